This design comes from an exercise in tuning for a short achievable clock period and few clock cycles on the open sky130 flow, not from production work. At most, simulation tests tie the RTL to the original design; equivalence was not proved. Order is by start time. A run may have started before the one above it ended, and the first run may already hold edits. The series may have gaps, and a smaller design here may also do less where the tests do not look. Only the layout flow was run in runs 1 and 4 to 7; the RTL was not checked for function there. Power figures rest on the tool's default switching activity, not on a simulated workload.

### flow/run.sh
#!/bin/bash
# synth_recipe.tcl (not shown) runs the flow's synth.tcl, then flattens the netlist and writes it again
# the make line also repeats each setting of config.mk as NAME=value (left out here)
make -C /OpenROAD-flow-scripts/flow DESIGN_CONFIG=/design/flow/config.mk WORK_HOME=/design/flow/orfs CLKGATE_MAP_FILE= SYNTH_SCRIPT=/design/flow/synth_recipe.tcl finish
### flow/config.mk
export PLATFORM = sky130hd
export DESIGN_NAME = mips
export DESIGN_NICKNAME = mips
export VERILOG_FILES = /design/flow/design.v
export SDC_FILE = /design/flow/constraint.sdc
export NUM_CORES = 4
export LEC_CHECK = 0
export CAP_MARGIN = 20
export CORE_MARGIN = 2
export CORE_UTILIZATION = 40
export SLEW_MARGIN = 20
### flow/constraint.sdc
create_clock -name core_clock -period 12.0 [get_ports {clk}]
set_input_delay 2.4000 -clock core_clock [delete_from_list [all_inputs] [get_ports {clk}]]
set_output_delay 2.4000 -clock core_clock [all_outputs]
set_load 0.01 [all_outputs]
### flow/design.v
module mips #(parameter WIDTH = 32, REGBITS = 5)
             (input              clk,
              input              rst,
              output [WIDTH-1:0] pc,
              input  [WIDTH-1:0] instr,
              output [WIDTH-1:0] aluout,
              output [WIDTH-1:0] writedata,
              output             memwrite,
              input  [WIDTH-1:0] readdata);
    localparam OPCODEW   = 6;
    localparam SHAMTW    = 5;
    localparam FUNCTW    = 6;
    localparam IMMW      = 16;
    localparam JADDRW    = 26;
    localparam OP_RTYPE  = 6'b000000;
    localparam OP_LB     = 6'b100000;
    localparam OP_SB     = 6'b101000;
    localparam OP_LW     = 6'b100011;
    localparam OP_SW     = 6'b101011;
    localparam OP_BEQ    = 6'b000100;
    localparam OP_ADDI   = 6'b001000;
    localparam OP_J      = 6'b000010;
    wire [WIDTH-1:0] pcbranch_d;
    wire [WIDTH-1:0] pcbranch_f;
    wire             pcsrc_d;
    wire [WIDTH-1:0] pcjump_d;
    wire             jump_d;
    wire [WIDTH-1:0] pcplus4_f;
    wire [WIDTH-1:0] pcnext;
    wire             stall_f;
    wire             stall_d;
    wire [WIDTH-1:0] instr_d;
    wire [WIDTH-1:0] pcplus4_d;
    wire             rst_d;
    wire             nop_f;
    wire             nop_d;
    assign pcplus4_f = pc + 4;
    mux2    #(WIDTH) pcbranch_mux(pcplus4_f, pcbranch_d, pcsrc_d, pcbranch_f);
    mux2    #(WIDTH) pcnext_mux(pcbranch_f, pcjump_d, jump_d, pcnext);
    flopenr #(WIDTH) pc_flop(clk, rst, !stall_f, pcnext, pc);
    assign rst_d = rst | pcsrc_d | (jump_d & !stall_d);
    assign nop_f = pcsrc_d | jump_d;
    flopenr #(WIDTH) instr_d_flop(clk, rst_d, !stall_d, instr, instr_d);
    flopenr #(WIDTH) pcplus4_d_flop(clk, rst_d, !stall_d, pcplus4_f, pcplus4_d);
    flopenr #(1)     nop_d_flop(clk, rst, !stall_d, nop_f, nop_d);
    wire [OPCODEW-1:0] opcode_d;
    wire [REGBITS-1:0] rs_d;
    wire [REGBITS-1:0] rt_d;
    wire [REGBITS-1:0] rd_d;
    wire [SHAMTW-1:0]  shamt_d;
    wire [FUNCTW-1:0]  funct_d;
    wire [IMMW-1:0]    imm_d;
    wire [WIDTH-1:0]   signimm_d;
    assign { opcode_d, rs_d, rt_d, rd_d, shamt_d, funct_d } = instr_d;
    assign imm_d      = instr_d[IMMW-1:0];
    assign signimm_d  = {{(WIDTH-IMMW){imm_d[IMMW-1]}}, imm_d};
    assign pcbranch_d = {signimm_d[WIDTH-3:0],2'b00} + pcplus4_d;
    wire [JADDRW-1:0]  addr_d;
    assign addr_d     = instr_d[JADDRW-1:0];
    assign pcjump_d   = {pcplus4_d[WIDTH-1:WIDTH-4],addr_d,2'b00};
    wire               regwrite_w;
    wire [REGBITS-1:0] writereg_w;
    wire [WIDTH-1:0]   result_w;
    wire [WIDTH-1:0]   rd1_d;
    wire [WIDTH-1:0]   rd2_d;
    regfile #(WIDTH, REGBITS) rfile(clk, rst, regwrite_w, rs_d, rt_d,
                                    writereg_w, result_w,
                                    rd1_d, rd2_d);
    wire [WIDTH-1:0]   rd1_e;
    wire [WIDTH-1:0]   rd2_e;
    wire [REGBITS-1:0] rs_e;
    wire [REGBITS-1:0] rt_e;
    wire [REGBITS-1:0] rd_e;
    wire [WIDTH-1:0]   signimm_e;
    wire               flush_e;
    wire               rst_e;
    wire [WIDTH-1:0] forwarda_d;
    wire [WIDTH-1:0] forwardb_d;
    wire             forwarda_sel_d;
    wire             forwardb_sel_d;
    wire [WIDTH-1:0] aluout_m;
    mux2 #(WIDTH) forwarda_d_mux(rd1_d, aluout_m, forwarda_sel_d, forwarda_d);
    mux2 #(WIDTH) forwardb_d_mux(rd2_d, aluout_m, forwardb_sel_d, forwardb_d);
    assign rst_e = rst | flush_e;
    flopr #(WIDTH)   rd1_e_flop(clk, rst_e, forwarda_d, rd1_e);
    flopr #(WIDTH)   rd2_e_flop(clk, rst_e, forwardb_d, rd2_e);
    flopr #(REGBITS) rs_e_flop(clk, rst_e, rs_d, rs_e);
    flopr #(REGBITS) rt_e_flop(clk, rst_e, rt_d, rt_e);
    flopr #(REGBITS) rd_e_flop(clk, rst_e, rd_d, rd_e);
    flopr #(WIDTH)   signimm_e_flop(clk, rst_e, signimm_d, signimm_e);
    wire op_rtype_d;
    wire op_lb_d;
    wire op_sb_d;
    wire op_lw_d;
    wire op_sw_d;
    wire op_beq_d;
    wire op_addi_d;
    wire op_j_d;
    assign op_rtype_d = (opcode_d == OP_RTYPE);
    assign op_lb_d    = (opcode_d == OP_LB);
    assign op_sb_d    = (opcode_d == OP_SB);
    assign op_lw_d    = (opcode_d == OP_LW);
    assign op_sw_d    = (opcode_d == OP_SW);
    assign op_beq_d   = (opcode_d == OP_BEQ);
    assign op_addi_d  = (opcode_d == OP_ADDI);
    assign op_j_d     = (opcode_d == OP_J);
    wire regwrite_d;
    wire memtoreg_d;
    wire memwrite_d;
    wire branch_d;
    wire alusrc_d;
    wire regdst_d;
    wire [1:0] aluop_d;
    wire [2:0] alucontrol_d;
    assign regwrite_d   = !nop_d & (op_rtype_d | op_lw_d | op_lb_d | op_addi_d);
    assign memtoreg_d   = !nop_d & (op_lw_d | op_lb_d);
    assign memwrite_d   = !nop_d & (op_sw_d | op_sb_d);
    assign branch_d     = !nop_d & op_beq_d;
    assign alusrc_d     = !nop_d & (op_lw_d | op_sw_d | op_lb_d | op_sb_d | op_addi_d);
    assign regdst_d     = !nop_d & op_rtype_d;
    assign jump_d       = !nop_d & op_j_d;
    assign aluop_d      = (op_lw_d | op_sw_d | op_lb_d | op_sb_d | op_addi_d) ? 2'b00 :
                          (op_beq_d) ? 2'b01 :
                          (op_rtype_d) ? 2'b10 : 2'b11;
    alucontrol alucont(aluop_d, funct_d, alucontrol_d);
    wire equal_d;
    assign equal_d      = forwarda_d == forwardb_d;
    assign pcsrc_d      = equal_d & branch_d & (!stall_d);
    wire       regwrite_e;
    wire       memtoreg_e;
    wire       memwrite_e;
    wire       branch_e;
    wire       alusrc_e;
    wire       regdst_e;
    wire [2:0] alucontrol_e;
    flopr #(1) regwrite_e_flop(clk, rst_e, regwrite_d, regwrite_e);
    flopr #(1) memtoreg_e_flop(clk, rst_e, memtoreg_d, memtoreg_e);
    flopr #(1) memwrite_e_flop(clk, rst_e, memwrite_d, memwrite_e);
    flopr #(1) branch_e_flop(clk, rst_e, branch_d, branch_e);
    flopr #(1) alusrc_e_flop(clk, rst_e, alusrc_d, alusrc_e);
    flopr #(1) regdst_e_flop(clk, rst_e, regdst_d, regdst_e);
    flopr #(3) alucontrol_e_flop(clk, rst_e, alucontrol_d, alucontrol_e);
    wire [WIDTH-1:0]   srca_e;
    wire [WIDTH-1:0]   srcb_e;
    wire [1:0]         forwarda_sel_e;
    wire [1:0]         forwardb_sel_e;
    wire [WIDTH-1:0]   forwarda_e;
    wire [WIDTH-1:0]   forwardb_e;
    wire [REGBITS-1:0] writereg_e;
    wire [WIDTH-1:0]   aluout_e;
    wire               zero_e;
    wire [WIDTH-1:0]   writedata_e;
    mux4 #(WIDTH) forwarda_e_mux(rd1_e, result_w, aluout_m, 0, forwarda_sel_e, forwarda_e);
    mux4 #(WIDTH) forwardb_e_mux(rd2_e, result_w, aluout_m, 0, forwardb_sel_e, forwardb_e);
    mux2 #(WIDTH) srcb_e_mux(forwardb_e, signimm_e, alusrc_e, srcb_e);
    assign srca_e      = forwarda_e;
    assign writedata_e = forwardb_e;
    mux2 #(REGBITS) writereg_e_mux(rt_e, rd_e, regdst_e, writereg_e);
    alu  #(WIDTH)   alu0(srca_e, srcb_e, alucontrol_e, aluout_e, zero_e);
    wire               regwrite_m;
    wire               memtoreg_m;
    wire               memwrite_m;
    wire [WIDTH-1:0]   writedata_m;
    wire [REGBITS-1:0] writereg_m;
    flopr #(1)       regwrite_m_flop(clk, rst, regwrite_e, regwrite_m);
    flopr #(1)       memtoreg_m_flop(clk, rst, memtoreg_e, memtoreg_m);
    flopr #(1)       memwrite_m_flop(clk, rst, memwrite_e, memwrite_m);
    flopr #(WIDTH)   aluout_m_flop(clk, rst, aluout_e, aluout_m);
    flopr #(WIDTH)   writedata_m_flop(clk, rst, writedata_e, writedata_m);
    flopr #(REGBITS) writereg_m_flop(clk, rst, writereg_e, writereg_m);
    wire [WIDTH-1:0] readdata_m;
    assign aluout     = aluout_m;
    assign writedata  = writedata_m;
    assign memwrite   = memwrite_m;
    assign readdata_m = readdata;
    wire             memtoreg_w;
    wire [WIDTH-1:0] aluout_w;
    wire [WIDTH-1:0] readdata_w;
    flopr #(1)       regwrite_w_flop(clk, rst, regwrite_m, regwrite_w);
    flopr #(1)       memtoreg_w_flop(clk, rst, memtoreg_m, memtoreg_w);
    flopr #(WIDTH)   aluout_w_flop(clk, rst, aluout_m, aluout_w);
    flopr #(WIDTH)   readdata_w_flop(clk, rst, readdata_m, readdata_w);
    flopr #(REGBITS) writereg_w_flop(clk, rst, writereg_m, writereg_w);
    mux2 #(WIDTH) result_w_mux(aluout_w, readdata_w, memtoreg_w, result_w);
    hazard_detect #(WIDTH, REGBITS) hazard_unit(
        rs_d, rt_d, rs_e, rt_e,
        branch_d,
        memtoreg_e, memtoreg_m,
        regwrite_e, regwrite_m, regwrite_w,
        writereg_e, writereg_m, writereg_w,
        stall_f, stall_d, flush_e,
        forwarda_sel_d, forwardb_sel_d,
        forwarda_sel_e, forwardb_sel_e);
endmodule
module alucontrol #(parameter FUNCTW = 6)
                   (input  [1:0]        aluop,
                    input  [FUNCTW-1:0] funct,
                    output [2:0]        alucont);
    localparam FUNCT_ADD = 6'b100000;
    localparam FUNCT_SUB = 6'b100010;
    localparam FUNCT_AND = 6'b100100;
    localparam FUNCT_OR  = 6'b100101;
    localparam FUNCT_SLT = 6'b101010;
    wire funct_add;
    wire funct_sub;
    wire funct_and;
    wire funct_or;
    wire funct_slt;
    assign funct_add = (funct == FUNCT_ADD);
    assign funct_sub = (funct == FUNCT_SUB);
    assign funct_and = (funct == FUNCT_AND);
    assign funct_or  = (funct == FUNCT_OR);
    assign funct_slt = (funct == FUNCT_SLT);
    assign alucont = (aluop == 2'b00) ? 3'b010 :
                     (aluop == 2'b01) ? 3'b110 :
                     (aluop == 2'b10 && funct_add) ? 3'b010 :
                     (aluop == 2'b10 && funct_sub) ? 3'b110 :
                     (aluop == 2'b10 && funct_and) ? 3'b000 :
                     (aluop == 2'b10 && funct_or)  ? 3'b001  :
                     (aluop == 2'b10 && funct_slt) ? 3'b111 : 3'b101;
endmodule
module hazard_detect #(parameter WIDTH = 32, REGBITS = 5)
                      (input  [REGBITS-1:0] rs_d,
                       input  [REGBITS-1:0] rt_d,
                       input  [REGBITS-1:0] rs_e,
                       input  [REGBITS-1:0] rt_e,
                       input                branch_d,
                       input                memtoreg_e,
                       input                memtoreg_m,
                       input                regwrite_e,
                       input                regwrite_m,
                       input                regwrite_w,
                       input  [REGBITS-1:0] writereg_e,
                       input  [REGBITS-1:0] writereg_m,
                       input  [REGBITS-1:0] writereg_w,
                       output               stall_f,
                       output               stall_d,
                       output               flush_e,
                       output               forwarda_sel_d,
                       output               forwardb_sel_d,
                       output [1:0]         forwarda_sel_e,
                       output [1:0]         forwardb_sel_e);
    assign forwarda_sel_d =
        (rs_d != 0) && (rs_d == writereg_m) && regwrite_m;
    assign forwardb_sel_d =
        (rt_d != 0) && (rt_d == writereg_m) && regwrite_m;
    assign forwarda_sel_e =
        ((rs_e != 0) && (rs_e == writereg_m) && regwrite_m) ? 2'b10 :
        ((rs_e != 0) && (rs_e == writereg_w) && regwrite_w) ? 2'b01 : 2'b00;
    assign forwardb_sel_e =
        ((rt_e != 0) && (rt_e == writereg_m) && regwrite_m) ? 2'b10 :
        ((rt_e != 0) && (rt_e == writereg_w) && regwrite_w) ? 2'b01 : 2'b00;
    wire lw_stall;
    wire branch_stall;
    wire stall;
    assign lw_stall = ((rs_d == rt_e) || (rt_d == rt_e)) && memtoreg_e;
    assign branch_stall = 
        (branch_d && regwrite_e &&
            ((writereg_e == rs_d) || (writereg_e == rt_d))) ||
        (branch_d && memtoreg_m &&
            ((writereg_m == rs_d) || (writereg_m == rt_d)));
    assign stall    = lw_stall | branch_stall;
    assign stall_f  = stall;
    assign stall_d  = stall;
    assign flush_e  = stall;
endmodule
module alu #(parameter WIDTH = 32)
            (input  [WIDTH-1:0] a,
             input  [WIDTH-1:0] b,
             input  [2:0]       s,
             output [WIDTH-1:0] y,
             output             zero);
    assign y = (s == 3'b010) ? a + b :
               (s == 3'b110) ? a - b :
               (s == 3'b000) ? a & b :
               (s == 3'b001)  ? a | b :
               (s == 3'b111) ? ((a < b) ? 1 : 0) : 0;
    assign zero = (y == 0);
endmodule
module regfile #(parameter WIDTH = 32, REGBITS = 5)
                (input                clk,
                 input                rst,
                 input                regwrite,
                 input  [REGBITS-1:0] ra1,
                 input  [REGBITS-1:0] ra2,
                 input  [REGBITS-1:0] wa,
                 input  [WIDTH-1:0]   wd,
                 output [WIDTH-1:0]   rd1,
                 output [WIDTH-1:0]   rd2);
    integer i;
    reg [WIDTH-1:0] rf[0:(1<<REGBITS)-1];
    assign rd1 = (|ra1 == 0) ? 0 : rf[ra1];
    assign rd2 = (|ra2 == 0) ? 0 : rf[ra2];
    always @(negedge clk) begin
        if (rst) begin
            for (i = 0; i < (1 << REGBITS); i = i + 1) begin
                rf[i] <= 32'b0;
            end
        end else if (regwrite) begin
            rf[wa] <= wd;
        end
    end
endmodule
module flop #(parameter WIDTH = 32)
             (input                  clk,
              input      [WIDTH-1:0] d,
              output reg [WIDTH-1:0] q);
    always @(posedge clk) begin
        q <= d;
    end
endmodule
module flopr #(parameter WIDTH = 32)
              (input                  clk,
               input                  rst,
               input      [WIDTH-1:0] d,
               output reg [WIDTH-1:0] q);
    always @(posedge clk) begin
        if (rst)
            q <= 0;
        else
            q <= d;
    end
endmodule
module flopenr #(parameter WIDTH = 32)
                (input                  clk,
                 input                  rst,
                 input                  en,
                 input      [WIDTH-1:0] d,
                 output reg [WIDTH-1:0] q);
    always @(posedge clk) begin
        if (rst)
            q <= 0;
        else if (en)
            q <= d;
    end
endmodule
module mux2 #(parameter WIDTH = 32)
             (input  [WIDTH-1:0] d0,
              input  [WIDTH-1:0] d1,
              input              s,
              output [WIDTH-1:0] y);
    assign y = s ? d1 : d0;
endmodule
module mux4 #(parameter WIDTH = 32)
             (input  [WIDTH-1:0] d0,
              input  [WIDTH-1:0] d1,
              input  [WIDTH-1:0] d2,
              input  [WIDTH-1:0] d3,
              input  [1:0]       s,
              output [WIDTH-1:0] y);
    assign y = (s == 2'b00) ? d0 :
               (s == 2'b01) ? d1 :
               (s == 2'b10) ? d2 : d3;
endmodule
==> results of run 1 <==
## cells in the mapped netlist, types with 89 or more instances
cell type / count
nor2_1: 1269
edfxtp_1: 1024
mux4_2: 477
clkbuf_1: 385
nand2_1: 361
dfxtp_1: 338
mux2i_1: 235
o21ai_0: 230
a21oi_1: 193
nor2b_1: 162
ha_1: 126
inv_1: 123
xnor2_1: 102
a22oi_1: 90
a211oi_1: 89
## sequential cells by signal (all words and copies together), names as in the netlist, 32 cells and up
| register | cells |
|---|---|
| pcplus4_d_flop.q | 32 |
| aluout_w_flop.q | 32 |
| aluout_m_flop.q | 32 |
| instr_d_flop.q | 32 |
| pc_flop.q | 32 |
| readdata_w_flop.q | 32 |
| rd1_e_flop.q | 32 |
| rfile.rf | 1024 |
| writedata_m_flop.q | 32 |
| rd2_e_flop.q | 32 |
## metrics by stage
step                setup slack, ns  power, mW  hold slack (ns)  instance area (µm²)
floorplan                      1.28       7.19            0.414                72400
global placement               1.08       7.93            0.445                76800
detailed placement             1.09       7.96            0.442                77100
CTS                            1.11       13.7            0.457                86000
global route                  0.919       14.2            0.463                86100
finish                         1.04       13.6            0.456                86100
## power by group
group          total (mW)  internal (mW)  switching [mW]
logic                1.99          0.762            1.23
registers            5.46           5.27           0.185
clock network        6.16           3.18            2.98
## layout by cell type (no fill, tap or decap), drive strengths merged, types with 56 or more instances in the layout
master and count:
nor2 1269, inv 1193, edfxtp 1024, mux4 484
nand2 362, dfxtp 338, mux2i 235, o21ai 232
buf 207, a21oi 193, clkbuf 170, nor2b 162
clkdlybuf4s50 161, ha 126, xnor2 102, a22oi 90
a211oi 90, a221oi 68, nand2b 65, nor3 56
## layout make-up
class,count,area (µm²)
diodes,5,12.5
repair buffers,369,3700
clock buffers,169,4030
multi-input cells,4071,32500
fillers,16300,94300
well taps,2370,2970
clock inverters,1141,4890
flip-flops and latches,1362,37600
inverters,125,469
## layer usage
| metal | global-route usage [%] | vias up |
|---|---|---|
| li1 | - | 24500 |
| met4 | 14.3 | 2 |
| met5 | 0 | - |
| met1 | 34.8 | 28600 |
| met3 | 8.82 | 659 |
| met2 | 45.1 | 3657 |
## cells by family (layout without fill, tap and decap cells)
family / after synthesis / after routing / synth area share, %
AND/OR/NAND/NOR: 2127 / 2127 / 12.7
multiplexers: 730 / 730 / 18.5
adder cells (fa/ha/maj): 129 / 129 / 2.26
AO/OA/AOI/OAI: 930 / 930 / 8.52
buffers and inverters: 673 / 1804 / 4.27
XOR/XNOR: 155 / 155 / 1.88
other: 0 / 5 / 0
flip-flops: 1362 / 1362 / 51.8
## worst min path at each step
stage / end / depth (start not counted)
global route: memwrite_m_flop.q$_SDFF_PP0_ / 1
detailed placement: memwrite_m_flop.q$_SDFF_PP0_ / 1
global placement: pcplus4_d_flop.q[0]$_SDFFE_PP0N_ / 2
finish: memwrite_m_flop.q$_SDFF_PP0_ / 1
floorplan: memwrite_m_flop.q$_SDFF_PP0_ / 1
CTS: pcplus4_d_flop.q[0]$_SDFFE_PP0N_ / 2
==> notes.md, run 1 <==
* Startpoint types: flip-flop
* Slew Viols, Final at 0
* Worst vdd ir at 0.000116 V
* Clock tree buffer depth at 3
* Vias per std cell at ~6
* Routed length on met2 at 125000 µm
* First-pass detailed-route iteration total at 6
* Critical Path Sink Type: flip-flop
* Post-route ant nets at 0
* RePlAce Congestion at between 0.9 and 1
* First-pass GRT wire length at around 380000 µm
* Hold-fix buffers, CTS at 0
* Outcome: no timing/DRC/antenna violations
* Syn Nets at between 6000 and 7000
* Total grt overflow at 0
* Setup_tns at 0 ns
* Vias in the first global route at between 50000 and 60000
* PD cells at approximately 160 nW/µm²
* Post-synth top area share at about 42%
* CTS Buf Count at about 150
* Fin util at 47.7%
* Maxcap violations at 0
* CORE AREA at ~180000 µm²
* Hold Startpoint: memwrite_e_flop.q$_SDFF_PP0_
* Chip height at 429 µm
* Antenna violations before repair at 6
* Final HPWL DP at 170000 µm
* WP depth at 13
* Buf/Inv on CP at 1
* Initial drt markers at between 7000 and 8000
* Total wire length at roughly 270000 µm
* Number of flops mapped to enable cells by yosys at just over 1000
* RSZ-0062 raised after global routing: no
* Max Clock Skew at 0.0772 ns
* Slowest-stage cell, CP: or4b_1
* Critical path launch point: rfile.rf[6][20]$_SDFFCE_NN0P_
* Top Layer Used: met5
* R2R setup slack at slightly above 1 ns
* Row cnt at 156
* Asr flop ratio synth at 0%
* Post-Syn Instances at about 6000
* Area Growth Syn to Fin at 18.9%
* Via count at around 57000
* Htree depth at 4
* Top cell family by delay on the critical path: simple AND/OR/NAND/NOR gates
* WL/cell at around 28 µm
* Sequential fraction of the synthesis area at around half
* Clock latency on the worst-skew pair at 0.84 ns
* HP Class: reg -> reg
* CTS root buffer: clkbuf_16
* Primary FF master, synth: edfxtp_1
* Worst reg2reg startpoint: rfile.rf[6][20]$_SDFFCE_NN0P_
* Post-Layout Cell Count at approximately 9600
* Largest net degree at the start of global routing at 98
* Crit-path cells: mux4_1, mux4_2, nand2_1, a221oi_1, o21a_1, or4b_1, or4_1, nor4_4, nor2_1, a21o_1, buf_4, a221oi_1, a21o_1
* Max-slew headroom at about 18%
* RR Endpoint: pc_flop.q[10]$_SDFFE_PP0N_
* Total track usage at between 20% and 30%
* Setup-failing EPs final at 0
* Top cell type by total area after synthesis: edfxtp_1
* Die W at ~430 µm
* Met3 Wirelength at roughly 31000 µm
* CTS Sinks at 1362
* CP peak stage delay at about 0.55 ns
* LEAKAGE at about 33 nW
* Critical path class: reg -> reg
* Least-Margin Pin Slew at 1.23 ns
* CTS resizes at 0
* CTS tree: yes
* Residual DRC at 0
* Synthesized area per cell at roughly 12 µm²
* Port Buffer Count at ~160
* Cell area after technology mapping at about 72000 µm²
* Biggest fanout along the worst timing path at 11
* Syn. warnings at 7
* DRT met1 WL at about 100000 µm
* R2r worst-path depth at 13
* Largest cells by area after synthesis: edfxtp_1 (42%), mux4_2 (15%), dfxtp_1 (9.3%)
* CTS clk-pin slew, worst paths at approximately 0.06 ns
* Setup crit end: pc_flop.q[10]$_SDFFE_PP0N_
* Fin. Hold Viols at 0
* Share of cells above drive strength 1 at 15.1%
* Number of distinct library cells after synthesis at 95
* Flops & latches, synth at 1362
* Dpl cells at just over 8000
* Postcts setup bufs at 0
* Worst path required time at between 10 and 15 ns
* Initial Utilization at 40.1%
* CP arrival at 11.72 ns
* Final net count at 7302
* Die area at about 180000 µm²
* Io pins at between 150 and 200
==> run 2: changes to the inputs <==
==> flow/design.v (replaced) <==
module mips #(parameter WIDTH = 32, REGBITS = 5)
             (input              clk,
              input              rst,
              output [WIDTH-1:0] pc,
              input  [WIDTH-1:0] instr,
              output [WIDTH-1:0] aluout,
              output [WIDTH-1:0] writedata,
              output             memwrite,
              input  [WIDTH-1:0] readdata);
    localparam OP_RTYPE = 6'b000000;
    localparam OP_LB    = 6'b100000;
    localparam OP_SB    = 6'b101000;
    localparam OP_LW    = 6'b100011;
    localparam OP_SW    = 6'b101011;
    localparam OP_BEQ   = 6'b000100;
    localparam OP_ADDI  = 6'b001000;
    localparam OP_J     = 6'b000010;
    localparam FUNCT_ADD = 6'b100000;
    localparam FUNCT_SUB = 6'b100010;
    localparam FUNCT_AND = 6'b100100;
    localparam FUNCT_OR  = 6'b100101;
    localparam FUNCT_SLT = 6'b101010;
    reg  [31:0] pc_f;
    reg  [31:0] ir_d, pc4_d;
    reg         v_d;
    reg  [31:0] a_e, b_e, s_e, tgt_e;
    reg         rw_e, ld_e, st_e, beq_e;
    reg         add_e, sub_e, and_e, or_e, slt_e;
    reg  [4:0]  dst_e;
    reg         fa_m, fa_w, fb_m, fb_w, fs_m, fs_w, fs_rd;
    reg  [31:0] res_m, wd_m;
    reg         mw_m, rw_m, ld_m;
    reg  [4:0]  dst_m;
    reg  [31:0] val_w;
    reg         rw_w;
    reg  [4:0]  dst_w;
    reg         rst_r;
    reg  [31:0] rf [1:31];
    wire [5:0]  op_d    = ir_d[31:26];
    wire [4:0]  rs_d    = ir_d[25:21];
    wire [4:0]  rt_d    = ir_d[20:16];
    wire [4:0]  rd_d    = ir_d[15:11];
    wire [5:0]  fn_d    = ir_d[5:0];
    wire [31:0] simm_d  = {{16{ir_d[15]}}, ir_d[15:0]};
    wire is_r_d    = (op_d == OP_RTYPE);
    wire is_addi_d = (op_d == OP_ADDI);
    wire is_ld_d   = (op_d == OP_LW) | (op_d == OP_LB);
    wire is_st_d   = (op_d == OP_SW) | (op_d == OP_SB);
    wire is_beq_d  = (op_d == OP_BEQ);
    wire rseqrt_d  = (rs_d == rt_d);
    wire use_rs_d  = is_r_d | is_addi_d | is_ld_d | is_st_d | (is_beq_d & !rseqrt_d);
    wire use_rt_d  = is_r_d | (is_beq_d & !rseqrt_d);    
    wire use_st_d  = is_st_d;                            
    wire alusrc_d  = is_addi_d | is_ld_d | is_st_d;
    wire [4:0] dst_d = is_r_d ? rd_d : rt_d;
    wire rw_d = v_d & (is_r_d | is_addi_d | is_ld_d) & (dst_d != 5'd0);
    wire f_add_d = is_r_d & (fn_d == FUNCT_ADD);
    wire f_sub_d = is_r_d & (fn_d == FUNCT_SUB);
    wire f_and_d = is_r_d & (fn_d == FUNCT_AND);
    wire f_or_d  = is_r_d & (fn_d == FUNCT_OR);
    wire f_slt_d = is_r_d & (fn_d == FUNCT_SLT);
    wire rs_nz = (rs_d != 5'd0);
    wire rt_nz = (rt_d != 5'd0);
    wire rs_he = rs_nz & rw_e & (dst_e == rs_d);
    wire rs_hm = rs_nz & rw_m & (dst_m == rs_d);
    wire rs_hw = rs_nz & rw_w & (dst_w == rs_d);
    wire rt_he = rt_nz & rw_e & (dst_e == rt_d);
    wire rt_hm = rt_nz & rw_m & (dst_m == rt_d);
    wire rt_hw = rt_nz & rw_w & (dst_w == rt_d);
    wire stall = v_d & ld_e & ((use_rs_d & rs_he) | (use_rt_d & rt_he));
    wire [31:0] rf_rs = rs_nz ? rf[rs_d] : 32'd0;
    wire [31:0] rf_rt = rt_nz ? rf[rt_d] : 32'd0;
    wire [31:0] rsv_d = (rs_hm & !ld_m) ? res_m : rs_hw ? val_w : rf_rs;
    wire [31:0] rtv_d = (rt_hm & !ld_m) ? res_m : rt_hw ? val_w : rf_rt;
    wire [31:0] tgt_d = pc4_d + {simm_d[29:0], 2'b00};
    wire redir_d = v_d & is_beq_d & rseqrt_d;
    wire [31:0] opa = fa_m ? res_m : fa_w ? val_w : a_e;
    wire [31:0] opb = fb_m ? res_m : fb_w ? val_w : b_e;
    wire [31:0] ops = fs_m ? res_m : fs_w ? val_w : s_e;
    wire        dosub = sub_e | slt_e;
    wire [32:0] sum   = {1'b0, opa} + {1'b0, opb ^ {32{dosub}}} + {32'd0, dosub};
    wire        ltu   = !sum[32];
    wire [31:0] res_e = ({32{add_e | sub_e}} & sum[31:0]) |
                        ({32{and_e}} & (opa & opb)) |
                        ({32{or_e}}  & (opa | opb)) |
                        {31'd0, slt_e & ltu};
    wire taken_e = beq_e & (opa == opb);
    wire [31:0] pc4_f  = pc_f + 32'd4;
    wire        j_f    = (instr[31:26] == OP_J);
    wire [31:0] jtgt_f = {pc4_f[31:28], instr[25:0], 2'b00};
    assign pc        = pc_f;
    assign aluout    = res_m;
    assign writedata = wd_m;
    assign memwrite  = mw_m;
    integer i;
    always @(posedge clk) begin
        rst_r <= rst;
        if (rst)
            pc_f <= 32'd0;
        else if (taken_e)
            pc_f <= tgt_e;
        else if (redir_d)
            pc_f <= tgt_d;
        else if (stall)
            pc_f <= pc_f;
        else if (j_f)
            pc_f <= jtgt_f;
        else
            pc_f <= pc4_f;
        if (rst | taken_e | redir_d)
            v_d <= 1'b0;
        else if (!stall)
            v_d <= !j_f;
        if (!stall) begin
            ir_d  <= instr;
            pc4_d <= pc4_f;
        end
        if (rst | taken_e | stall | !v_d) begin
            rw_e  <= 1'b0;
            ld_e  <= 1'b0;
            st_e  <= 1'b0;
            beq_e <= 1'b0;
        end else begin
            rw_e  <= rw_d;
            ld_e  <= is_ld_d;
            st_e  <= is_st_d;
            beq_e <= is_beq_d & !rseqrt_d;
        end
        add_e <= alusrc_d | f_add_d;
        sub_e <= f_sub_d;
        and_e <= f_and_d;
        or_e  <= f_or_d;
        slt_e <= f_slt_d;
        dst_e <= dst_d;
        a_e   <= rsv_d;
        b_e   <= alusrc_d ? simm_d : rtv_d;
        s_e   <= rtv_d;
        tgt_e <= tgt_d;
        fa_m  <= use_rs_d & rs_he;
        fa_w  <= use_rs_d & !rs_he & rs_hm & ld_m;
        fb_m  <= !alusrc_d & rt_he;
        fb_w  <= !alusrc_d & !rt_he & rt_hm & ld_m;
        fs_m  <= rt_he & !ld_e;
        fs_rd <= rt_he & ld_e;
        fs_w  <= !rt_he & rt_hm & ld_m;
        if (rst) begin
            mw_m <= 1'b0;
            rw_m <= 1'b0;
            ld_m <= 1'b0;
        end else begin
            mw_m <= st_e;
            rw_m <= rw_e;
            ld_m <= ld_e;
        end
        dst_m <= dst_e;
        res_m <= res_e;
        wd_m  <= fs_rd ? readdata : ops;
        if (rst)
            rw_w <= 1'b0;
        else
            rw_w <= rw_m;
        dst_w <= dst_m;
        val_w <= ld_m ? readdata : res_m;
        if (rst_r) begin
            for (i = 1; i < 32; i = i + 1)
                rf[i] <= 32'd0;
        end else if (rw_w) begin
            rf[dst_w] <= val_w;
        end
    end
endmodule
--- a/flow/config.mk
+++ b/flow/config.mk
@@ -5,7 +5,9 @@
 export SDC_FILE = /design/flow/constraint.sdc
 export NUM_CORES = 4
 export LEC_CHECK = 0
+export ABC_CLOCK_PERIOD_IN_PS = 3000
 export CAP_MARGIN = 20
 export CORE_MARGIN = 2
 export CORE_UTILIZATION = 40
+export SETUP_SLACK_MARGIN = 5
 export SLEW_MARGIN = 20
==> run 2 against run 1 <==
Against the previous run: area after synthesis up 2.5%; final cell count decreased by 17%; die area up 2.4%; total power is 13% lower; register-to-register slack gained 6.0 ns; first-iteration DRC count is 16% lower; sequential share of layout area grew 2.9 points; sequential power is 2% higher; critical path type unchanged; critical endpoint is now ld_e$_SDFF_PP0_.
==> notes.md, run 2 <==
* Clock power share at 40.4% (-4.9 points)
* Fill cells at 16400 (+0.54%)
* Worst path required time at 12.69 ns (-0.07 ns)
* Vias per std cell at 5.98 (about the same)
* Top cell family by delay on the critical path: simple AND/OR/NAND/NOR gates
* Setup crit end: ld_e$_SDFF_PP0_
* Startpoint types: flip-flop
* Share of cells above drive strength 1 at 23.1% (+8.0 points)
* Total track usage at 25.3% (-3.1 points)
* Number of flops mapped to enable cells by yosys at 1088 (+6.3%)
* Residual DRC at 0 (unchanged)
* Clock latency on the worst-skew pair at 0.80 ns (-0.04 ns)
* First-pass detailed-route iteration total at 6 (unchanged)
* Critical path class: reg -> reg
* WL/cell at 30.0 µm (+8.3%)
* Via count at 47500 (-17%)
* Crit-path cells: buf_4, nor2_1, a21oi_1, ha_1, nor4_1, buf_4, nand4_1, or4_1, buf_4, nand3_1, nand4_1, nor3_1
* P_sw at 3.04 mW (-31%)
* CORE AREA at 185000 µm² (+2.5%)
* Chip height at 435 µm (+1.2%)
* Max reg flops at 1024 (unchanged)
* Synthesized area per cell at 13.8 µm² (+16%)
* Post-synth top area share at 44.0% (+1.6 points)
* Initial Utilization at 40.1% (about the same)
* Pre-CTS WS at 7.16 ns (+6.07 ns)
* RR Endpoint: ld_e$_SDFF_PP0_
* Syn Nets at 5587 (-11%)
* Setup_tns at 0 ns (unchanged)
* Vias in the first global route at 48400 (-17%)
* Seq pwr share at 47.1% (+7.0 points)
* Post-Layout Cell Count at 7944 (-17%)
* Die area at 189000 µm² (+2.4%)
* Critical path launch point: fb_m$_DFF_P_
* HP Class: reg -> reg
* Cell Int Power at 8.80 mW (-4.5%)
* CP arrival at 5.63 ns (-6.09 ns)
* Outcome: no timing/DRC/antenna violations
* Slowest-stage cell, CP: nand3_1
* Fin util at 45.1% (-2.6 points)
* Commonest non-fill, non-tap cell in the layout: edfxtp_1
* Max-slew headroom at 24.0% (+6.1 points)
* Total wire length at 238000 µm (-10%)
* CTS resizes at 0 (unchanged)
* Fin crit share at roughly two fifths
* Final net count at 5525 (-24%)
* Post-route ant nets at 0 (unchanged)
* CTS Sinks at 1391 (+2.1%)
* Fin. Hold Viols at 0 (unchanged)
* Biggest fanout along the worst timing path at 43 (+32)
* PD cells at 142 nW/µm² (-10%)
* First-pass GRT wire length at 344000 µm (-10%)
* Sequential fraction of the synthesis area at 52.2% (+0.40 points)
* LEAKAGE at 30.4 nW (-8.9%)
* Antenna violations before repair at 10 (+4)
* CP peak stage delay at 0.69 ns (+0.14 ns)
* Setup-failing EPs final at 0 (unchanged)
* Number of distinct library cells after synthesis at 75 (-21%)
* Largest cells by area after synthesis: edfxtp_1 (44%), mux4_2 (19%), and2_1 (8.4%)
* Area of the multi-input gates at 33300 µm² (+2.7%)
* Final HPWL DP at 139000 µm (-18%)
* CTS root buffer: clkbuf_16
* Max Clock Skew at 0.0293 ns (-0.0479 ns)
* Power, Total at 11.8 mW (-13%)
* Top cell type by total area after synthesis: edfxtp_1
* CTS Buf Count at 153 (-0.65%)
* Initial drt markers at 6052 (-16%)
* Crit path time final at 4.93 ns
* Clock tree buffer depth at 3 (unchanged)
* Crit path top cell by count: buf_4
* Flops & latches, synth at 1391 (+2.1%)
* Worst reg2reg startpoint: fb_m$_DFF_P_
* Syn. warnings at 1 (-6)
* Maxcap violations at 0 (unchanged)
* Combinational Power Share at 12.5% (-2.1 points)
* Most frequent cells after synthesis: edfxtp_1 (1088), and2_1 (1000), mux4_2 (640)
* CTS tree: yes
* F_max at ~0.2 GHz
* Hold-fix buffers, CTS at 0 (unchanged)
* Most frequent cells in the layout: edfxtp_1 (1088), and2_1 (1000), mux4_2 (640)
* Worst vdd ir at 0.000151 V (+30%)
* Busiest grt layer: met2
* GR Util met2 at 40.1% (-5.0 points)
* GR met3 Demand/Resource at 3.85% (-5.0 points)
* Post-Syn Instances at 5394 (-12%)
* Asr flop ratio synth at 0% (unchanged)
* Largest reg by FF count: rf
* Cell area after technology mapping at 74200 µm² (+2.5%)
* RePlAce Congestion at 0.902 (-4.4%)
* WP depth at 12 (-1)
* Die W at 435 µm (+1.2%)
* Htree depth at 4 (unchanged)
* Critical Path Sink Type: flip-flop
* R2R setup slack at 7.07 ns (+6.03 ns)
* Port Buffer Count at 162 (unchanged)
* CTS clk-pin slew, worst paths at 0.06 ns (about the same)
* Met1 Track Usage GR at 34.5% (-0.24 points)
* Slew Viols, Final at 0 (unchanged)
* Row cnt at 158 (+1.3%)
* RSZ-0062 raised after global routing: no
* Postcts setup bufs at 0 (unchanged)
* Total grt overflow at 0 (unchanged)
* R2r worst-path depth at 12 (-1)
* Least-Margin Pin Slew at 1.14 ns (-0.0911 ns)
* Buf/Inv on CP at 3 (+2)
* Largest net degree at the start of global routing at 130 (+33%)
* FF+latch area at 38800 µm² (+3.3%)
* Switching portion of total power at 25.7% (-6.6 points)
* Area Growth Syn to Fin at 12.4%
* Io pins at 163 (unchanged)
* Dpl cells at 7657 (-7.7%)
* Worst Setup Slack, final at 7.07 ns (+6.03 ns)
* Primary FF master, synth: edfxtp_1
* Most frequent cell after synthesis: edfxtp_1
[run 2: cell count changes after synthesis, sizes merged, moves of 77 or more]
cell | before | now
mux4 | 484 | 640
nand2 | 362 | 187
a211oi | 90 | 13
nor2 | 1269 | 312
a22oi | 90 | 2
o21ai | 232 | 94
mux2 | 11 | 133
and2 | 42 | 1002
mux2i | 235 | 118
nor2b | 162 | 15
[run 2: through the flow]
stage | cell area [µm²] | hold slack (ns)
after floorplan | 74200 | 0.349
after global placement | 78300 | 0.355
after detailed placement | 78300 | 0.367
after CTS | 83300 | 0.380
after global routing | 83300 | 0.398
final | 83300 | 0.377
[run 2: worst min-delay path by stage]
| stage | endpoint | from | cells past startpoint | slack (ns) |
|---|---|---|---|---|
| global placement | tgt_e[0]$_DFF_P_ | pc4_d[0]$_DFFE_PP_ | 0 | 0.36 |
| detailed placement | tgt_e[0]$_DFF_P_ | pc4_d[0]$_DFFE_PP_ | 0 | 0.37 |
| CTS | tgt_e[0]$_DFF_P_ | pc4_d[0]$_DFFE_PP_ | 0 | 0.38 |
| global route | dst_m[0]$_DFF_P_ | dst_e[0]$_DFF_P_ | 0 | 0.40 |
| floorplan | tgt_e[0]$_DFF_P_ | pc4_d[0]$_DFFE_PP_ | 0 | 0.35 |
| finish | tgt_e[0]$_DFF_P_ | pc4_d[0]$_DFFE_PP_ | 0 | 0.38 |
[run 2: power groups by stage]
stage | sequential, mW | clock (mW) | combinational [mW]
2_1_floorplan | 5.58 | 0 | 1.01
3_3_place_gp | 5.67 | 0 | 1.46
3_5_place_dp | 5.67 | 0 | 1.47
4_1_cts | 5.57 | 4.83 | 1.48
5_1_grt | 5.60 | 5.01 | 1.58
6_report | 5.58 | 4.78 | 1.48
[run 2: metal layers]
metal	wire length [µm]	vias to the layer above
met4	11100	6
met5	34	-
li1	-	20100
met3	20000	429
met1	95600	24700
met2	112000	2298
[run 2: worst register-to-register path, cell delays in order, from the launching register on]
cell and delay [ns]:
dfxtp_2 0.52, buf_4 0.63, nor2_1 0.17, a21oi_1 0.32, ha_1 0.31, nor4_1 0.41, buf_4 0.22, nand4_1 0.16
or4_1 0.58, buf_4 0.26, nand3_1 0.71, nand4_1 0.30, nor3_1 0.27
[run 2: logic make-up (layout without fill, tap and decap cells)]
kind of cell	count (synthesis)	in the layout	synth area share [%]
mux	891	891	23.2
simple gates	1700	1700	12.6
compound gates	507	507	4.57
buf+inv	617	681	3.23
other cells	0	6	0
flops	1391	1391	52.2
fa+ha+maj	128	128	2.18
xor+xnor	160	160	1.96
[run 2: final cells by class]
class	count	area share, %
repair buffers	294	3.22
inverters	106	0.477
clock buffers	193	4.97
flip-flops and latches	1391	46.5
well taps	2480	3.72
clock inverters	88	1.04
diodes	6	0.0180
multi-input cells	3386	40.0
Testbench counts for the RTL of run 2, summed over its fixed seeds: cycles 64,684.
==> run 3: changes to the inputs <==
==> flow/flow/run.sh (new file) <==
#!/bin/bash
set -euo pipefail
MARGIN=${MARGIN:-8.7}
bash standard.sh SETUP_SLACK_MARGIN=$MARGIN TNS_END_PERCENT=100 finish > run_standard.log 2>&1
==> flow/standard.sh (new file) <==
#!/bin/bash
# synth_recipe.tcl (not shown) runs the flow's synth.tcl, then flattens the netlist and writes it again
# the make line also repeats each setting of config.mk as NAME=value (left out here)
make -C /OpenROAD-flow-scripts/flow DESIGN_CONFIG=/design/flow/config.mk WORK_HOME=/design/flow/orfs CLKGATE_MAP_FILE= SYNTH_SCRIPT=/design/flow/synth_recipe.tcl "${@:-finish}"
--- a/flow/config.mk
+++ b/flow/config.mk
@@ -9,5 +9,4 @@
 export CAP_MARGIN = 20
 export CORE_MARGIN = 2
 export CORE_UTILIZATION = 40
-export SETUP_SLACK_MARGIN = 5
 export SLEW_MARGIN = 20
removed: flow/run.sh
==> run 3 against run 2 <==
Against the previous run: sequential share of layout area decreased by 2.0 points; largest power group unchanged; count of clock-buffer cells in the layout increased by 17; combinational power is 18% higher; fmax increased by 26%; highest routed layer unchanged; core utilization grew 2.4 points; still clean; final cell count rose by 3.1%; largest cell class unchanged; die area stayed put; critical endpoint is now res_m[29]$_DFF_P_; worst hold slack better by 0.016 ns; critical path depth up 7; register-to-register slack gained 1.0 ns.
==> notes.md, run 3 <==
* Outcome: no timing/DRC/antenna violations
* Total grt overflow at 0 (unchanged)
* Die W at 435 µm (unchanged)
* Port Buffer Count at 162 (unchanged)
* Power, Total at 12.1 mW (+1.8%)
* Startpoint types: flip-flop
* CTS clk-pin slew, worst paths at 0.06 ns (about the same)
* Share of cells above drive strength 1 at 31.5% (+8.4 points)
* Most frequent cells after synthesis: edfxtp_1 (1088), and2_1 (1000), mux4_2 (640)
* Dpl cells at 7653 (-0.052%)
* Syn. warnings at 1 (unchanged)
* CTS Buf Count at 151 (-1.3%)
* Slew Viols, Final at 0 (unchanged)
* CTS tree: yes
* CTS Sinks at 1391 (unchanged)
* Hold Startpoint: dst_e[1]$_DFF_P_
* Worst Setup Slack, final at 8.10 ns (+1.03 ns)
* RSZ-0062 raised after global routing: yes
* Number of distinct library cells after synthesis at 75 (unchanged)
* Top cell family by delay on the critical path: compound AO/OA/AOI/OAI gates
* Vias in the first global route at 49900 (+3.0%)
* Final Cell Area at 87700 µm² (+5.2%)
* LEAKAGE at 32.6 nW (+7.3%)
* Post-Layout Cell Count at 8188 (+3.1%)
* Antenna violations before repair at 20 (+10)
* Setup-failing EPs final at 0 (unchanged)
* Flops & latches, synth at 1391 (unchanged)
* Worst reg2reg startpoint: fb_w$_DFF_P_
* Fin. Hold Viols at 0 (unchanged)
* Worst vdd ir at 0.000124 V (-18%)
* Crit path top cell by count: a21o_1
* Top cell type by total area after synthesis: edfxtp_1
* Total track usage at 28.0% (+2.8 points)
* F_max at 0.256 GHz (+26%)
* Hold slack final at 0.392 ns (+0.0156 ns)
* Row cnt at 158 (unchanged)
* CORE AREA at 185000 µm² (unchanged)
* Largest cells by area after synthesis: edfxtp_1 (44%), mux4_2 (19%), and2_1 (8.4%)
* Primary FF master, synth: edfxtp_1
* RePlAce Congestion at 0.904 (+0.23%)
* Max reg flops at 1024 (unchanged)
* Least-Margin Pin Slew at 1.03 ns (-0.114 ns)
* Via count at 50400 (+6.0%)
* Crit path time final at 3.90 ns (-1.03 ns)
* Initial drt markers at 7350 (+21%)
* Vias per std cell at 6.15 (+2.9%)
* Io pins at 163 (unchanged)
* First-pass detailed-route iteration total at 7 (+1)
* DP Area at 78400 µm² (+0.15%)
* Cell area after technology mapping at 74200 µm² (unchanged)
* WL/cell at 32.5 µm (+8.4%)
* Critical Path Sink Type: flip-flop
* Biggest fanout along the worst timing path at 6 (-86%)
* Max-slew headroom at 31.6% (+7.6 points)
* HP Class: reg -> reg
* Most frequent cells in the layout: edfxtp_1 (1088), and2_1 (999), mux4_2 (640)
* Pre-CTS WS at 7.14 ns (-0.0155 ns)
* Most frequent cell after synthesis: edfxtp_1
* Fill cells at 16000 (-2.3%)
* Worst path required time at 12.64 ns (-0.05 ns)
* Final net count at 5766 (+4.4%)
* Slowest-stage cell, CP: ha_1
* Setup_tns at 0 ns (unchanged)
* Commonest non-fill, non-tap cell in the layout: edfxtp_1
* Total wire length at 266000 µm (+12%)
* Max Clock Skew at 0.0258 ns (-0.00350 ns)
* Fin crit share at 32.5% (-8.6 points)
* Residual DRC at 0 (unchanged)
* Htree depth at 4 (unchanged)
* Largest reg by FF count: rf
* Chip height at 435 µm (unchanged)
* Crit-path cells: buf_4, buf_12, buf_16, buf_12, mux2i_1, nor2_1, a21oi_1, xnor2_1, ha_1, a21o_1, a21o_1, a21o_1, a21o_1, a21oi_1, nor2_1, a311o_1, a21oi_2, xnor2_1, o221ai_1
* Fin util at 47.4% (+2.4 points)
* Post-synth top area share at 44.0% (unchanged)
* PD cells at 137 nW/µm² (-3.3%)
* CTS root buffer: clkbuf_16
* Area Growth Syn to Fin at 18.2%
* Clock latency on the worst-skew pair at 0.81 ns (about the same)
* Largest net degree at the start of global routing at 71 (-45%)
* Initial Utilization at 40.1% (unchanged)
* Synthesized area per cell at 13.8 µm² (unchanged)
* Sequential fraction of the synthesis area at 52.2% (unchanged)
* Critical path class: reg -> reg
* CP arrival at 4.54 ns (-1.09 ns)
* Number of flops mapped to enable cells by yosys at 1088 (unchanged)
* Asr flop ratio synth at 0% (unchanged)
* CP peak stage delay at 0.44 ns (-0.25 ns)
* Clock tree buffer depth at 3 (unchanged)
* Maxcap violations at 0 (unchanged)
* Final HPWL DP at 142000 µm (+2.4%)
* Critical path launch point: fb_w$_DFF_P_
* Syn Nets at 5587 (unchanged)
* Buf/Inv on CP at 4 (+1)
* Post-route ant nets at 0 (unchanged)
* Post-Syn Instances at 5394 (unchanged)
* Die area at 189000 µm² (unchanged)
* First-pass GRT wire length at 373000 µm (+8.5%)
run 3: cell counts after synthesis:
No cell type changed its count.
run 3: worst paths after layout:
check | endpoint | cells after the start | slack, ns
worst min-delay path | dst_m[1]$_DFF_P_ | 0 | 0.39
worst max-delay path | res_m[29]$_DFF_P_ | 19 | 8.10
worst min register to register | dst_m[1]$_DFF_P_ | 0 | 0.39
worst max register to register | res_m[29]$_DFF_P_ | 19 | 8.10
run 3: final cells by class:
type | instances | area, µm² | area share [%]
timing repair inverter | 1 | 7.51 | 0.00856
inverter | 106 | 408 | 0.465
antenna | 8 | 20.0 | 0.0228
clock inverter | 70 | 682 | 0.777
clock buffer | 210 | 4260 | 4.86
sequential | 1391 | 39000 | 44.5
tap | 2480 | 3100 | 3.54
multi-input combinational | 3397 | 34300 | 39.1
timing repair buffer | 525 | 5850 | 6.67
run 3: cell families after synthesis:
kind of cell | count (synthesis) | share of synthesized area, %
mux | 891 | 23.2
simple gates | 1700 | 12.6
fa+ha+maj | 128 | 2.18
compound gates | 507 | 4.57
flops | 1391 | 52.2
xor+xnor | 160 | 1.96
buf+inv | 617 | 3.23
run 3: routing by layer:
metal	wire [µm]	global-route usage, %	up-vias
li1	-	-	20600
met1	105000	39.5	26000
met2	119000	41.7	3141
met5	14	0	-
met4	14400	13.6	2
met3	28300	5.35	620
run 3: repair_timing:
| item | CTS | global route |
|---|---|---|
| gates resized for setup | 842 | 107 |
| pin swaps | 53 | 46 |
| hold buffers | 0 | 0 |
| endpoints found under the setup margin | 1007 | 529 |
| setup buffers | 167 | 36 |
| cloned | 37 | 7 |
| hold endpoints to repair | 0 | 0 |
run 3: worst register-to-register path: cells and delay by family (launching register included):
kind	cells	cell delay, ns
buf+inv	4	0.55
simple gates	2	0.14
flops	1	0.35
xor+xnor	2	0.27
fa+ha+maj	1	0.44
mux	1	0.14
compound gates	9	1.86
run 3: report_power, final:
group          switching [mW]  internal (mW)  total [mW]
clock                    2.02           2.74        4.76
sequential              0.149           5.39        5.54
combinational           0.955          0.793        1.75
==> run 4: changes to the inputs <==
--- a/flow/design.v
+++ b/flow/design.v
@@ -22,12 +22,26 @@
     localparam FUNCT_SLT = 6'b101010;
     reg  [31:0] pc_f;
     reg  [31:0] ir_d, pc4_d;
-    reg         v_d;
+    reg         v_d, pt_d, bh_d;
+    reg  [1:0]  bc_d;
+    reg         bv   [0:15];
+    reg  [5:0]  btag [0:15];
+    reg  [9:0]  btgt [0:15];
+    reg  [1:0]  bctr [0:15];
+    reg  [31:0] pc4_e;
+    reg         isbeq_e, se_e, pt_e, bh_e;
+    reg  [1:0]  bc_e;
+    reg         u_v, u_act, u_bh, u_ok;
+    reg  [1:0]  u_bc;
+    reg  [3:0]  u_i;
+    reg  [5:0]  u_tag;
+    reg  [9:0]  u_tgt;
     reg  [31:0] a_e, b_e, s_e, tgt_e;
     reg         rw_e, ld_e, st_e, beq_e;
     reg         add_e, sub_e, and_e, or_e, slt_e;
     reg  [4:0]  dst_e;
-    reg         fa_m, fa_w, fb_m, fb_w, fs_m, fs_w, fs_rd;
+    reg  [3:0]  fa_m, fb_m;
+    reg         fs_m, fs_rd;
     reg  [31:0] res_m, wd_m;
     reg         mw_m, rw_m, ld_m;
     reg  [4:0]  dst_m;
@@ -70,13 +84,21 @@
     wire stall = v_d & ld_e & ((use_rs_d & rs_he) | (use_rt_d & rt_he));
     wire [31:0] rf_rs = rs_nz ? rf[rs_d] : 32'd0;
     wire [31:0] rf_rt = rt_nz ? rf[rt_d] : 32'd0;
-    wire [31:0] rsv_d = (rs_hm & !ld_m) ? res_m : rs_hw ? val_w : rf_rs;
-    wire [31:0] rtv_d = (rt_hm & !ld_m) ? res_m : rt_hw ? val_w : rf_rt;
+    wire [31:0] rsv_d = rs_hm ? res_m : rs_hw ? val_w : rf_rs;
+    wire [31:0] rtv_d = rt_hm ? res_m : rt_hw ? val_w : rf_rt;
+    wire        rd_a  = rs_hm & ld_m;
+    wire        rd_b  = rt_hm & ld_m;
     wire [31:0] tgt_d = pc4_d + {simm_d[29:0], 2'b00};
-    wire redir_d = v_d & is_beq_d & rseqrt_d;
-    wire [31:0] opa = fa_m ? res_m : fa_w ? val_w : a_e;
-    wire [31:0] opb = fb_m ? res_m : fb_w ? val_w : b_e;
-    wire [31:0] ops = fs_m ? res_m : fs_w ? val_w : s_e;
+    wire redir_d = v_d & is_beq_d & rseqrt_d & !pt_d;
+    wire [31:0] opa, opb;
+    genvar g;
+    generate
+        for (g = 0; g < 4; g = g + 1) begin : fwd
+            assign opa[8*g+7:8*g] = fa_m[g] ? res_m[8*g+7:8*g] : a_e[8*g+7:8*g];
+            assign opb[8*g+7:8*g] = fb_m[g] ? res_m[8*g+7:8*g] : b_e[8*g+7:8*g];
+        end
+    endgenerate
+    wire [31:0] ops = fs_m ? res_m : s_e;
     wire        dosub = sub_e | slt_e;
     wire [32:0] sum   = {1'b0, opa} + {1'b0, opb ^ {32{dosub}}} + {32'd0, dosub};
     wire        ltu   = !sum[32];
@@ -84,10 +106,22 @@
                         ({32{and_e}} & (opa & opb)) |
                         ({32{or_e}}  & (opa | opb)) |
                         {31'd0, slt_e & ltu};
-    wire taken_e = beq_e & (opa == opb);
+    wire eq_e    = (opa == opb);
+    wire taken_e = beq_e & (eq_e != pt_e);
+    wire [31:0] fix_e = pt_e ? pc4_e : tgt_e;
+    wire act_e   = se_e | eq_e;
+    wire [3:0] bi_e = pc4_e[5:2] - 4'd1;
+    wire [31:0] pcb_e = pc4_e - 32'd4;
     wire [31:0] pc4_f  = pc_f + 32'd4;
     wire        j_f    = (instr[31:26] == OP_J);
     wire [31:0] jtgt_f = {pc4_f[31:28], instr[25:0], 2'b00};
+    wire [3:0]  bi_f   = pc_f[5:2];
+    wire        bh_f   = bv[bi_f] & (btag[bi_f] == pc_f[11:6]) & (pc_f[31:12] == 20'd0);
+    wire [1:0]  bc_f   = bctr[bi_f];
+    wire        pt_f   = bh_f & bc_f[1];
+    wire [31:0] pcn_early = taken_e ? fix_e : redir_d ? tgt_d : stall ? pc_f :
+                            pt_f ? {20'd0, btgt[bi_f], 2'b00} : pc4_f;
+    wire        j_ok   = j_f & !taken_e & !redir_d & !stall;
     assign pc        = pc_f;
     assign aluout    = res_m;
     assign writedata = wd_m;
@@ -97,16 +131,10 @@
         rst_r <= rst;
         if (rst)
             pc_f <= 32'd0;
-        else if (taken_e)
-            pc_f <= tgt_e;
-        else if (redir_d)
-            pc_f <= tgt_d;
-        else if (stall)
-            pc_f <= pc_f;
-        else if (j_f)
+        else if (j_ok)
             pc_f <= jtgt_f;
         else
-            pc_f <= pc4_f;
+            pc_f <= pcn_early;
         if (rst | taken_e | redir_d)
             v_d <= 1'b0;
         else if (!stall)
@@ -114,13 +142,18 @@
         if (!stall) begin
             ir_d  <= instr;
             pc4_d <= pc4_f;
+            pt_d  <= pt_f;
+            bh_d  <= bh_f;
+            bc_d  <= bc_f;
         end
         if (rst | taken_e | stall | !v_d) begin
             rw_e  <= 1'b0;
             ld_e  <= 1'b0;
             st_e  <= 1'b0;
             beq_e <= 1'b0;
+            isbeq_e <= 1'b0;
         end else begin
+            isbeq_e <= is_beq_d;
             rw_e  <= rw_d;
             ld_e  <= is_ld_d;
             st_e  <= is_st_d;
@@ -132,17 +165,52 @@
         or_e  <= f_or_d;
         slt_e <= f_slt_d;
         dst_e <= dst_d;
-        a_e   <= rsv_d;
-        b_e   <= alusrc_d ? simm_d : rtv_d;
-        s_e   <= rtv_d;
+        a_e   <= rd_a ? readdata : rsv_d;
+        b_e   <= alusrc_d ? simm_d : rd_b ? readdata : rtv_d;
+        s_e   <= rd_b ? readdata : rtv_d;
         tgt_e <= tgt_d;
-        fa_m  <= use_rs_d & rs_he;
-        fa_w  <= use_rs_d & !rs_he & rs_hm & ld_m;
-        fb_m  <= !alusrc_d & rt_he;
-        fb_w  <= !alusrc_d & !rt_he & rt_hm & ld_m;
+        pc4_e <= pc4_d;
+        se_e  <= rseqrt_d;
+        pt_e  <= pt_d;
+        bh_e  <= bh_d;
+        bc_e  <= bc_d;
+        u_v   <= isbeq_e & !rst;
+        u_act <= act_e;
+        u_bh  <= bh_e;
+        u_bc  <= bc_e;
+        u_i   <= bi_e;
+        u_tag <= pcb_e[11:6];
+        u_tgt <= tgt_e[11:2];
+        u_ok  <= (pcb_e[31:12] == 20'd0) & (tgt_e[31:12] == 20'd0);
+        if (rst) begin
+            for (i = 0; i < 16; i = i + 1)
+                bv[i] <= 1'b0;
+        end else if (u_v) begin
+            if (u_act) begin
+                if (u_bh) begin
+                    if (u_bc != 2'd3)
+                        bctr[u_i] <= u_bc + 2'd1;
+                end else if (u_ok) begin
+                    bv[u_i]   <= 1'b1;
+                    btag[u_i] <= u_tag;
+                    btgt[u_i] <= u_tgt;
+                    bctr[u_i] <= 2'd2;
+                end
+            end else if (u_bh) begin
+                if (u_bc != 2'd0)
+                    bctr[u_i] <= u_bc - 2'd1;
+            end
+        end
+        fa_m[0] <= rs_he;
+        fa_m[1] <= rs_he & use_rs_d;
+        fa_m[2] <= rs_he & v_d;
+        fa_m[3] <= rs_he & (use_rs_d | !v_d);
+        fb_m[0] <= rt_he & !alusrc_d;
+        fb_m[1] <= rt_he & use_rt_d;
+        fb_m[2] <= rt_he & !alusrc_d & v_d;
+        fb_m[3] <= rt_he & !alusrc_d & (use_rt_d | !v_d);
         fs_m  <= rt_he & !ld_e;
         fs_rd <= rt_he & ld_e;
-        fs_w  <= !rt_he & rt_hm & ld_m;
         if (rst) begin
             mw_m <= 1'b0;
             rw_m <= 1'b0;
==> flow/flow/run.sh (replaced) <==
#!/bin/bash
set -euo pipefail
bash standard.sh SETUP_SLACK_MARGIN=8.4 finish > run_standard.log 2>&1
--- a/flow/config.mk
+++ b/flow/config.mk
@@ -5,7 +5,7 @@
 export SDC_FILE = /design/flow/constraint.sdc
 export NUM_CORES = 4
 export LEC_CHECK = 0
-export ABC_CLOCK_PERIOD_IN_PS = 3000
+export ABC_CLOCK_PERIOD_IN_PS = 2000
 export CAP_MARGIN = 20
 export CORE_MARGIN = 2
 export CORE_UTILIZATION = 40
==> run 4 against run 3 <==
Against the previous run: largest power group unchanged; worst hold slack got worse by 0.064 ns; still clean on timing, DRC and antenna; global-route usage fell by 2.0 points; critical endpoint is now writedata[0]; largest cell class unchanged; final cell count rose by 11%; critical path type is now reg -> out; total power rose by 24%; wire length rose by 11%; register-to-register slack improved by 0.13 ns; first-iteration DRC count fell by 5.1%; highest routed layer unchanged; fmax rose by 2.9%; final area rose by 17%.
==> notes.md, run 4 <==
* Setup-failing EPs final at 0 (unchanged)
* Slowest-stage cell, CP: dfxtp_4
* Vias in the first global route at 55200 (+11%)
* Antenna violations before repair at 17 (-15%)
* Critical Path Sink Type: output port
* Maxcap violations at 0 (unchanged)
* Total wire length at 294000 µm (+11%)
* Post-route ant nets at 0 (unchanged)
* Fin crit share at 31.6% (-0.91 points)
* HP Class: reg -> reg
* Number of distinct library cells after synthesis at 80 (+6.7%)
* Dpl cells at 8488 (+11%)
* Port Buffer Count at 162 (unchanged)
* First-pass GRT wire length at 411000 µm (+10%)
* Share of cells above drive strength 1 at 32.0% (+0.45 points)
* Post-synth top area share at 47.7% (+3.6 points)
* Clock tree buffer depth at 3 (unchanged)
* PD cells at 145 nW/µm² (+5.8%)
* Outcome: no timing/DRC/antenna violations
* Crit-path cells: buf_6
* RSZ-0062 raised after global routing: yes
* Buf/Inv on CP at 1 (-3)
* Syn. warnings at 1 (unchanged)
* Hold slack final at 0.328 ns (-0.0643 ns)
* Syn Nets at 6035 (+8.0%)
* Fin. Hold Viols at 0 (unchanged)
* Sequential fraction of the synthesis area at 56.6% (+4.4 points)
* Setup_tns at 0 ns (unchanged)
* Biggest fanout along the worst timing path at 1 (-5)
* Area Growth Syn to Fin at 17.8%
* Largest cells by area after synthesis: edfxtp_1 (48%), mux4_2 (19%), dfxtp_1 (8.9%)
* Via count at 55100 (+9.4%)
* CORE AREA at 217000 µm² (+17%)
* Initial drt markers at 6972 (-5.1%)
* CP peak stage delay at 0.42 ns (-0.02 ns)
* CTS Sinks at 1768 (+27%)
* Post-Layout Cell Count at 9072 (+11%)
* Residual DRC at 0 (unchanged)
* Max Clock Skew at 0.0510 ns (+0.0251 ns)
* LEAKAGE at 36.7 nW (+12%)
* Io pins at 163 (unchanged)
* Top cell type by total area after synthesis: edfxtp_1
* Fin util at 47.3% (-0.16 points)
* Largest reg by FF count: rf
* F_max at 0.263 GHz (+2.9%)
* CTS Buf Count at 185 (+23%)
* Final net count at 6254 (+8.5%)
* Clock latency on the worst-skew pair at 0.85 ns (+0.04 ns)
* Worst vdd ir at 0.000163 V (+31%)
* First-pass detailed-route iteration total at 7 (unchanged)
* RePlAce Congestion at 0.899 (-0.53%)
* Post-Syn Instances at 5839 (+8.2%)
* Biggest registers after layout: rf: 1024 flops, btgt: 160 flops, btag: 96 flops
* Max reg flops at 1024 (unchanged)
* Most frequent cells in the layout: edfxtp_1 (1380), and2_1 (1010), mux4_2 (731)
* CTS tree: yes
* Die W at 470 µm (+8.2%)
* CTS clk-pin slew, worst paths at 0.06 ns (about the same)
* Max-slew headroom at 21.9% (-9.7 points)
* Vias per std cell at 6.07 (-1.2%)
* Crit path time final at 3.80 ns (-0.109 ns)
* Asr flop ratio synth at 0% (unchanged)
* Most frequent cell after synthesis: edfxtp_1
* Startpoint types: flip-flop
* Initial Utilization at 40.2% (about the same)
* Critical path class: reg -> out
* WL/cell at 32.5 µm (-0.23%)
* Commonest non-fill, non-tap cell in the layout: edfxtp_1
* Primary FF master, synth: edfxtp_1
* Row cnt at 171 (+8.2%)
* Largest net degree at the start of global routing at 70 (-1.4%)
* Flops & latches, synth at 1768 (+27%)
* Top cell family by delay on the critical path: flip-flops
* Cell area after technology mapping at 86900 µm² (+17%)
* Final HPWL DP at 171000 µm (+20%)
* Die area at 221000 µm² (+17%)
* Slew Viols, Final at 0 (unchanged)
* Most frequent cells after synthesis: edfxtp_1 (1380), and2_1 (1013), mux4_2 (731)
* Number of flops mapped to enable cells by yosys at 1380 (+27%)
* Chip height at 470 µm (+8.2%)
* Total grt overflow at 0 (unchanged)
* CTS root buffer: clkbuf_16
* Least-Margin Pin Slew at 1.17 ns (+0.144 ns)
* Total track usage at 26.0% (-2.0 points)
* Htree depth at 4 (unchanged)
* Synthesized area per cell at 14.9 µm² (+8.3%)
* CP arrival at 1.40 ns (-3.14 ns)
* Worst path required time at 9.60 ns (-3.04 ns)
[run 4: cell types whose count changed after synthesis, sizes merged, moves of 33 or more]
cell / change
dfxtp: +85
edfxtp: +292
inv: +55
mux2i: +33
mux4: +91
nand2: -45
nor2: -150
[run 4: area by class of cell]
type                            count  area (µm²)
Multi-Input combinational cell   3421       36900
Clock inverter                     78         769
Tap cell                         2854        3570
Inverter                          162         619
Antenna cell                        6        15.0
Clock buffer                      263        5390
Sequential cell                  1768       49600
Timing Repair inverter              1        5.00
Timing Repair Buffer              519        5520
Fill cell                       18400      114000
[run 4: final timing paths]
path                         from                    to  slack [ns]  depth (start not counted)
hold reg to reg   bc_e[1]$_DFF_P_       u_bc[1]$_DFF_P_        0.33                          0
setup reg to reg  fb_m[3]$_DFF_P_  pc_f[7]$_SDFFE_PP0N_        8.23                         16
hold / removal    bc_e[1]$_DFF_P_       u_bc[1]$_DFF_P_        0.33                          0
setup / recovery  wd_m[0]$_DFF_P_          writedata[0]        8.20                          1
[run 4: kinds of logic (layout without fill, tap and decap cells)]
| logic type | count (synthesis) | count (layout) | share of synthesized area [%] |
|---|---|---|---|
| flops | 1768 | 1768 | 56.6 |
| simple gates | 1583 | 1588 | 10.5 |
| mux | 1006 | 1006 | 22.3 |
| buf+inv | 655 | 1023 | 2.88 |
| compound gates | 520 | 520 | 4.06 |
| xor+xnor | 176 | 176 | 1.79 |
| fa+ha+maj | 131 | 131 | 1.90 |
| other cells | 0 | 6 | 0 |
[run 4: report_power, final]
| group | leakage, nW | switching, mW | internal (mW) | total, mW |
|---|---|---|---|---|
| logic | 16.4 | 1.04 | 0.853 | 1.89 |
| registers | 17.2 | 0.256 | 6.85 | 7.11 |
| clock network | 3.03 | 2.54 | 3.35 | 5.88 |
[run 4: per-layer routing]
metal  GRT usage (%)  wire, µm  vias to the layer above
li1                -         -                    22800
met2            41.7    140000                     3001
met1            34.3    112000                    28600
met4            12.6     16600                        4
met5               0        27                        -
met3            4.61     25900                      675
[run 4: through the flow]
stage / worst slack [ns] / total power, mW / area, µm²
after floorplan: 7.91 / 8.19 / 87200
after global routing: 8.17 / 15.3 / 102000
after CTS: 8.15 / 14.8 / 101000
after global placement: 6.28 / 8.86 / 91700
after detailed placement: 6.25 / 8.89 / 91800
final: 8.20 / 14.9 / 102000
[run 4: repair_timing]
action	CTS	global route
hold buffers	0	0
gates cloned	14	6
pin swaps	38	74
endpoints found under the setup margin	759	341
resized for setup	874	148
buffers inserted	153	64
==> run 5: changes to the inputs <==
--- a/flow/design.v
+++ b/flow/design.v
@@ -42,6 +42,7 @@
     reg  [4:0]  dst_e;
     reg  [3:0]  fa_m, fb_m;
     reg         fs_m, fs_rd;
+    reg         fqa_e, fqb_e;
     reg  [31:0] res_m, wd_m;
     reg         mw_m, rw_m, ld_m;
     reg  [4:0]  dst_m;
@@ -88,6 +89,8 @@
     wire [31:0] rtv_d = rt_hm ? res_m : rt_hw ? val_w : rf_rt;
     wire        rd_a  = rs_hm & ld_m;
     wire        rd_b  = rt_hm & ld_m;
+    wire [31:0] an_d  = rd_a ? readdata : rsv_d;
+    wire [31:0] bn_d  = rd_b ? readdata : rtv_d;
     wire [31:0] tgt_d = pc4_d + {simm_d[29:0], 2'b00};
     wire redir_d = v_d & is_beq_d & rseqrt_d & !pt_d;
     wire [31:0] opa, opb;
@@ -106,7 +109,8 @@
                         ({32{and_e}} & (opa & opb)) |
                         ({32{or_e}}  & (opa | opb)) |
                         {31'd0, slt_e & ltu};
-    wire eq_e    = (opa == opb);
+    wire eq_e    = fqa_e ? (fqb_e | (res_m == b_e)) :
+                   fqb_e ? (a_e == res_m) : (a_e == b_e);
     wire taken_e = beq_e & (eq_e != pt_e);
     wire [31:0] fix_e = pt_e ? pc4_e : tgt_e;
     wire act_e   = se_e | eq_e;
@@ -119,9 +123,8 @@
     wire        bh_f   = bv[bi_f] & (btag[bi_f] == pc_f[11:6]) & (pc_f[31:12] == 20'd0);
     wire [1:0]  bc_f   = bctr[bi_f];
     wire        pt_f   = bh_f & bc_f[1];
-    wire [31:0] pcn_early = taken_e ? fix_e : redir_d ? tgt_d : stall ? pc_f :
-                            pt_f ? {20'd0, btgt[bi_f], 2'b00} : pc4_f;
-    wire        j_ok   = j_f & !taken_e & !redir_d & !stall;
+    wire [31:0] pcn_mid = redir_d ? tgt_d : pt_f ? {20'd0, btgt[bi_f], 2'b00} : pc4_f;
+    wire        j_ok   = j_f & !redir_d;
     assign pc        = pc_f;
     assign aluout    = res_m;
     assign writedata = wd_m;
@@ -131,10 +134,14 @@
         rst_r <= rst;
         if (rst)
             pc_f <= 32'd0;
+        else if (taken_e)
+            pc_f <= fix_e;
+        else if (stall)
+            pc_f <= pc_f;
         else if (j_ok)
             pc_f <= jtgt_f;
         else
-            pc_f <= pcn_early;
+            pc_f <= pcn_mid;
         if (rst | taken_e | redir_d)
             v_d <= 1'b0;
         else if (!stall)
@@ -165,9 +172,11 @@
         or_e  <= f_or_d;
         slt_e <= f_slt_d;
         dst_e <= dst_d;
-        a_e   <= rd_a ? readdata : rsv_d;
-        b_e   <= alusrc_d ? simm_d : rd_b ? readdata : rtv_d;
-        s_e   <= rd_b ? readdata : rtv_d;
+        a_e   <= an_d;
+        b_e   <= alusrc_d ? simm_d : bn_d;
+        s_e   <= bn_d;
+        fqa_e <= rs_he & is_beq_d;
+        fqb_e <= rt_he & is_beq_d;
         tgt_e <= tgt_d;
         pc4_e <= pc4_d;
         se_e  <= rseqrt_d;
==> run 5 against run 4 <==
Against the previous run: still clean; fmax down 3.4%; count of clock-buffer cells in the layout shrank 18; clock power barely moved; area after synthesis grew 0.26%; core utilization down 0.32 points; setup slack got worse by 0.13 ns; die area increased by 0.26%; worst hold slack got worse by 0.00066 ns; largest cell class unchanged; largest power group unchanged.
==> notes.md, run 5 <==
* Outcome: no timing/DRC/antenna violations
* Largest reg by FF count: rf
* Slowest-stage cell, CP: dfxtp_2
* LEAKAGE at 36.3 nW (-0.87%)
* Crit path time final at 3.93 ns (+0.132 ns)
* CP peak stage delay at 0.57 ns (+0.15 ns)
* Via count at 56000 (+1.6%)
* Fin. Hold Viols at 0 (unchanged)
* Synthesized area per cell at 14.7 µm² (-1.5%)
* Switching portion of total power at 26.0% (+0.22 points)
* CTS Buf Count at 188 (+1.6%)
* Worst Setup Slack, final at 8.07 ns (-0.132 ns)
* Htree depth at 4 (unchanged)
* Worst path required time at 12.72 ns (+3.12 ns)
* Top cell type by total area after synthesis: edfxtp_1
* Dpl cells at 8574 (+1.0%)
* Startpoint types: flip-flop
* Die W at 471 µm (+0.13%)
* Asr flop ratio synth at 0% (unchanged)
* Vias per std cell at 6.13 (+0.86%)
* Residual DRC at 0 (unchanged)
* CTS clk-pin slew, worst paths at 0.06 ns (about the same)
* Biggest fanout along the worst timing path at 17 (+16)
* P_sw at 3.85 mW (+0.52%)
* Slew Viols, Final at 0 (unchanged)
* CTS tree: yes
* Final HPWL DP at 171000 µm (+0.57%)
* Final net count at 6250 (-0.064%)
* Clock latency on the worst-skew pair at 0.86 ns (about the same)
* Seq pwr share at 48.2% (+0.4 points)
* Port Buffer Count at 162 (unchanged)
* Row cnt at 171 (unchanged)
* Fin util at 47.0% (-0.32 points)
* Io pins at 163 (unchanged)
* Number of distinct library cells after synthesis at 75 (-6.3%)
* Crit-path cells: mux2_2, ha_1, a21o_1, and3b_1, a21o_1, a311oi_2, a211oi_1, o21ai_0, a41oi_2, o41ai_2, o31a_1, xor2_1, o221ai_1
* CTS root buffer: clkbuf_16
* Cell Int Power at 11.0 mW (-0.62%)
* Die area at 222000 µm² (+0.26%)
* Area Growth Syn to Fin at 16.9%
* Fin crit share at 32.7% (+1.1 points)
* Flops & latches, synth at 1770 (+0.11%)
* F_max at 0.255 GHz (-3.4%)
* Least-Margin Pin Slew at 1.17 ns (+0.00311 ns)
* Number of flops mapped to enable cells by yosys at 1380 (unchanged)
* Critical Path Sink Type: flip-flop
* RSZ-0062 raised after global routing: yes
* Chip height at 471 µm (+0.13%)
* Most frequent cells after synthesis: edfxtp_1 (1380), and2_1 (1000), mux4_2 (734)
* Pre-CTS WS at 6.73 ns (+0.486 ns)
* Post-Layout Cell Count at 9142 (+0.77%)
* CP arrival at 4.65 ns (+3.25 ns)
* Post-route ant nets at 0 (unchanged)
* Sequential fraction of the synthesis area at 56.5% (-0.10 points)
* Maxcap violations at 0 (unchanged)
* Initial Utilization at 40.2% (about the same)
* Worst vdd ir at 0.000170 V (+4.0%)
* RePlAce Congestion at 0.882 (-1.9%)
* CORE AREA at 217000 µm² (+0.20%)
* Largest net degree at the start of global routing at 65 (-7.1%)
* Hold slack final at 0.327 ns (-0.000655 ns)
* Cell area after technology mapping at 87200 µm² (+0.26%)
* CTS Sinks at 1770 (+0.11%)
* Total track usage at 26.3% (+0.27 points)
* Clock tree buffer depth at 3 (unchanged)
* Hold-fix buffers, CTS at 0 (unchanged)
* Post-synth top area share at 47.5% (-0.12 points)
* Setup-failing EPs final at 0 (unchanged)
* Most frequent cell after synthesis: edfxtp_1
* Largest cells by area after synthesis: edfxtp_1 (48%), mux4_2 (19%), dfxtp_1 (9.0%)
* Primary FF master, synth: edfxtp_1
* Max reg flops at 1024 (unchanged)
* Critical path class: reg -> reg
* HP Class: reg -> reg
* Share of cells above drive strength 1 at 30.4% (-1.6 points)
* Clock power share at 39.9% (+0.4 points)
* Biggest registers after layout: rf: 1024 flops, btgt: 160 flops, btag: 96 flops
* Max-slew headroom at 21.6% (-0.21 points)
* PD cells at 146 nW/µm² (+0.15%)
* Crit path top cell by count: a21o_1
* WL/cell at 32.6 µm (+0.48%)
* First-pass detailed-route iteration total at 8 (+1)
* Combinational Power Share at 12.0% (-0.7 points)
* Post-Syn Instances at 5945 (+1.8%)
* Total wire length at 298000 µm (+1.3%)
* Syn. warnings at 1 (unchanged)
* First-pass GRT wire length at 417000 µm (+1.4%)
* Syn Nets at 6077 (+0.70%)
* Most frequent cells in the layout: edfxtp_1 (1380), and2_1 (998), mux4_2 (734)
* Max Clock Skew at 0.0545 ns (+0.00355 ns)
* Antenna violations before repair at 19 (+2)
* Initial drt markers at 7504 (+7.6%)
* Total grt overflow at 0 (unchanged)
* Setup_tns at 0 ns (unchanged)
* Vias in the first global route at 56000 (+1.5%)
* Commonest non-fill, non-tap cell in the layout: edfxtp_1
run 5: cell types whose count changed in the layout (fill, tap and decap cells not counted), moves of 30 or more:
cell	before	now
xor2_1	48	84
nand2_1	135	213
inv_1	159	77
o21ai_0	65	109
nor2_1	103	140
ha_1	121	60
o22ai_1	31	1
buf_4	257	220
run 5: cell families after synthesis:
family,Yosys count,synth area share (%)
DFF,1770,56.5
and+or+nand+nor,1701,10.9
muxes,1008,22.3
buffers and inverters,592,2.61
AOI/OAI and AO/OA,571,4.30
xor gates and xnor gates,236,2.39
adders and majority gates,67,0.976
run 5: per-stage QoR:
| step | cell area, µm² | total power, mW |
|---|---|---|
| 6_report | 102000 | 14.8 |
| 3_5_place_dp | 92000 | 8.89 |
| 3_3_place_gp | 92000 | 8.87 |
| 4_1_cts | 101000 | 14.8 |
| 2_1_floorplan | 87500 | 8.22 |
| 5_1_grt | 102000 | 15.2 |
run 5: cell type report:
| cell class | instances | area (µm²) |
|---|---|---|
| Inverter | 83 | 348 |
| Tap cell | 2854 | 3570 |
| Fill cell | 18500 | 115000 |
| Clock buffer | 245 | 5140 |
| Antenna cell | 7 | 17.5 |
| Clock inverter | 108 | 1080 |
| Multi-Input combinational cell | 3584 | 36800 |
| Timing Repair Buffer | 489 | 5320 |
| Sequential cell | 1770 | 49600 |
| Timing Repair inverter | 2 | 16.3 |
run 5: worst paths after layout:
| path | from | end | slack [ns] | cells past startpoint |
|---|---|---|---|---|
| worst max-delay path | fa_m[1]$_DFF_P_ | res_m[30]$_DFF_P_ | 8.07 | 13 |
| worst max register to register | fa_m[1]$_DFF_P_ | res_m[30]$_DFF_P_ | 8.07 | 13 |
| worst min-delay path | bc_e[0]$_DFF_P_ | u_bc[0]$_DFF_P_ | 0.33 | 0 |
| worst min register to register | bc_e[0]$_DFF_P_ | u_bc[0]$_DFF_P_ | 0.33 | 0 |
run 5: what timing repair did:
action | 4_1_cts | 5_1_grt
setup endpoints to repair | 821 | 427
setup buffers | 137 | 52
gates cloned | 10 | 8
resized for setup | 784 | 136
pin swaps | 39 | 51
run 5: routing by layer:
metal  up-vias  wire [µm]  part of all wire, %  global-route usage (%)
met5         -         54                0.018                       0
met4         8      15900                  5.3                    12.4
met3       636      26500                  8.9                    4.39
met2      3128     142000                   47                    42.2
met1     29200     114000                   38                    34.9
li1      23100          -                    -                       -
run 5: power by group through the flow:
stage                     Clock [mW]  Sequential [mW]  Combinational (mW)
after floorplan                    0             7.12                1.10
after global placement             0             7.28                1.59
after detailed placement           0             7.30                1.60
after CTS                       5.97             7.14                1.70
after global routing            6.20             7.17                1.86
final                           5.91             7.15                1.77
run 5: worst max-delay path: cells and delay by family, from the launching register on:
family | cells | cell delay [ns]
mux | 1 | 0.42
xor+xnor | 1 | 0.17
simple gates | 1 | 0.18
compound gates | 9 | 2.08
fa+ha+maj | 1 | 0.35
flops | 1 | 0.57
==> run 6: changes to the inputs <==
==> flow/flow/run.sh (replaced) <==
#!/bin/bash
set -euo pipefail
bash standard.sh SETUP_SLACK_MARGIN=8.4 \
  "CTS_ARGS=-sink_clustering_enable -repair_clock_nets -sink_clustering_size 25 -sink_clustering_max_diameter 100" \
  finish > run_standard.log 2>&1
--- a/flow/config.mk
+++ b/flow/config.mk
@@ -8,5 +8,5 @@
 export ABC_CLOCK_PERIOD_IN_PS = 2000
 export CAP_MARGIN = 20
 export CORE_MARGIN = 2
-export CORE_UTILIZATION = 40
+export CORE_UTILIZATION = 45
 export SLEW_MARGIN = 20
==> run 6 against run 5 <==
Against the previous run: sequential share of layout area up 2.1 points; non-clock buffer count grew 6; final area fell by 4.1%; worst hold slack better by 0.0096 ns; synthesized cell count unchanged; area after synthesis stayed put; combinational power barely moved; final cell count shrank 5.8%; count of clock-buffer cells in the layout is 120 lower; clock power down 42%; critical path type unchanged.
==> notes.md, run 6 <==
* Outcome: no timing/DRC/antenna violations
* Area Growth Syn to Fin at 12.1%
* Power, Total at 12.3 mW (-17%)
* Hold-critical path endpoint: u_bc[0]$_DFF_P_
* Hold Path Stages at 0 (unchanged)
* HP Class: reg -> reg
* Total track usage at 28.8% (+2.5 points)
* Number of distinct library cells after synthesis at 75 (unchanged)
* Io pins at 163 (unchanged)
* CTS tree: yes
* PD cells at 126 nW/µm² (-14%)
* Met1 Track Usage GR at 38.9% (+4.0 points)
* Die W at 444 µm (-5.7%)
* GR Util met2 at 46.3% (+4.2 points)
* Initial Utilization at 45.3% (+5.1 points)
* Slew Viols, Final at 0 (unchanged)
* Buf/Inv on CP at 2 (+2)
* Worst vdd ir at 0.000136 V (-20%)
* Max reg flops at 1024 (unchanged)
* Fill cells at 15900 (-14%)
* Largest cells by area after synthesis: edfxtp_1 (48%), mux4_2 (19%), dfxtp_1 (9.0%)
* Vias in the first global route at 54000 (-3.5%)
* Post-Syn Instances at 5945 (unchanged)
* Residual DRC at 0 (unchanged)
* Flops & latches, synth at 1770 (unchanged)
* First-pass detailed-route iteration total at 6 (-2)
* Clock latency on the worst-skew pair at 0.78 ns (-0.08 ns)
* Max-slew headroom at 22.6% (+0.96 points)
* CTS clk-pin slew, worst paths at 0.11 ns (+0.05 ns)
* Critical Path Sink Type: flip-flop
* LEAKAGE at 34.6 nW (-4.8%)
* F_max at 0.259 GHz (+1.6%)
* Primary FF master, synth: edfxtp_1
* Htree depth at 3 (-1)
* WL/cell at 33.5 µm (+2.8%)
* Vias per std cell at 6.34 (+3.4%)
* Top cell family by delay on the critical path: compound AO/OA/AOI/OAI gates
* Chip height at 444 µm (-5.7%)
* RePlAce Congestion at 0.911 (+3.3%)
* Syn. warnings at 1 (unchanged)
* Pre-CTS WS at 6.98 ns (+0.249 ns)
* Total wire length at 289000 µm (-3.2%)
* Final net count at 6154 (-1.5%)
* Sequential fraction of the synthesis area at 56.5% (unchanged)
* Hold-fix buffers, CTS at 0 (unchanged)
* Most frequent cell after synthesis: edfxtp_1
* RSZ-0062 raised after global routing: yes
* Post-route ant nets at 0 (unchanged)
* Setup-failing EPs final at 0 (unchanged)
* Largest reg by FF count: rf
* Total grt overflow at 0 (unchanged)
* Busiest grt layer: met2
* Final HPWL DP at 165000 µm (-3.7%)
* R2r worst-path depth at 16 (+3)
* Hold Startpoint: bc_e[0]$_DFF_P_
* First-pass GRT wire length at 404000 µm (-3.2%)
* Worst path required time at 12.63 ns (-0.09 ns)
* Synthesized area per cell at 14.7 µm² (unchanged)
* Setup_tns at 0 ns (unchanged)
* Cell area after technology mapping at 87200 µm² (unchanged)
* Number of flops mapped to enable cells by yosys at 1380 (unchanged)
* Commonest non-fill, non-tap cell in the layout: edfxtp_1
* CTS root buffer: clkbuf_16
* Row cnt at 161 (-5.8%)
* Most frequent cells in the layout: edfxtp_1 (1380), and2_1 (998), mux4_2 (734)
* Most frequent cells after synthesis: edfxtp_1 (1380), and2_1 (1000), mux4_2 (734)
* Antenna violations before repair at 13 (-6)
* Initial drt markers at 6899 (-8.1%)
* CTS Buf Count at 83 (-56%)
* Biggest registers after layout: rf: 1024 flops, btgt: 160 flops, btag: 96 flops
* Crit-path cells: buf_4, o21ba_2, o22ai_2, inv_1, fa_2, nor2b_4, o31ai_4, a21oi_2, or4b_4, a32oi_4, o2111ai_4, a41oi_2, o41ai_2, o31a_1, xor2_1, o221ai_1
* Share of cells above drive strength 1 at 28.4% (-2.0 points)
* Fin. Hold Viols at 0 (unchanged)
* Fin crit share at 32.2% (-0.50 points)
* Syn Nets at 6077 (unchanged)
* Critical path class: reg -> reg
* Post-synth top area share at 47.5% (unchanged)
* Crit path time final at 3.87 ns (-0.0600 ns)
* GR met3 Demand/Resource at 3.96% (-0.43 points)
* Top cell type by total area after synthesis: edfxtp_1
* Die area at 197000 µm² (-11%)
* Startpoint types: flip-flop
* Biggest fanout along the worst timing path at 7 (-10)
* Worst reg2reg startpoint: fb_m[0]$_DFF_P_
* CP arrival at 4.49 ns (-0.16 ns)
* CORE AREA at 193000 µm² (-11%)
* CP peak stage delay at 0.50 ns (-0.07 ns)
* Slowest-stage cell, CP: or4b_4
* Maxcap violations at 0 (unchanged)
* Largest net degree at the start of global routing at 65 (unchanged)
* Max Clock Skew at 0.0441 ns (-0.0104 ns)
* Asr flop ratio synth at 0% (unchanged)
* Via count at 54600 (-2.6%)
* Worst Setup Slack, final at 8.13 ns (+0.0600 ns)
* Least-Margin Pin Slew at 1.16 ns (-0.0144 ns)
* R2R setup slack at 8.13 ns (+0.06 ns)
* RR Endpoint: res_m[30]$_DFF_P_
* Clock tree buffer depth at 3 (unchanged)
* Port Buffer Count at 162 (unchanged)
* CTS Sinks at 1770 (unchanged)
==> run 6: cell counts after synthesis <==
No cell type changed its count.
==> run 6: metrics by stage <==
stage | cell area [µm²] | hold slack (ns) | std cells | utilization (%)
2_1_floorplan | 87500 | 0.310 | 5945 | -
3_3_place_gp | 91700 | 0.316 | 8253 | 47.6
3_5_place_dp | 91700 | 0.315 | 8253 | 47.6
4_1_cts | 96700 | 0.338 | 8557 | 50.2
5_1_grt | 97700 | 0.344 | 8605 | 50.7
6_report | 97700 | 0.337 | 8610 | 50.8
==> run 6: report_power, final <==
part | switching [mW] | internal, mW | total, mW
sequential | 0.264 | 6.85 | 7.11
clock | 2.05 | 1.35 | 3.40
combinational | 0.981 | 0.798 | 1.78
total | 3.29 | 9.00 | 12.3
==> run 6: worst register-to-register path, delay by kind of cell (launching register included) <==
family	cells	cell delay [ns]
simple gates	2	0.65
xor+xnor	1	0.15
fa+ha+maj	1	0.37
buf+inv	2	0.23
flops	1	0.40
compound gates	10	1.91
==> run 6: layout make-up <==
| cell class | instances | area [µm²] | share of cell area, % |
|---|---|---|---|
| Clock buffer | 125 | 2270 | 2.32 |
| Sequential cell | 1770 | 49600 | 50.8 |
| Clock inverter | 15 | 209 | 0.214 |
| Antenna cell | 7 | 17.5 | 0.0179 |
| Tap cell | 2526 | 3160 | 3.23 |
| Multi-Input combinational cell | 3586 | 36800 | 37.6 |
| Timing Repair Buffer | 495 | 5330 | 5.46 |
| Inverter | 83 | 353 | 0.361 |
| Timing Repair inverter | 3 | 30.0 | 0.0307 |
==> run 6: logic make-up after synthesis <==
| group | after synthesis | share of synthesized area [%] |
|---|---|---|
| adder cells (fa/ha/maj) | 67 | 0.976 |
| AO/OA/AOI/OAI | 571 | 4.30 |
| flip-flops | 1770 | 56.5 |
| multiplexers | 1008 | 22.3 |
| XOR/XNOR | 236 | 2.39 |
| buffers and inverters | 592 | 2.61 |
| AND/OR/NAND/NOR | 1701 | 10.9 |
==> run 6: worst max path at each step <==
stage | slack (ns) | startpoint | to | cells past startpoint
floorplan | 8.17 | rst | btag[15][0]$_DFFE_PP_ | 7
global placement | 6.97 | instr[29] | pc_f[18]$_SDFFE_PP0N_ | 9
detailed placement | 6.98 | instr[29] | pc_f[15]$_SDFFE_PP0N_ | 9
CTS | 8.12 | fb_m[0]$_DFF_P_ | res_m[30]$_DFF_P_ | 15
global route | 7.94 | fb_m[0]$_DFF_P_ | res_m[30]$_DFF_P_ | 15
finish | 8.13 | fb_m[0]$_DFF_P_ | res_m[30]$_DFF_P_ | 16
==> run 6: timing repair <==
| item | 4_1_cts | 5_1_grt |
|---|---|---|
| setup endpoints to repair | 716 | 391 |
| cloned | 15 | 9 |
| pin swaps | 42 | 41 |
| gates resized for setup | 771 | 115 |
| setup buffers | 149 | 37 |
==> run 6: routing by layer <==
metal,up-vias,share of wire (%)
met4,4,5.7
met2,2797,47
met5,-,0.0083
met1,28400,39
li1,22700,-
met3,582,8.3
==> run 7: changes to the inputs <==
--- a/flow/design.v
+++ b/flow/design.v
@@ -40,9 +40,7 @@
     reg         rw_e, ld_e, st_e, beq_e;
     reg         add_e, sub_e, and_e, or_e, slt_e;
     reg  [4:0]  dst_e;
-    reg  [3:0]  fa_m, fb_m;
-    reg         fs_m, fs_rd;
-    reg         fqa_e, fqb_e;
+    reg         fs_rd;
     reg  [31:0] res_m, wd_m;
     reg         mw_m, rw_m, ld_m;
     reg  [4:0]  dst_m;
@@ -93,15 +91,8 @@
     wire [31:0] bn_d  = rd_b ? readdata : rtv_d;
     wire [31:0] tgt_d = pc4_d + {simm_d[29:0], 2'b00};
     wire redir_d = v_d & is_beq_d & rseqrt_d & !pt_d;
-    wire [31:0] opa, opb;
-    genvar g;
-    generate
-        for (g = 0; g < 4; g = g + 1) begin : fwd
-            assign opa[8*g+7:8*g] = fa_m[g] ? res_m[8*g+7:8*g] : a_e[8*g+7:8*g];
-            assign opb[8*g+7:8*g] = fb_m[g] ? res_m[8*g+7:8*g] : b_e[8*g+7:8*g];
-        end
-    endgenerate
-    wire [31:0] ops = fs_m ? res_m : s_e;
+    wire [31:0] opa = a_e;
+    wire [31:0] opb = b_e;
     wire        dosub = sub_e | slt_e;
     wire [32:0] sum   = {1'b0, opa} + {1'b0, opb ^ {32{dosub}}} + {32'd0, dosub};
     wire        ltu   = !sum[32];
@@ -109,8 +100,7 @@
                         ({32{and_e}} & (opa & opb)) |
                         ({32{or_e}}  & (opa | opb)) |
                         {31'd0, slt_e & ltu};
-    wire eq_e    = fqa_e ? (fqb_e | (res_m == b_e)) :
-                   fqb_e ? (a_e == res_m) : (a_e == b_e);
+    wire eq_e    = (a_e == b_e);
     wire taken_e = beq_e & (eq_e != pt_e);
     wire [31:0] fix_e = pt_e ? pc4_e : tgt_e;
     wire act_e   = se_e | eq_e;
@@ -172,11 +162,9 @@
         or_e  <= f_or_d;
         slt_e <= f_slt_d;
         dst_e <= dst_d;
-        a_e   <= an_d;
-        b_e   <= alusrc_d ? simm_d : bn_d;
-        s_e   <= bn_d;
-        fqa_e <= rs_he & is_beq_d;
-        fqb_e <= rt_he & is_beq_d;
+        a_e   <= rs_he ? res_e : an_d;
+        b_e   <= alusrc_d ? simm_d : rt_he ? res_e : bn_d;
+        s_e   <= rt_he ? res_e : bn_d;
         tgt_e <= tgt_d;
         pc4_e <= pc4_d;
         se_e  <= rseqrt_d;
@@ -210,15 +198,6 @@
                     bctr[u_i] <= u_bc - 2'd1;
             end
         end
-        fa_m[0] <= rs_he;
-        fa_m[1] <= rs_he & use_rs_d;
-        fa_m[2] <= rs_he & v_d;
-        fa_m[3] <= rs_he & (use_rs_d | !v_d);
-        fb_m[0] <= rt_he & !alusrc_d;
-        fb_m[1] <= rt_he & use_rt_d;
-        fb_m[2] <= rt_he & !alusrc_d & v_d;
-        fb_m[3] <= rt_he & !alusrc_d & (use_rt_d | !v_d);
-        fs_m  <= rt_he & !ld_e;
         fs_rd <= rt_he & ld_e;
         if (rst) begin
             mw_m <= 1'b0;
@@ -231,7 +210,7 @@
         end
         dst_m <= dst_e;
         res_m <= res_e;
-        wd_m  <= fs_rd ? readdata : ops;
+        wd_m  <= fs_rd ? readdata : s_e;
         if (rst)
             rw_w <= 1'b0;
         else
==> flow/flow/run.sh (replaced) <==
#!/bin/bash
set -euo pipefail
bash standard.sh SETUP_SLACK_MARGIN=8.5 \
  "CTS_ARGS=-sink_clustering_enable -repair_clock_nets -sink_clustering_size 25 -sink_clustering_max_diameter 100" \
  finish > run_standard.log 2>&1
--- a/flow/config.mk
+++ b/flow/config.mk
@@ -5,7 +5,7 @@
 export SDC_FILE = /design/flow/constraint.sdc
 export NUM_CORES = 4
 export LEC_CHECK = 0
-export ABC_CLOCK_PERIOD_IN_PS = 2000
+export ABC_CLOCK_PERIOD_IN_PS = 1000
 export CAP_MARGIN = 20
 export CORE_MARGIN = 2
 export CORE_UTILIZATION = 45
==> run 7 against run 6 <==
Against the previous run: clock skew grew 0.021 ns; worst hold slack gained 0.0066 ns; final area shrank 0.19%; total power shrank 0.62%; critical path type is now reg -> out; critical endpoint is now pc[3]; largest power group unchanged.
==> notes.md, run 7 <==
* Outcome: no timing/DRC/antenna violations
* Largest net degree at the start of global routing at 65 (unchanged)
* RePlAce Congestion at 0.886 (-2.8%)
* Critical path class: reg -> out
* Cell area after technology mapping at 86800 µm² (-0.39%)
* Residual DRC at 0 (unchanged)
* Combinational Power Share at 14.4% (about the same)
* LEAKAGE at 35.3 nW (+2.0%)
* Die W at 443 µm (-0.20%)
* Hold-fix buffers, CTS at 0 (unchanged)
* Max-slew headroom at 22.5% (-0.12 points)
* Final HPWL DP at 166000 µm (+0.46%)
* Top cell type by total area after synthesis: edfxtp_1
* Worst path required time at 9.60 ns (-3.03 ns)
* Total track usage at 28.6% (-0.19 points)
* Startpoint types: flip-flop
* Most frequent cell after synthesis: edfxtp_1
* Vias in the first global route at 54100 (+0.093%)
* Synthesized area per cell at 14.6 µm² (-0.55%)
* Switching portion of total power at 26.6% (-0.15 points)
* Number of flops mapped to enable cells by yosys at 1380 (unchanged)
* Asr flop ratio synth at 0% (unchanged)
* Clock tree buffer depth at 3 (unchanged)
* Worst vdd ir at 0.000162 V (+19%)
* Max reg flops at 1024 (unchanged)
* CTS root buffer: clkbuf_16
* Row cnt at 161 (unchanged)
* CTS clk-pin slew, worst paths at 0.11 ns (about the same)
* Buf/Inv on CP at 1 (-1)
* Number of distinct library cells after synthesis at 83 (+11%)
* Die area at 196000 µm² (-0.39%)
* Top cell family by delay on the critical path: flip-flops
* Area of the multi-input gates at 36600 µm² (-0.50%)
* CTS tree: yes
* Largest reg by FF count: rf
* Initial drt markers at 6662 (-3.4%)
* Cell Int Power at 8.96 mW (-0.42%)
* Least-Margin Pin Slew at 1.16 ns (+0.00186 ns)
* PD cells at 125 nW/µm² (-0.43%)
* First-pass GRT wire length at 402000 µm (-0.52%)
* Biggest registers after layout: rf: 1024 flops, btgt: 160 flops, btag: 96 flops
* CP arrival at 1.34 ns (-3.15 ns)
* Crit path time final at 3.74 ns (-0.128 ns)
* Crit-path cells: buf_6
* Post-route ant nets at 0 (unchanged)
* Vias per std cell at 6.31 (-0.44%)
* Max Clock Skew at 0.0649 ns (+0.0207 ns)
* Chip height at 443 µm (-0.20%)
* Syn. warnings at 1 (unchanged)
* Seq pwr share at 58.0% (about the same)
* Setup-failing EPs final at 0 (unchanged)
* CORE AREA at 192000 µm² (-0.21%)
* Most frequent cells after synthesis: edfxtp_1 (1380), and2_1 (1005), mux4_2 (721)
* Commonest non-fill, non-tap cell in the layout: edfxtp_1
* Clock power share at 27.6% (about the same)
* Antenna violations before repair at 9 (-4)
* Total wire length at 286000 µm (-0.99%)
* First-pass detailed-route iteration total at 5 (-1)
* Initial Utilization at 45.2% (-0.084 points)
* Sequential fraction of the synthesis area at 56.5% (about the same)
* Htree depth at 3 (unchanged)
* Largest cells by area after synthesis: edfxtp_1 (48%), mux4_2 (19%), dfxtp_1 (8.7%)
* Total grt overflow at 0 (unchanged)
* Maxcap violations at 0 (unchanged)
* Share of cells above drive strength 1 at 28.2% (-0.19 points)
* RSZ-0062 raised after global routing: yes
* Critical Path Sink Type: output port
* Slowest-stage cell, CP: dfxtp_4
* Most frequent cells in the layout: edfxtp_1 (1380), and2_1 (1003), mux4_2 (721)
* Port Buffer Count at 162 (unchanged)
* Via count at 54400 (-0.20%)
* Fin crit share at 31.2% (-1.1 points)
* Final net count at 6252 (+1.6%)
* Flops & latches, synth at 1759 (-0.62%)
* F_max at 0.267 GHz (+3.4%)
* HP Class: reg -> reg
* Power, Total at 12.2 mW (-0.62%)
* Biggest fanout along the worst timing path at 2 (-5)
* Syn Nets at 6158 (+1.3%)
* Post-synth top area share at 47.7% (+0.19 points)
* WL/cell at 33.1 µm (-1.2%)
* Slew Viols, Final at 0 (unchanged)
* FF+latch area at 49300 µm² (-0.63%)
* Fill cells at 16000 (+0.28%)
* Area Growth Syn to Fin at 12.4%
* Io pins at 163 (unchanged)
* Clock latency on the worst-skew pair at 0.79 ns (about the same)
* P_sw at 3.25 mW (-1.2%)
* CTS Buf Count at 82 (-1.2%)
* Post-Syn Instances at 5954 (+0.15%)
* CP peak stage delay at 0.43 ns (-0.07 ns)
* Setup_tns at 0 ns (unchanged)
* Fin. Hold Viols at 0 (unchanged)
* CTS Sinks at 1759 (-0.62%)
* Primary FF master, synth: edfxtp_1
run 7: cell count changes in the layout (fill, tap and decap cells not counted), moves of 28 or more:
| cell | change |
|---|---|
| xor2_1 | -31 |
| ha_1 | +64 |
| mux2_2 | -28 |
| a221oi_1 | -51 |
| dfxtp_2 | +30 |
| xnor2_1 | -53 |
| inv_1 | +40 |
| dfxtp_4 | -35 |
run 7: layout make-up:
| cell class | instances | area share (%) |
|---|---|---|
| Sequential cell | 1759 | 50.5 |
| Multi-Input combinational cell | 3576 | 37.5 |
| Timing Repair Buffer | 508 | 5.71 |
| Tap cell | 2526 | 3.24 |
| Clock buffer | 119 | 2.26 |
| Inverter | 121 | 0.498 |
| Clock inverter | 18 | 0.257 |
| Antenna cell | 4 | 0.0103 |
run 7: layer usage:
metal  track usage (%)  wire, µm
met5                 0       102
met4              13.8     16300
met3              4.08     23100
met2              46.1    136000
met1              38.3    110000
run 7: cell families after synthesis:
group	Yosys count	share of synthesized area (%)
adder cells (fa/ha/maj)	138	2.01
buffers and inverters	621	2.87
XOR/XNOR	153	1.54
AO/OA/AOI/OAI	598	4.46
multiplexers	951	21.5
flip-flops	1759	56.5
AND/OR/NAND/NOR	1734	11.2
run 7: repair_timing:
item                       CTS  global route
setup endpoints to repair  686           495
pin swaps                   42            51
buffers inserted           108            78
hold endpoints to repair     0             0
cloned                      12             8
gates resized for setup    753           131
run 7: final timing paths:
kind                                         to            startpoint  cells past startpoint  slack [ns]
worst max register to register  a_e[31]$_DFF_P_         slt_e$_DFF_P_                     15        8.36
worst min-delay path               u_bh$_DFF_P_          bh_e$_DFF_P_                      0        0.34
worst min register to register     u_bh$_DFF_P_          bh_e$_DFF_P_                      0        0.34
worst max-delay path                      pc[3]  pc_f[3]$_SDFFE_PP0N_                      1        8.26
run 7: power groups by stage:
stage	Sequential [mW]	Combinational, mW	Clock (mW)
finish	7.09	1.75	3.37
global route	7.12	1.84	3.61
CTS	7.09	1.64	3.42
detailed placement	7.24	1.54	0
global placement	7.23	1.53	0
floorplan	7.08	1.05	0
run 7: per-stage QoR:
step / hold slack [ns] / util (%) / std cells / area, µm² / setup WS [ns]
after floorplan: 0.310 / - / 5954 / 87100 / 8.19
after global placement: 0.313 / 47.5 / 8283 / 91200 / 6.84
after detailed placement: 0.322 / 47.5 / 8283 / 91200 / 6.86
after CTS: 0.348 / 50.0 / 8540 / 96100 / 8.23
after global routing: 0.356 / 50.8 / 8628 / 97500 / 8.23
final: 0.344 / 50.8 / 8631 / 97500 / 8.26
==> run 8: changes to the inputs <==
--- a/flow/design.v
+++ b/flow/design.v
@@ -42,6 +42,7 @@
     reg  [4:0]  dst_e;
     reg         fs_rd;
     reg  [31:0] res_m, wd_m;
+    reg  [31:0] ao_m;           
     reg         mw_m, rw_m, ld_m;
     reg  [4:0]  dst_m;
     reg  [31:0] val_w;
@@ -116,7 +117,7 @@
     wire [31:0] pcn_mid = redir_d ? tgt_d : pt_f ? {20'd0, btgt[bi_f], 2'b00} : pc4_f;
     wire        j_ok   = j_f & !redir_d;
     assign pc        = pc_f;
-    assign aluout    = res_m;
+    assign aluout    = ao_m;
     assign writedata = wd_m;
     assign memwrite  = mw_m;
     integer i;
@@ -182,13 +183,15 @@
         if (rst) begin
             for (i = 0; i < 16; i = i + 1)
                 bv[i] <= 1'b0;
-        end else if (u_v) begin
+        end else if (u_v & u_act & !u_bh & u_ok) begin
+            bv[u_i] <= 1'b1;
+        end
+        if (u_v) begin
             if (u_act) begin
                 if (u_bh) begin
                     if (u_bc != 2'd3)
                         bctr[u_i] <= u_bc + 2'd1;
                 end else if (u_ok) begin
-                    bv[u_i]   <= 1'b1;
                     btag[u_i] <= u_tag;
                     btgt[u_i] <= u_tgt;
                     bctr[u_i] <= 2'd2;
@@ -210,6 +213,7 @@
         end
         dst_m <= dst_e;
         res_m <= res_e;
+        ao_m  <= (rw_e | ld_e | st_e) ? res_e : 32'd0;
         wd_m  <= fs_rd ? readdata : s_e;
         if (rst)
             rw_w <= 1'b0;
==> run 8 against run 7 <==
Against the previous run: count of clock-buffer cells in the layout up 1; fmax up 0.51%; clock skew up 0.030 ns; sequential power up 1%; setup slack better by 0.019 ns; critical endpoint is now pc[14]; largest power group unchanged.
==> notes.md, run 8 <==
* Outcome: no timing/DRC/antenna violations
* Flops & latches, synth at 1791 (+1.8%)
* Setup-failing EPs final at 0 (unchanged)
* CP peak stage delay at 0.41 ns (-0.02 ns)
* CORE AREA at 193000 µm² (+0.42%)
* R2R setup slack at 8.39 ns (+0.03 ns)
* Dpl cells at 8374 (+1.1%)
* Biggest registers after layout: rf: 1024 flops, btgt: 160 flops, btag: 96 flops
* Worst vdd ir at 0.000128 V (-21%)
* Syn Nets at 6239 (+1.3%)
* Worst path required time at 9.60 ns (about the same)
* Worst reg2reg startpoint: sub_e$_DFF_P_
* FF+latch area at 49900 µm² (+1.3%)
* Fin crit share at 31.0% (-0.16 points)
* Post-synth top area share at 47.3% (-0.40 points)
* RR Endpoint: b_e[0]$_DFF_P_
* Asr flop ratio synth at 0% (unchanged)
* Post-Syn Instances at 6035 (+1.4%)
* HP Class: reg -> reg
* Chip height at 445 µm (+0.42%)
* Share of cells above drive strength 1 at 27.0% (-1.2 points)
* Row cnt at 161 (unchanged)
* Max reg flops at 1024 (unchanged)
* Most frequent cells after synthesis: edfxtp_1 (1380), and2_1 (1000), mux4_2 (717)
* Hold-critical path endpoint: u_bc[1]$_DFF_P_
* CTS root buffer: clkbuf_16
* Largest cells by area after synthesis: edfxtp_1 (47%), mux4_2 (18%), dfxtp_1 (9.4%)
* WL/cell at 33.3 µm (+0.46%)
* Hold slack final at 0.336 ns (-0.00717 ns)
* Antenna violations before repair at 9 (unchanged)
* Via count at 54800 (+0.57%)
* Critical Path Sink Type: output port
* Area of the multi-input gates at 36700 µm² (+0.24%)
* Die area at 198000 µm² (+0.84%)
* First-pass detailed-route iteration total at 6 (+1)
* Crit-path cells: buf_6
* CTS Buf Count at 83 (+1.2%)
* Cell area after technology mapping at 87600 µm² (+0.85%)
* Vias per std cell at 6.31 (about the same)
* Total wire length at 289000 µm (+1.0%)
* Fill cells at 16100 (+1.1%)
* Setup_tns at 0 ns (unchanged)
* Most frequent cells in the layout: edfxtp_1 (1380), and2_1 (999), mux4_2 (717)
* Hold Startpoint: bc_e[1]$_DFF_P_
* Number of flops mapped to enable cells by yosys at 1380 (unchanged)
* RSZ-0062 raised after global routing: yes
* Largest net degree at the start of global routing at 65 (unchanged)
* Most frequent cell after synthesis: edfxtp_1
* Maxcap violations at 0 (unchanged)
* Initial Utilization at 45.4% (+0.19 points)
* Buf/Inv on CP at 1 (unchanged)
* Least-Margin Pin Slew at 1.16 ns (+0.00165 ns)
* Vias in the first global route at 54700 (+1.1%)
* RePlAce Congestion at 0.905 (+2.1%)
* Syn. warnings at 1 (unchanged)
* R2r worst-path depth at 15 (unchanged)
* Synthesized area per cell at 14.5 µm² (-0.50%)
* Area Growth Syn to Fin at 11.5%
* CP arrival at 1.32 ns (-0.02 ns)
* Post-route ant nets at 0 (unchanged)
* Primary FF master, synth: edfxtp_1
* Number of distinct library cells after synthesis at 79 (-4.8%)
* CTS clk-pin slew, worst paths at 0.11 ns (about the same)
* Final net count at 6305 (+0.85%)
* F_max at 0.269 GHz (+0.51%)
* Fin util at 50.6% (-0.16 points)
* Htree depth at 3 (unchanged)
* Clock tree buffer depth at 3 (unchanged)
* Final HPWL DP at 166000 µm (-0.27%)
* PD cells at 126 nW/µm² (+1.0%)
* DP Area at 91900 µm² (+0.77%)
* Residual DRC at 0 (unchanged)
* Max-slew headroom at 22.4% (-0.11 points)
* Top cell family by delay on the critical path: flip-flops
* Die W at 445 µm (+0.42%)
* Port Buffer Count at 162 (unchanged)
* Initial drt markers at 6371 (-4.4%)
* Sequential fraction of the synthesis area at 56.7% (+0.26 points)
* Critical path class: reg -> out
* LEAKAGE at 35.2 nW (about the same)
* Biggest fanout along the worst timing path at 4 (+2)
* Total track usage at 28.5% (-0.12 points)
* Crit path time final at 3.72 ns (-0.0190 ns)
* Hold Path Stages at 0 (unchanged)
* Startpoint types: flip-flop
* CTS Sinks at 1791 (+1.8%)
* Slowest-stage cell, CP: dfxtp_4
* Commonest non-fill, non-tap cell in the layout: edfxtp_1
* CTS tree: yes
* First-pass GRT wire length at 402000 µm (about the same)
* Final Cell Area at 97600 µm² (+0.11%)
* Total grt overflow at 0 (unchanged)
* Slew Viols, Final at 0 (unchanged)
* Io pins at 163 (unchanged)
* Top cell type by total area after synthesis: edfxtp_1
* Post-Layout Cell Count at 8680 (+0.57%)
* Max Clock Skew at 0.0947 ns (+0.0299 ns)
* Fin. Hold Viols at 0 (unchanged)
* Clock latency on the worst-skew pair at 0.78 ns (about the same)
* Largest reg by FF count: rf
[run 8: how the worst max path moves through the flow]
stage                          startpoint               endpoint  depth (start not counted)  slack (ns)
finish              pc_f[14]$_SDFFE_PP0N_                 pc[14]                          1        8.28
global route        pc_f[14]$_SDFFE_PP0N_                 pc[14]                          1        8.25
CTS                 pc_f[14]$_SDFFE_PP0N_                 pc[14]                          1        8.25
detailed placement     ir_d[24]$_DFFE_PN_  pc_f[13]$_SDFFE_PP0N_                         14        6.70
global placement       ir_d[22]$_DFFE_PN_  pc_f[13]$_SDFFE_PP0N_                         14        6.73
floorplan                       instr[29]  pc_f[21]$_SDFFE_PP0N_                          7        8.42
[run 8: routing by layer]
metal	share of wire, %	vias up	track usage [%]
li1	-	22800	-
met1	39	28800	37.3
met2	49	2630	47.5
met3	7.4	540	3.64
met4	5.2	2	13.0
met5	0.0024	-	0
[run 8: final cells by class]
class / count / share of cell area, %
Sequential cell: 1791 / 51.1
Timing Repair Buffer: 471 / 4.97
Antenna cell: 6 / 0.0154
Tap cell: 2526 / 3.24
Inverter: 143 / 0.580
Clock inverter: 12 / 0.229
Clock buffer: 120 / 2.27
Multi-Input combinational cell: 3608 / 37.5
Timing Repair inverter: 3 / 0.0333
[run 8: worst register-to-register path, stage by stage, from the launching register on]
cell and delay [ns]:
dfxtp_4 0.37, nor2_4 0.13, buf_12 0.15, xnor2_4 0.13
inv_2 0.06, fa_2 0.35, nand3b_1 0.21, a21oi_2 0.17
o211a_1 0.27, and3_4 0.25, nor2_4 0.04, o21ai_2 0.18
o211ai_1 0.33, a221oi_2 0.45, a22oi_2 0.15, mux2_4 0.28
[run 8: logic make-up after synthesis]
family / Yosys count / share of synthesized area, %
AND/OR/NAND/NOR: 1798 / 11.4
multiplexers: 944 / 21.3
AO/OA/AOI/OAI: 569 / 4.11
buffers and inverters: 637 / 2.90
adder cells (fa/ha/maj): 138 / 1.99
XOR/XNOR: 158 / 1.58
flip-flops: 1791 / 56.7
[run 8: metrics by stage]
stage,power (mW),worst slack [ns]
floorplan,8.24,8.42
global placement,8.86,6.73
detailed placement,8.88,6.70
CTS,12.3,8.25
global route,12.7,8.25
finish,12.3,8.28
[run 8: timing repair]
action,CTS,global route
setup endpoints to repair,373,193
hold buffers,0,0
buffers inserted,90,58
gates cloned,9,11
pin swaps,28,60
gates resized for setup,710,169
[run 8: report_power, final]
| group | total, mW | internal (mW) | switching [mW] |
|---|---|---|---|
| logic | 1.78 | 0.796 | 0.983 |
| clock network | 3.39 | 1.33 | 2.06 |
| registers | 7.18 | 6.92 | 0.255 |
Testbench counts for the RTL of run 8, summed over its fixed seeds: cycles 63,671.
==> run 9: changes to the inputs <==
--- a/flow/config.mk
+++ b/flow/config.mk
@@ -8,5 +8,5 @@
 export ABC_CLOCK_PERIOD_IN_PS = 1000
 export CAP_MARGIN = 20
 export CORE_MARGIN = 2
-export CORE_UTILIZATION = 45
+export CORE_UTILIZATION = 55
 export SLEW_MARGIN = 20
==> run 9 against run 8 <==
Against the previous run: wire length increased by 3.4%; core utilization grew 11 points; count of clock-buffer cells in the layout decreased by 8; sequential power barely moved; non-clock buffer count increased by 14; final cell count shrank 5.0%; still clean; sequential share of layout area fell by 0.055 points; total power up 0.80%; highest routed layer unchanged; worst hold slack got worse by 0.011 ns; final area rose by 0.10%; global-route usage rose by 8.1 points; critical path depth is the same.
==> notes.md, run 9 <==
* Combinational Power Share at 15.1% (+0.7 points)
* Pre-CTS WS at 6.66 ns (-0.0417 ns)
* CP arrival at 1.27 ns (-0.05 ns)
* Final net count at 6329 (+0.38%)
* Power, Total at 12.4 mW (+0.80%)
* LEAKAGE at 35.5 nW (+0.60%)
* R2R setup slack at 8.40 ns (about the same)
* Primary FF master, synth: edfxtp_1
* Port Buffer Count at 162 (unchanged)
* Max Clock Skew at 0.0367 ns (-0.0580 ns)
* CTS tree: yes
* Slowest-stage cell, CP: dfxtp_4
* Flops & latches, synth at 1791 (unchanged)
* Biggest registers after layout: rf: 1024 flops, btgt: 160 flops, btag: 96 flops
* RSZ-0062 raised after global routing: yes
* Switching portion of total power at 27.0% (+0.27 points)
* Critical path class: reg -> out
* Fin util at 61.8% (+11 points)
* Slew Viols, Final at 0 (unchanged)
* Antenna violations before repair at 24 (+15)
* Top cell type by total area after synthesis: edfxtp_1
* Critical Path Sink Type: output port
* Chip height at 403 µm (-9.5%)
* Setup_tns at 0 ns (unchanged)
* RR Endpoint: b_e[12]$_DFF_P_
* Max-slew headroom at 19.2% (-3.1 points)
* CORE AREA at 158000 µm² (-18%)
* CTS Buf Count at 82 (-1.2%)
* Htree depth at 3 (unchanged)
* Share of cells above drive strength 1 at 28.0% (+0.94 points)
* First-pass GRT wire length at 415000 µm (+3.3%)
* Vias in the first global route at 54300 (-0.66%)
* Crit-path cells: buf_6
* Total grt overflow at 0 (unchanged)
* WL/cell at 36.2 µm (+8.8%)
* Cell area after technology mapping at 87600 µm² (unchanged)
* Hold-critical path endpoint: u_bc[1]$_DFF_P_
* Largest cells by area after synthesis: edfxtp_1 (47%), mux4_2 (18%), dfxtp_1 (9.4%)
* Commonest non-fill, non-tap cell in the layout: edfxtp_1
* Post-Layout Cell Count at 8245 (-5.0%)
* Total track usage at 36.5% (+8.1 points)
* Initial Utilization at 55.3% (+10 points)
* First-pass detailed-route iteration total at 6 (unchanged)
* RePlAce Congestion at 0.879 (-2.8%)
* Worst vdd ir at 0.000141 V (+10%)
* Largest reg by FF count: rf
* Cell Int Power at 9.09 mW (+0.42%)
* Hold Startpoint: bc_e[1]$_DFF_P_
* Die area at 162000 µm² (-18%)
* Outcome: no timing/DRC/antenna violations
* PD cells at 127 nW/µm² (+0.69%)
* Vias per std cell at 6.77 (+7.3%)
* CTS Sinks at 1791 (unchanged)
* Die W at 403 µm (-9.5%)
* Clock power share at 27.1% (-0.4 points)
* R2r worst-path depth at 9 (-6)
* Asr flop ratio synth at 0% (unchanged)
* Number of flops mapped to enable cells by yosys at 1380 (unchanged)
* Hold Path Stages at 0 (unchanged)
* Worst path required time at 9.60 ns (about the same)
* Most frequent cells after synthesis: edfxtp_1 (1380), and2_1 (1000), mux4_2 (717)
* Fin. Hold Viols at 0 (unchanged)
* Post-synth top area share at 47.3% (unchanged)
* Post-Syn Instances at 6035 (unchanged)
* Largest net degree at the start of global routing at 72 (+11%)
* Total wire length at 299000 µm (+3.4%)
* CP peak stage delay at 0.38 ns (-0.03 ns)
* Row cnt at 146 (-9.3%)
* Initial drt markers at 8033 (+26%)
* Buf/Inv on CP at 1 (unchanged)
* Startpoint types: flip-flop
* Top cell family by delay on the critical path: flip-flops
* Worst Setup Slack, final at 8.33 ns (+0.0484 ns)
* Synthesized area per cell at 14.5 µm² (unchanged)
* Final HPWL DP at 167000 µm (+0.63%)
* Clock tree buffer depth at 3 (unchanged)
* Most frequent cells in the layout: edfxtp_1 (1380), and2_1 (1000), mux4_2 (717)
* Max reg flops at 1024 (unchanged)
* Residual DRC at 0 (unchanged)
* Number of distinct library cells after synthesis at 79 (unchanged)
* Setup-failing EPs final at 0 (unchanged)
* P_sw at 3.36 mW (+1.8%)
* Sequential fraction of the synthesis area at 56.7% (unchanged)
* CTS clk-pin slew, worst paths at 0.11 ns (about the same)
* Least-Margin Pin Slew at 1.21 ns (+0.0485 ns)
* Maxcap violations at 0 (unchanged)
* Io pins at 163 (unchanged)
* Area Growth Syn to Fin at 11.6%
* Dpl cells at 7902 (-5.6%)
* Biggest fanout along the worst timing path at 2 (-2)
* Seq pwr share at 57.8% (-0.3 points)
* Most frequent cell after synthesis: edfxtp_1
* Crit path time final at 3.67 ns (-0.0484 ns)
* Fin crit share at 30.6% (-0.40 points)
* Syn Nets at 6239 (unchanged)
* Syn. warnings at 1 (unchanged)
* HP Class: reg -> reg
* Via count at 55800 (+2.0%)
* CTS root buffer: clkbuf_16
* F_max at 0.272 GHz (+1.3%)
* Clock latency on the worst-skew pair at 0.79 ns (about the same)
* Post-route ant nets at 0 (unchanged)
[run 9: cell counts after synthesis]
Identical to the previous run, type by type.
[run 9: power groups by stage]
stage | registers [mW] | clock network [mW] | logic (mW)
finish | 7.19 | 3.37 | 1.89
global route | 7.22 | 3.59 | 1.97
CTS | 7.17 | 3.40 | 1.73
detailed placement | 7.33 | 0 | 1.58
global placement | 7.32 | 0 | 1.57
floorplan | 7.18 | 0 | 1.06
[run 9: logic make-up after synthesis]
| family | after synthesis | share of synthesized area, % |
|---|---|---|
| simple gates | 1798 | 11.4 |
| xor+xnor | 158 | 1.58 |
| mux | 944 | 21.3 |
| compound gates | 569 | 4.11 |
| flops | 1791 | 56.7 |
| fa+ha+maj | 138 | 1.99 |
| buf+inv | 637 | 2.90 |
[run 9: per-stage QoR]
stage	area [µm²]	hold slack [ns]
floorplan	87600	0.310
global placement	91200	0.310
detailed placement	91300	0.312
CTS	96100	0.329
global route	97700	0.339
finish	97700	0.325
[run 9: routing by layer]
layer | vias up | global-route usage (%) | part of all wire [%]
li1 | 22900 | - | -
met1 | 29000 | 49.9 | 37
met2 | 3324 | 56.8 | 46
met3 | 640 | 7.87 | 11
met4 | 4 | 16.3 | 5.5
met5 | - | 0 | 0.0080
[run 9: repair_timing]
item / 4_1_cts / 5_1_grt
cloned: 26 / 6
buffers inserted: 115 / 64
hold buffers: 0 / 0
gates resized for setup: 759 / 178
setup endpoints to repair: 646 / 397
pin swaps: 46 / 75
[run 9: worst max-delay path by stage]
| stage | from | endpoint | slack, ns | depth (start not counted) |
|---|---|---|---|---|
| final | pc_f[23]$_SDFFE_PP0N_ | pc[23] | 8.33 | 1 |
| after floorplan | instr[29] | pc_f[21]$_SDFFE_PP0N_ | 8.42 | 7 |
| after CTS | pc_f[19]$_SDFFE_PP0N_ | pc[19] | 8.29 | 1 |
| after global placement | flip-flop | b_e[28]$_DFF_P_ | 6.63 | 9 |
| after global routing | pc_f[23]$_SDFFE_PP0N_ | pc[23] | 8.29 | 1 |
| after detailed placement | flip-flop | b_e[28]$_DFF_P_ | 6.66 | 9 |
[run 9: cell type report]
type,count,area (µm²)
timing repair buffer,485,5060
sequential,1791,49900
multi-input combinational,3621,37200
antenna,9,22.5
tap,2072,2590
timing repair inverter,1,5.00
clock inverter,11,236
inverter,143,548
fill,11700,60400
clock buffer,112,2160
==> run 10: changes to the inputs <==
--- a/flow/design.v
+++ b/flow/design.v
@@ -20,7 +20,9 @@
     localparam FUNCT_AND = 6'b100100;
     localparam FUNCT_OR  = 6'b100101;
     localparam FUNCT_SLT = 6'b101010;
-    reg  [31:0] pc_f;
+    reg  [31:0] pc_f;           
+    reg  [31:0] pcn_f;          
+    wire [31:0] pcv_f = ~pcn_f;
     reg  [31:0] ir_d, pc4_d;
     reg         v_d, pt_d, bh_d;
     reg  [1:0]  bc_d;
@@ -107,11 +109,11 @@
     wire act_e   = se_e | eq_e;
     wire [3:0] bi_e = pc4_e[5:2] - 4'd1;
     wire [31:0] pcb_e = pc4_e - 32'd4;
-    wire [31:0] pc4_f  = pc_f + 32'd4;
+    wire [31:0] pc4_f  = pcv_f + 32'd4;
     wire        j_f    = (instr[31:26] == OP_J);
     wire [31:0] jtgt_f = {pc4_f[31:28], instr[25:0], 2'b00};
-    wire [3:0]  bi_f   = pc_f[5:2];
-    wire        bh_f   = bv[bi_f] & (btag[bi_f] == pc_f[11:6]) & (pc_f[31:12] == 20'd0);
+    wire [3:0]  bi_f   = pcv_f[5:2];
+    wire        bh_f   = bv[bi_f] & (btag[bi_f] == pcv_f[11:6]) & (pcv_f[31:12] == 20'd0);
     wire [1:0]  bc_f   = bctr[bi_f];
     wire        pt_f   = bh_f & bc_f[1];
     wire [31:0] pcn_mid = redir_d ? tgt_d : pt_f ? {20'd0, btgt[bi_f], 2'b00} : pc4_f;
@@ -128,11 +130,21 @@
         else if (taken_e)
             pc_f <= fix_e;
         else if (stall)
-            pc_f <= pc_f;
+            pc_f <= pcv_f;
         else if (j_ok)
             pc_f <= jtgt_f;
         else
             pc_f <= pcn_mid;
+        if (rst)
+            pcn_f <= ~32'd0;
+        else if (taken_e)
+            pcn_f <= ~fix_e;
+        else if (stall)
+            pcn_f <= pcn_f;
+        else if (j_ok)
+            pcn_f <= ~jtgt_f;
+        else
+            pcn_f <= ~pcn_mid;
         if (rst | taken_e | redir_d)
             v_d <= 1'b0;
         else if (!stall)
==> run 10 against run 9 <==
Against the previous run: critical path depth stayed put; via count is 0.47% higher; sequential share of layout area up 0.35 points; non-clock buffer count decreased by 51; flip-flop and latch count grew 28; critical path type unchanged; area after synthesis is 1.2% higher; sequential power grew 1%; still clean on timing, DRC and antenna.
==> notes.md, run 10 <==
* Outcome: no timing/DRC/antenna violations
* Power, Total at 12.6 mW (+1.1%)
* Cell area after technology mapping at 88600 µm² (+1.2%)
* Setup_tns at 0 ns (unchanged)
* Vias per std cell at 6.74 (-0.44%)
* Number of flops mapped to enable cells by yosys at 1380 (unchanged)
* Setup-failing EPs final at 0 (unchanged)
* Hold slack final at 0.331 ns (+0.00533 ns)
* Hold Path Stages at 0 (unchanged)
* Max Clock Skew at 0.0439 ns (+0.00714 ns)
* Synthesized area per cell at 14.6 µm² (+0.49%)
* Buf/Inv on CP at 1 (unchanged)
* Io pins at 163 (unchanged)
* P_sw at 3.42 mW (+1.7%)
* Seq pwr share at 57.9% (about the same)
* Total wire length at 302000 µm (+1.3%)
* Clock power share at 27.2% (about the same)
* Final HPWL DP at 177000 µm (+6.3%)
* Share of cells above drive strength 1 at 27.1% (-0.85 points)
* Asr flop ratio synth at 0% (unchanged)
* Die W at 405 µm (+0.59%)
* CTS root buffer: clkbuf_16
* Flops & latches, synth at 1819 (+1.6%)
* Vias in the first global route at 54600 (+0.57%)
* Least-Margin Pin Slew at 1.14 ns (-0.0741 ns)
* Total track usage at 36.7% (+0.16 points)
* Final net count at 6305 (-0.38%)
* Worst Setup Slack, final at 8.32 ns (-0.00916 ns)
* Max-slew headroom at 24.1% (+4.8 points)
* Number of distinct library cells after synthesis at 83 (+5.1%)
* Clock latency on the worst-skew pair at 0.78 ns (about the same)
* Die area at 164000 µm² (+1.2%)
* RR Endpoint: b_e[0]$_DFF_P_
* Hold Startpoint: bc_e[1]$_DFF_P_
* Top cell type by total area after synthesis: edfxtp_1
* Syn. warnings at 1 (unchanged)
* Crit path time final at 3.68 ns (+0.00916 ns)
* Largest cells by area after synthesis: edfxtp_1 (47%), mux4_2 (19%), dfxtp_1 (9.9%)
* CTS clk-pin slew, worst paths at 0.12 ns (about the same)
* Clock tree buffer depth at 3 (unchanged)
* CTS tree: yes
* Slew Viols, Final at 0 (unchanged)
* HP Class: reg -> reg
* CORE AREA at 160000 µm² (+1.3%)
* Post-route ant nets at 0 (unchanged)
* PD cells at 128 nW/µm² (+0.83%)
* First-pass GRT wire length at 419000 µm (+1.0%)
* Max reg flops at 1024 (unchanged)
* Post-Syn Instances at 6078 (+0.71%)
* Hold-fix buffers, CTS at 0 (unchanged)
* Worst path required time at 9.60 ns (about the same)
* First-pass detailed-route iteration total at 7 (+1)
* Biggest fanout along the worst timing path at 1 (-1)
* Initial Utilization at 55.3% (about the same)
* Most frequent cells after synthesis: edfxtp_1 (1380), and2_1 (1014), mux4_2 (730)
* LEAKAGE at 35.6 nW (+0.32%)
* Startpoint types: flip-flop
* Fin. Hold Viols at 0 (unchanged)
* Most frequent cell after synthesis: edfxtp_1
* Chip height at 405 µm (+0.59%)
* Switching portion of total power at 27.1% (+0.14 points)
* Pre-CTS WS at 6.83 ns (+0.172 ns)
* Commonest non-fill, non-tap cell in the layout: edfxtp_1
* CP peak stage delay at 0.38 ns (about the same)
* Area Growth Syn to Fin at 10.7%
* R2r worst-path depth at 7 (-2)
* Post-synth top area share at 46.8% (-0.56 points)
* Worst vdd ir at 0.000120 V (-15%)
* CTS Sinks at 1819 (+1.6%)
* Port Buffer Count at 162 (unchanged)
* Via count at 56100 (+0.47%)
* Initial drt markers at 7977 (-0.70%)
* Critical Path Sink Type: output port
* Total grt overflow at 0 (unchanged)
* Biggest registers after layout: rf: 1024 flops, btgt: 160 flops, btag: 96 flops
* Largest net degree at the start of global routing at 79 (+9.7%)
* RePlAce Congestion at 0.923 (+4.9%)
* Hold-critical path endpoint: u_bc[1]$_DFF_P_
* RSZ-0062 raised after global routing: yes
* Cell Int Power at 9.17 mW (+0.95%)
* Top cell family by delay on the critical path: flip-flops
* Syn Nets at 6282 (+0.69%)
* WL/cell at 36.3 µm (+0.34%)
* Maxcap violations at 0 (unchanged)
* CP arrival at 1.28 ns (about the same)
* Antenna violations before repair at 29 (+21%)
* Slowest-stage cell, CP: dfxtp_4
* CTS Buf Count at 83 (+1.2%)
* Row cnt at 147 (+0.68%)
* Htree depth at 3 (unchanged)
* R2R setup slack at 8.47 ns (+0.07 ns)
* Primary FF master, synth: edfxtp_1
* Residual DRC at 0 (unchanged)
* Most frequent cells in the layout: edfxtp_1 (1380), and2_1 (1013), mux4_2 (730)
* Largest reg by FF count: rf
* Crit-path cells: buf_6
* F_max at 0.272 GHz (-0.25%)
* Sequential fraction of the synthesis area at 56.7% (about the same)
* Critical path class: reg -> out
* Combinational Power Share at 14.9% (-0.2 points)
* Fin crit share at 30.7% (+0.076 points)
run 10: layer usage:
metal,GRT usage (%),wire length [µm],vias up
met3,8.13,32500,681
met4,18.2,18000,8
li1,-,-,23000
met5,0,46,-
met1,50.2,114000,29000
met2,55.9,137000,3406
run 10: layout make-up:
| class | instances | area [µm²] |
|---|---|---|
| fill | 12100 | 62100 |
| sequential | 1819 | 50400 |
| multi-input combinational | 3609 | 37200 |
| timing repair buffer | 434 | 4730 |
| tap | 2160 | 2700 |
| clock buffer | 129 | 2250 |
| inverter | 153 | 578 |
| clock inverter | 10 | 193 |
| antenna | 6 | 15.0 |
| timing repair inverter | 1 | 7.51 |
run 10: cells by family after synthesis:
family / share of synthesized area, %
muxes: 20.9
and+or+nand+nor: 11.3
buffers and inverters: 2.95
AOI/OAI and AO/OA: 4.64
DFF: 56.7
xor gates and xnor gates: 1.57
adders and majority gates: 1.97
run 10: timing repair:
action,CTS,global route
setup endpoints to repair,1060,357
setup buffers,33,52
gates cloned,16,9
pin swaps,8,43
resized for setup,678,173
run 10: worst max path at each step:
stage,startpoint,endpoint,cells past startpoint
4_1_cts,pc_f[2]$_SDFF_PP0_,pc[2],1
3_3_place_gp,flip-flop,b_e[31]$_DFF_P_,9
5_1_grt,pc_f[2]$_SDFF_PP0_,pc[2],1
6_report,pc_f[2]$_SDFF_PP0_,pc[2],1
3_5_place_dp,flip-flop,a_e[26]$_DFF_P_,10
2_1_floorplan,instr[29],pcn_f[22]$_SDFFE_PP1P_,7
run 10: through the flow:
stage / cell area (µm²) / utilization, % / cells
6_report: 98100 / 61.2 / 8321
5_1_grt: 98000 / 61.2 / 8315
4_1_cts: 96700 / 60.3 / 8254
3_5_place_dp: 92700 / 57.9 / 8066
3_3_place_gp: 92700 / 57.8 / 8063
2_1_floorplan: 88700 / - / 6078
run 10: power groups by stage:
| stage | combinational [mW] | sequential (mW) | clock (mW) |
|---|---|---|---|
| 2_1_floorplan | 1.08 | 7.28 | 0 |
| 4_1_cts | 1.74 | 7.29 | 3.44 |
| 3_5_place_dp | 1.64 | 7.44 | 0 |
| 3_3_place_gp | 1.63 | 7.43 | 0 |
| 5_1_grt | 1.96 | 7.32 | 3.64 |
| 6_report | 1.88 | 7.29 | 3.42 |
Testbench counts for the RTL of run 10, summed over its fixed seeds: cycles 63,671.
==> run 11: changes to the inputs <==
==> flow/flow/run.sh (replaced) <==
#!/bin/bash
set -euo pipefail
bash standard.sh SETUP_SLACK_MARGIN=8.6 \
  "CTS_ARGS=-sink_clustering_enable -repair_clock_nets -sink_clustering_size 20 -sink_clustering_max_diameter 80" \
  finish > run_standard.log 2>&1
==> run 11 against run 10 <==
Against the previous run: total power grew 7.2%; core utilization up 1.5 points; sequential share of layout area decreased by 1.2 points; largest cell class unchanged; wire length rose by 1.5%; combinational power grew 4%; final cell count is 1.3% higher; first-iteration DRC count up 1.9%; worst hold slack lost 0.0029 ns; die area stayed put; count of clock-buffer cells in the layout grew 33; non-clock buffer count up 33.
==> notes.md, run 11 <==
* Worst vdd ir at 0.000154 V (+29%)
* Area Growth Syn to Fin at 13.4%
* Biggest registers after layout: rf: 1024 flops, btgt: 160 flops, btag: 96 flops
* LEAKAGE at 36.5 nW (+2.6%)
* Most frequent cell after synthesis: edfxtp_1
* Sequential fraction of the synthesis area at 56.7% (unchanged)
* Antenna violations before repair at 30 (+3.4%)
* RePlAce Congestion at 0.901 (-2.4%)
* First-pass GRT wire length at 424000 µm (+1.1%)
* Critical path launch point: pc_f[2]$_SDFF_PP0_
* Fin. Hold Viols at 0 (unchanged)
* Crit-path cells: buf_6
* Most frequent cells after synthesis: edfxtp_1 (1380), and2_1 (1014), mux4_2 (730)
* Initial Utilization at 55.3% (unchanged)
* Max Clock Skew at 0.0415 ns (-0.00238 ns)
* Vias per std cell at 6.74 (about the same)
* Crit path time final at 3.70 ns (+0.0167 ns)
* Most frequent cells in the layout: edfxtp_1 (1380), and2_1 (1012), mux4_2 (730)
* Top cell type by total area after synthesis: edfxtp_1
* Asr flop ratio synth at 0% (unchanged)
* Syn. warnings at 1 (unchanged)
* Fin crit share at 30.8% (+0.14 points)
* Worst reg2reg startpoint: sub_e$_DFF_P_
* Vias in the first global route at 55000 (+0.63%)
* Worst path required time at 9.60 ns (about the same)
* Critical path class: reg -> out
* Final HPWL DP at 176000 µm (-0.35%)
* CTS tree: yes
* Pre-CTS WS at 6.85 ns (+0.0151 ns)
* PD cells at 134 nW/µm² (+4.6%)
* Slew Viols, Final at 0 (unchanged)
* Cell area after technology mapping at 88600 µm² (unchanged)
* FF+latch area at 50400 µm² (about the same)
* Largest reg by FF count: rf
* Outcome: no timing/DRC/antenna violations
* Clock latency on the worst-skew pair at 0.81 ns (+0.03 ns)
* Critical Path Sink Type: output port
* HP Class: reg -> reg
* Buf/Inv on CP at 1 (unchanged)
* Total track usage at 37.2% (+0.55 points)
* Area of the multi-input gates at 38000 µm² (+2.1%)
* Final net count at 6372 (+1.1%)
* CP arrival at 1.30 ns (+0.02 ns)
* Routed length on met2 at 140000 µm (+2.1%)
* Maxcap violations at 0 (unchanged)
* Startpoint types: flip-flop
* Via count at 56800 (+1.3%)
* Residual DRC at 0 (unchanged)
* Primary FF master, synth: edfxtp_1
* Chip height at 405 µm (unchanged)
* Setup-failing EPs final at 0 (unchanged)
* Number of distinct library cells after synthesis at 83 (unchanged)
* Initial drt markers at 8125 (+1.9%)
* F_max at 0.270 GHz (-0.45%)
* Share of cells above drive strength 1 at 29.6% (+2.5 points)
* Least-Margin Pin Slew at 1.10 ns (-0.0347 ns)
* Die W at 405 µm (unchanged)
* First-pass detailed-route iteration total at 6 (-1)
* Number of flops mapped to enable cells by yosys at 1380 (unchanged)
* Htree depth at 3 (unchanged)
* Commonest non-fill, non-tap cell in the layout: edfxtp_1
* Slowest-stage cell, CP: dfxtp_4
* Port Buffer Count at 162 (unchanged)
* CTS Sinks at 1819 (unchanged)
* CTS Buf Count at 114 (+37%)
* Flops & latches, synth at 1819 (unchanged)
* CTS clk-pin slew, worst paths at 0.09 ns (-0.03 ns)
* RSZ-0062 raised after global routing: yes
* CTS root buffer: clkbuf_16
* Fill cells at 11800 (-2.2%)
* Post-route ant nets at 0 (unchanged)
* Hold Startpoint: bc_e[0]$_DFF_P_
* Row cnt at 147 (unchanged)
* DRT met1 WL at 114000 µm (-0.60%)
* Setup_tns at 0 ns (unchanged)
* Post-Syn Instances at 6078 (unchanged)
* Die area at 164000 µm² (unchanged)
* Synthesized area per cell at 14.6 µm² (unchanged)
* Post-synth top area share at 46.8% (unchanged)
* CP peak stage delay at 0.38 ns (about the same)
* Biggest fanout along the worst timing path at 1 (unchanged)
* Top Layer Used: met5
* WL/cell at 36.4 µm (+0.16%)
* Clock tree buffer depth at 3 (unchanged)
* Io pins at 163 (unchanged)
* CORE AREA at 160000 µm² (unchanged)
* Top cell family by delay on the critical path: flip-flops
* Largest cells by area after synthesis: edfxtp_1 (47%), mux4_2 (19%), dfxtp_1 (9.9%)
* Max-slew headroom at 26.4% (+2.3 points)
* Largest net degree at the start of global routing at 69 (-13%)
* Worst Setup Slack, final at 8.30 ns (-0.0167 ns)
* Met3 Wirelength at 34100 µm (+4.7%)
* Syn Nets at 6282 (unchanged)
* Total grt overflow at 0 (unchanged)
* Total wire length at 307000 µm (+1.5%)
* Max reg flops at 1024 (unchanged)
==> run 11: cell counts after synthesis <==
Identical to the previous run, type by type.
==> run 11: metrics by stage <==
stage / power [mW] / utilization, % / hold slack (ns) / area (µm²) / cells
floorplan: 8.36 / - / 0.310 / 88700 / 6078
global placement: 9.06 / 57.8 / 0.313 / 92600 / 8048
detailed placement: 9.08 / 57.8 / 0.314 / 92600 / 8048
CTS: 13.4 / 61.7 / 0.332 / 98800 / 8355
global route: 13.9 / 62.7 / 0.340 / 100000 / 8424
finish: 13.5 / 62.7 / 0.328 / 100000 / 8431
==> run 11: area by class of cell <==
| type | count | share of cell area, % |
|---|---|---|
| clock inverters | 50 | 0.595 |
| diodes | 7 | 0.0174 |
| clock buffers | 162 | 3.08 |
| multi-input cells | 3612 | 37.8 |
| inverters | 153 | 0.583 |
| repair buffers | 467 | 5.07 |
| repair inverters | 1 | 0.00498 |
| flip-flops and latches | 1819 | 50.2 |
| well taps | 2160 | 2.69 |
==> run 11: timing repair <==
item,CTS,global route
gates resized for setup,771,229
cloned,21,7
setup buffers,74,62
pin swaps,34,69
endpoints found under the setup margin,584,376
hold buffers,0,0
==> run 11: per-layer routing <==
metal,up-vias,track usage [%]
met4,10,18.3
met1,29400,50.3
met3,697,8.20
met5,-,0
li1,23200,-
met2,3483,57.5
==> run 11: path summary, 6_finish.rpt <==
| path | to | slack (ns) | cells past startpoint |
|---|---|---|---|
| max | pc[2] | 8.30 | 1 |
| min | u_bc[0]$_DFF_P_ | 0.33 | 0 |
| max reg2reg | a_e[19]$_DFF_P_ | 8.54 | 19 |
| min reg2reg | u_bc[0]$_DFF_P_ | 0.33 | 0 |
==> run 11: cell families (layout without fill, tap and decap cells) <==
kind of cell    after synthesis  after routing  synth area share [%]
xor+xnor                    159            159                  1.57
other cells                   0              7                     0
simple gates               1791           1796                  11.3
fa+ha+maj                   138            138                  1.97
compound gates              595            595                  4.64
flops                      1819           1819                  56.7
mux                         924            924                  20.9
buf+inv                     652            833                  2.95
==> run 11: where the power goes <==
part           leakage, nW  internal (mW)  total, mW  switching (mW)
registers             17.6           7.02       7.29           0.271
clock network         1.76           1.95       4.24            2.29
logic                 17.1          0.859       1.96            1.11
==> run 12: changes to the inputs <==
==> flow/flow/run.sh (replaced) <==
#!/bin/bash
set -euo pipefail
bash standard.sh SETUP_SLACK_MARGIN=8.5 \
  "CTS_ARGS=-sink_clustering_enable -repair_clock_nets -sink_clustering_size 25 -sink_clustering_max_diameter 100" \
  finish > run_standard.log 2>&1
--- a/flow/config.mk
+++ b/flow/config.mk
@@ -9,4 +9,5 @@
 export CAP_MARGIN = 20
 export CORE_MARGIN = 2
 export CORE_UTILIZATION = 55
+export PLACE_DENSITY = 0.75
 export SLEW_MARGIN = 20
==> run 12 against run 11 <==
Against the previous run: final cell count is 1.4% lower; worst hold slack better by 0.0067 ns; sequential power hardly changed; synthesized cell count stayed put; largest power group unchanged.
==> notes.md, run 12 <==
* Initial Utilization at 55.3% (unchanged)
* Sequential fraction of the synthesis area at 56.7% (unchanged)
* Biggest fanout along the worst timing path at 1 (unchanged)
* Hold slack final at 0.335 ns (+0.00672 ns)
* Critical Path Sink Type: output port
* Cell area after technology mapping at 88600 µm² (unchanged)
* Max-slew headroom at 21.3% (-5.1 points)
* Largest net degree at the start of global routing at 69 (unchanged)
* Critical path class: reg -> out
* Slew Viols, Final at 0 (unchanged)
* Antenna violations before repair at 12 (-60%)
* Buf/Inv on CP at 1 (unchanged)
* Residual DRC at 0 (unchanged)
* Least-Margin Pin Slew at 1.18 ns (+0.0771 ns)
* Total wire length at 286000 µm (-6.9%)
* Number of distinct library cells after synthesis at 83 (unchanged)
* Max Clock Skew at 0.0678 ns (+0.0263 ns)
* Startpoint types: flip-flop
* Hold-fix buffers, CTS at 0 (unchanged)
* CTS Sinks at 1819 (unchanged)
* Total track usage at 34.6% (-2.7 points)
* Synthesized area per cell at 14.6 µm² (unchanged)
* Number of flops mapped to enable cells by yosys at 1380 (unchanged)
* Commonest non-fill, non-tap cell in the layout: edfxtp_1
* Largest reg by FF count: rf
* Clock tree buffer depth at 3 (unchanged)
* CTS root buffer: clkbuf_16
* Die area at 164000 µm² (unchanged)
* Largest cells by area after synthesis: edfxtp_1 (47%), mux4_2 (19%), dfxtp_1 (9.9%)
* Io pins at 163 (unchanged)
* Post-Syn Instances at 6078 (unchanged)
* Post-route ant nets at 0 (unchanged)
* Row cnt at 147 (unchanged)
* Most frequent cell after synthesis: edfxtp_1
* Worst vdd ir at 0.000175 V (+13%)
* Worst Setup Slack, final at 8.29 ns (-0.00653 ns)
* Htree depth at 3 (unchanged)
* Chip height at 405 µm (unchanged)
* Fin. Hold Viols at 0 (unchanged)
* Area Growth Syn to Fin at 10.3%
* Primary FF master, synth: edfxtp_1
* Fin util at 61.0% (-1.7 points)
* F_max at 0.270 GHz (-0.18%)
* Syn Nets at 6282 (unchanged)
* Most frequent cells in the layout: edfxtp_1 (1380), and2_1 (1012), mux4_2 (730)
* PD cells at 128 nW/µm² (-4.8%)
* Final HPWL DP at 168000 µm (-4.8%)
* Top cell family by delay on the critical path: flip-flops
* Clock latency on the worst-skew pair at 0.81 ns (about the same)
* First-pass detailed-route iteration total at 8 (+2)
* CTS Buf Count at 83 (-27%)
* CORE AREA at 160000 µm² (unchanged)
* Vias in the first global route at 56500 (+2.8%)
* Syn. warnings at 1 (unchanged)
* Most frequent cells after synthesis: edfxtp_1 (1380), and2_1 (1014), mux4_2 (730)
* Flops & latches, synth at 1819 (unchanged)
* Total grt overflow at 0 (unchanged)
* Crit-path cells: buf_6
* Initial drt markers at 9223 (+14%)
* CP peak stage delay at 0.38 ns (about the same)
* Setup_tns at 0 ns (unchanged)
* CTS clk-pin slew, worst paths at 0.10 ns (about the same)
* Asr flop ratio synth at 0% (unchanged)
* Post-synth top area share at 46.8% (unchanged)
* RSZ-0062 raised after global routing: yes
* Biggest registers after layout: rf: 1024 flops, btgt: 160 flops, btag: 96 flops
* Maxcap violations at 0 (unchanged)
* Max reg flops at 1024 (unchanged)
* Outcome: no timing/DRC/antenna violations
* Fin crit share at 30.9% (+0.054 points)
* Vias per std cell at 6.88 (+2.0%)
* Final net count at 6296 (-1.2%)
* Setup-failing EPs final at 0 (unchanged)
* Die W at 405 µm (unchanged)
* Worst path required time at 9.60 ns (about the same)
* Port Buffer Count at 162 (unchanged)
* LEAKAGE at 35.4 nW (-3.1%)
* Pre-CTS WS at 6.91 ns (+0.0663 ns)
* Share of cells above drive strength 1 at 26.9% (-2.7 points)
* CP arrival at 1.31 ns (about the same)
* Top cell type by total area after synthesis: edfxtp_1
* Via count at 57200 (+0.61%)
* HP Class: reg -> reg
* RePlAce Congestion at 0.945 (+4.9%)
* WL/cell at 34.4 µm (-5.5%)
* CTS tree: yes
* Slowest-stage cell, CP: dfxtp_4
* First-pass GRT wire length at 402000 µm (-5.1%)
* Crit path time final at 3.71 ns (+0.00653 ns)
[run 12: cell count changes in the layout (fill, tap and decap cells not counted), moves of 11 or more]
cell,before,now
a21oi_1,136,151
clkbuf_16,121,87
a21oi_2,19,8
buf_4,210,191
a221oi_1,26,42
or2_2,13,35
inv_6,12,0
or2_4,29,4
[run 12: logic make-up (layout without fill, tap and decap cells)]
kind of cell | after synthesis | in the layout | synth area share, %
AND/OR/NAND/NOR | 1791 | 1792 | 11.3
adder cells (fa/ha/maj) | 138 | 138 | 1.97
XOR/XNOR | 159 | 159 | 1.57
flip-flops | 1819 | 1819 | 56.7
buffers and inverters | 652 | 724 | 2.95
AO/OA/AOI/OAI | 595 | 595 | 4.64
multiplexers | 924 | 924 | 20.9
other | 0 | 3 | 0
[run 12: power by group]
part           internal, mW  total [mW]  switching, mW
Clock                  1.34        3.40           2.06
Sequential             7.02        7.32          0.291
Combinational         0.780        1.78          0.997
Total                  9.15        12.5           3.35
[run 12: worst paths after layout]
path | from | endpoint | slack [ns] | depth (start not counted)
hold reg to reg | bc_e[0]$_DFF_P_ | u_bc[0]$_DFF_P_ | 0.33 | 0
setup / recovery | pc_f[5]$_SDFF_PP0_ | pc[5] | 8.29 | 1
hold / removal | bc_e[0]$_DFF_P_ | u_bc[0]$_DFF_P_ | 0.33 | 0
setup reg to reg | a_e[24]$_DFF_P_ | pc_f[24]$_SDFF_PP0_ | 8.45 | 13
[run 12: metal layers]
layer	share of wire, %	vias up	track usage [%]
met4	7.5	10	22.0
met5	0.022	-	0
met2	45	4270	52.5
li1	-	23000	-
met1	34	28900	44.4
met3	13	976	9.10
[run 12: metrics by stage]
step	total power [mW]	instances	instance area, µm²
5_1_grt	12.8	8311	97700
2_1_floorplan	8.36	6078	88700
6_report	12.5	8314	97700
4_1_cts	12.4	8272	96700
3_5_place_dp	9.02	8057	92600
3_3_place_gp	8.98	8057	92600
[run 12: area by class of cell]
type	count	area [µm²]
clock buffer	132	2260
clock inverter	12	243
antenna	3	7.51
fill	11600	62500
timing repair inverter	1	5.00
timing repair buffer	426	4450
sequential	1819	50400
tap	2160	2700
inverter	153	582
multi-input combinational	3608	37100
[run 12: what timing repair did]
item | in CTS | in global routing
endpoints found under the hold margin | 0 | 0
endpoints found under the setup margin | 1055 | 369
pin swaps | 16 | 35
buffers inserted | 58 | 35
gates resized for setup | 672 | 161
cloned | 13 | 4

separate check: timing with driven ports:
The results above use ideal ports. As a check the final layouts listed here were re-extracted and re-timed, cells and wires unchanged. Step 1 assumes that a clkbuf_16 drives the clock port and a buf_2 every other input. Step 2 moves the port delays by t, midway between the first and last clock arrival at a register: inputs arrive t later, outputs are due t later. That takes back most of the time a late clock gives input paths. Slacks: no drivers / after step 1 / after step 2; pairs: no drivers / after step 1.
run | t (ns) | setup WS [ns] | hold WS [ns] | latest minus earliest clock arrival (ns)
run 2 | 0.873 | 7.067 / 7.067 / 7.067 | 0.377 / 0.377 / 0.377 | 0.037 / 0.037
run 3 | 0.885 | 8.095 / 8.095 / 7.637 | 0.392 / 0.392 / 0.392 | 0.028 / 0.028
run 4 | 0.926 | 8.204 / 8.111 / 7.507 | 0.328 / 0.328 / 0.328 | 0.067 / 0.067
run 5 | 0.931 | 8.072 / 8.030 / 7.654 | 0.327 / 0.327 / 0.327 | 0.061 / 0.062
run 6 | 0.843 | 8.132 / 8.131 / 7.650 | 0.337 / 0.337 / 0.337 | 0.051 / 0.051
run 7 | 0.857 | 8.260 / 8.164 / 7.731 | 0.344 / 0.344 / 0.344 | 0.073 / 0.073
run 8 | 0.824 | 8.279 / 8.195 / 7.791 | 0.336 / 0.336 / 0.336 | 0.105 / 0.106
run 9 | 0.841 | 8.327 / 8.248 / 7.661 | 0.325 / 0.325 / 0.325 | 0.047 / 0.048
run 10 | 0.837 | 8.318 / 8.235 / 7.660 | 0.331 / 0.331 / 0.331 | 0.045 / 0.044
run 11 | 0.881 | 8.301 / 8.211 / 7.725 | 0.328 / 0.328 / 0.328 | 0.047 / 0.047
run 12 | 0.867 | 8.295 / 8.205 / 7.677 | 0.335 / 0.335 / 0.335 | 0.075 / 0.074
After both steps setup and hold are still met in every run listed. For run 4, which loses most, drivers alone change the setup slack by -0.093 ns; drivers and shift together by -0.697 ns.
